Source: an optimization exercise on an open RTL-to-GDS flow (aim: small area). Production flows keep margins and buffers that such runs may drop.
At most, simulation tests tie the RTL to the original design; equivalence was not proved.
Runs are listed by start time; runs that overlapped did not see each other's results, and the first one shown may already differ from the original design.
Some runs may be left out. An edit can pass the tests and still lose a function that they never use.
For runs 2 to 7, only the layout was checked, not whether the RTL still works.
The clock cells of runs 9 to 17 come from the design's own scripts or RTL, not from TritonCTS.
The clock input has no modelled driver; a real chip could not lean on it and would need a root buffer or a full tree.
Power figures rest on the tool's default switching activity, not on a simulated workload.

`design/flow/design.v`:
```
`timescale 1ns / 1ps
module tele(
    input clk,
    input rst,
    input startCall,
    input answerCall,
    input endCallCaller,
    input endCallCallee,
    input sendCharCaller,
    input sendCharCallee,
    input [7:0] charSent,
    output reg [63:0] statusMsg,
    output reg [63:0] sentMsg,
	 output reg [15:0] cost
    );
parameter	IDLE 			= 3'b 000;
parameter	RINGING 		= 3'b 001;
parameter	REJECTED 	= 3'b 010;
parameter	CALLER_SEND = 3'b 011;
parameter	CALLEE_SEND = 3'b 100;
parameter	COST 			= 3'b 101;
reg [2:0] current_state;							
reg [2:0] next_state;
reg counter_enable;
reg [5:0] counter;
reg [1:0] constant;
reg msg_enabler;
always @(posedge clk or posedge rst)
begin
	if(rst)
		current_state <= IDLE;
	else
		current_state <= next_state;
end
always @(posedge clk)
begin
	if(counter_enable)
		counter <= counter + 1;
	else
		counter <= 0;
end
always @*
begin
	case(current_state)
	IDLE:
	begin
		counter_enable = 0;
		if(startCall)
			next_state = RINGING;
		else 
			next_state = IDLE;
	end
	RINGING:
	begin
		counter_enable = 1;
		if(endCallCaller | counter == 9)
		begin
			next_state = IDLE;
			counter_enable = 0;
		end
		else if(endCallCallee)
		begin
			next_state = REJECTED;
			counter_enable = 0;
		end
		else if(answerCall)
		begin
			next_state = CALLER_SEND;
			counter_enable = 0;
		end	
		else
		begin
			next_state = RINGING;
		end
	end
	REJECTED:
	begin
		counter_enable = 1;
		if(counter == 9)
			next_state = IDLE;
		else 
			next_state = REJECTED;
	end
	CALLER_SEND:
	begin
		counter_enable = 0;
		if(endCallCallee | endCallCaller)
			next_state = COST;
		else if(sendCharCaller & charSent == 8'd127)
			next_state = CALLEE_SEND;
		else
			next_state = CALLER_SEND;
	end
	CALLEE_SEND:
	begin
		counter_enable = 0;
		if(endCallCallee | endCallCaller)
			next_state = COST;
		else if(sendCharCallee & charSent == 8'd127)
			next_state = CALLER_SEND;
		else
			next_state = CALLEE_SEND;
	end
	COST:
	begin
		counter_enable = 1;
		if(counter == 4)
		begin
			next_state = IDLE;
			counter_enable = 0;
		end
		else 
			next_state = COST;
	end
	default:
	begin
		counter_enable = 0;
		next_state = IDLE;
	end
	endcase
end
always @*
begin
	constant = 0;
	case(current_state)
	IDLE:
	begin
		statusMsg = "IDLE    ";
		msg_enabler = 0;
	end
	RINGING:
	begin
		statusMsg = "RINGING ";
				msg_enabler = 0;
	end
	REJECTED:
	begin
		statusMsg = "REJECTED";
		msg_enabler = 0;
	end
	CALLER_SEND:
	begin
		statusMsg = "CALLER  ";
		msg_enabler = 0;
		if(sendCharCaller)
		begin
			if((charSent >= 8'd48) & (charSent <= 8'd57))
				constant = 1;
			else if(((charSent >= 8'd32) & (charSent <= 8'd47)) | ((charSent >= 8'd58) & (charSent <= 8'd127)))
				constant = 2;
			else 
				constant = 0;
		end
		else
		begin
			constant = 0;
		end
	end
	CALLEE_SEND:
	begin
		statusMsg = "CALLEE  ";
		msg_enabler = 0;
		if(sendCharCallee)
		begin
			if((charSent >= 8'd48) & (charSent <= 8'd57))
				constant = 1;
			else if(((charSent >= 8'd32) & (charSent <= 8'd47)) | ((charSent >= 8'd58) & (charSent <= 8'd127)))
				constant = 2;
			else 
				constant = 0;
		end
		else
		begin
			constant = 0;
		end
	end
	COST:
	begin
		statusMsg = "COST    ";
		msg_enabler = 1;
	end
	default:
	begin
		statusMsg = "IDLE    ";
		msg_enabler = 0;
	end
	endcase
end
always @(posedge clk or posedge rst)
begin
	if(rst)
	begin
		cost <= 0;
		sentMsg <= 0;
	end
	else
	begin
			if(msg_enabler == 0) begin
				cost <= cost + constant;
				if(constant ==1 | constant == 2)
					sentMsg <= {sentMsg[56-1:0], charSent};
				else
					sentMsg <= sentMsg;
			end
			else
			begin
				if ((cost & 8'h0F) < 10)
					sentMsg[7:0]   <=(cost & 8'h0F) +48;
				else
					sentMsg[7:0]   <=((cost & 8'h0F)  - 10) +65;
				if (((cost >> 4)  & 8'h0F) < 10)
					sentMsg[15:8]   <=((cost >> 4) & 8'h0F) +48;
				else
					sentMsg[15:8]   <=(((cost >> 4) & 8'h0F)  - 10) +65;
				if (((cost >> 8)  & 8'h0F) < 10)
					sentMsg[23:16]   <=((cost >> 8) & 8'h0F) +48;
				else
					sentMsg[23:16]   <=(((cost >> 8) & 8'h0F)  - 10) +65;
				if (((cost >> 12)  & 8'h0F) < 10)
					sentMsg[31:24]   <=((cost >> 12) & 8'h0F) +48;
				else
					sentMsg[31:24]   <=(((cost >> 12) & 8'h0F)  - 10) +65;
				if (((cost >> 16)  & 8'h0F) < 10)
					sentMsg[39:32]   <=((cost >> 16) & 8'h0F) +48;
				else
					sentMsg[39:32]   <=(((cost >> 16) & 8'h0F)  - 10) +65;
				if (((cost >> 20)  & 8'h0F) < 10)
					sentMsg[47:40]   <=((cost >> 20) & 8'h0F) +48;
				else
					sentMsg[47:40]   <=(((cost >> 20) & 8'h0F)  - 10) +65;
				if (((cost >> 24)  & 8'h0F) < 10)
					sentMsg[55:48]   <=((cost >> 24) & 8'h0F) +48;
				else
					sentMsg[55:48]   <=(((cost >> 24) & 8'h0F)  - 10) +65;
				if (((cost >> 28)  & 8'h0F) < 10)
					sentMsg[63:56]   <=((cost >> 28) & 8'h0F) +48;
				else
					sentMsg[63:56]   <=(((cost >> 28) & 8'h0F)  - 10) +65;
			end
	end
end
endmodule
```
`design/flow/run.sh`:
```
#!/bin/bash
# synth_recipe.tcl (not shown) runs the flow's synth.tcl, then flattens the netlist and writes it again
# the make line also repeats each setting of config.mk as NAME=value (left out here)
make -C /OpenROAD-flow-scripts/flow DESIGN_CONFIG=/design/flow/config.mk WORK_HOME=/design/flow/orfs CLKGATE_MAP_FILE= SYNTH_SCRIPT=/design/flow/synth_recipe.tcl finish
```
`design/flow/config.mk`:
```
export PLATFORM = sky130hd
export DESIGN_NAME = tele
export DESIGN_NICKNAME = tele
export VERILOG_FILES = /design/flow/design.v
export SDC_FILE = /design/flow/constraint.sdc
export NUM_CORES = 4
export LEC_CHECK = 0
export CAP_MARGIN = 20
export CORE_AREA = 5 5 105 105
export DIE_AREA = 0 0 110 110
export SLEW_MARGIN = 20
```
`design/flow/constraint.sdc`:
```
create_clock -name core_clock -period 5.0 [get_ports {clk}]
set_input_delay 1.0000 -clock core_clock [delete_from_list [all_inputs] [get_ports {clk}]]
set_output_delay 1.0000 -clock core_clock [all_outputs]
set_load 0.01 [all_outputs]
```
==> impl_metrics.yaml, run 1 <==
timing:
  min_period_ps: 3658
  setup_violations: 0
  final_max_slew_viol_count: 0
  setup-tns-final_ps: 0
  timing.final.crit_share_pct: 73.16
  skew_ps: 7.865
  hold_viol: 0
  max_slew.worst_pin.slew_ps: 926.9
  rsz0062_at_grt: "no"
  holdWs_ps: 493.2
  max_slew_margin_pct: 38.21
  max_clock_freq_mhz: 273.4
placed_design:
  hpwl_um: 9338
  portBuffers: 133
  place_congestion: 0.8587
clocking:
  cts-root-buf: "clkbuf_8"
  cts.sinks: 89
  cts_setup_buffers: 0
  cts_buffers: 9
  htreeDepth: 3
  worstSkewPairLatency_ps: 360
  post_cts_resized: 0
  cts_hold_buf: 0
  clkTransAtPathRegs_ps: 90
  cts_tree: "built"
  clockBufferDepth: 2
synthesis:
  netlist_instances: 595
  ys_seq_area_share_pct: 42.20
  ys.warnings.count: 1
  synth_area_sq_um: 5206
  synth-main-ff-cell: "dfrtp_1"
  syn_avg_cell_area_sq_um: 8.750
  ys_seq_elements: 89
  synth_cell_types: 56
  ys_async_sr_fraction_pct: 93.26
  synth_edf_count: 0
finish:
  final_cell_mix: "133 x clkdlybuf4s50_1, 119 x nand2_1, 83 x dfrtp_1, 70 x a21oi_1, 30 x nand3_1"
  fin_nets: 734
  area_growth_pct: 26.20
  layout-drive-gt1-share_pct: 4.460
  fillCellCount: 841
  antennaDiodeCount: 0
  layout_commonest_cell: "clkdlybuf4s50_1"
setup_path:
  crit_buf_inv: 2
  cp_slowest_cell: "clkdlybuf4s50_1"
  critPathMaxFanout: 4
  path_class: "input port to flip-flop"
  rrSetupSlack_ps: 1750
  worstPathArrival_ps: 3900
  cp.required_ps: 5250
  worst_setup_path_start_kind: "input port"
  crit_chain: "clkdlybuf4s50_1 > nand4b_4 > a21oi_1 > nand2_1 > nor3_1 > ha_1 > inv_1 > fa_1 > nand3b_1 > nor4_1 > nand2_1 > xnor2_1"
  cp_common_cell: "nand2_1"
  cp_top_family: "simple AND/OR/NAND/NOR gates"
  crit_path_end_kind: "flip-flop"
  slowest_delay_ps: 580
global_route:
  grt_use_met3_pct: 3.378
  grt_max_degree: 54
  grt_pass1_wl_um: 20930
  grt_overflow: 0
  grt_use_met1_pct: 28.54
  antenna_found_initial: 0
  grt-busiest-layer: "met2"
  first_global_vias: 4202
  gr-usage-all-layers_pct: 22.04
  grtUsageMet2_pct: 37.31
detailed_routing:
  wl_um: 13050
  detailroute.via_count: 4381
  wire_per_inst_um: 15.76
  dr.pass1.iters: 4
  drtIter0Drc: 194
  drc: 0
  viasPerCell: 5.291
  ant_nets: 0
floorplan:
  die_y_um: 110
  die_w_um: 110
  die_area_sq_um: 12100
  start_util_pct: 53.26
  rows: 36
  core_sq_um: 9774
  ios: 160
hold_path:
  hold_path.class: "flip-flop to flip-flop"
job:
  max-cap-violations: 0
power_and_ir_drop:
  p_total_w: 0.003437
  leakagePower_nw: 2.870
  ir_drop_mv: 0.3055
  powerDensity_nw_per_um2: 523.1
run_status:
  outcome: "finished clean"
==> state kept, by name, summed over array words and instances (netlist names) <==
signal and cells:
cost 16, counter 6, current_state 3, sentMsg 64
==> final cells by class <==
class                      instances  area, sq um  area share [%]
multi-input combinational        428         2524           38.41
inverter                          24        91.34           1.390
tap                              133        166.4           2.533
timing repair buffer             138         1369           20.83
clock buffer                      14        162.7           2.476
sequential                        89         2197           33.44
clock inverter                     2        60.06          0.9141
==> report_power, final <==
group / leakage [nW] / switching, W / internal, W
clock: 0.111 / 0.000256 / 0.000310
sequential: 1.10 / 0.000239 / 0.000925
combinational: 1.66 / 0.000797 / 0.000910
==> path summary, 6_finish.rpt <==
kind / from / to / cells past startpoint
setup / recovery: sendCharCaller / cost[14]$_DFFE_PP0N_ / 12
hold / removal: counter[0]$_SDFF_PN0_ / counter[0]$_SDFF_PN0_ / 1
setup reg to reg: current_state[0]$_DFF_PP0_ / cost[14]$_DFFE_PP0N_ / 11
hold reg to reg: counter[0]$_SDFF_PN0_ / counter[0]$_SDFF_PN0_ / 1
max in group asynchronous: rst / sentMsg[4]$_DFFE_PP0P_ / 3
min in group asynchronous: rst / sentMsg[29]$_DFFE_PP0P_ / 2
==> per-stage QoR <==
stage	area [sq um]	cells	setup slack, ps	util (%)
5_1_grt	6570	828	1060	67.22
6_report	6570	828	1342	67.22
4_1_cts	6570	828	1360	67.22
2_1_floorplan	5296	619	1835	-
3_3_place_gp	6347	812	1069	64.94
3_5_place_dp	6347	812	966.2	64.94
==> routing by layer <==
metal	vias to the layer above	part of all wire [%]
li1	2123	-
met1	2094	43
met2	144	49
met3	20	5.9
met4	0	1.8
met5	-	0
==> logic make-up after synthesis <==
family / synth area share (%)
AOI/OAI and AO/OA: 13.27
xor gates and xnor gates: 5.047
adders and majority gates: 6.873
buffers and inverters: 11.20
DFF: 42.20
muxes: 0.7691
other: 0.1442
and+or+nand+nor: 20.50
==> Yosys cell counts (all sizes together) (2+ instances only) <==
library cell  instances  area share (%)
nand2               119             8.6
dfrtp                83              40
a21oi                70             6.7
buf                  65             8.5
nand3                30             2.9
nor2                 28             2.0
ha                   27             6.5
inv                  24             1.7
xnor2                21             3.5
clkbuf               13            0.94
o21ai                12             1.2
o211ai               10             1.4
nor3                  9            0.96
xor2                  9             1.5
and3                  7            0.84
dfxtp                 6             2.3
nand4                 6            0.72
nand3b                5            0.72
mux2i                 4            0.77
o32ai                 4            0.67
and2                  3            0.36
nor2b                 3            0.36
nor4b                 3            0.79
a211o                 2            0.34
a211oi                2            0.38
a221oi                2            0.46
a22oi                 2            0.29
a31oi                 2            0.24
conb                  2            0.14
nand2b                2            0.24
nand4b                2            0.62
or3                   2            0.24
==> run 2: changes to the inputs <==
==> design/flow/design.v (replaced) <==
`timescale 1ns / 1ps
module tele(
    input clk,
    input rst,
    input startCall,
    input answerCall,
    input endCallCaller,
    input endCallCallee,
    input sendCharCaller,
    input sendCharCallee,
    input [7:0] charSent,
    output [63:0] statusMsg,
    output [63:0] sentMsg,
    output [15:0] cost
    );
reg s0, s1, s2;
reg [3:0] cnt;
reg [15:0] cost_r;
reg [55:0] msg;      
wire idle   = ~s2 & ~s0;
wire ring   = s2 & s1;
wire rej    = ~s2 & s1;
wire talk   = s0 & ~s1;           
wire callee = s2 & s0 & ~s1;
wire caller = ~s2 & s0 & ~s1;
wire cst    = s2 & ~s0;
wire valid = ~charSent[7] & (charSent[6] | charSent[5]);
wire digit = ~charSent[7] & ~charSent[6] & charSent[5] & charSent[4] &
             (~charSent[3] | (~charSent[2] & ~charSent[1]));
wire is127 = (charSent == 8'd127);
wire sendok = talk & (s2 ? sendCharCallee : sendCharCaller);
wire shift  = sendok & valid;
wire inc1   = sendok & digit;             
wire inc2   = shift & ~digit;             
wire hangup = endCallCaller | endCallCallee;
wire cnt9 = cnt[3] & cnt[0];
wire cnt4 = cnt[2];
reg n0, n1, n2;
always @* begin
    n0 = s0; n1 = s1; n2 = s2;
    if (idle) begin
        if (startCall) begin n0 = 1; n1 = 1; n2 = 1; end
    end else if (ring) begin
        if (endCallCaller | cnt9) begin n0 = 0; n1 = 0; n2 = 0; end
        else if (endCallCallee) begin n0 = 1; n1 = 1; n2 = 0; end
        else if (answerCall) begin n0 = 1; n1 = 0; n2 = 0; end
    end else if (rej) begin
        if (cnt9) begin n0 = 0; n1 = 0; n2 = 0; end
    end else if (talk) begin
        if (hangup) begin n0 = 0; n1 = 0; n2 = 1; end
        else if (sendok & is127) n2 = ~s2;
    end else begin  
        if (cnt4) begin n0 = 0; n1 = 0; n2 = 0; end
    end
end
always @(posedge clk or posedge rst)
    if (rst) begin
        s0 <= 1'b0; s1 <= 1'b0; s2 <= 1'b0;
    end else begin
        s0 <= n0; s1 <= n1; s2 <= n2;
    end
wire cnt_run = (ring & ~endCallCallee) | rej | cst;
wire [3:0] cnt_inc = {cnt[3] ^ (cnt[2] & cnt[1] & cnt[0]),
                      cnt[2] ^ (cnt[1] & cnt[0]),
                      cnt[1] ^ cnt[0],
                      ~cnt[0]};
always @(posedge clk)
    cnt <= cnt_run ? cnt_inc : 4'd0;
wire [16:0] cy;
assign cy[1] = inc2 | (inc1 & cost_r[0]);
genvar gi;
generate
    for (gi = 1; gi < 16; gi = gi + 1) begin : g_cy
        assign cy[gi+1] = cy[gi] & cost_r[gi];
    end
endgenerate
wire [15:0] cost_n;
assign cost_n[0] = cost_r[0] ^ inc1;
assign cost_n[15:1] = cost_r[15:1] ^ cy[15:1];
function [6:0] hex7;
    input [3:0] n;
    reg ge10;
    begin
        ge10 = n[3] & (n[2] | n[1]);
        hex7 = ge10 ? {3'b100, n + 4'd7} : {3'b011, n};
    end
endfunction
wire [27:0] hexlo = {hex7(cost_r[15:12]), hex7(cost_r[11:8]),
                     hex7(cost_r[7:4]), hex7(cost_r[3:0])};
wire [27:0] hexhi = {4{7'h30}};
wire hold = ~(shift | cst);
wire [55:0] msg_n = ({56{shift}} & {msg[48:0], charSent[6:0]}) |
                    ({56{cst}}   & {hexhi, hexlo}) |
                    ({56{hold}}  & msg);
always @(posedge clk or posedge rst)
    if (rst) begin
        cost_r <= 16'd0;
        msg <= 56'd0;
    end else begin
        cost_r <= cost_n;
        msg <= msg_n;
    end
assign cost = cost_r;
genvar gb;
generate
    for (gb = 0; gb < 8; gb = gb + 1) begin : g_msg
        assign sentMsg[8*gb+7]   = 1'b0;
        assign sentMsg[8*gb+6:8*gb] = msg[7*gb+6:7*gb];
    end
endgenerate
reg [63:0] st;
always @* begin
    if (idle)        st = "IDLE    ";
    else if (ring)   st = "RINGING ";
    else if (rej)    st = "REJECTED";
    else if (caller) st = "CALLER  ";
    else if (callee) st = "CALLEE  ";
    else             st = "COST    ";
end
assign statusMsg = st;
endmodule
==> run 2 against run 1 <==
Against the previous run:
- critical path type unchanged
- area after synthesis decreased by 23%
- critical endpoint is now cost_r[15]$_DFF_PP0_
- hold slack improved by 7.5 ps
- still clean on timing, DRC and antenna
- utilization decreased by 13 points
- sequential power decreased by about 20%
- wire length decreased by 20%
- largest power group unchanged
- die area unchanged
- sequential cell count decreased by 10
- total power decreased by 21%
- worst setup slack got worse by 1000 ps
- count of clock-buffer cells in the layout decreased by 4
- maximum frequency decreased by 22%
==> impl_metrics.yaml, run 2 <==
synthesis:
  yosysMostFrequentCell: "nand2_1"
  netlist_instances: 426
  synth-main-ff-cell: "dfrtp_1"
  synth_edf_count: 0
  yosys-top-cells-area: "dfrtp_1 47%, buf_4 10%, nand2_1 8.2%"
  synthTopCellsByCount: "88 x nand2_1, 75 x dfrtp_1, 54 x buf_4, 32 x o21ai_0, 25 x nor2_1"
  yosys.area.top_type: "dfrtp_1"
  synth_area_sq_um: 4024
  ys_async_sr_fraction_pct: 94.94
  ys_seq_elements: 79
  syn_avg_cell_area_sq_um: 9.446
  ys_seq_area_share_pct: 48.63
  ys.warnings.count: 1
  netlist.area_leader.share_pct: 46.64
  synth_cell_types: 38
finish:
  antennaDiodeCount: 0
  area_growth_pct: 32.71
  fin_area_sq_um: 5340
  layout_commonest_cell: "clkdlybuf4s50_1"
  largest_reg_flops: 56
  fillCellCount: 937
  multiInputGateArea_sq_um: 1619
  top_register: "msg"
  regArea_sq_um: 1957
  layout-drive-gt1-share_pct: 5.587
  top_regs: "msg (56), cost_r (16), cnt (4)"
  fin_nets: 568
  final_cell_mix: "125 x clkdlybuf4s50_1, 88 x nand2_1, 75 x dfrtp_1, 34 x conb_1, 32 x o21ai_0"
timing:
  setup-tns-final_ps: 0
  setup_violations: 0
  min_period_ps: 4675
  max_slew.worst_pin.slew_ps: 991.1
  max_slew_margin_pct: 33.85
  timing.final.crit_share_pct: 93.51
  holdWs_ps: 500.7
  skew_ps: 12.43
  max_clock_freq_mhz: 213.9
  rsz0062_at_grt: "no"
  hold_viol: 0
  final_max_slew_viol_count: 0
placed_design:
  place_congestion: 0.8540
  portBuffers: 125
  placed_area_sq_um: 5134
  hpwl_um: 7593
setup_path:
  worst_setup_path_start_kind: "input port"
  crit_chain: "clkdlybuf4s50_1 > mux2i_2 > nor3b_1 > ha_1 > o21bai_1 > ha_1 > ha_1 > ha_1 > ha_1 > ha_1 > ha_1 > ha_1 > ha_1 > ha_1 > ha_1 > ha_1 > ha_1 > ha_1 > ha_1 > xor2_1"
  cp_slowest_cell: "clkdlybuf4s50_1"
  r2r_end: "cost_r[15]$_DFF_PP0_"
  path_class: "input port to flip-flop"
  cp_common_cell: "ha_1"
  rrSetupSlack_ps: 690
  slowest_delay_ps: 410
  startpoint: "sendCharCallee"
  worstPathArrival_ps: 4910
  crit_path_end_kind: "flip-flop"
  critPathMaxFanout: 4
  crit_path_end: "cost_r[15]$_DFF_PP0_"
  rr_worst_depth: 19
  cp.required_ps: 5230
  r2r-start: "s2$_DFFE_PP0P_"
detailed_routing:
  wl_um: 10410
  wire_per_inst_um: 15.53
  ant_nets: 0
  drc: 0
  dr.pass1.iters: 5
  detailroute.via_count: 3246
  drtIter0Drc: 163
  viasPerCell: 4.845
clocking:
  post_cts_resized: 0
  cts_setup_buffers: 0
  cts-root-buf: "clkbuf_8"
  cts_hold_buf: 0
  cts.sinks: 79
  clkTransAtPathRegs_ps: 90
  worstSkewPairLatency_ps: 340
  cts_tree: "built"
  cts_buffers: 9
  clockBufferDepth: 2
  htreeDepth: 3
floorplan:
  rows: 36
  die_y_um: 110
  core_sq_um: 9774
  start_util_pct: 41.17
  die_area_sq_um: 12100
  die_w_um: 110
  ios: 160
run_status:
  outcome: "finished clean"
power_and_ir_drop:
  comb_power_share_pct: 47.9
  swShare_pct: 38.62
  pwr-share-seq_pct: 34.2
  powerDensity_nw_per_um2: 509.4
  leakagePower_nw: 2.429
  switchingPower_w: 0.001051
  ir_drop_mv: 0.2540
  internal_power_w: 0.001670
  clockPowerShare_pct: 17.9
hold_path:
  hp-start: "msg[54]$_DFF_PP0_"
  hold_path.class: "flip-flop to flip-flop"
global_route:
  grt_max_degree: 75
  antenna_found_initial: 0
  first_global_vias: 3132
  gr-usage-all-layers_pct: 17.24
  grt_overflow: 0
  grt_pass1_wl_um: 16210
job:
  max-cap-violations: 0
[run 2: changes by cell type in the layout (fill, tap and decap cells not counted), sizes merged, moves of 8 or more]
cell | previous run | this run
a221o | 0 | 14
o21ai | 12 | 33
o211ai | 10 | 2
a21oi | 70 | 14
nand3 | 30 | 12
dfrtp | 83 | 75
conb | 26 | 34
clkdlybuf4s50 | 133 | 125
nand2 | 119 | 88
xnor2 | 21 | 5
[run 2: worst min path at each step]
| stage | endpoint | slack [ps] | cells after the start |
|---|---|---|---|
| 2_1_floorplan | cnt[0]$_SDFF_PN0_ | 440 | 1 |
| 3_3_place_gp | cnt[0]$_SDFF_PN0_ | 470 | 1 |
| 3_5_place_dp | msg[54]$_DFF_PP0_ | 480 | 2 |
| 4_1_cts | msg[54]$_DFF_PP0_ | 510 | 2 |
| 5_1_grt | cnt[0]$_SDFF_PN0_ | 530 | 1 |
| 6_report | msg[54]$_DFF_PP0_ | 500 | 2 |
[run 2: layer usage]
metal / GRT usage [%] / wire, um / part of all wire, %
met2: 26.43 / 5033 / 48
met4: 6.144 / 152 / 1.5
met3: 3.262 / 753 / 7.2
met5: 0 / 0 / 0
met1: 24.37 / 4469 / 43
[run 2: power groups by stage]
| stage | clock [W] | sequential, W | combinational (W) |
|---|---|---|---|
| 6_report | 0.000487 | 0.000930 | 0.00130 |
| 5_1_grt | 0.000532 | 0.000955 | 0.00142 |
| 4_1_cts | 0.000499 | 0.000932 | 0.00132 |
| 3_5_place_dp | 0 | 0.000942 | 0.00131 |
| 3_3_place_gp | 0 | 0.000939 | 0.00131 |
| 2_1_floorplan | 0 | 0.000937 | 0.000714 |
[run 2: area by class of cell]
type,count,share of cell area (%)
sequential,79,36.64
clock inverter,6,1.289
multi-input combinational,287,30.32
inverter,23,1.640
timing repair buffer,132,24.41
clock buffer,10,2.577
tap,133,3.116
[run 2: kinds of logic (layout without fill, tap and decap cells)]
family          count (synthesis)  after routing  share of synthesized area [%]
xor+xnor                        7              7                          1.524
compound gates                 85             85                          13.99
other cells                     2             34                         0.1866
flops                          79             79                          48.63
simple gates                  139            139                          14.65
fa+ha+maj                      20             20                          6.219
buf+inv                        92            171                          14.18
mux                             2              2                         0.6218
[run 2: critical path, delay by kind of cell]
kind	cells	cell delay, ps
muxes	1	370
buffers and inverters	1	410
and+or+nand+nor	1	100
AOI/OAI and AO/OA	1	150
xor gates and xnor gates	1	130
adders and majority gates	15	2730
[run 2: metrics by stage]
step                util (%)  power, W  worst slack [ps]  instances
floorplan                  -  0.001651             563.5        458
global placement       52.52  0.002246             22.70        654
detailed placement     52.52  0.002255            -37.91        654
CTS                    54.63  0.002752             340.9        670
global route           54.63  0.002909             197.1        670
finish                 54.63  0.002720             324.7        670
==> run 3: changes to the inputs <==
==> design/flow/flow/run.sh (new file) <==
#!/bin/bash
# Standard ORFS layout, with the smallest buffer on every port and a clock
# tree built from small clock buffers without dummy loads.
set -euo pipefail
export BUFFER_PORTS_ARGS="-buffer_cell sky130_fd_sc_hd__buf_1"
export CTS_ARGS="-sink_clustering_enable -repair_clock_nets -dont_use_dummy_load -buf_list {sky130_fd_sc_hd__clkbuf_2 sky130_fd_sc_hd__clkbuf_4 sky130_fd_sc_hd__clkbuf_8}"
bash standard.sh > make_flow.log 2>&1
==> design/flow/standard.sh (new file) <==
#!/bin/bash
# synth_recipe.tcl (not shown) runs the flow's synth.tcl, then flattens the netlist and writes it again
# the make line also repeats each setting of config.mk as NAME=value (left out here)
make -C /OpenROAD-flow-scripts/flow DESIGN_CONFIG=/design/flow/config.mk WORK_HOME=/design/flow/orfs CLKGATE_MAP_FILE= SYNTH_SCRIPT=/design/flow/synth_recipe.tcl "${@:-finish}"
removed: design/flow/run.sh
==> run 3 against run 2 <==
Against the previous run:
- total power down 19%
- die area stayed put
- largest cell class unchanged
- critical endpoint unchanged
- highest routed layer unchanged
- final cell count decreased by 1.6%
- sequential cell count stayed put
==> impl_metrics.yaml, run 3 <==
finish:
  area_growth_pct: 10.60
  fin_nets: 564
  fin_cells: 659
  top_regs: "msg (56), cost_r (16), cnt (4)"
  antennaDiodeCount: 0
  largest_reg_flops: 56
  final_cell_mix: "125 x buf_1, 88 x nand2_1, 75 x dfrtp_1, 34 x conb_1, 32 x o21ai_0"
  layout_commonest_cell: "buf_1"
  layout-drive-gt1-share_pct: 3.612
  top_register: "msg"
  postLayoutCoreUtil_pct: 45.53
synthesis:
  yosys-top-cells-area: "dfrtp_1 47%, buf_4 10%, nand2_1 8.2%"
  synth_cell_types: 38
  syn_avg_cell_area_sq_um: 9.446
  synth_edf_count: 0
  synth_area_sq_um: 4024
  ys_async_sr_fraction_pct: 94.94
  synth-main-ff-cell: "dfrtp_1"
  yosysMostFrequentCell: "nand2_1"
  synthTopCellsByCount: "88 x nand2_1, 75 x dfrtp_1, 54 x buf_4, 32 x o21ai_0, 25 x nor2_1"
  ys_seq_area_share_pct: 48.63
  ys.warnings.count: 1
  ys_seq_elements: 79
  netlist.area_leader.share_pct: 46.64
  netlist_instances: 426
  yosys.area.top_type: "dfrtp_1"
setup_path:
  critPathMaxFanout: 3
  worst_setup_path_start_kind: "input port"
  cp.required_ps: 5210
  path_class: "input port to flip-flop"
  rrSetupSlack_ps: 720
  worstPathArrival_ps: 4550
  crit_path_end_kind: "flip-flop"
job:
  max-cap-violations: 0
global_route:
  grt_pass1_wl_um: 14830
  grt_max_degree: 75
  gr-usage-all-layers_pct: 15.77
  grt_overflow: 0
  antenna_found_initial: 0
  first_global_vias: 2964
timing:
  skew_ps: 17.48
  max_slew.worst_pin.slew_ps: 971.5
  final_max_slew_viol_count: 0
  setup_violations: 0
  min_period_ps: 4338
  max_clock_freq_mhz: 230.5
  hold_viol: 0
  holdWs_ps: 489.8
  timing.final.crit_share_pct: 86.76
  max_slew_margin_pct: 35.24
  rsz0062_at_grt: "no"
  setup-tns-final_ps: 0
floorplan:
  die_w_um: 110
  die_y_um: 110
  core_sq_um: 9774
  die_area_sq_um: 12100
  ios: 160
  rows: 36
  start_util_pct: 41.17
run_status:
  outcome: "finished clean"
detailed_routing:
  ant_nets: 0
  wl_um: 9484
  drtIter0Drc: 216
  dr.pass1.iters: 5
  detailroute.via_count: 3172
  drc: 0
  viasPerCell: 4.813
  wire_per_inst_um: 14.39
clocking:
  clkTransAtPathRegs_ps: 60
  cts-root-buf: "clkbuf_8"
  clockBufferDepth: 2
  cts_hold_buf: 0
  htreeDepth: 3
  worstSkewPairLatency_ps: 330
  cts_buffers: 9
  cts.sinks: 79
  cts_setup_buffers: 0
  post_cts_resized: 0
  cts_tree: "built"
power_and_ir_drop:
  ir_drop_mv: 0.2624
  leakagePower_nw: 2.059
  powerDensity_nw_per_um2: 497.8
hold_path:
  hold_path.class: "flip-flop to flip-flop"
placed_design:
  dp_cells: 650
  place_congestion: 0.7934
  hpwl_um: 6894
  portBuffers: 125
-- run 3: changes by cell type in the layout (fill, tap and decap cells not counted), sizes merged --
cell and delta:
clkinv -3, clkdlybuf4s50 -125, bufinv -1, buf +121, inv -1, clkbuf -1
clkinvlp -1
-- run 3: final timing paths --
check / cells after the start / start / to
max: 21 / charSent[7] / cost_r[15]$_DFF_PP0_
min: 1 / cnt[0]$_SDFF_PN0_ / cnt[0]$_SDFF_PN0_
max reg2reg: 19 / s2$_DFFE_PP0P_ / cost_r[15]$_DFF_PP0_
min reg2reg: 1 / cnt[0]$_SDFF_PN0_ / cnt[0]$_SDFF_PN0_
max in group asynchronous: 3 / rst / msg[18]$_DFF_PP0_
min in group asynchronous: 2 / rst / msg[48]$_DFF_PP0_
-- run 3: logic make-up after synthesis --
family | count (synthesis) | share of synthesized area [%]
AOI/OAI and AO/OA | 85 | 13.99
xor gates and xnor gates | 7 | 1.524
adders and majority gates | 20 | 6.219
buffers and inverters | 92 | 14.18
DFF | 79 | 48.63
muxes | 2 | 0.6218
other | 2 | 0.1866
and+or+nand+nor | 139 | 14.65
-- run 3: per-layer routing --
metal	GRT usage (%)	part of all wire (%)	vias to the layer above
li1	-	-	1549
met1	21.83	44	1485
met2	24.18	47	125
met3	3.902	7.2	13
met4	5.254	1.5	0
met5	0	0	-
-- run 3: report_power, final --
part | switching (W) | internal (W)
registers | 0.000153 | 0.000774
clock network | 0.000194 | 0.000161
logic | 0.000630 | 0.000303
-- run 3: area by class of cell --
class,instances,area (sq um)
fillers,989,5324
flip-flops and latches,79,1957
multi-input cells,287,1624
repair buffers,128,491.7
well taps,133,166.4
clock buffers,9,123.9
inverters,23,87.58
-- run 3: per-stage QoR --
step	setup slack [ps]	instance area, sq um	power (W)
2_1_floorplan	563.5	4144	0.001651
3_3_place_gp	371.8	4322	0.001871
3_5_place_dp	300.3	4322	0.001879
4_1_cts	663.0	4446	0.002247
5_1_grt	506.3	4451	0.002404
6_report	662.2	4451	0.002216
-- run 3: worst max-delay path: stages --
cell	delay, ps
buf_1	160
nand3b_1	170
nor3_1	70
nor3b_1	150
ha_1	190
o21bai_1	170
ha_1	190
ha_1	180
ha_1	180
ha_1	180
ha_1	180
ha_1	180
ha_1	170
ha_1	180
ha_1	180
ha_1	180
ha_1	180
ha_1	180
ha_1	170
ha_1	180
xor2_1	130
==> run 4: changes to the inputs <==
--- a/design/flow/design.v
+++ b/design/flow/design.v
@@ -83,5 +83,9 @@
     begin
         ge10 = n[3] & (n[2] | n[1]);
-        hex7 = ge10 ? {3'b100, n + 4'd7} : {3'b011, n};
+        hex7 = {ge10, ~ge10, ~ge10,
+                n[3] & ~ge10,
+                n[2] & (~n[3] | n[1] | n[0]),
+                n[1] ^ (ge10 & ~n[0]),
+                n[0] ^ ge10};
     end
 endfunction
==> design/flow/flow/run.sh (replaced) <==
#!/bin/bash
# The standard ORFS layout (standard.sh) with these changes:
#  - synthesis maps the logic with an area-oriented ABC script (flow/abc_area.script);
#    the rest of the synthesis, and so every register, is as in the standard one
#  - every port gets the smallest buffer (buf_1)
#  - the clock tree is built from small clock buffers, without dummy loads
#  - constant outputs share their tie cells
# Each step's full output is in orfs/logs/; make's own output in make_flow.log.
set -euo pipefail
here=$(pwd)
rm -rf "$here/scripts"
cp -r "$FLOW_HOME/scripts" "$here/scripts"
cp "$here/flow/abc_area.script" "$here/scripts/abc_area.script"
cp "$here/flow/abc_area.script" "$here/scripts/abc_speed.script"
export SCRIPTS_DIR="$here/scripts"
export BUFFER_PORTS_ARGS="-buffer_cell sky130_fd_sc_hd__buf_1"
export CTS_ARGS="-sink_clustering_enable -repair_clock_nets -dont_use_dummy_load -buf_list {sky130_fd_sc_hd__clkbuf_4}"
export SKIP_REPAIR_TIE_FANOUT=1
bash standard.sh > make_flow.log 2>&1
==> design/flow/flow/abc_area.script (new file) <==
strash
&get -n
&st
&dch -f
&nf -a -R 1000
&put
==> run 4 against run 3 <==
Against the previous run:
- clock skew up 15 ps
- count of clock-buffer cells in the layout did not move
- via count is 12% lower
- area after synthesis is 8.2% lower
- non-clock buffer count up 1
- global-route usage fell by 1.0 points
- sequential power shrank 3.6%
- largest cell class unchanged
- die area is the same
- critical path type unchanged
- utilization is 3.8 points lower
- first-iteration DRC count decreased by 18%
- maximum frequency grew 3.0%
==> impl_metrics.yaml, run 4 <==
synthesis:
  synth-main-ff-cell: "dfrtp_1"
  synth_top_family_by_area: "compound AO/OA/AOI/OAI gates"
  synth_compound_area_share_pct: 18.60
  synth_edf_count: 0
  ys_seq_elements: 79
  netlist_instances: 328
  synth_simple_gate_area_share_pct: 8.333
  synthMuxAreaShare_pct: 0.3049
  ys_seq_area_share_pct: 52.98
  synth_cell_types: 33
  yosys-top-cells-area: "dfrtp_1 51%, buf_4 11%, ha_1 6.8%"
  ys_async_sr_fraction_pct: 94.94
  netlist.area_leader.share_pct: 50.81
  synth_xor_area_share_pct: 0.7114
  yosysMostFrequentCell: "dfrtp_1"
  syn_avg_cell_area_sq_um: 11.26
  synthAdderAreaFrac_pct: 6.775
  synthTopCellsByCount: "75 x dfrtp_1, 52 x buf_4, 28 x nor2_1, 26 x nand2_1"
  yosys.area.top_type: "dfrtp_1"
  synth_area_sq_um: 3694
  ys.warnings.count: 1
floorplan:
  ios: 160
  core_sq_um: 9774
  die_w_um: 110
  die_y_um: 110
  rows: 36
  die_area_sq_um: 12100
  start_util_pct: 37.79
timing:
  skew_ps: 32.70
  min_period_ps: 4213
  max_slew.worst_pin.slew_ps: 576.2
  setup_violations: 0
  rsz0062_at_grt: "no"
  final_max_slew_viol_count: 0
  max_slew_margin_pct: 61.59
  timing.final.crit_share_pct: 84.26
  setup-tns-final_ps: 0
  max_clock_freq_mhz: 237.3
  hold_viol: 0
detailed_routing:
  drtIter0Drc: 178
  wl_um: 8720
  dr.pass1.iters: 4
  viasPerCell: 5.113
  wire_per_inst_um: 15.94
  ant_nets: 0
  drc: 0
  detailroute.via_count: 2797
clocking:
  clockBufferDepth: 2
  cts_setup_buffers: 0
  cts-root-buf: "clkbuf_4"
  cts_buffers: 9
  clkTransAtPathRegs_ps: 130
  cts_hold_buf: 0
  cts.sinks: 79
  cts_tree: "built"
  post_cts_resized: 0
  htreeDepth: 3
  worstSkewPairLatency_ps: 410
setup_path:
  path_class: "input port to flip-flop"
  worstPathArrival_ps: 4520
  worst_setup_path_start_kind: "input port"
  critPathMaxFanout: 4
  crit_path_end_kind: "flip-flop"
  cp.required_ps: 5300
finish:
  fin_cells: 547
  area_growth_pct: 10.37
  layout-drive-gt1-share_pct: 3.865
  top_register: "msg"
  final_cell_mix: "125 x buf_1, 75 x dfrtp_1, 27 x nor2_1, 26 x nand2_1"
  top_regs: "msg (56), cost_r (16), cnt (4)"
  largest_reg_flops: 56
  layout_commonest_cell: "buf_1"
  antennaDiodeCount: 0
  fin_nets: 452
global_route:
  gr-usage-all-layers_pct: 14.74
  first_global_vias: 2739
  grt_pass1_wl_um: 13870
  grt_max_degree: 50
  grt_overflow: 0
  antenna_found_initial: 0
power_and_ir_drop:
  ir_drop_mv: 0.2154
  powerDensity_nw_per_um2: 504.6
  leakagePower_nw: 1.828
hold_path:
  hold_path.class: "flip-flop to flip-flop"
run_status:
  outcome: "finished clean"
placed_design:
  portBuffers: 125
  hpwl_um: 6237
  place_congestion: 0.7892
  dp_cells: 537
job:
  max-cap-violations: 0
run 4: cell types whose count changed in the layout (fill, tap and decap cells not counted), moves of 5 or more:
cell and change:
a21oi_1 -5, clkbuf_8 -9, clkinv_1 +14, a22o_1 +20, inv_1 -22, clkbuf_4 +9
nand2_1 -62, conb_1 -32, o22a_1 +8, o21ai_0 -22, nand3_1 -11, a221o_1 +5
run 4: metal layers:
metal / vias up / track usage [%] / part of all wire, %
met5: - / 0 / 0
met4: 0 / 5.610 / 1.5
met3: 12 / 3.262 / 6.5
met2: 96 / 23.35 / 48
met1: 1371 / 19.72 / 44
li1: 1318 / - / -
run 4: final cells by class:
class / instances / area (sq um)
clock buffer: 9 / 67.56
sequential: 79 / 1957
timing repair buffer: 129 / 519.2
multi-input combinational: 182 / 1309
tap: 133 / 166.4
fill: 1009 / 5698
inverter: 15 / 57.56
run 4: per-stage QoR:
step	utilization [%]	hold slack [ps]	power, W	worst slack (ps)	cell area [sq um]
after detailed placement	40.73	476.2	0.001785	325.4	3981
after global placement	40.73	469.6	0.001769	404.3	3981
final	41.71	500.2	0.002057	786.8	4076
after global routing	41.71	528.4	0.002232	575.9	4076
after floorplan	-	441.5	0.001522	498.9	3705
after CTS	41.42	506.5	0.002061	795.7	4049
run 4: worst paths after layout:
path | start | to | slack [ps] | depth (start not counted)
max | sendCharCaller | cost_r[15]$_DFF_PP0_ | 790 | 20
min | msg[54]$_DFF_PP0_ | msg[54]$_DFF_PP0_ | 500 | 1
max reg2reg | s2$_DFFE_PP0P_ | cost_r[15]$_DFF_PP0_ | 850 | 19
min reg2reg | msg[54]$_DFF_PP0_ | msg[54]$_DFF_PP0_ | 500 | 1
max in group asynchronous | rst | cost_r[0]$_DFF_PP0_ | 3430 | 3
min in group asynchronous | rst | msg[49]$_DFF_PP0_ | 560 | 2
run 4: logic make-up (layout without fill, tap and decap cells):
logic type               count (synthesis)  after routing
XOR/XNOR                                 3              3
multiplexers                             1              1
other                                    2              2
buffers and inverters                   67            153
flip-flops                              79             79
AND/OR/NAND/NOR                         71             71
adder cells (fa/ha/maj)                 20             20
AO/OA/AOI/OAI                           85             85
run 4: power breakdown:
| part | total [W] | leakage, nW | internal (W) | switching, W |
|---|---|---|---|---|
| Combinational | 0.000892 | 0.785 | 0.000309 | 0.000584 |
| Clock | 0.000270 | 0.0414 | 0.0000840 | 0.000186 |
| Sequential | 0.000894 | 1.00 | 0.000760 | 0.000135 |
run 4: worst max-delay path, stage by stage:
cell	delay, ps
buf_1	70
o211ai_1	370
nor2_1	110
ha_1	200
a21o_1	160
ha_1	180
ha_1	180
ha_1	170
ha_1	170
ha_1	180
ha_1	170
ha_1	180
ha_1	180
ha_1	180
ha_1	180
ha_1	170
ha_1	180
ha_1	180
ha_1	180
xor2_1	140
==> run 5: changes to the inputs <==
--- a/design/flow/flow/run.sh
+++ b/design/flow/flow/run.sh
@@ -15,5 +15,5 @@
 export SCRIPTS_DIR="$here/scripts"
 export BUFFER_PORTS_ARGS="-buffer_cell sky130_fd_sc_hd__buf_1"
-export CTS_ARGS="-sink_clustering_enable -repair_clock_nets -dont_use_dummy_load -buf_list {sky130_fd_sc_hd__clkbuf_4}"
+export CTS_ARGS="-sink_clustering_enable -repair_clock_nets -dont_use_dummy_load -buf_list {sky130_fd_sc_hd__clkbuf_4 sky130_fd_sc_hd__clkbuf_8}"
 export SKIP_REPAIR_TIE_FANOUT=1
 bash standard.sh > make_flow.log 2>&1
--- a/design/flow/config.mk
+++ b/design/flow/config.mk
@@ -7,5 +7,5 @@
 export LEC_CHECK = 0
 export CAP_MARGIN = 20
-export CORE_AREA = 5 5 105 105
-export DIE_AREA = 0 0 110 110
+export CORE_AREA = 5 5 85 85
+export DIE_AREA = 0 0 90 90
 export SLEW_MARGIN = 20
==> run 5 against run 4 <==
Against the previous run:
- still clean
- utilization is 23 points higher
- synthesized cell count stayed put
- maximum frequency is 1.7% lower
- clock skew is 11 ps lower
- sequential cell count stayed put
- critical path type unchanged
==> impl_metrics.yaml, run 5 <==
synthesis:
  synth_xor_area_share_pct: 0.7114
  synth_edf_count: 0
  yosys.area.top_type: "dfrtp_1"
  ys_seq_area_share_pct: 52.98
  syn_avg_cell_area_sq_um: 11.26
  synth-main-ff-cell: "dfrtp_1"
  ys_async_sr_fraction_pct: 94.94
  yosys-top-cells-area: "dfrtp_1 51%, buf_4 11%, ha_1 6.8%"
  synthMuxAreaShare_pct: 0.3049
  ys_seq_elements: 79
  synthAdderAreaFrac_pct: 6.775
  synthTopCellsByCount: "75 x dfrtp_1, 52 x buf_4, 28 x nor2_1, 26 x nand2_1"
  synth_area_sq_um: 3694
  netlist.area_leader.share_pct: 50.81
  synth_cell_types: 33
  ys.warnings.count: 1
  synth_top_family_by_area: "compound AO/OA/AOI/OAI gates"
  synth_compound_area_share_pct: 18.60
  synth_simple_gate_area_share_pct: 8.333
  yosysMostFrequentCell: "dfrtp_1"
  netlist_instances: 328
detailed_routing:
  ant_nets: 0
  drtIter0Drc: 121
  wire_per_inst_um: 16.96
  detailroute.via_count: 2812
  drc: 0
  wl_um: 8327
  viasPerCell: 5.727
  dr.pass1.iters: 4
setup_path:
  path_depth: 20
  worst_setup_path_start_kind: "input port"
  rr_worst_depth: 19
  cp_top_family: "adder cells"
  worstPathArrival_ps: 4500
  crit_chain: "buf_1 > o211ai_1 > nor2_1 > ha_1 > a21o_1 > ha_1 > ha_1 > ha_1 > ha_1 > ha_1 > ha_1 > ha_1 > ha_1 > ha_1 > ha_1 > ha_1 > ha_1 > ha_1 > ha_1 > xor2_1"
  crit_buf_inv: 1
  path_class: "input port to flip-flop"
  cp_slowest_cell: "o211ai_1"
  rrSetupSlack_ps: 860
  critPathMaxFanout: 4
  crit_path_end_kind: "flip-flop"
  slowest_delay_ps: 350
  cp.required_ps: 5210
  cp_common_cell: "ha_1"
timing:
  final_max_slew_viol_count: 0
  min_period_ps: 4286
  rsz0062_at_grt: "no"
  setup_violations: 0
  hold_viol: 0
  max_clock_freq_mhz: 233.3
  setup-tns-final_ps: 0
  holdWs_ps: 486.8
  max_slew_margin_pct: 39.31
  max_slew.worst_pin.slew_ps: 910.4
  timing.final.crit_share_pct: 85.73
  skew_ps: 21.92
clocking:
  clkTransAtPathRegs_ps: 70
  cts_setup_buffers: 0
  worstSkewPairLatency_ps: 340
  post_cts_resized: 0
  clockBufferDepth: 2
  cts.sinks: 79
  cts_tree: "built"
  cts-root-buf: "clkbuf_8"
  cts_buffers: 9
  htreeDepth: 3
  cts_hold_buf: 0
floorplan:
  rows: 29
  die_y_um: 90
  core_sq_um: 6277
  start_util_pct: 58.84
  ios: 160
  die_w_um: 90
  die_area_sq_um: 8100
global_route:
  gr-usage-all-layers_pct: 20.50
  grt_pass1_wl_um: 13840
  grt_max_degree: 76
  antenna_found_initial: 0
  first_global_vias: 2686
  grt_overflow: 0
power_and_ir_drop:
  powerDensity_nw_per_um2: 524.8
  p_total_w: 0.002128
  leakagePower_nw: 1.848
  ir_drop_mv: 0.4094
finish:
  top_register: "msg"
  top_regs: "msg (56), cost_r (16), cnt (4)"
  fin_nets: 452
  largest_reg_flops: 56
  layout_commonest_cell: "buf_1"
  fin_area_sq_um: 4055
  area_growth_pct: 9.790
  antennaDiodeCount: 0
  final_cell_mix: "125 x buf_1, 75 x dfrtp_1, 27 x nor2_1, 26 x nand2_1"
  layout-drive-gt1-share_pct: 3.865
placed_design:
  place_congestion: 0.7982
  hpwl_um: 5880
  placed_area_sq_um: 3911
  portBuffers: 125
hold_path:
  whs_path_depth: 1
  hold_path.class: "flip-flop to flip-flop"
job:
  max-cap-violations: 0
run_status:
  outcome: "finished clean"
## run 5: cell count changes in the layout (fill, tap and decap cells not counted)
cell	change
buf_12	+1
clkbuf_8	+9
clkbuf_4	-9
buf_16	-1
## run 5: worst paths after layout
kind | start | to
worst min register to register | cnt[0]$_SDFF_PN0_ | cnt[0]$_SDFF_PN0_
worst max-delay path | sendCharCaller | cost_r[15]$_DFF_PP0_
min in group asynchronous | rst | msg[40]$_DFF_PP0_
worst min-delay path | cnt[0]$_SDFF_PN0_ | cnt[0]$_SDFF_PN0_
worst max register to register | s2$_DFFE_PP0P_ | cost_r[15]$_DFF_PP0_
max in group asynchronous | rst | cost_r[0]$_DFF_PP0_
## run 5: per-stage QoR
step / util, % / setup slack [ps] / cells
2_1_floorplan: - / 498.9 / 328
3_3_place_gp: 62.31 / 406.2 / 481
3_5_place_dp: 62.31 / 324.5 / 481
4_1_cts: 64.28 / 692.4 / 490
5_1_grt: 64.60 / 521.7 / 491
6_report: 64.60 / 713.7 / 491
## run 5: area by class of cell
| cell class | instances | area (sq um) |
|---|---|---|
| Multi-Input combinational cell | 182 | 1309 |
| Tap cell | 77 | 96.34 |
| Inverter | 15 | 57.56 |
| Clock buffer | 9 | 123.9 |
| Sequential cell | 79 | 1957 |
| Timing Repair Buffer | 129 | 511.7 |
| Fill cell | 560 | 2222 |
## run 5: power breakdown
group / leakage, nW / switching (W) / internal [W] / total, W
Sequential: 1.00 / 0.000132 / 0.000761 / 0.000893
Combinational: 0.782 / 0.000583 / 0.000302 / 0.000885
Clock: 0.0647 / 0.000189 / 0.000161 / 0.000350
## run 5: cells by family after synthesis
logic type | count (synthesis)
AO/OA/AOI/OAI | 85
flip-flops | 79
AND/OR/NAND/NOR | 71
buffers and inverters | 67
adder cells (fa/ha/maj) | 20
XOR/XNOR | 3
other | 2
multiplexers | 1
## run 5: per-layer routing
metal  vias to the layer above  global-route usage, %  share of wire (%)
met2                        98                  31.77                 48
li1                       1308                      -                  -
met5                         -                      0                  0
met1                      1396                  28.00                 43
met3                        10                  4.508                7.3
met4                         0                  8.437                1.8
==> run 6: changes to the inputs <==
--- a/design/flow/flow/run.sh
+++ b/design/flow/flow/run.sh
@@ -15,5 +15,5 @@
 export SCRIPTS_DIR="$here/scripts"
 export BUFFER_PORTS_ARGS="-buffer_cell sky130_fd_sc_hd__buf_1"
-export CTS_ARGS="-sink_clustering_enable -repair_clock_nets -dont_use_dummy_load -buf_list {sky130_fd_sc_hd__clkbuf_4 sky130_fd_sc_hd__clkbuf_8}"
+export CTS_ARGS="-sink_clustering_enable -repair_clock_nets -dont_use_dummy_load -buf_list {sky130_fd_sc_hd__clkbuf_16} -sink_clustering_size 40 -sink_clustering_max_diameter 200"
 export SKIP_REPAIR_TIE_FANOUT=1
 bash standard.sh > make_flow.log 2>&1
==> run 6 against run 5 <==
Against the previous run:
- still clean
- worst setup slack worse by 7.5 ps
- wire length increased by 1.4%
- hold slack got worse by 4.1 ps
- highest routed layer unchanged
==> impl_metrics.yaml, run 6 <==
setup_path:
  cp.required_ps: 5200
  critPathMaxFanout: 4
  cp_common_cell: "ha_1"
  cp_top_family: "adder cells"
  path_class: "input port to flip-flop"
  worstPathArrival_ps: 4500
  slowest_delay_ps: 350
  crit_path_end_kind: "flip-flop"
  worst_setup_path_start_kind: "input port"
  startpoint: "sendCharCaller"
  r2r-start: "s2$_DFFE_PP0P_"
  crit_buf_inv: 1
  cp_slowest_cell: "o211ai_1"
  crit_chain: "buf_1 > o211ai_1 > nor2_1 > ha_1 > a21o_1 > ha_1 > ha_1 > ha_1 > ha_1 > ha_1 > ha_1 > ha_1 > ha_1 > ha_1 > ha_1 > ha_1 > ha_1 > ha_1 > ha_1 > xor2_1"
floorplan:
  core_sq_um: 6277
  rows: 29
  die_w_um: 90
  ios: 160
  die_area_sq_um: 8100
  die_y_um: 90
  start_util_pct: 58.84
detailed_routing:
  dr.pass1.iters: 4
  ant_nets: 0
  drc: 0
  drtIter0Drc: 95
  detailroute.via_count: 2805
  wl_um: 8443
  wire_per_inst_um: 17.20
  viasPerCell: 5.713
synthesis:
  ys_seq_elements: 79
  netlist.area_leader.share_pct: 50.81
  synth_top_family_by_area: "compound AO/OA/AOI/OAI gates"
  synthTopCellsByCount: "75 x dfrtp_1, 52 x buf_4, 28 x nor2_1, 26 x nand2_1"
  synth_cell_types: 33
  yosys.area.top_type: "dfrtp_1"
  ys_seq_area_share_pct: 52.98
  synth_xor_area_share_pct: 0.7114
  synth_area_sq_um: 3694
  yosys-top-cells-area: "dfrtp_1 51%, buf_4 11%, ha_1 6.8%"
  synth_simple_gate_area_share_pct: 8.333
  synth-main-ff-cell: "dfrtp_1"
  synth_compound_area_share_pct: 18.60
  synth_edf_count: 0
  synthAdderAreaFrac_pct: 6.775
  synthMuxAreaShare_pct: 0.3049
  ys_async_sr_fraction_pct: 94.94
  syn_avg_cell_area_sq_um: 11.26
  ys.warnings.count: 1
  yosysMostFrequentCell: "dfrtp_1"
  netlist_instances: 328
power_and_ir_drop:
  ir_drop_mv: 0.5065
  leakagePower_nw: 1.894
  powerDensity_nw_per_um2: 555.3
run_status:
  outcome: "finished clean"
finish:
  fin_area_sq_um: 4156
  fin_nets: 452
  top_regs: "msg (56), cost_r (16), cnt (4)"
  layout_commonest_cell: "buf_1"
  fillCellCount: 547
  antennaDiodeCount: 0
  largest_reg_flops: 56
  area_growth_pct: 12.53
  fin_cells: 491
  final_cell_mix: "125 x buf_1, 75 x dfrtp_1, 27 x nor2_1, 26 x nand2_1"
  layout-drive-gt1-share_pct: 3.865
  top_register: "msg"
timing:
  min_period_ps: 4294
  setup_violations: 0
  max_slew_margin_pct: 38.59
  timing.final.crit_share_pct: 85.88
  skew_ps: 14.11
  max_slew.worst_pin.slew_ps: 921.1
  setup-tns-final_ps: 0
  holdWs_ps: 482.8
  max_clock_freq_mhz: 232.9
  final_max_slew_viol_count: 0
  rsz0062_at_grt: "no"
  hold_viol: 0
clocking:
  cts_buffers: 9
  cts-root-buf: "clkbuf_16"
  cts.sinks: 79
  cts_hold_buf: 0
  clockBufferDepth: 2
  htreeDepth: 3
  worstSkewPairLatency_ps: 330
  clkTransAtPathRegs_ps: 50
  cts_tree: "built"
  post_cts_resized: 0
  cts_setup_buffers: 0
global_route:
  gr-usage-all-layers_pct: 20.78
  grt_overflow: 0
  first_global_vias: 2727
  grt_max_degree: 76
  antenna_found_initial: 0
  grt_pass1_wl_um: 13940
placed_design:
  portBuffers: 125
  hpwl_um: 5880
  placed_area_sq_um: 3911
  place_congestion: 0.7982
  dp_cells: 481
hold_path:
  hold_path.class: "flip-flop to flip-flop"
  hp-start: "cnt[0]$_SDFF_PN0_"
job:
  max-cap-violations: 0
-- run 6: metal layers --
metal / GRT usage (%) / up-vias / wire [um] / share of wire, %
met4: 9.057 / 0 / 163 / 1.9
met5: 0 / - / 0 / 0
li1: - / 1308 / - / -
met1: 27.65 / 1389 / 3637 / 43
met3: 4.841 / 12 / 580 / 6.9
met2: 32.56 / 96 / 4061 / 48
-- run 6: report_power, final --
| group | switching [W] | total [W] | internal (W) |
|---|---|---|---|
| combinational | 0.000584 | 0.000886 | 0.000302 |
| clock | 0.000212 | 0.000527 | 0.000315 |
| sequential | 0.000133 | 0.000895 | 0.000762 |
-- run 6: cell type report --
type,count,area [sq um],share of cell area (%)
Clock buffer,9,225.2,5.418
Inverter,15,57.56,1.385
Multi-Input combinational cell,182,1309,31.49
Sequential cell,79,1957,47.08
Tap cell,77,96.34,2.318
Timing Repair Buffer,129,511.7,12.31
-- run 6: cell families after synthesis --
logic type | count (synthesis)
fa+ha+maj | 20
xor+xnor | 3
other cells | 2
compound gates | 85
flops | 79
mux | 1
simple gates | 71
buf+inv | 67
-- run 6: worst paths after layout --
check,to,slack [ps],depth (start not counted)
max in group asynchronous,msg[8]$_DFF_PP0_,3460,3
min reg2reg,cnt[0]$_SDFF_PN0_,480,1
max,cost_r[15]$_DFF_PP0_,710,20
min in group asynchronous,msg[40]$_DFF_PP0_,930,3
min,cnt[0]$_SDFF_PN0_,480,1
max reg2reg,cost_r[15]$_DFF_PP0_,870,19
-- run 6: through the flow --
stage                     util (%)  total power [W]  setup slack (ps)
after floorplan                  -         0.001522             498.9
after global placement       62.31         0.001761             406.2
after detailed placement     62.31         0.001776             324.5
after CTS                    65.90         0.002310             673.0
after global routing         66.21         0.002463             500.5
final                        66.21         0.002308             706.2
==> run 7: changes to the inputs <==
--- a/design/flow/flow/run.sh
+++ b/design/flow/flow/run.sh
@@ -15,5 +15,5 @@
 export SCRIPTS_DIR="$here/scripts"
 export BUFFER_PORTS_ARGS="-buffer_cell sky130_fd_sc_hd__buf_1"
-export CTS_ARGS="-sink_clustering_enable -repair_clock_nets -dont_use_dummy_load -buf_list {sky130_fd_sc_hd__clkbuf_16} -sink_clustering_size 40 -sink_clustering_max_diameter 200"
+export CTS_ARGS="-sink_clustering_enable -repair_clock_nets -dont_use_dummy_load -root_buf sky130_fd_sc_hd__clkbuf_8 -buf_list {sky130_fd_sc_hd__clkbuf_4}"
 export SKIP_REPAIR_TIE_FANOUT=1
 bash standard.sh > make_flow.log 2>&1
--- a/design/flow/config.mk
+++ b/design/flow/config.mk
@@ -7,5 +7,5 @@
 export LEC_CHECK = 0
 export CAP_MARGIN = 20
-export CORE_AREA = 5 5 85 85
-export DIE_AREA = 0 0 90 90
+export CORE_AREA = 5 5 105 105
+export DIE_AREA = 0 0 110 110
 export SLEW_MARGIN = 20
==> run 7 against run 6 <==
Against the previous run:
- global-route usage is 6.1 points lower
- area after synthesis stayed put
- clock power is 32% lower
- combinational power is 0.7% higher
- die area is 49% higher
- largest cell class unchanged
==> impl_metrics.yaml, run 7 <==
setup_path:
  critPathMaxFanout: 4
  crit_buf_inv: 1
  cp_top_family: "adder cells"
  path_class: "input port to flip-flop"
  crit_chain: "buf_1 > o211ai_1 > nor2_1 > ha_1 > a21o_1 > ha_1 > ha_1 > ha_1 > ha_1 > ha_1 > ha_1 > ha_1 > ha_1 > ha_1 > ha_1 > ha_1 > ha_1 > ha_1 > ha_1 > xor2_1"
  slowest_delay_ps: 370
  cp_slowest_cell: "o211ai_1"
  cp.required_ps: 5220
  worst_setup_path_start_kind: "input port"
  crit_path_end_kind: "flip-flop"
  worstPathArrival_ps: 4510
  cp_common_cell: "ha_1"
timing:
  max_slew.worst_pin.slew_ps: 590.6
  skew_ps: 17.93
  max_clock_freq_mhz: 232.9
  max_slew_margin_pct: 60.63
  hold_viol: 0
  setup_violations: 0
  min_period_ps: 4294
  final_max_slew_viol_count: 0
  timing.final.crit_share_pct: 85.88
  final.setup.worst_slack_ps: 705.8
  rsz0062_at_grt: "no"
  setup-tns-final_ps: 0
finish:
  antennaDiodeCount: 0
  final_cell_mix: "125 x buf_1, 75 x dfrtp_1, 27 x nor2_1, 26 x nand2_1"
  multiInputGateArea_sq_um: 1309
  regArea_sq_um: 1957
  fin_nets: 452
  largest_reg_flops: 56
  top_regs: "msg (56), cost_r (16), cnt (4)"
  fin_area_sq_um: 4133
  area_growth_pct: 11.89
  layout-drive-gt1-share_pct: 3.865
  layout_commonest_cell: "buf_1"
  fillCellCount: 1007
  top_register: "msg"
clocking:
  clkTransAtPathRegs_ps: 80
  worstSkewPairLatency_ps: 340
  cts-root-buf: "clkbuf_8"
  post_cts_resized: 0
  cts.sinks: 79
  cts_setup_buffers: 0
  cts_hold_buf: 0
  cts_tree: "built"
  htreeDepth: 3
  cts_buffers: 9
  clockBufferDepth: 2
placed_design:
  portBuffers: 125
  placed_area_sq_um: 3981
  place_congestion: 0.7892
  hpwl_um: 6237
  dp_slack_ps: 325.4
floorplan:
  rows: 36
  die_w_um: 110
  ios: 160
  die_y_um: 110
  core_sq_um: 9774
  die_area_sq_um: 12100
  start_util_pct: 37.79
synthesis:
  ys_seq_elements: 79
  yosys-top-cells-area: "dfrtp_1 51%, buf_4 11%, ha_1 6.8%"
  synth_area_sq_um: 3694
  synthTopCellsByCount: "75 x dfrtp_1, 52 x buf_4, 28 x nor2_1, 26 x nand2_1"
  netlist.area_leader.share_pct: 50.81
  syn_avg_cell_area_sq_um: 11.26
  yosys.area.top_type: "dfrtp_1"
  synth_edf_count: 0
  yosysMostFrequentCell: "dfrtp_1"
  ys_seq_area_share_pct: 52.98
  synth_cell_types: 33
  ys_async_sr_fraction_pct: 94.94
  netlist_instances: 328
  ys.warnings.count: 1
  synth-main-ff-cell: "dfrtp_1"
power_and_ir_drop:
  powerDensity_nw_per_um2: 519.3
  ir_drop_mv: 0.2162
  leakagePower_nw: 1.852
global_route:
  first_global_vias: 2738
  gr-usage-all-layers_pct: 14.73
  grt_overflow: 0
  grt_max_degree: 50
  antenna_found_initial: 0
  grt_pass1_wl_um: 13880
detailed_routing:
  viasPerCell: 5.108
  dr.pass1.iters: 6
  drtIter0Drc: 146
  drc: 0
  wire_per_inst_um: 16.06
  detailroute.via_count: 2794
  wl_um: 8787
  ant_nets: 0
run_status:
  outcome: "finished clean"
hold_path:
  hold_path.class: "flip-flop to flip-flop"
job:
  max-cap-violations: 0
## run 7: cell counts after synthesis
No cell type changed its count.
## run 7: path summary, 6_finish.rpt
kind,from,end,slack [ps],cells past startpoint
setup / recovery,sendCharCaller,cost_r[15]$_DFF_PP0_,710,20
min in group asynchronous,rst,msg[42]$_DFF_PP0_,650,2
max in group asynchronous,rst,msg[11]$_DFF_PP0_,3350,3
hold / removal,msg[54]$_DFF_PP0_,msg[54]$_DFF_PP0_,490,1
setup reg to reg,s2$_DFFE_PP0P_,cost_r[15]$_DFF_PP0_,840,19
hold reg to reg,msg[54]$_DFF_PP0_,msg[54]$_DFF_PP0_,490,1
## run 7: cell families after synthesis
family,after synthesis,share of synthesized area (%)
other,2,0.2033
muxes,1,0.3049
DFF,79,52.98
buffers and inverters,67,12.09
AOI/OAI and AO/OA,85,18.60
xor gates and xnor gates,3,0.7115
adders and majority gates,20,6.775
and+or+nand+nor,71,8.333
## run 7: area by class of cell
cell class                      count  area share (%)
Multi-Input combinational cell    182           31.67
Tap cell                          133           4.027
Timing Repair Buffer              129           12.56
Inverter                           15           1.393
Clock buffer                        9           2.997
Sequential cell                    79           47.35
## run 7: through the flow
step	cells	total power (W)	util [%]	hold slack (ps)
floorplan	328	0.001522	-	441.5
global placement	537	0.001769	40.73	469.6
detailed placement	537	0.001785	40.73	476.2
CTS	546	0.002149	42.00	495.6
global route	547	0.002320	42.28	517.1
finish	547	0.002146	42.28	489.1
## run 7: routing by layer
metal / global-route usage [%] / vias to the layer above / share of wire (%)
li1: - / 1315 / -
met1: 19.69 / 1386 / 46
met2: 23.48 / 81 / 48
met3: 3.436 / 12 / 5.4
met4: 5.076 / 0 / 1.0
met5: 0 / - / 0
## run 7: power breakdown
part,switching (W),internal (W),total (W)
combinational,0.000584,0.000309,0.000892
sequential,0.000136,0.000761,0.000896
clock,0.000196,0.000161,0.000357
total,0.000916,0.00123,0.00215
==> run 8: changes to the inputs <==
--- a/design/flow/design.v
+++ b/design/flow/design.v
@@ -18,16 +18,15 @@
 reg [15:0] cost_r;
 reg [55:0] msg;      
-wire idle   = ~s2 & ~s0;
-wire ring   = s2 & s1;
-wire rej    = ~s2 & s1;
-wire talk   = s0 & ~s1;           
-wire callee = s2 & s0 & ~s1;
-wire caller = ~s2 & s0 & ~s1;
-wire cst    = s2 & ~s0;
+wire idle   = (~s0 & ~s1 & ~s2);
+wire ring   = (s0 & ~s2);
+wire rej    = (s1 & ~s2);
+wire talk   = (~s1 & s2);
+wire cst    = (s1 & s2);
+wire sel_callee = (~s0);
 wire valid = ~charSent[7] & (charSent[6] | charSent[5]);
 wire digit = ~charSent[7] & ~charSent[6] & charSent[5] & charSent[4] &
              (~charSent[3] | (~charSent[2] & ~charSent[1]));
 wire is127 = (charSent == 8'd127);
-wire sendok = talk & (s2 ? sendCharCallee : sendCharCaller);
+wire sendok = talk & (sel_callee ? sendCharCallee : sendCharCaller);
 wire shift  = sendok & valid;
 wire inc1   = sendok & digit;             
@@ -36,22 +35,23 @@
 wire cnt9 = cnt[3] & cnt[0];
 wire cnt4 = cnt[2];
-reg n0, n1, n2;
+reg [2:0] nx;
 always @* begin
-    n0 = s0; n1 = s1; n2 = s2;
+    nx = {s2, s1, s0};
     if (idle) begin
-        if (startCall) begin n0 = 1; n1 = 1; n2 = 1; end
+        if (startCall) nx = {1'b0,1'b0,1'b1};
     end else if (ring) begin
-        if (endCallCaller | cnt9) begin n0 = 0; n1 = 0; n2 = 0; end
-        else if (endCallCallee) begin n0 = 1; n1 = 1; n2 = 0; end
-        else if (answerCall) begin n0 = 1; n1 = 0; n2 = 0; end
+        if (endCallCaller | cnt9) nx = {1'b0,1'b0,1'b0};
+        else if (endCallCallee) nx = {1'b0,1'b1,1'b0};
+        else if (answerCall) nx = {1'b1,1'b0,1'b1};
     end else if (rej) begin
-        if (cnt9) begin n0 = 0; n1 = 0; n2 = 0; end
+        if (cnt9) nx = {1'b0,1'b0,1'b0};
     end else if (talk) begin
-        if (hangup) begin n0 = 0; n1 = 0; n2 = 1; end
-        else if (sendok & is127) n2 = ~s2;
+        if (hangup) nx = {1'b1,1'b1,1'b0};
+        else if (sendok & is127) nx = sel_callee ? {1'b1,1'b0,1'b1} : {1'b1,1'b0,1'b0};
     end else begin  
-        if (cnt4) begin n0 = 0; n1 = 0; n2 = 0; end
+        if (cnt4) nx = {1'b0,1'b0,1'b0};
     end
 end
+wire n0 = nx[0], n1 = nx[1], n2 = nx[2];
 always @(posedge clk or posedge rst)
     if (rst) begin
@@ -113,13 +113,67 @@
     end
 endgenerate
-reg [63:0] st;
-always @* begin
-    if (idle)        st = "IDLE    ";
-    else if (ring)   st = "RINGING ";
-    else if (rej)    st = "REJECTED";
-    else if (caller) st = "CALLER  ";
-    else if (callee) st = "CALLEE  ";
-    else             st = "COST    ";
-end
-assign statusMsg = st;
+assign statusMsg[0] = 1'b0;
+assign statusMsg[1] = 1'b0;
+assign statusMsg[2] = (s1 & ~s2);
+assign statusMsg[3] = 1'b0;
+assign statusMsg[4] = 1'b0;
+assign statusMsg[5] = (~s1) | (s2);
+assign statusMsg[6] = (s1 & ~s2);
+assign statusMsg[7] = 1'b0;
+assign statusMsg[8] = (s0 & ~s2) | (s1 & ~s2);
+assign statusMsg[9] = (s0 & ~s2);
+assign statusMsg[10] = (s0 & ~s2) | (s1 & ~s2);
+assign statusMsg[11] = 1'b0;
+assign statusMsg[12] = 1'b0;
+assign statusMsg[13] = (~s0 & ~s1) | (s2);
+assign statusMsg[14] = (s0 & ~s2) | (s1 & ~s2);
+assign statusMsg[15] = 1'b0;
+assign statusMsg[16] = (~s0 & ~s1 & s2);
+assign statusMsg[17] = (s0);
+assign statusMsg[18] = (~s0 & ~s1 & s2) | (s0 & ~s2) | (s1 & ~s2);
+assign statusMsg[19] = (s0 & ~s2);
+assign statusMsg[20] = (s0 & s2) | (s1 & ~s2);
+assign statusMsg[21] = (~s0 & ~s1 & ~s2) | (s1 & s2);
+assign statusMsg[22] = (s0) | (~s1 & s2) | (s1 & ~s2);
+assign statusMsg[23] = 1'b0;
+assign statusMsg[24] = (s0) | (~s1 & s2) | (s1 & ~s2);
+assign statusMsg[25] = (s1 & ~s2);
+assign statusMsg[26] = (~s1 & s2);
+assign statusMsg[27] = (s0 & ~s2);
+assign statusMsg[28] = 1'b0;
+assign statusMsg[29] = (~s0 & ~s1 & ~s2) | (s1 & s2);
+assign statusMsg[30] = (s0) | (~s1 & s2) | (s1 & ~s2);
+assign statusMsg[31] = 1'b0;
+assign statusMsg[32] = (~s2);
+assign statusMsg[33] = (s0 & ~s2);
+assign statusMsg[34] = 1'b1;
+assign statusMsg[35] = (~s1 & s2);
+assign statusMsg[36] = (s1 & s2);
+assign statusMsg[37] = 1'b0;
+assign statusMsg[38] = 1'b1;
+assign statusMsg[39] = 1'b0;
+assign statusMsg[40] = (s1 & s2);
+assign statusMsg[41] = (s0 & ~s2) | (s1);
+assign statusMsg[42] = (~s1);
+assign statusMsg[43] = (~s1) | (~s2);
+assign statusMsg[44] = (s1 & s2);
+assign statusMsg[45] = 1'b0;
+assign statusMsg[46] = 1'b1;
+assign statusMsg[47] = 1'b0;
+assign statusMsg[48] = (s0) | (s1) | (s2);
+assign statusMsg[49] = (s1 & s2);
+assign statusMsg[50] = (~s0 & ~s2) | (s1);
+assign statusMsg[51] = (s0 & ~s2) | (s1 & s2);
+assign statusMsg[52] = 1'b0;
+assign statusMsg[53] = 1'b0;
+assign statusMsg[54] = 1'b1;
+assign statusMsg[55] = 1'b0;
+assign statusMsg[56] = (~s0 & ~s1) | (s2);
+assign statusMsg[57] = (s0) | (s1) | (s2);
+assign statusMsg[58] = 1'b0;
+assign statusMsg[59] = (~s0 & ~s1 & ~s2);
+assign statusMsg[60] = (s0 & ~s2) | (s1 & ~s2);
+assign statusMsg[61] = 1'b0;
+assign statusMsg[62] = 1'b1;
+assign statusMsg[63] = 1'b0;
 endmodule
--- a/design/flow/flow/run.sh
+++ b/design/flow/flow/run.sh
@@ -4,5 +4,5 @@
 #    the rest of the synthesis, and so every register, is as in the standard one
 #  - every port gets the smallest buffer (buf_1)
-#  - the clock tree is built from small clock buffers, without dummy loads
+#  - the clock tree is built from clkbuf_8 buffers, without dummy loads
 #  - constant outputs share their tie cells
 # Each step's full output is in orfs/logs/; make's own output in make_flow.log.
@@ -15,5 +15,5 @@
 export SCRIPTS_DIR="$here/scripts"
 export BUFFER_PORTS_ARGS="-buffer_cell sky130_fd_sc_hd__buf_1"
-export CTS_ARGS="-sink_clustering_enable -repair_clock_nets -dont_use_dummy_load -root_buf sky130_fd_sc_hd__clkbuf_8 -buf_list {sky130_fd_sc_hd__clkbuf_4}"
+export CTS_ARGS="-sink_clustering_enable -repair_clock_nets -dont_use_dummy_load -buf_list {sky130_fd_sc_hd__clkbuf_8}"
 export SKIP_REPAIR_TIE_FANOUT=1
 bash standard.sh > make_flow.log 2>&1
==> run 8 against run 7 <==
Against the previous run:
- clock power hardly changed
- critical endpoint unchanged
- total power is 0.88% higher
- synthesized cell count is 0.91% higher
- clock skew is 3.4 ps higher
- final cell count is 0.55% lower
- sequential share of layout area is 0.58 points higher
- maximum frequency is 3.2% lower
- first-iteration DRC count is 28% higher
- via count is 0.54% higher
- still clean
- design area is 1.2% lower
==> impl_metrics.yaml, run 8 <==
clocking:
  cts-root-buf: "clkbuf_8"
  clkTransAtPathRegs_ps: 70
  cts_buffers: 9
  worstSkewPairLatency_ps: 340
  cts_tree: "built"
  clockBufferDepth: 2
  cts_setup_buffers: 0
  cts.sinks: 79
  htreeDepth: 3
  post_cts_resized: 0
  cts_hold_buf: 0
synthesis:
  synth_xor_area_share_pct: 0.7109
  yosysMostFrequentCell: "dfrtp_1"
  synth_top_family_by_area: "compound AO/OA/AOI/OAI gates"
  synth-main-ff-cell: "dfrtp_1"
  synth_compound_area_share_pct: 18.65
  ys_seq_elements: 79
  synthMuxAreaShare_pct: 0
  synthAdderAreaFrac_pct: 6.770
  syn_avg_cell_area_sq_um: 11.17
  synthTopCellsByCount: "75 x dfrtp_1, 57 x buf_4, 29 x nand2_1, 27 x nor2_1"
  ys_seq_area_share_pct: 52.95
  synth_area_sq_um: 3696
  netlist.area_leader.share_pct: 50.78
  synth_edf_count: 0
  ys.warnings.count: 1
  synth_simple_gate_area_share_pct: 7.414
  synth_cell_types: 31
  netlist_instances: 331
  yosys-top-cells-area: "dfrtp_1 51%, buf_4 12%, ha_1 6.8%"
  yosys.area.top_type: "dfrtp_1"
  ys_async_sr_fraction_pct: 94.94
power_and_ir_drop:
  ir_drop_mv: 0.2330
  powerDensity_nw_per_um2: 530.2
  leakagePower_nw: 1.830
setup_path:
  rrSetupSlack_ps: 740
  r2r-start: "s1$_DFFE_PP0P_"
  crit_path_end_kind: "flip-flop"
  r2r_end: "cost_r[15]$_DFF_PP0_"
  critPathMaxFanout: 3
  rr_worst_depth: 22
  path_class: "input port to flip-flop"
  crit_path_end: "cost_r[15]$_DFF_PP0_"
  worst_setup_path_start_kind: "input port"
  cp.required_ps: 5220
  worstPathArrival_ps: 4660
  startpoint: "sendCharCallee"
timing:
  max_clock_freq_mhz: 225.4
  skew_ps: 21.33
  min_period_ps: 4437
  rsz0062_at_grt: "no"
  max_slew.worst_pin.slew_ps: 901.4
  hold_viol: 0
  setup-tns-final_ps: 0
  timing.final.crit_share_pct: 88.73
  final_max_slew_viol_count: 0
  setup_violations: 0
  max_slew_margin_pct: 39.84
  final.setup.worst_slack_ps: 563.3
finish:
  antennaDiodeCount: 0
  top_register: "msg"
  area_growth_pct: 10.46
  final_cell_mix: "125 x buf_1, 75 x dfrtp_1, 29 x nand2_1, 26 x nor2_1"
  top_regs: "msg (56), cost_r (16), cnt (4)"
  fin_area_sq_um: 4083
  layout_commonest_cell: "buf_1"
  fin_cells: 544
  fillCellCount: 1008
  layout-drive-gt1-share_pct: 3.650
  largest_reg_flops: 56
  fin_nets: 449
global_route:
  antenna_found_initial: 0
  grt_max_degree: 53
  grt_pass1_wl_um: 13830
  first_global_vias: 2563
  gr-usage-all-layers_pct: 14.70
  grt_overflow: 0
detailed_routing:
  wire_per_inst_um: 16.60
  detailroute.via_count: 2809
  viasPerCell: 5.164
  wl_met3_um: 632
  wirelength_met1_um: 4030
  maxUsedRoutingLayer: "met4"
  drc: 0
  drtIter0Drc: 187
  wl_um: 9030
  dr_wl_met2_um: 4327
  dr.pass1.iters: 4
  ant_nets: 0
placed_design:
  portBuffers: 125
  hpwl_um: 6483
  place_congestion: 0.8312
  placed_area_sq_um: 3939
  dp_cells: 534
  dp_slack_ps: 159.4
floorplan:
  die_y_um: 110
  die_w_um: 110
  start_util_pct: 37.81
  ios: 160
  die_area_sq_um: 12100
  rows: 36
  core_sq_um: 9774
hold_path:
  hold_path.class: "flip-flop to flip-flop"
run_status:
  outcome: "finished clean"
job:
  max-cap-violations: 0
-- run 8: how the worst min path moves through the flow --
stage                     cells after the start           endpoint  slack (ps)              start
after CTS                                     1  cnt[0]$_SDFF_PN0_         490  cnt[0]$_SDFF_PN0_
final                                         1  cnt[0]$_SDFF_PN0_         490  cnt[0]$_SDFF_PN0_
after floorplan                               1  cnt[0]$_SDFF_PN0_         440  cnt[0]$_SDFF_PN0_
after global placement                        1  cnt[0]$_SDFF_PN0_         460  cnt[0]$_SDFF_PN0_
after detailed placement                      1  cnt[0]$_SDFF_PN0_         480  cnt[0]$_SDFF_PN0_
after global routing                          1  msg[54]$_DFF_PP0_         520  msg[54]$_DFF_PP0_
-- run 8: area by class of cell --
type / count / area, sq um / area share (%)
Tap cell: 133 / 166.4 / 4.076
Timing Repair Buffer: 128 / 504.2 / 12.35
Clock buffer: 9 / 123.9 / 3.034
Sequential cell: 79 / 1957 / 47.93
Inverter: 17 / 65.06 / 1.594
Multi-Input combinational cell: 178 / 1266 / 31.01
-- run 8: logic make-up (layout without fill, tap and decap cells) --
logic type / count (synthesis) / after routing
simple gates: 67 / 67
other cells: 2 / 2
compound gates: 86 / 86
flops: 79 / 79
fa+ha+maj: 20 / 20
buf+inv: 74 / 154
xor+xnor: 3 / 3
-- run 8: worst max-delay path: stages --
cell	delay (ps)
buf_1	70
o21ai_0	470
nor2_1	120
ha_1	200
a21o_1	160
ha_1	190
ha_1	180
ha_1	180
ha_1	180
ha_1	170
ha_1	170
ha_1	180
ha_1	180
ha_1	180
ha_1	180
ha_1	180
ha_1	180
ha_1	170
ha_1	180
xor2_1	140
-- run 8: power by group --
group,internal [W],switching (W)
clock network,0.000161,0.000196
registers,0.000766,0.000138
logic,0.000303,0.000602
-- run 8: stage by stage --
step                      hold WS, ps  power [W]  utilization [%]
after floorplan                 441.9   0.001596                -
after global placement          464.3   0.001802            40.30
after detailed placement        477.5   0.001812            40.30
after CTS                       491.8   0.002178            41.56
after global routing            524.4   0.002337            41.77
final                           485.3   0.002165            41.77
-- run 8: metal layers --
metal  global-route usage [%]  vias up
met3                    4.601        4
met5                        0        -
met2                    23.09       86
met4                    3.651        0
li1                         -     1299
met1                    19.77     1420
==> run 9: changes to the inputs <==
==> design/flow/flow/run.sh (replaced) <==
#!/bin/bash
# The standard ORFS layout (standard.sh) with these changes:
#  - synthesis maps the logic with an area-oriented ABC script (flow/abc_area.script);
#    the rest of the synthesis, and so every register, is as in the standard one
#  - every port gets the smallest buffer (buf_1)
#  - the clock tree is flow/manual_cts.tcl: the flip-flops split by placement
#    into 3 groups, each driven by one clkbuf_16 fed from the clock port
#  - constant outputs share their tie cells
# Each step's full output is in orfs/logs/; make's own output in make_flow.log.
set -euo pipefail
here=$(pwd)
rm -rf "$here/scripts"
cp -r "$FLOW_HOME/scripts" "$here/scripts"
cp "$here/flow/abc_area.script" "$here/scripts/abc_area.script"
cp "$here/flow/abc_area.script" "$here/scripts/abc_speed.script"
python3 - "$here/scripts/cts.tcl" "$here/flow/manual_cts.tcl" <<'PY'
import sys
p, m = sys.argv[1], sys.argv[2]
s = open(p).read()
old = "log_cmd clock_tree_synthesis {*}$cts_args"
assert s.count(old) == 1
s = s.replace(old, "source " + m)
open(p, "w").write(s)
PY
export SCRIPTS_DIR="$here/scripts"
export BUFFER_PORTS_ARGS="-buffer_cell sky130_fd_sc_hd__buf_1"
export MCTS_N=3
export MCTS_BUF=sky130_fd_sc_hd__clkbuf_16
export SKIP_REPAIR_TIE_FANOUT=1
bash standard.sh > make_flow.log 2>&1
==> design/flow/flow/manual_cts.tcl (new file) <==
# A small clock tree: the flip-flops are split by placement into MCTS_N groups
# of about equal size (halving along x, then y, ...); each group gets one
# clock buffer at its centre, driven straight from the clock port.
set mcts_n [expr {[info exists ::env(MCTS_N)] ? $::env(MCTS_N) : 4}]
set mcts_buf [expr {[info exists ::env(MCTS_BUF)] ? $::env(MCTS_BUF) : "sky130_fd_sc_hd__clkbuf_8"}]
set block [ord::get_db_block]
set db [ord::get_db]
set clk_port [$block findBTerm clk]
set clknet [$clk_port getNet]
set sinks {}
foreach it [$clknet getITerms] {
  set inst [$it getInst]
  set bb [$inst getBBox]
  lappend sinks [list $it [expr {([$bb xMin] + [$bb xMax]) / 2}] [expr {([$bb yMin] + [$bb yMax]) / 2}]]
}
puts "manual CTS: [llength $sinks] sinks, $mcts_n groups of $mcts_buf"
proc mcts_split {items n axis} {
  if {$n <= 1} { return [list $items] }
  set idx [expr {$axis == 0 ? 1 : 2}]
  set s [lsort -integer -index $idx $items]
  set n1 [expr {$n / 2}]
  set k [expr {int(round(double([llength $s]) * $n1 / $n))}]
  set a [lrange $s 0 [expr {$k - 1}]]
  set b [lrange $s $k end]
  return [concat [mcts_split $a $n1 [expr {1 - $axis}]] [mcts_split $b [expr {$n - $n1}] [expr {1 - $axis}]]]
}
set die [$block getDieArea]
set axis [expr {[$die dx] >= [$die dy] ? 0 : 1}]
set groups [mcts_split $sinks $mcts_n $axis]
set master [$db findMaster $mcts_buf]
set i 0
foreach g $groups {
  set sx 0; set sy 0
  foreach s $g { set sx [expr {$sx + [lindex $s 1]}]; set sy [expr {$sy + [lindex $s 2]}] }
  set cx [expr {$sx / [llength $g]}]; set cy [expr {$sy / [llength $g]}]
  set inst [odb::dbInst_create $block $master "clkbuf_m_$i"]
  set net [odb::dbNet_create $block "clknet_m_$i"]
  $net setSigType CLOCK
  foreach s $g {
    set it [lindex $s 0]
    $it disconnect
    $it connect $net
  }
  [$inst findITerm X] connect $net
  [$inst findITerm A] connect $clknet
  $inst setLocation [expr {$cx - [$master getWidth] / 2}] [expr {$cy - [$master getHeight] / 2}]
  $inst setPlacementStatus PLACED
  puts "manual CTS: group $i has [llength $g] sinks, buffer at ($cx, $cy)"
  incr i
}
$clknet setSigType CLOCK
set_propagated_clock [all_clocks]
==> run 9 against run 8 <==
Against the previous run:
- register-to-register slack barely moved
- via count shrank 1.3%
- sequential share of layout area rose by 0.58 points
- total power down 4.1%
- hold slack gained 9.3 ps
- design area decreased by 1.2%
- critical endpoint unchanged
- sequential power hardly changed
- final cell count is 1.1% lower
- critical path depth unchanged
- sequential cell count stayed put
- worst setup slack got worse by 150 ps
==> impl_metrics.yaml, run 9 <==
floorplan:
  start_util_pct: 37.81
  ios: 160
  die_area_sq_um: 12100
  rows: 36
  core_sq_um: 9774
  die_y_um: 110
  die_w_um: 110
synthesis:
  ys_seq_area_share_pct: 52.95
  synth_simple_gate_area_share_pct: 7.414
  synthMuxAreaShare_pct: 0
  synth_cell_types: 31
  synthAdderAreaFrac_pct: 6.770
  synth_compound_area_share_pct: 18.65
  synth_xor_area_share_pct: 0.7109
  synth-main-ff-cell: "dfrtp_1"
  netlist.area_leader.share_pct: 50.78
  ys_async_sr_fraction_pct: 94.94
  synth_area_sq_um: 3696
  synth_top_family_by_area: "compound AO/OA/AOI/OAI gates"
  ys.warnings.count: 1
  netlist_instances: 331
  yosys.area.top_type: "dfrtp_1"
  synthTopCellsByCount: "75 x dfrtp_1, 57 x buf_4, 29 x nand2_1, 27 x nor2_1"
  ys_seq_elements: 79
  yosys-top-cells-area: "dfrtp_1 51%, buf_4 12%, ha_1 6.8%"
  synth_edf_count: 0
  syn_avg_cell_area_sq_um: 11.17
  yosysMostFrequentCell: "dfrtp_1"
finish:
  fillCellCount: 1012
  final_cell_mix: "125 x buf_1, 75 x dfrtp_1, 29 x nand2_1, 26 x nor2_1"
  fin_cells: 538
  postLayoutCoreUtil_pct: 41.27
  area_growth_pct: 9.140
  top_regs: "msg (56), cost_r (16), cnt (4)"
  antennaDiodeCount: 0
  top_register: "msg"
  fin_nets: 443
  layout_commonest_cell: "buf_1"
  layout-drive-gt1-share_pct: 2.222
  largest_reg_flops: 56
clocking:
  cts_setup_buffers: 0
  worstSkewPairLatency_ps: 160
  cts_hold_buf: 0
  post_cts_resized: 0
  clkTransAtPathRegs_ps: 100
hold_path:
  hold_path.class: "flip-flop to flip-flop"
setup_path:
  cp_common_cell: "ha_1"
  cp_top_family: "adder cells"
  crit_path_end_kind: "flip-flop"
  crit_chain: "buf_1 > o21ai_0 > nor2_1 > ha_1 > a21o_1 > ha_1 > ha_1 > ha_1 > ha_1 > ha_1 > ha_1 > ha_1 > ha_1 > ha_1 > ha_1 > ha_1 > ha_1 > ha_1 > ha_1 > xor2_1"
  cp.required_ps: 5060
  worstPathArrival_ps: 4650
  worst_setup_path_start_kind: "input port"
  slowest_delay_ps: 470
  path_class: "input port to flip-flop"
  rrSetupSlack_ps: 730
  critPathMaxFanout: 3
  crit_buf_inv: 1
  cp_slowest_cell: "o21ai_0"
global_route:
  grt_max_degree: 53
  first_global_vias: 2524
  grt_overflow: 0
  gr-usage-all-layers_pct: 13.75
  grt_pass1_wl_um: 13730
  antenna_found_initial: 0
placed_design:
  hpwl_um: 6483
  dp_cells: 534
  portBuffers: 125
  place_congestion: 0.8312
power_and_ir_drop:
  powerDensity_nw_per_um2: 514.8
  p_total_w: 0.002076
  ir_drop_mv: 0.2331
  leakagePower_nw: 1.802
detailed_routing:
  viasPerCell: 5.152
  drc: 0
  ant_nets: 0
  wl_um: 8895
  detailroute.via_count: 2772
  wire_per_inst_um: 16.53
  drtIter0Drc: 160
  dr.pass1.iters: 4
timing:
  max_slew_margin_pct: 39.71
  setup_violations: 0
  setup-tns-final_ps: 0
  final_max_slew_viol_count: 0
  hold_viol: 0
  max_slew.worst_pin.slew_ps: 903.3
  max_clock_freq_mhz: 217.8
  skew_ps: 9.874
  timing.final.crit_share_pct: 91.83
  rsz0062_at_grt: "no"
  min_period_ps: 4591
run_status:
  outcome: "finished clean"
job:
  max-cap-violations: 0
run 9: per-stage QoR:
| stage | worst slack, ps | area (sq um) | hold slack, ps |
|---|---|---|---|
| CTS | 349.4 | 4014 | 501.9 |
| global route | 269.4 | 4034 | 528.0 |
| global placement | 231.9 | 3939 | 464.3 |
| floorplan | 437.8 | 3707 | 441.9 |
| finish | 408.7 | 4034 | 494.6 |
| detailed placement | 159.4 | 3939 | 477.5 |
run 9: path summary, 6_finish.rpt:
path / start / endpoint / cells after the start
max reg2reg: s1$_DFFE_PP0P_ / cost_r[15]$_DFF_PP0_ / 22
min in group asynchronous: rst / s0$_DFFE_PP0P_ / 2
max in group asynchronous: rst / cost_r[9]$_DFF_PP0_ / 3
min reg2reg: msg[54]$_DFF_PP0_ / msg[54]$_DFF_PP0_ / 1
min: msg[54]$_DFF_PP0_ / msg[54]$_DFF_PP0_ / 1
max: sendCharCallee / cost_r[15]$_DFF_PP0_ / 20
run 9: routing by layer:
layer / share of wire [%] / vias up / global-route usage [%] / wire (um)
met3: 6.7 / 7 / 2.038 / 594
met4: 0.75 / 0 / 1.069 / 67
li1: - / 1288 / - / -
met1: 44 / 1395 / 19.54 / 3953
met2: 48 / 82 / 23.22 / 4280
met5: 0 / - / 0 / 0
run 9: area by class of cell:
class	instances	area [sq um]	share of cell area, %
Sequential cell	79	1957	48.51
Timing Repair Buffer	128	504.2	12.50
Buffer	3	75.07	1.861
Inverter	17	65.06	1.613
Tap cell	133	166.4	4.125
Multi-Input combinational cell	178	1266	31.39
run 9: kinds of logic after synthesis:
family | Yosys count
buf+inv | 74
compound gates | 86
simple gates | 67
flops | 79
fa+ha+maj | 20
xor+xnor | 3
other cells | 2
run 9: power by group:
| group | switching, W | internal, W |
|---|---|---|
| Combinational | 0.000601 | 0.000303 |
| Sequential | 0.000138 | 0.000765 |
| Clock | 0.000160 | 0.000111 |
| Total | 0.000899 | 0.00118 |
==> run 10: changes to the inputs <==
--- a/design/flow/flow/run.sh
+++ b/design/flow/flow/run.sh
@@ -5,5 +5,5 @@
 #  - every port gets the smallest buffer (buf_1)
 #  - the clock tree is flow/manual_cts.tcl: the flip-flops split by placement
-#    into 3 groups, each driven by one clkbuf_16 fed from the clock port
+#    into 4 groups, each driven by one clkbuf_8 fed from the clock port
 #  - constant outputs share their tie cells
 # Each step's full output is in orfs/logs/; make's own output in make_flow.log.
@@ -25,6 +25,6 @@
 export SCRIPTS_DIR="$here/scripts"
 export BUFFER_PORTS_ARGS="-buffer_cell sky130_fd_sc_hd__buf_1"
-export MCTS_N=3
-export MCTS_BUF=sky130_fd_sc_hd__clkbuf_16
+export MCTS_N=4
+export MCTS_BUF=sky130_fd_sc_hd__clkbuf_8
 export SKIP_REPAIR_TIE_FANOUT=1
 bash standard.sh > make_flow.log 2>&1
--- a/design/flow/config.mk
+++ b/design/flow/config.mk
@@ -9,3 +9,4 @@
 export CORE_AREA = 5 5 105 105
 export DIE_AREA = 0 0 110 110
+export PLACE_DENSITY = 0.8
 export SLEW_MARGIN = 20
==> run 10 against run 9 <==
Against the previous run:
- utilization barely moved
- synthesized cell count stayed put
- sequential cell count stayed put
- clock skew shrank 1.7 ps
==> impl_metrics.yaml, run 10 <==
run_status:
  outcome: "finished clean"
synthesis:
  yosys-top-cells-area: "dfrtp_1 51%, buf_4 12%, ha_1 6.8%"
  yosys.area.top_type: "dfrtp_1"
  syn_avg_cell_area_sq_um: 11.17
  ys_async_sr_fraction_pct: 94.94
  ys_seq_area_share_pct: 52.95
  synth_area_sq_um: 3696
  netlist.area_leader.share_pct: 50.78
  synthTopCellsByCount: "75 x dfrtp_1, 57 x buf_4, 29 x nand2_1, 27 x nor2_1"
  yosysMostFrequentCell: "dfrtp_1"
  ys.warnings.count: 1
  synth_cell_types: 31
  synth-main-ff-cell: "dfrtp_1"
  netlist_instances: 331
  synth_edf_count: 0
  ys_seq_elements: 79
placed_design:
  dp_cells: 537
  portBuffers: 125
  place_congestion: 0.7625
  placed_area_sq_um: 3961
  hpwl_um: 6697
clocking:
  post_cts_resized: 0
  cts_hold_buf: 0
  clkTransAtPathRegs_ps: 120
  cts_setup_buffers: 0
  worstSkewPairLatency_ps: 170
setup_path:
  worstPathArrival_ps: 4500
  crit_path_end_kind: "flip-flop"
  cp_top_family: "adder cells"
  cp_slowest_cell: "o21ai_0"
  cp.required_ps: 5070
  critPathMaxFanout: 3
  worst_setup_path_start_kind: "input port"
  crit_buf_inv: 2
  slowest_delay_ps: 240
  crit_chain: "buf_1 > o21ai_0 > buf_4 > nor2_1 > ha_1 > a21o_1 > ha_1 > ha_1 > ha_1 > ha_1 > ha_1 > ha_1 > ha_1 > ha_1 > ha_1 > ha_1 > ha_1 > ha_1 > ha_1 > ha_1 > xor2_1"
  path_class: "input port to flip-flop"
  cp_common_cell: "ha_1"
finish:
  fin_area_sq_um: 4036
  area_growth_pct: 9.208
  final_cell_mix: "125 x buf_1, 75 x dfrtp_1, 29 x nand2_1, 26 x nor2_1"
  fin_nets: 447
  top_register: "msg"
  largest_reg_flops: 56
  layout-drive-gt1-share_pct: 3.178
  fillCellCount: 965
  layout_commonest_cell: "buf_1"
  top_regs: "msg (56), cost_r (16), cnt (4)"
  fin_cells: 542
  antennaDiodeCount: 0
timing:
  max_clock_freq_mhz: 225.9
  final_max_slew_viol_count: 0
  rsz0062_at_grt: "no"
  setup-tns-final_ps: 0
  min_period_ps: 4428
  timing.final.crit_share_pct: 88.55
  skew_ps: 8.157
  setup_violations: 0
  hold_viol: 0
  holdWs_ps: 506.7
  max_slew.worst_pin.slew_ps: 690.2
  max_slew_margin_pct: 53.56
floorplan:
  start_util_pct: 37.81
  rows: 36
  ios: 160
  die_area_sq_um: 12100
  die_y_um: 110
  die_w_um: 110
  core_sq_um: 9774
global_route:
  grt_overflow: 0
  gr-usage-all-layers_pct: 14.17
  first_global_vias: 2637
  grt_pass1_wl_um: 14000
  grt_max_degree: 50
  antenna_found_initial: 0
detailed_routing:
  drc: 0
  wl_um: 9019
  detailroute.via_count: 2762
  wire_per_inst_um: 16.64
  wirelength_met1_um: 3991
  dr.pass1.iters: 4
  drtIter0Drc: 138
  viasPerCell: 5.096
  ant_nets: 0
  dr_wl_met2_um: 4361
  maxUsedRoutingLayer: "met4"
  wl_met3_um: 577
power_and_ir_drop:
  p_total_w: 0.002066
  leakagePower_nw: 1.808
  ir_drop_mv: 0.2992
  powerDensity_nw_per_um2: 511.8
hold_path:
  hold_path.class: "flip-flop to flip-flop"
job:
  max-cap-violations: 0
## run 10: power breakdown
part / switching [W] / internal, W / total [W] / leakage, nW
clock network: 0.000156 / 0.0000750 / 0.000231 / 0.0288
registers: 0.000144 / 0.000764 / 0.000908 / 1.00
logic: 0.000612 / 0.000315 / 0.000927 / 0.777
total: 0.000912 / 0.00115 / 0.00207 / 1.81
## run 10: final timing paths
check                                        to  slack (ps)         startpoint  cells after the start
min                           cnt[0]$_SDFF_PN0_         510  cnt[0]$_SDFF_PN0_                      1
max in group asynchronous     msg[49]$_DFF_PP0_        3230                rst                      3
max                        cost_r[15]$_DFF_PP0_         570     sendCharCallee                     21
min in group asynchronous     msg[32]$_DFF_PP0_         820                rst                      2
max reg2reg                cost_r[15]$_DFF_PP0_         750     s1$_DFFE_PP0P_                     23
min reg2reg                   cnt[0]$_SDFF_PN0_         510  cnt[0]$_SDFF_PN0_                      1
## run 10: area by class of cell
type | instances | area, sq um | share of cell area [%]
Inverter | 17 | 65.06 | 1.612
Timing Repair Buffer | 131 | 526.8 | 13.05
Buffer | 4 | 55.05 | 1.364
Multi-Input combinational cell | 178 | 1266 | 31.37
Tap cell | 133 | 166.4 | 4.123
Sequential cell | 79 | 1957 | 48.48
## run 10: metal layers
layer	vias to the layer above	global-route usage [%]
met3	5	1.223
met2	96	24.18
met5	-	0
met1	1357	20.38
li1	1304	-
met4	0	1.336
## run 10: cells by family (layout without fill, tap and decap cells)
family | Yosys count | after routing | synth area share, %
XOR/XNOR | 3 | 3 | 0.7110
buffers and inverters | 74 | 152 | 13.30
flip-flops | 79 | 79 | 52.95
adder cells (fa/ha/maj) | 20 | 20 | 6.770
other | 2 | 2 | 0.2032
AO/OA/AOI/OAI | 86 | 86 | 18.65
AND/OR/NAND/NOR | 67 | 67 | 7.414
## run 10: per-stage QoR
| step | util, % | setup WS, ps |
|---|---|---|
| 2_1_floorplan | - | 437.8 |
| 3_3_place_gp | 40.53 | 343.4 |
| 3_5_place_dp | 40.53 | 328.3 |
| 4_1_cts | 41.09 | 517.6 |
| 5_1_grt | 41.30 | 397.1 |
| 6_report | 41.30 | 572.4 |
==> run 11: changes to the inputs <==
--- a/design/flow/design.v
+++ b/design/flow/design.v
@@ -33,6 +33,6 @@
 wire inc2   = shift & ~digit;             
 wire hangup = endCallCaller | endCallCallee;
-wire cnt9 = cnt[3] & cnt[0];
-wire cnt4 = cnt[2];
+wire cnt9 = cnt[3] & cnt[2];
+wire cnt4 = cnt[3];
 reg [2:0] nx;
 always @* begin
@@ -61,10 +61,6 @@
     end
 wire cnt_run = (ring & ~endCallCallee) | rej | cst;
-wire [3:0] cnt_inc = {cnt[3] ^ (cnt[2] & cnt[1] & cnt[0]),
-                      cnt[2] ^ (cnt[1] & cnt[0]),
-                      cnt[1] ^ cnt[0],
-                      ~cnt[0]};
 always @(posedge clk)
-    cnt <= cnt_run ? cnt_inc : 4'd0;
+    cnt <= cnt_run ? {cnt[2:0], ~(cnt[3] ^ cnt[0])} : 4'd0;
 wire [16:0] cy;
 assign cy[1] = inc2 | (inc1 & cost_r[0]);
@@ -78,22 +74,24 @@
 assign cost_n[0] = cost_r[0] ^ inc1;
 assign cost_n[15:1] = cost_r[15:1] ^ cy[15:1];
-function [6:0] hex7;
+function [6:0] hexg;
     input [3:0] n;
-    reg ge10;
+    input c;
+    reg p, l6;
     begin
-        ge10 = n[3] & (n[2] | n[1]);
-        hex7 = {ge10, ~ge10, ~ge10,
-                n[3] & ~ge10,
-                n[2] & (~n[3] | n[1] | n[0]),
-                n[1] ^ (ge10 & ~n[0]),
-                n[0] ^ ge10};
+        p = n[2] | n[1];
+        l6 = c & n[3] & p;                  
+        hexg = {l6, c & ~l6, c & ~l6,
+                c & n[3] & ~p,
+                c & n[2] & (~n[3] | n[1] | n[0]),
+                (c & n[1]) ^ (l6 & ~n[0]),
+                (c & n[0]) ^ l6};
     end
 endfunction
-wire [27:0] hexlo = {hex7(cost_r[15:12]), hex7(cost_r[11:8]),
-                     hex7(cost_r[7:4]), hex7(cost_r[3:0])};
-wire [27:0] hexhi = {4{7'h30}};
+wire [27:0] hexlo = {hexg(cost_r[15:12], cst), hexg(cost_r[11:8], cst),
+                     hexg(cost_r[7:4], cst), hexg(cost_r[3:0], cst)};
+wire [27:0] hexhi = {4{1'b0, cst, cst, 4'b0000}};
 wire hold = ~(shift | cst);
 wire [55:0] msg_n = ({56{shift}} & {msg[48:0], charSent[6:0]}) |
-                    ({56{cst}}   & {hexhi, hexlo}) |
+                    {hexhi, hexlo} |
                     ({56{hold}}  & msg);
 always @(posedge clk or posedge rst)
--- a/design/flow/flow/run.sh
+++ b/design/flow/flow/run.sh
@@ -5,5 +5,5 @@
 #  - every port gets the smallest buffer (buf_1)
 #  - the clock tree is flow/manual_cts.tcl: the flip-flops split by placement
-#    into 4 groups, each driven by one clkbuf_8 fed from the clock port
+#    into 3 groups, each driven by one clkbuf_16 fed from the clock port
 #  - constant outputs share their tie cells
 # Each step's full output is in orfs/logs/; make's own output in make_flow.log.
@@ -25,6 +25,6 @@
 export SCRIPTS_DIR="$here/scripts"
 export BUFFER_PORTS_ARGS="-buffer_cell sky130_fd_sc_hd__buf_1"
-export MCTS_N=4
-export MCTS_BUF=sky130_fd_sc_hd__clkbuf_8
+export MCTS_N=3
+export MCTS_BUF=sky130_fd_sc_hd__clkbuf_16
 export SKIP_REPAIR_TIE_FANOUT=1
 bash standard.sh > make_flow.log 2>&1
--- a/design/flow/config.mk
+++ b/design/flow/config.mk
@@ -9,4 +9,3 @@
 export CORE_AREA = 5 5 105 105
 export DIE_AREA = 0 0 110 110
-export PLACE_DENSITY = 0.8
 export SLEW_MARGIN = 20
==> run 11 against run 10 <==
Against the previous run:
- still clean
- design area fell by 0.99%
- global-route usage fell by 0.73 points
- utilization fell by 0.41 points
- critical path type unchanged
- highest routed layer unchanged
==> impl_metrics.yaml, run 11 <==
finish:
  antennaDiodeCount: 0
  top_register: "msg"
  fillCellCount: 979
  fin_nets: 428
  top_regs: "msg (56), cost_r (16), cnt (4)"
  final_cell_mix: "125 x buf_1, 75 x dfrtp_1, 31 x nand2_1, 23 x a221o_1, 21 x nor2_1"
  largest_reg_flops: 56
  area_growth_pct: 9.684
  postLayoutCoreUtil_pct: 40.89
  fin_cells: 528
  layout_commonest_cell: "buf_1"
  layout-drive-gt1-share_pct: 2.532
synthesis:
  netlist.area_leader.share_pct: 51.51
  synth_area_sq_um: 3643
  synth-main-ff-cell: "dfrtp_1"
  yosys.area.top_type: "dfrtp_1"
  synth_edf_count: 0
  synth_cell_types: 30
  ys.warnings.count: 1
  ys_async_sr_fraction_pct: 94.94
  ys_seq_elements: 79
  syn_avg_cell_area_sq_um: 11.39
  yosysMostFrequentCell: "dfrtp_1"
  netlist_instances: 320
  synthTopCellsByCount: "75 x dfrtp_1, 57 x buf_4, 31 x nand2_1, 23 x a221o_1, 22 x nor2_1"
  yosys-top-cells-area: "dfrtp_1 52%, buf_4 12%, a221o_1 6.3%"
  ys_seq_area_share_pct: 53.71
setup_path:
  path_class: "input port to flip-flop"
  critPathMaxFanout: 2
  crit_chain: "buf_1 > o21ai_0 > nor2_1 > ha_1 > a21o_1 > ha_1 > ha_1 > ha_1 > ha_1 > ha_1 > ha_1 > ha_1 > ha_1 > ha_1 > ha_1 > ha_1 > ha_1 > ha_1 > ha_1 > xor2_1"
  worstPathArrival_ps: 4430
  crit_path_end_kind: "flip-flop"
  cp_slowest_cell: "o21ai_0"
  cp_top_family: "adder cells"
  cp.required_ps: 5060
  cp_common_cell: "ha_1"
  worst_setup_path_start_kind: "input port"
  slowest_delay_ps: 280
  rr_worst_depth: 22
  crit_buf_inv: 1
  r2r-start: "s1$_DFFE_PP0P_"
  rrSetupSlack_ps: 830
  r2r_end: "cost_r[15]$_DFF_PP0_"
global_route:
  gr-usage-all-layers_pct: 13.45
  grt_overflow: 0
  grt_max_degree: 52
  antenna_found_initial: 0
  first_global_vias: 2444
  grt_pass1_wl_um: 13260
placed_design:
  place_congestion: 0.7935
  portBuffers: 125
  dp_cells: 524
  hpwl_um: 6470
  dp_slack_ps: 364.7
detailed_routing:
  dr.pass1.iters: 5
  wl_um: 8738
  wire_per_inst_um: 16.55
  drtIter0Drc: 168
  viasPerCell: 5.078
  detailroute.via_count: 2681
  ant_nets: 0
  drc: 0
hold_path:
  hold_path.class: "flip-flop to flip-flop"
  hp-start: "cnt[1]$_SDFF_PN0_"
  hold_end: "cnt[2]$_SDFF_PN0_"
  whs_path_depth: 1
timing:
  setup-tns-final_ps: 0
  final_max_slew_viol_count: 0
  min_period_ps: 4377
  timing.final.crit_share_pct: 87.54
  max_clock_freq_mhz: 228.5
  hold_viol: 0
  skew_ps: 3.259
  max_slew.worst_pin.slew_ps: 861.1
  rsz0062_at_grt: "no"
  setup_violations: 0
  final.setup.worst_slack_ps: 623.0
  max_slew_margin_pct: 42.53
run_status:
  outcome: "finished clean"
clocking:
  cts_hold_buf: 0
  post_cts_resized: 0
  cts_setup_buffers: 0
  worstSkewPairLatency_ps: 160
  clkTransAtPathRegs_ps: 100
power_and_ir_drop:
  leakagePower_nw: 1.776
  ir_drop_mv: 0.2125
  p_total_w: 0.002090
  powerDensity_nw_per_um2: 523.0
floorplan:
  core_sq_um: 9774
  die_area_sq_um: 12100
  die_y_um: 110
  ios: 160
  die_w_um: 110
  rows: 36
  start_util_pct: 37.28
job:
  max-cap-violations: 0
## run 11: cell count changes in the layout (fill, tap and decap cells not counted), sizes merged, moves of 3 or more
cell | before | now
a22oi | 7 | 0
o21ai | 12 | 5
a21oi | 7 | 2
a221o | 18 | 23
ha | 20 | 15
nor2 | 27 | 22
nor3 | 3 | 8
a221oi | 0 | 4
a32oi | 3 | 0
clkinv | 17 | 14
xnor2 | 1 | 4
## run 11: per-stage QoR
| step | cell area (sq um) | hold WS [ps] |
|---|---|---|
| 5_1_grt | 3996 | 486.2 |
| 4_1_cts | 3969 | 462.2 |
| 3_3_place_gp | 3894 | 420.7 |
| 2_1_floorplan | 3655 | 413.8 |
| 3_5_place_dp | 3894 | 439.7 |
| 6_report | 3996 | 458.0 |
## run 11: where the power goes
group	total, W	leakage [nW]	switching (W)	internal [W]
logic	0.000911	0.736	0.000601	0.000310
registers	0.000906	1.00	0.000138	0.000768
clock network	0.000273	0.0370	0.000162	0.000111
## run 11: worst register-to-register path: cells and delay by family, from the launching register on
kind            cells  cell delay, ps
compound gates      3             350
xor+xnor            1             130
fa+ha+maj          15            2700
buf+inv             1             160
flops               1             430
simple gates        2             290
## run 11: layout make-up
| type | count | area (sq um) | share of cell area [%] |
|---|---|---|---|
| sequential | 79 | 1957 | 48.97 |
| multi-input combinational | 170 | 1225 | 30.65 |
| timing repair buffer | 129 | 519.2 | 12.99 |
| tap | 133 | 166.4 | 4.164 |
| buffer | 3 | 75.07 | 1.879 |
| inverter | 14 | 53.80 | 1.346 |
## run 11: how the worst max path moves through the flow
stage	from	end	slack (ps)	cells past startpoint
finish	sendCharCallee	cost_r[15]$_DFF_PP0_	620	20
global route	sendCharCallee	cost_r[15]$_DFF_PP0_	420	20
CTS	sendCharCallee	cost_r[15]$_DFF_PP0_	560	20
detailed placement	sendCharCallee	cost_r[15]$_DFF_PP0_	360	20
global placement	sendCharCallee	cost_r[15]$_DFF_PP0_	450	20
floorplan	sendCharCaller	cost_r[15]$_DFF_PP0_	420	20
## run 11: logic make-up (layout without fill, tap and decap cells)
kind of cell,Yosys count,in the layout,share of synthesized area (%)
DFF,79,79,53.71
AOI/OAI and AO/OA,74,74,17.72
and+or+nand+nor,73,73,8.585
buffers and inverters,71,146,13.19
adders and majority gates,15,15,5.151
xor gates and xnor gates,6,6,1.442
other,2,2,0.2061
## run 11: routing by layer
layer  wire length, um  share of wire, %  global-route usage, %  up-vias
li1                  -                 -                      -     1269
met2              4139                47                  21.88       86
met5                 0                 0                      0        -
met1              3979                46                  20.23     1319
met4                75              0.86                  1.069        0
met3               543               6.2                  1.340        7
==> run 12: changes to the inputs <==
--- a/design/flow/config.mk
+++ b/design/flow/config.mk
@@ -6,6 +6,6 @@
 export NUM_CORES = 4
 export LEC_CHECK = 0
-export CAP_MARGIN = 20
+export CAP_MARGIN = 0
 export CORE_AREA = 5 5 105 105
 export DIE_AREA = 0 0 110 110
-export SLEW_MARGIN = 20
+export SLEW_MARGIN = 0
==> run 12 against run 11 <==
Against the previous run:
- via count about the same
- register-to-register slack about the same
- wire length down 0.30%
- clock skew about the same
- combinational power down 3.2%
- synthesized cell count unchanged
- sequential power about the same
- utilization down 0.28 points
- worst setup slack about the same
- design area down 0.69%
- critical path type unchanged
- critical endpoint unchanged
==> impl_metrics.yaml, run 12 <==
clocking:
  cts_hold_buf: 0
  cts_setup_buffers: 0
  clkTransAtPathRegs_ps: 100
  worstSkewPairLatency_ps: 160
  post_cts_resized: 0
finish:
  area_growth_pct: 8.929
  largest_reg_flops: 56
  top_register: "msg"
  fin_nets: 427
  top_regs: "msg (56), cost_r (16), cnt (4)"
  antennaDiodeCount: 0
  layout_commonest_cell: "buf_1"
  layout-drive-gt1-share_pct: 2.284
  final_cell_mix: "125 x buf_1, 75 x dfrtp_1, 31 x nand2_1, 23 x a221o_1, 21 x nor2_1"
power_and_ir_drop:
  p_total_w: 0.002060
  leakagePower_nw: 1.762
  ir_drop_mv: 0.2125
  powerDensity_nw_per_um2: 518.9
detailed_routing:
  wl_um: 8712
  detailroute.via_count: 2679
  dr.pass1.iters: 4
  wire_per_inst_um: 16.53
  drtIter0Drc: 186
  drc: 0
  viasPerCell: 5.083
  ant_nets: 0
setup_path:
  critPathMaxFanout: 2
  cp.required_ps: 5050
  worstPathArrival_ps: 4430
  r2r_end: "cost_r[15]$_DFF_PP0_"
  rr_worst_depth: 22
  rrSetupSlack_ps: 840
  path_class: "input port to flip-flop"
  crit_path_end_kind: "flip-flop"
  worst_setup_path_start_kind: "input port"
  r2r-start: "s1$_DFFE_PP0P_"
timing:
  rsz0062_at_grt: "no"
  skew_ps: 3.101
  hold_viol: 0
  setup_violations: 0
  max_slew_margin_pct: 24.63
  min_period_ps: 4377
  setup-tns-final_ps: 0
  final_max_slew_viol_count: 0
  max_clock_freq_mhz: 228.4
  timing.final.crit_share_pct: 87.55
  max_slew.worst_pin.slew_ps: 1128
synthesis:
  ys.warnings.count: 1
  ys_async_sr_fraction_pct: 94.94
  yosysMostFrequentCell: "dfrtp_1"
  synthTopCellsByCount: "75 x dfrtp_1, 57 x buf_4, 31 x nand2_1, 23 x a221o_1, 22 x nor2_1"
  synth_cell_types: 30
  synth_edf_count: 0
  syn_avg_cell_area_sq_um: 11.39
  yosys-top-cells-area: "dfrtp_1 52%, buf_4 12%, a221o_1 6.3%"
  ys_seq_elements: 79
  netlist_instances: 320
  netlist.area_leader.share_pct: 51.51
  synth-main-ff-cell: "dfrtp_1"
  yosys.area.top_type: "dfrtp_1"
  ys_seq_area_share_pct: 53.71
  synth_area_sq_um: 3643
floorplan:
  die_w_um: 110
  die_area_sq_um: 12100
  die_y_um: 110
  core_sq_um: 9774
  ios: 160
  rows: 36
  start_util_pct: 37.28
run_status:
  outcome: "finished clean"
global_route:
  antenna_found_initial: 0
  first_global_vias: 2444
  grt_max_degree: 52
  gr-usage-all-layers_pct: 13.45
  grt_overflow: 0
  grt_pass1_wl_um: 13260
hold_path:
  whs_path_depth: 1
  hp-start: "cnt[1]$_SDFF_PN0_"
  hold_end: "cnt[2]$_SDFF_PN0_"
  hold_path.class: "flip-flop to flip-flop"
job:
  max-cap-violations: 0
placed_design:
  hpwl_um: 6470
  portBuffers: 125
  place_congestion: 0.7935
run 12: where the power goes:
part           internal, W  switching (W)  leakage [nW]  total, W
sequential        0.000768       0.000138          1.00  0.000906
combinational     0.000288       0.000595         0.723  0.000882
clock             0.000111       0.000160        0.0370  0.000271
total              0.00117       0.000893          1.76   0.00206
run 12: critical path, cell delays in order:
cell     delay, ps
buf_1           70
o21ai_0        280
nor2_1         100
ha_1           190
a21o_1         150
ha_1           190
ha_1           180
ha_1           190
ha_1           180
ha_1           180
ha_1           180
ha_1           180
ha_1           170
ha_1           170
ha_1           180
ha_1           180
ha_1           170
ha_1           180
ha_1           180
xor2_1         130
run 12: worst max-delay path by stage:
stage | from | end | slack, ps
after global placement | sendCharCallee | cost_r[15]$_DFF_PP0_ | 450
final | sendCharCallee | cost_r[15]$_DFF_PP0_ | 620
after CTS | sendCharCallee | cost_r[15]$_DFF_PP0_ | 560
after detailed placement | sendCharCallee | cost_r[15]$_DFF_PP0_ | 360
after floorplan | sendCharCaller | cost_r[15]$_DFF_PP0_ | 420
after global routing | sendCharCallee | cost_r[15]$_DFF_PP0_ | 420
run 12: through the flow:
| step | area (sq um) | worst slack [ps] | hold slack [ps] | std cells | util, % |
|---|---|---|---|---|---|
| final | 3969 | 622.6 | 457.7 | 527 | 40.60 |
| after global routing | 3969 | 417.1 | 486.2 | 527 | 40.60 |
| after CTS | 3969 | 556.3 | 462.2 | 527 | 40.60 |
| after detailed placement | 3894 | 364.7 | 439.7 | 524 | 39.84 |
| after global placement | 3894 | 446.9 | 420.7 | 524 | 39.84 |
| after floorplan | 3655 | 419.5 | 413.8 | 320 | - |
run 12: routing by layer:
metal	part of all wire (%)	track usage, %	up-vias
met3	6.8	1.340	5
met4	0.85	1.069	0
li1	-	-	1267
met2	47	21.88	92
met1	45	20.23	1315
met5	0	0	-
run 12: kinds of logic (layout without fill, tap and decap cells):
logic type / Yosys count / count (layout) / share of synthesized area, %
fa+ha+maj: 15 / 15 / 5.151
xor+xnor: 6 / 6 / 1.442
compound gates: 74 / 74 / 17.72
flops: 79 / 79 / 53.71
buf+inv: 71 / 145 / 13.19
simple gates: 73 / 73 / 8.585
other cells: 2 / 2 / 0.2061
run 12: area by class of cell:
| cell class | count | area, sq um |
|---|---|---|
| Buffer | 3 | 75.07 |
| Inverter | 14 | 53.80 |
| Timing Repair Buffer | 128 | 491.7 |
| Sequential cell | 79 | 1957 |
| Tap cell | 133 | 166.4 |
| Multi-Input combinational cell | 170 | 1225 |
| Fill cell | 981 | 5806 |
==> run 13: changes to the inputs <==
--- a/design/flow/flow/run.sh
+++ b/design/flow/flow/run.sh
@@ -7,4 +7,5 @@
 #    into 3 groups, each driven by one clkbuf_16 fed from the clock port
 #  - constant outputs share their tie cells
+#  - no timing repair before placement (REMOVE_ABC_BUFFERS=1; ABC adds no buffers)
 # Each step's full output is in orfs/logs/; make's own output in make_flow.log.
 set -euo pipefail
@@ -28,3 +29,4 @@
 export MCTS_BUF=sky130_fd_sc_hd__clkbuf_16
 export SKIP_REPAIR_TIE_FANOUT=1
+export REMOVE_ABC_BUFFERS=1
 bash standard.sh > make_flow.log 2>&1
--- a/design/flow/config.mk
+++ b/design/flow/config.mk
@@ -7,5 +7,5 @@
 export LEC_CHECK = 0
 export CAP_MARGIN = 0
-export CORE_AREA = 5 5 105 105
-export DIE_AREA = 0 0 110 110
+export CORE_AREA = 5 5 85 85
+export DIE_AREA = 0 0 90 90
 export SLEW_MARGIN = 0
==> run 13 against run 12 <==
Against the previous run:
- maximum frequency is 1.9% lower
- utilization increased by 21 points
- global-route usage is 6.2 points higher
- wire length down 6.0%
- clock skew up 4.5 ps
- critical endpoint unchanged
- largest cell class unchanged
- largest power group unchanged
==> impl_metrics.yaml, run 13 <==
floorplan:
  die_area_sq_um: 8100
  rows: 29
  die_y_um: 90
  core_sq_um: 6277
  start_util_pct: 58.04
  ios: 160
  die_w_um: 90
finish:
  top_regs: "msg (56), cost_r (16), cnt (4)"
  fin_nets: 426
  final_cell_mix: "125 x buf_1, 75 x dfrtp_1, 31 x nand2_1, 23 x a221o_1, 21 x nor2_1"
  antennaDiodeCount: 0
  layout-drive-gt1-share_pct: 2.036
  layout_commonest_cell: "buf_1"
  multiInputGateArea_sq_um: 1219
  fillCellCount: 545
  largest_reg_flops: 56
  regArea_sq_um: 1957
  area_growth_pct: 6.593
  top_register: "msg"
setup_path:
  crit_chain: "buf_1 > o21ai_0 > nor2_1 > ha_1 > a21o_1 > ha_1 > ha_1 > ha_1 > ha_1 > ha_1 > ha_1 > ha_1 > ha_1 > ha_1 > ha_1 > ha_1 > ha_1 > ha_1 > ha_1 > xor2_1"
  worst_setup_path_start_kind: "input port"
  cp_slowest_cell: "o21ai_0"
  path_depth: 20
  path_class: "input port to flip-flop"
  critPathMaxFanout: 3
  rr_worst_depth: 22
  worstPathArrival_ps: 4510
  r2r_end: "cost_r[15]$_DFF_PP0_"
  cp_common_cell: "ha_1"
  cp.required_ps: 5050
  startpoint: "sendCharCallee"
  slowest_delay_ps: 360
  r2r-start: "s1$_DFFE_PP0P_"
  crit_path_end: "cost_r[15]$_DFF_PP0_"
  crit_buf_inv: 1
  cp_top_family: "adder cells"
  crit_path_end_kind: "flip-flop"
  rrSetupSlack_ps: 770
clocking:
  worstSkewPairLatency_ps: 160
  cts_setup_buffers: 0
  cts_hold_buf: 0
  clkTransAtPathRegs_ps: 100
  post_cts_resized: 0
detailed_routing:
  detailroute.via_count: 2715
  viasPerCell: 5.777
  ant_nets: 0
  dr.pass1.iters: 4
  wire_per_inst_um: 17.43
  wl_um: 8191
  drtIter0Drc: 122
  drc: 0
synthesis:
  ys.warnings.count: 1
  synth_area_sq_um: 3643
  synth-main-ff-cell: "dfrtp_1"
  synthTopCellsByCount: "75 x dfrtp_1, 57 x buf_4, 31 x nand2_1, 23 x a221o_1, 22 x nor2_1"
  syn_avg_cell_area_sq_um: 11.39
  ys_async_sr_fraction_pct: 94.94
  ys_seq_area_share_pct: 53.71
  yosys.area.top_type: "dfrtp_1"
  yosysMostFrequentCell: "dfrtp_1"
  ys_seq_elements: 79
  yosys-top-cells-area: "dfrtp_1 52%, buf_4 12%, a221o_1 6.3%"
  synth_edf_count: 0
  netlist.area_leader.share_pct: 51.51
  netlist_instances: 320
  synth_cell_types: 30
power_and_ir_drop:
  leakagePower_nw: 1.755
  ir_drop_mv: 0.4927
  p_total_w: 0.002038
  powerDensity_nw_per_um2: 524.8
timing:
  max_slew_margin_pct: 27.96
  max_slew.worst_pin.slew_ps: 1078
  setup-tns-final_ps: 0
  setup_violations: 0
  min_period_ps: 4464
  final.setup.worst_slack_ps: 536.3
  timing.final.crit_share_pct: 89.27
  holdWs_ps: 451.9
  final_max_slew_viol_count: 0
  rsz0062_at_grt: "no"
  hold_viol: 0
  max_clock_freq_mhz: 224.0
  skew_ps: 7.564
placed_design:
  place_congestion: 0.8357
  hpwl_um: 5901
  dp_slack_ps: 337.7
  portBuffers: 125
job:
  max-cap-violations: 0
global_route:
  grt_max_degree: 50
  grt_overflow: 0
  gr-usage-all-layers_pct: 19.63
  first_global_vias: 2676
  antenna_found_initial: 0
  grt_pass1_wl_um: 13850
run_status:
  outcome: "finished clean"
hold_path:
  hold_path.class: "flip-flop to flip-flop"
## run 13: routing by layer
metal	global-route usage, %	vias up	wire [um]
li1	-	1267	-
met1	28.03	1338	3565
met2	32.20	94	3963
met3	3.005	16	534
met4	3.474	0	127
met5	0	-	0
## run 13: worst min path at each step
stage	startpoint	endpoint	slack [ps]	depth (start not counted)
after global routing	cnt[1]$_SDFF_PN0_	cnt[2]$_SDFF_PN0_	470	1
after CTS	cnt[1]$_SDFF_PN0_	cnt[2]$_SDFF_PN0_	460	1
final	cnt[1]$_SDFF_PN0_	cnt[2]$_SDFF_PN0_	450	1
after detailed placement	cnt[1]$_SDFF_PN0_	cnt[2]$_SDFF_PN0_	440	1
after global placement	cnt[1]$_SDFF_PN0_	cnt[2]$_SDFF_PN0_	420	1
after floorplan	cnt[1]$_SDFF_PN0_	cnt[2]$_SDFF_PN0_	410	1
## run 13: stage by stage
step	utilization (%)	instance area, sq um	std cells
floorplan	-	3216	263
global placement	60.67	3809	467
detailed placement	60.67	3809	467
CTS	61.87	3884	470
global route	61.87	3884	470
finish	61.87	3884	470
## run 13: final cells by class
type | instances | area share, %
sequential | 79 | 50.39
multi-input combinational | 170 | 31.38
timing repair buffer | 127 | 12.47
tap | 77 | 2.481
buffer | 3 | 1.933
inverter | 14 | 1.353
## run 13: logic make-up after synthesis
| kind of cell | count (synthesis) | synth area share [%] |
|---|---|---|
| flip-flops | 79 | 53.71 |
| AO/OA/AOI/OAI | 74 | 17.72 |
| AND/OR/NAND/NOR | 73 | 8.585 |
| buffers and inverters | 71 | 13.19 |
| adder cells (fa/ha/maj) | 15 | 5.151 |
| XOR/XNOR | 6 | 1.442 |
| other | 2 | 0.2061 |
## run 13: power breakdown
| group | leakage, nW | total, W | internal (W) | switching [W] |
|---|---|---|---|---|
| Combinational | 0.716 | 0.000866 | 0.000283 | 0.000583 |
| Clock | 0.0370 | 0.000268 | 0.000111 | 0.000157 |
| Sequential | 1.00 | 0.000905 | 0.000768 | 0.000138 |
## run 13: worst register-to-register path, stage by stage, from the launching register on
cell      delay [ps]
dfrtp_1          430
clkinv_1         170
nand2_1          190
a21oi_1           50
o21ai_0          190
nor2_1           110
ha_1             200
a21o_1           170
ha_1             180
ha_1             180
ha_1             180
ha_1             180
ha_1             180
ha_1             170
ha_1             170
ha_1             170
ha_1             170
ha_1             170
ha_1             180
ha_1             180
ha_1             170
ha_1             180
xor2_1           140
==> run 14: changes to the inputs <==
--- a/design/flow/config.mk
+++ b/design/flow/config.mk
@@ -7,5 +7,5 @@
 export LEC_CHECK = 0
 export CAP_MARGIN = 0
-export CORE_AREA = 5 5 85 85
-export DIE_AREA = 0 0 90 90
+export CORE_AREA = 5 5 105 105
+export DIE_AREA = 0 0 110 110
 export SLEW_MARGIN = 0
==> run 14 against run 13 <==
Against the previous run:
- combinational power up 0.6%
- utilization down 21 points
- area after synthesis unchanged
- sequential cell count unchanged
- maximum frequency up 1.5%
- first-iteration DRC count up 30%
- wire length up 5.3%
- largest power group unchanged
- sequential power about the same
==> impl_metrics.yaml, run 14 <==
finish:
  largest_reg_flops: 56
  layout_commonest_cell: "buf_1"
  area_growth_pct: 8.551
  fin_nets: 426
  top_regs: "msg (56), cost_r (16), cnt (4)"
  multiInputGateArea_sq_um: 1219
  fillCellCount: 982
  regArea_sq_um: 1957
  final_cell_mix: "125 x buf_1, 75 x dfrtp_1, 31 x nand2_1, 23 x a221o_1, 21 x nor2_1"
  layout-drive-gt1-share_pct: 2.036
  top_register: "msg"
  postLayoutCoreUtil_pct: 40.46
  antennaDiodeCount: 0
synthesis:
  synthTopCellsByCount: "75 x dfrtp_1, 57 x buf_4, 31 x nand2_1, 23 x a221o_1, 22 x nor2_1"
  synth_area_sq_um: 3643
  ys_seq_elements: 79
  synth-main-ff-cell: "dfrtp_1"
  ys_seq_area_share_pct: 53.71
  synth_cell_types: 30
  netlist_instances: 320
  netlist.area_leader.share_pct: 51.51
  syn_avg_cell_area_sq_um: 11.39
  yosys.area.top_type: "dfrtp_1"
  yosys-top-cells-area: "dfrtp_1 52%, buf_4 12%, a221o_1 6.3%"
  ys_async_sr_fraction_pct: 94.94
  ys.warnings.count: 1
  synth_edf_count: 0
  yosysMostFrequentCell: "dfrtp_1"
global_route:
  gr-usage-all-layers_pct: 13.78
  first_global_vias: 2574
  grt_pass1_wl_um: 13770
  antenna_found_initial: 0
  grt_overflow: 0
  grt_max_degree: 62
floorplan:
  ios: 160
  die_y_um: 110
  rows: 36
  die_w_um: 110
  die_area_sq_um: 12100
  core_sq_um: 9774
  start_util_pct: 37.28
power_and_ir_drop:
  leakagePower_nw: 1.755
  ir_drop_mv: 0.3860
  swShare_pct: 43.13
  clockPowerShare_pct: 13.1
  pwr-share-seq_pct: 44.2
  comb_power_share_pct: 42.7
  switchingPower_w: 0.0008807
  powerDensity_nw_per_um2: 516.3
  internal_power_w: 0.001161
setup_path:
  cp_top_family: "adder cells"
  cp_common_cell: "ha_1"
  cp.required_ps: 5050
  worstPathArrival_ps: 4450
  worst_setup_path_start_kind: "input port"
  crit_path_end_kind: "flip-flop"
  critPathMaxFanout: 3
  cp_slowest_cell: "o21ai_0"
  path_class: "input port to flip-flop"
  slowest_delay_ps: 310
  crit_chain: "buf_1 > o21ai_0 > nor2_1 > ha_1 > a21o_1 > ha_1 > ha_1 > ha_1 > ha_1 > ha_1 > ha_1 > ha_1 > ha_1 > ha_1 > ha_1 > ha_1 > ha_1 > ha_1 > ha_1 > xor2_1"
  crit_buf_inv: 1
job:
  max-cap-violations: 0
clocking:
  clkTransAtPathRegs_ps: 100
  post_cts_resized: 0
  cts_setup_buffers: 0
  cts_hold_buf: 0
  worstSkewPairLatency_ps: 160
timing:
  hold_viol: 0
  timing.final.crit_share_pct: 87.94
  skew_ps: 7.456
  rsz0062_at_grt: "no"
  setup_violations: 0
  final_max_slew_viol_count: 0
  max_slew.worst_pin.slew_ps: 1120
  final.setup.worst_slack_ps: 603.0
  max_slew_margin_pct: 25.17
  max_clock_freq_mhz: 227.4
  min_period_ps: 4397
hold_path:
  hold_path.class: "flip-flop to flip-flop"
detailed_routing:
  viasPerCell: 5.219
  wire_per_inst_um: 16.39
  ant_nets: 0
  wl_um: 8623
  drtIter0Drc: 158
  detailroute.via_count: 2745
  drc: 0
  dr.pass1.iters: 5
placed_design:
  portBuffers: 125
  dp_slack_ps: 422.2
  hpwl_um: 6299
  place_congestion: 0.8903
run_status:
  outcome: "finished clean"
run 14: cell types whose count changed in the layout (fill, tap and decap cells not counted):
| cell | delta |
|---|---|
| inv_2 | -1 |
| clkinv_2 | +1 |
run 14: metal layers:
| metal | global-route usage, % | routed length (um) | vias up |
|---|---|---|---|
| li1 | - | - | 1266 |
| met1 | 19.93 | 3722 | 1333 |
| met2 | 23.09 | 4083 | 137 |
| met3 | 1.631 | 731 | 9 |
| met4 | 1.247 | 87 | 0 |
| met5 | 0 | 0 | - |
run 14: power groups by stage:
stage / combinational (W) / clock [W] / sequential, W
2_1_floorplan: 0.000496 / 0 / 0.000930
3_3_place_gp: 0.000873 / 0 / 0.000914
3_5_place_dp: 0.000880 / 0 / 0.000915
4_1_cts: 0.000882 / 0.000279 / 0.000903
5_1_grt: 0.000964 / 0.000300 / 0.000925
6_report: 0.000871 / 0.000268 / 0.000903
run 14: path summary, 6_finish.rpt:
| path | startpoint | end | slack, ps | cells past startpoint |
|---|---|---|---|---|
| max | sendCharCallee | cost_r[15]$_DFF_PP0_ | 600 | 20 |
| min | cnt[1]$_SDFF_PN0_ | cnt[2]$_SDFF_PN0_ | 470 | 1 |
| max reg2reg | s1$_DFFE_PP0P_ | cost_r[15]$_DFF_PP0_ | 820 | 22 |
| min reg2reg | cnt[1]$_SDFF_PN0_ | cnt[2]$_SDFF_PN0_ | 470 | 1 |
| max in group asynchronous | rst | msg[2]$_DFF_PP0_ | 3220 | 3 |
| min in group asynchronous | rst | msg[55]$_DFF_PP0_ | 720 | 2 |
run 14: cells by family after synthesis:
family / count (synthesis) / synth area share, %
buffers and inverters: 71 / 13.19
AO/OA/AOI/OAI: 74 / 17.72
adder cells (fa/ha/maj): 15 / 5.151
XOR/XNOR: 6 / 1.442
flip-flops: 79 / 53.71
AND/OR/NAND/NOR: 73 / 8.585
other: 2 / 0.2061
run 14: area by class of cell:
cell class	instances	area share, %
repair buffers	127	12.24
multi-input cells	170	30.81
plain buffers	3	1.898
well taps	133	4.208
flip-flops and latches	79	49.48
inverters	14	1.360
run 14: stage by stage:
| stage | hold WS, ps | power (W) | area (sq um) | instances | setup TNS (ps) |
|---|---|---|---|---|---|
| after floorplan | 413.8 | 0.001427 | 3216 | 263 | -61550 |
| after global placement | 424.6 | 0.001787 | 3880 | 523 | 0 |
| after CTS | 468.5 | 0.002064 | 3955 | 526 | 0 |
| final | 465.5 | 0.002042 | 3955 | 526 | 0 |
| after global routing | 484.3 | 0.002189 | 3955 | 526 | 0 |
| after detailed placement | 431.8 | 0.001794 | 3880 | 523 | 0 |
==> run 15: changes to the inputs <==
--- a/design/flow/config.mk
+++ b/design/flow/config.mk
@@ -9,3 +9,4 @@
 export CORE_AREA = 5 5 105 105
 export DIE_AREA = 0 0 110 110
+export GPL_TIMING_DRIVEN = 0
 export SLEW_MARGIN = 0
==> run 15 against run 14 <==
Against the previous run:
- die area unchanged
- register-to-register slack worse by 40 ps
- critical path depth up 1
- via count down 0.95%
- synthesized cell count unchanged
- design area up 1.9%
- clock power about the same
- hold slack worse by 16 ps
- wire length up 0.64%
- worst setup slack worse by 85 ps
- total power up 1.8%
- critical endpoint unchanged
- highest routed layer unchanged
==> impl_metrics.yaml, run 15 <==
finish:
  final_cell_mix: "125 x buf_1, 75 x dfrtp_1, 31 x nand2_1, 23 x a221o_1, 21 x nor2_1"
  layout-drive-gt1-share_pct: 2.778
  fin_area_sq_um: 4029
  postLayoutCoreUtil_pct: 41.22
  fillCellCount: 1009
  layout_commonest_cell: "buf_1"
  fin_nets: 429
  top_regs: "msg (56), cost_r (16), cnt (4)"
  area_growth_pct: 10.58
  largest_reg_flops: 56
  antennaDiodeCount: 0
  top_register: "msg"
setup_path:
  worst_setup_path_start_kind: "input port"
  slowest_delay_ps: 760
  crit_buf_inv: 2
  crit_path_end: "cost_r[15]$_DFF_PP0_"
  r2r-start: "s1$_DFFE_PP0P_"
  worstPathArrival_ps: 4580
  startpoint: "sendCharCaller"
  cp_common_cell: "ha_1"
  critPathMaxFanout: 14
  cp.required_ps: 5090
  rrSetupSlack_ps: 780
  crit_chain: "buf_1 > clkinv_1 > a21oi_1 > o21ai_0 > nor3_2 > a21o_1 > ha_1 > ha_1 > ha_1 > ha_1 > ha_1 > ha_1 > ha_1 > ha_1 > ha_1 > ha_1 > ha_1 > ha_1 > ha_1 > ha_1 > xor2_1"
  crit_path_end_kind: "flip-flop"
  path_class: "input port to flip-flop"
  rr_worst_depth: 22
  path_depth: 21
  cp_slowest_cell: "nor3_2"
  cp_top_family: "adder cells"
  r2r_end: "cost_r[15]$_DFF_PP0_"
synthesis:
  synth-main-ff-cell: "dfrtp_1"
  synth_edf_count: 0
  netlist.area_leader.share_pct: 51.51
  yosys.area.top_type: "dfrtp_1"
  synth_xor_area_share_pct: 1.442
  synth_simple_gate_area_share_pct: 8.585
  yosysMostFrequentCell: "dfrtp_1"
  ys_async_sr_fraction_pct: 94.94
  synthAdderAreaFrac_pct: 5.151
  synthMuxAreaShare_pct: 0
  syn_avg_cell_area_sq_um: 11.39
  synth_top_family_by_area: "compound AO/OA/AOI/OAI gates"
  synth_compound_area_share_pct: 17.72
  yosys-top-cells-area: "dfrtp_1 52%, buf_4 12%, a221o_1 6.3%"
  synth_cell_types: 30
  ys_seq_area_share_pct: 53.71
  synthTopCellsByCount: "75 x dfrtp_1, 57 x buf_4, 31 x nand2_1, 23 x a221o_1, 22 x nor2_1"
  ys.warnings.count: 1
  ys_seq_elements: 79
  synth_area_sq_um: 3643
  netlist_instances: 320
timing:
  timing.final.crit_share_pct: 89.65
  hold_viol: 0
  rsz0062_at_grt: "no"
  final_max_slew_viol_count: 0
  max_slew_margin_pct: 40.13
  skew_ps: 5.330
  min_period_ps: 4482
  max_clock_freq_mhz: 223.1
  setup_violations: 0
  max_slew.worst_pin.slew_ps: 893.1
global_route:
  grt_overflow: 0
  first_global_vias: 2675
  grt_pass1_wl_um: 14100
  grt_max_degree: 50
  antenna_found_initial: 0
  gr-usage-all-layers_pct: 14.07
job:
  max-cap-violations: 0
detailed_routing:
  wire_per_inst_um: 16.40
  ant_nets: 0
  wl_um: 8678
  detailroute.via_count: 2719
  drc: 0
  drtIter0Drc: 128
  dr.pass1.iters: 4
  viasPerCell: 5.140
placed_design:
  placed_area_sq_um: 3954
  place_congestion: 0.9010
  portBuffers: 125
  hpwl_um: 6600
run_status:
  outcome: "finished clean"
floorplan:
  die_y_um: 110
  ios: 160
  start_util_pct: 37.28
  core_sq_um: 9774
  die_area_sq_um: 12100
  die_w_um: 110
  rows: 36
power_and_ir_drop:
  leakagePower_nw: 1.789
  clockPowerShare_pct: 13.0
  swShare_pct: 42.66
  internal_power_w: 0.001192
  switchingPower_w: 0.0008865
  ir_drop_mv: 0.3149
  pwr-share-seq_pct: 43.4
  comb_power_share_pct: 43.5
  powerDensity_nw_per_um2: 515.8
clocking:
  worstSkewPairLatency_ps: 160
  post_cts_resized: 0
  clkTransAtPathRegs_ps: 100
  cts_setup_buffers: 0
  cts_hold_buf: 0
hold_path:
  hp-start: "cnt[1]$_SDFF_PN0_"
  hold_path.class: "flip-flop to flip-flop"
-- run 15: cell counts after synthesis --
Identical to the previous run, type by type.
-- run 15: worst min-delay path by stage --
stage	slack, ps	to	depth (start not counted)
finish	450	cnt[2]$_SDFF_PN0_	1
global route	470	cnt[2]$_SDFF_PN0_	1
CTS	460	cnt[2]$_SDFF_PN0_	1
detailed placement	440	cnt[2]$_SDFF_PN0_	1
global placement	420	cnt[2]$_SDFF_PN0_	1
floorplan	410	cnt[2]$_SDFF_PN0_	1
-- run 15: layout make-up --
cell class / instances / area, sq um / share of cell area [%]
Multi-Input combinational cell: 170 / 1219 / 30.25
Tap cell: 133 / 166.4 / 4.130
Inverter: 14 / 53.80 / 1.335
Timing Repair Buffer: 130 / 558.0 / 13.85
Buffer: 3 / 75.07 / 1.863
Sequential cell: 79 / 1957 / 48.57
-- run 15: power by group through the flow --
| stage | Sequential, W | Clock, W | Combinational [W] |
|---|---|---|---|
| 2_1_floorplan | 0.000930 | 0 | 0.000496 |
| 3_3_place_gp | 0.000912 | 0 | 0.000866 |
| 3_5_place_dp | 0.000914 | 0 | 0.000918 |
| 4_1_cts | 0.000901 | 0.000284 | 0.000921 |
| 5_1_grt | 0.000923 | 0.000309 | 0.00100 |
| 6_report | 0.000903 | 0.000271 | 0.000905 |
-- run 15: cells by family after synthesis --
family,Yosys count
fa+ha+maj,15
xor+xnor,6
compound gates,74
flops,79
other cells,2
buf+inv,71
simple gates,73
-- run 15: routing by layer --
metal	GRT usage [%]	up-vias	wire (um)
li1	-	1266	-
met1	19.18	1327	3726
met2	24.65	117	4171
met3	1.805	9	683
met4	1.603	0	97
met5	0	-	0
-- run 15: worst reg2reg max path, delay by kind of cell, from the launching register on --
kind,cells,cell delay [ps]
fa+ha+maj,15,2710
compound gates,3,410
flops,1,410
simple gates,2,290
buf+inv,1,150
xor+xnor,1,140
-- run 15: through the flow --
stage | setup WS [ps] | TNS, ps | instances | hold slack [ps] | power, W
after floorplan | -1191 | -61550 | 263 | 413.8 | 0.001427
after global placement | -4684 | -257140 | 521 | 423.4 | 0.001777
after detailed placement | 243.8 | 0 | 526 | 443.6 | 0.001832
after CTS | 422.1 | 0 | 529 | 456.1 | 0.002107
after global routing | 150.7 | 0 | 529 | 471.2 | 0.002234
final | 517.6 | 0 | 529 | 449.9 | 0.002078
==> run 16: changes to the inputs <==
--- a/design/flow/flow/run.sh
+++ b/design/flow/flow/run.sh
@@ -5,5 +5,5 @@
 #  - every port gets the smallest buffer (buf_1)
 #  - the clock tree is flow/manual_cts.tcl: the flip-flops split by placement
-#    into 3 groups, each driven by one clkbuf_16 fed from the clock port
+#    into 4 groups, each driven by one clkbuf_8 fed from the clock port
 #  - constant outputs share their tie cells
 #  - no timing repair before placement (REMOVE_ABC_BUFFERS=1; ABC adds no buffers)
@@ -26,6 +26,6 @@
 export SCRIPTS_DIR="$here/scripts"
 export BUFFER_PORTS_ARGS="-buffer_cell sky130_fd_sc_hd__buf_1"
-export MCTS_N=3
-export MCTS_BUF=sky130_fd_sc_hd__clkbuf_16
+export MCTS_N=4
+export MCTS_BUF=sky130_fd_sc_hd__clkbuf_8
 export SKIP_REPAIR_TIE_FANOUT=1
 export REMOVE_ABC_BUFFERS=1
--- a/design/flow/config.mk
+++ b/design/flow/config.mk
@@ -7,6 +7,5 @@
 export LEC_CHECK = 0
 export CAP_MARGIN = 0
-export CORE_AREA = 5 5 105 105
-export DIE_AREA = 0 0 110 110
-export GPL_TIMING_DRIVEN = 0
+export CORE_AREA = 5 5 85 85
+export DIE_AREA = 0 0 90 90
 export SLEW_MARGIN = 0
==> run 16 against run 15 <==
Against the previous run:
- synthesized cell count unchanged
- still clean on timing, DRC and antenna
- critical path depth fell by 1
- sequential cell count stayed put
- critical path type unchanged
- highest routed layer unchanged
- global-route usage rose by 5.7 points
- critical endpoint unchanged
- total power is 3.5% lower
==> impl_metrics.yaml, run 16 <==
run_status:
  outcome: "finished clean"
setup_path:
  r2r-start: "s1$_DFFE_PP0P_"
  crit_path_end: "cost_r[15]$_DFF_PP0_"
  worst_setup_path_start_kind: "input port"
  cp.required_ps: 5060
  crit_path_end_kind: "flip-flop"
  startpoint: "sendCharCallee"
  path_class: "input port to flip-flop"
  r2r_end: "cost_r[15]$_DFF_PP0_"
  critPathMaxFanout: 3
  worstPathArrival_ps: 4520
  rrSetupSlack_ps: 760
  rr_worst_depth: 22
synthesis:
  synth_edf_count: 0
  synth_cell_types: 30
  ys.warnings.count: 1
  synth-main-ff-cell: "dfrtp_1"
  netlist_instances: 320
  yosys-top-cells-area: "dfrtp_1 52%, buf_4 12%, a221o_1 6.3%"
  syn_avg_cell_area_sq_um: 11.39
  yosysMostFrequentCell: "dfrtp_1"
  ys_seq_area_share_pct: 53.71
  synthTopCellsByCount: "75 x dfrtp_1, 57 x buf_4, 31 x nand2_1, 23 x a221o_1, 22 x nor2_1"
  synth_area_sq_um: 3643
  ys_seq_elements: 79
  netlist.area_leader.share_pct: 51.51
  ys_async_sr_fraction_pct: 94.94
  yosys.area.top_type: "dfrtp_1"
timing:
  final_max_slew_viol_count: 0
  max_clock_freq_mhz: 224.4
  rsz0062_at_grt: "no"
  timing.final.crit_share_pct: 89.13
  max_slew_margin_pct: 27.62
  min_period_ps: 4456
  setup_violations: 0
  max_slew.worst_pin.slew_ps: 1083
  final.setup.worst_slack_ps: 543.5
  hold_viol: 0
  skew_ps: 9.135
placed_design:
  dp_cells: 467
  portBuffers: 125
  dp_slack_ps: 337.7
  hpwl_um: 5901
  place_congestion: 0.8357
floorplan:
  rows: 29
  core_sq_um: 6277
  die_w_um: 90
  die_y_um: 90
  die_area_sq_um: 8100
  ios: 160
  start_util_pct: 58.04
finish:
  area_growth_pct: 6.044
  final_cell_mix: "125 x buf_1, 75 x dfrtp_1, 31 x nand2_1, 23 x a221o_1, 21 x nor2_1"
  fillCellCount: 547
  layout_commonest_cell: "buf_1"
  antennaDiodeCount: 0
  top_register: "msg"
  top_regs: "msg (56), cost_r (16), cnt (4)"
  fin_nets: 427
  fin_cells: 471
  largest_reg_flops: 56
  layout-drive-gt1-share_pct: 2.284
global_route:
  grt_pass1_wl_um: 13920
  antenna_found_initial: 0
  gr-usage-all-layers_pct: 19.77
  first_global_vias: 2673
  grt_overflow: 0
  grt_max_degree: 50
job:
  max-cap-violations: 0
clocking:
  clkTransAtPathRegs_ps: 120
  cts_setup_buffers: 0
  post_cts_resized: 0
  worstSkewPairLatency_ps: 170
  cts_hold_buf: 0
detailed_routing:
  viasPerCell: 5.786
  drc: 0
  dr.pass1.iters: 5
  wire_per_inst_um: 17.56
  wl_um: 8269
  ant_nets: 0
  detailroute.via_count: 2725
  drtIter0Drc: 124
hold_path:
  whs_path_depth: 1
  hp-start: "cnt[1]$_SDFF_PN0_"
  hold_path.class: "flip-flop to flip-flop"
power_and_ir_drop:
  leakagePower_nw: 1.747
  p_total_w: 0.002005
  powerDensity_nw_per_um2: 518.8
  ir_drop_mv: 0.3971
-- run 16: cell types whose count changed in the layout (fill, tap and decap cells not counted), sizes merged --
cell,change
inv,+1
buf,-3
clkbuf,+1
clkinv,-1
-- run 16: worst min path at each step --
stage / slack, ps / end
4_1_cts: 460 / cnt[2]$_SDFF_PN0_
3_5_place_dp: 440 / cnt[2]$_SDFF_PN0_
2_1_floorplan: 410 / cnt[2]$_SDFF_PN0_
3_3_place_gp: 420 / cnt[2]$_SDFF_PN0_
6_report: 460 / cnt[2]$_SDFF_PN0_
5_1_grt: 480 / cnt[2]$_SDFF_PN0_
-- run 16: cells by family after synthesis --
kind of cell	count (synthesis)	share of synthesized area (%)
AO/OA/AOI/OAI	74	17.72
XOR/XNOR	6	1.442
buffers and inverters	71	13.19
AND/OR/NAND/NOR	73	8.585
flip-flops	79	53.71
other	2	0.2061
adder cells (fa/ha/maj)	15	5.151
-- run 16: critical path, cell delays in order --
cell and delay, ps:
buf_1 70, o21ai_0 360, nor2_1 110, ha_1 200, a21o_1 170, ha_1 180
ha_1 180, ha_1 180, ha_1 180, ha_1 180, ha_1 170, ha_1 170
ha_1 170, ha_1 170, ha_1 170, ha_1 180, ha_1 180, ha_1 170
ha_1 180, xor2_1 140
-- run 16: power breakdown --
group | total (W) | switching [W] | internal (W)
logic | 0.000866 | 0.000583 | 0.000283
clock network | 0.000235 | 0.000160 | 0.0000752
registers | 0.000903 | 0.000136 | 0.000767
total | 0.00200 | 0.000879 | 0.00113
-- run 16: cell type report --
class | instances | area, sq um | area share (%)
inverters | 14 | 52.55 | 1.360
flip-flops and latches | 79 | 1957 | 50.65
multi-input cells | 170 | 1219 | 31.54
plain buffers | 4 | 55.05 | 1.425
well taps | 77 | 96.34 | 2.494
repair buffers | 127 | 484.2 | 12.53
-- run 16: layer usage --
layer	part of all wire (%)	global-route usage, %	vias to the layer above
li1	-	-	1268
met1	42	28.42	1324
met2	48	32.01	115
met3	7.7	3.506	18
met4	1.7	3.226	0
met5	0	0	-
-- run 16: per-stage QoR --
step	hold slack (ps)	TNS, ps	utilization [%]	instance area (sq um)
4_1_cts	460.6	0	61.55	3864
6_report	456.2	0	61.55	3864
2_1_floorplan	413.8	-61550	-	3216
3_3_place_gp	424.2	0	60.67	3809
5_1_grt	475.4	0	61.55	3864
3_5_place_dp	437.7	0	60.67	3809
==> run 17: changes to the inputs <==
--- a/design/flow/flow/run.sh
+++ b/design/flow/flow/run.sh
@@ -8,4 +8,5 @@
 #  - constant outputs share their tie cells
 #  - no timing repair before placement (REMOVE_ABC_BUFFERS=1; ABC adds no buffers)
+#  - after global routing, gates off the critical paths are downsized (RECOVER_POWER=100)
 # Each step's full output is in orfs/logs/; make's own output in make_flow.log.
 set -euo pipefail
@@ -30,3 +31,4 @@
 export SKIP_REPAIR_TIE_FANOUT=1
 export REMOVE_ABC_BUFFERS=1
+export RECOVER_POWER=100
 bash standard.sh > make_flow.log 2>&1
==> run 17 against run 16 <==
Against the previous run:
- sequential power about the same
- worst setup slack got worse by 6.3 ps
- synthesized cell count unchanged
- area after synthesis unchanged
- utilization decreased by 0.18 points
- wire length increased by 0.56%
- maximum frequency decreased by 0.14%
- critical path depth unchanged
- via count increased by 0.18%
- die area unchanged
- clock skew decreased by 1.0 ps
- now fails the layout checks on max-capacitance violations, max-slew violations
==> impl_metrics.yaml, run 17 <==
run_status:
  outcome: "complete, but fails checks"
  violations: "max-capacitance violations, max-slew violations"
power_and_ir_drop:
  leakagePower_nw: 1.742
  p_total_w: 0.002003
  powerDensity_nw_per_um2: 520.0
  ir_drop_mv: 0.3975
floorplan:
  core_sq_um: 6277
  rows: 29
  die_w_um: 90
  ios: 160
  die_area_sq_um: 8100
  start_util_pct: 58.04
  die_y_um: 90
global_route:
  grt_pass1_wl_um: 13920
  first_global_vias: 2673
  grt_overflow: 0
  antenna_found_initial: 0
  grt_max_degree: 50
  gr-usage-all-layers_pct: 19.77
finish:
  layout-drive-gt1-share_pct: 1.777
  multiInputGateArea_sq_um: 1214
  fin_nets: 427
  top_regs: "msg (56), cost_r (16), cnt (4)"
  area_growth_pct: 5.735
  antennaDiodeCount: 0
  layout_commonest_cell: "buf_1"
  final_cell_mix: "125 x buf_1, 75 x dfrtp_1, 31 x nand2_1, 23 x a221o_1, 21 x nor2_1"
  regArea_sq_um: 1957
  top_register: "msg"
  largest_reg_flops: 56
  fillCellCount: 551
setup_path:
  crit_path_end_kind: "flip-flop"
  cp.required_ps: 5060
  worst_setup_path_start_kind: "input port"
  path_class: "input port to flip-flop"
  rrSetupSlack_ps: 750
  critPathMaxFanout: 3
  worstPathArrival_ps: 4520
timing:
  rsz0062_at_grt: "no"
  max_clock_freq_mhz: 224.1
  final_max_slew_viol_count: 86
  setup-tns-final_ps: 0
  min_period_ps: 4463
  holdWs_ps: 456.6
  setup_violations: 0
  skew_ps: 8.110
  max_slew_margin_pct: -28.16
  final.setup.worst_slack_ps: 537.2
  max_slew.worst_pin.slew_ps: 1922
  timing.final.crit_share_pct: 89.26
  hold_viol: 0
synthesis:
  synth-main-ff-cell: "dfrtp_1"
  netlist.area_leader.share_pct: 51.51
  synthTopCellsByCount: "75 x dfrtp_1, 57 x buf_4, 31 x nand2_1, 23 x a221o_1, 22 x nor2_1"
  synth_edf_count: 0
  synth_area_sq_um: 3643
  ys_seq_area_share_pct: 53.71
  synth_cell_types: 30
  ys.warnings.count: 1
  syn_avg_cell_area_sq_um: 11.39
  ys_seq_elements: 79
  ys_async_sr_fraction_pct: 94.94
  yosys-top-cells-area: "dfrtp_1 52%, buf_4 12%, a221o_1 6.3%"
  netlist_instances: 320
  yosys.area.top_type: "dfrtp_1"
  yosysMostFrequentCell: "dfrtp_1"
placed_design:
  hpwl_um: 5901
  place_congestion: 0.8357
  dp_slack_ps: 337.7
  portBuffers: 125
clocking:
  clkTransAtPathRegs_ps: 120
  cts_setup_buffers: 0
  post_cts_resized: 0
  worstSkewPairLatency_ps: 170
  cts_hold_buf: 0
detailed_routing:
  wl_um: 8315
  drtIter0Drc: 108
  wire_per_inst_um: 17.65
  dr.pass1.iters: 4
  drc: 0
  viasPerCell: 5.796
  ant_nets: 0
  detailroute.via_count: 2730
hold_path:
  hold_path.class: "flip-flop to flip-flop"
job:
  max-cap-violations: 2
[run 17: cell counts after synthesis]
Identical to the previous run, type by type.
[run 17: report_power, final]
part	internal, W	switching (W)
clock	0.0000752	0.000161
sequential	0.000767	0.000136
combinational	0.000280	0.000584
[run 17: cell type report]
cell class                 instances  share of cell area (%)
buffer                             4                   1.429
inverter                          14                   1.364
multi-input combinational        170                   31.50
sequential                        79                   50.80
tap                               77                   2.501
timing repair buffer             127                   12.41
[run 17: logic make-up after synthesis]
family	synth area share, %
buf+inv	13.19
xor+xnor	1.442
compound gates	17.72
simple gates	8.585
fa+ha+maj	5.151
other cells	0.2061
flops	53.71
[run 17: path summary, 6_finish.rpt]
| check | cells after the start | to | startpoint |
|---|---|---|---|
| min reg2reg | 1 | cnt[2]$_SDFF_PN0_ | cnt[1]$_SDFF_PN0_ |
| min in group asynchronous | 2 | msg[53]$_DFF_PP0_ | rst |
| max in group asynchronous | 3 | msg[21]$_DFF_PP0_ | rst |
| min | 1 | cnt[2]$_SDFF_PN0_ | cnt[1]$_SDFF_PN0_ |
| max | 20 | cost_r[15]$_DFF_PP0_ | sendCharCallee |
| max reg2reg | 22 | cost_r[15]$_DFF_PP0_ | s1$_DFFE_PP0P_ |
[run 17: critical path, cell delays in order]
cell     delay [ps]
buf_1            70
o21ai_0         370
nor2_1          110
ha_1            200
a21o_1          170
ha_1            180
ha_1            180
ha_1            180
ha_1            180
ha_1            180
ha_1            170
ha_1            170
ha_1            170
ha_1            170
ha_1            170
ha_1            180
ha_1            180
ha_1            170
ha_1            180
xor2_1          140
[run 17: through the flow]
step | utilization, % | instance area [sq um] | instances
floorplan | - | 3216 | 263
global placement | 60.67 | 3809 | 467
detailed placement | 60.67 | 3809 | 467
CTS | 61.55 | 3864 | 471
global route | 61.37 | 3852 | 471
finish | 61.37 | 3852 | 471
[run 17: layer usage]
layer  global-route usage [%]  part of all wire, %  vias to the layer above
li1                         -                    -                     1266
met1                    28.42                   43                     1344
met2                    32.01                   47                      103
met3                    3.506                  7.5                       17
met4                    3.226                  1.8                        0
met5                        0                    0                        -

==> re-timing with driven ports <==
The results above use ideal ports. As a check the final layouts listed here were re-extracted and re-timed, cells and wires unchanged. Step 1, drivers: a clkbuf_16 drives clk and a buf_2 each remaining input, both assumed. Step 2 adds t to the input delays and takes it off the output delays; t is the mean of the earliest and latest rising clock arrival at the registers after step 1. Input paths then give back, and output paths get back, about the clock's delay inside the block. Slacks: ideal ports / drivers / drivers and shift; pairs: ideal ports / drivers.
run | t, ns | setup WS [ns] | clock arrival spread, ns | worst register clock-pin slew, ns | cell pins on the clock port's net
run 1 | 0.392 | 1.342 / 1.328 / 0.937 | 0.008 / 0.009 | 0.09 / 0.09 | 1
run 2 | 0.366 | 0.325 / 0.334 / -0.033 | 0.013 / 0.013 | 0.09 / 0.09 | 1
run 3 | 0.358 | 0.662 / 0.670 / 0.312 | 0.018 / 0.018 | 0.08 / 0.08 | 1
run 4 | 0.424 | 0.787 / 0.793 / 0.369 | 0.034 / 0.034 | 0.13 / 0.13 | 1
run 5 | 0.358 | 0.714 / 0.723 / 0.364 | 0.028 / 0.029 | 0.09 / 0.09 | 1
run 6 | 0.354 | 0.706 / 0.720 / 0.366 | 0.018 / 0.018 | 0.06 / 0.06 | 1
run 7 | 0.356 | 0.706 / 0.714 / 0.358 | 0.020 / 0.020 | 0.08 / 0.08 | 1
run 8 | 0.362 | 0.563 / 0.570 / 0.208 | 0.021 / 0.022 | 0.08 / 0.08 | 1
run 9 | 0.218 | 0.409 / 0.445 / 0.226 | 0.010 / 0.009 | 0.10 / 0.10 | 3
run 10 | 0.227 | 0.572 / 0.609 / 0.382 | 0.009 / 0.010 | 0.12 / 0.12 | 4
run 11 | 0.223 | 0.623 / 0.661 / 0.439 | 0.003 / 0.003 | 0.10 / 0.10 | 3
run 12 | 0.221 | 0.623 / 0.661 / 0.440 | 0.003 / 0.004 | 0.10 / 0.10 | 3
run 13 | 0.217 | 0.536 / 0.575 / 0.357 | 0.010 / 0.009 | 0.10 / 0.10 | 3
run 14 | 0.226 | 0.603 / 0.646 / 0.421 | 0.009 / 0.009 | 0.10 / 0.10 | 3
run 15 | 0.224 | 0.518 / 0.552 / 0.328 | 0.008 / 0.007 | 0.10 / 0.10 | 3
run 16 | 0.231 | 0.544 / 0.586 / 0.354 | 0.009 / 0.009 | 0.12 / 0.12 | 4
run 17 | 0.232 | 0.537 / 0.579 / 0.347 | 0.008 / 0.009 | 0.12 / 0.12 | 4
With both steps, setup timing fails in run 2, where it was met with ideal ports. For run 4, which loses most, drivers alone change the setup slack by +0.006 ns; drivers and shift together by -0.418 ns.
